This is an optimization exercise on Yosys and OpenROAD, whose aim is small area, not a production implementation.
Where RTL was checked, it was by simulation tests only, not by an equivalence proof against the original.
Order is by start time. A run may have started before the one above it ended, and the first run may already hold edits.
The series may have gaps, and a smaller design here may also do less where the tests do not look.
For runs 3, 4, 7 and 8, only the layout was checked, not whether the RTL still works.
No activity file was given, so power comes from the tool's default toggle rates.

`flow/char_lib.hex`:
```
000000
000000
000000
000000
000000
000000
000400
000c00
007c00
07fc00
001c00
001c00
001c00
001c00
001c00
001c00
001c00
001c00
001c00
001c00
001c00
001c00
001c00
001c00
001c00
001c00
001c00
001c00
001c00
001c00
001c00
003c00
07ffe0
000000
000000
000000
000000
000000
000000
000000
000000
000000
000000
000000
000000
000000
000000
000000
000000
000000
000000
000000
000000
000000
000000
000000
000000
000000
000000
000000
000000
000000
000000
000000
000000
000000
000000
000000
000000
000000
000000
000000
000000
000000
000000
000000
000000
000000
000000
000000
000000
000000
000000
000000
000000
000000
000000
000000
000000
000000
000000
000000
000000
000000
000000
000000
000000
000000
000000
000000
000000
000000
000000
000000
000000
000000
000000
000000
000000
000000
000000
000000
000000
000000
000000
000000
000000
000000
000000
000000
000000
000000
000000
000000
000000
000000
000000
000000
000000
000000
000000
000000
000000
000000
000000
000000
000000
000000
000000
000000
000000
000000
000000
000000
000000
000000
000000
000000
000000
000000
000000
000000
000000
000000
000000
000000
000000
000000
000000
000000
000000
000000
000000
000000
000000
000000
000000
000000
000000
000000
000000
000000
000000
000000
000000
000000
000000
000000
000000
000000
000000
000000
000000
000000
000000
000000
000000
000000
000000
000000
000000
000000
000000
000000
000000
000000
000000
000000
000000
000000
000000
000000
000000
000000
000000
000000
000000
000000
000000
000000
000000
000000
000000
000000
000000
000000
000000
000000
000000
000000
000000
000000
000000
000000
000000
000000
000000
000000
000000
000000
000000
000000
000000
000000
000000
000000
000000
000000
000000
000000
000000
000000
000000
000000
000000
000000
000000
000000
000000
000000
000000
000000
000000
000000
000000
000000
000000
000000
000000
000000
000000
000000
000000
000000
000000
000000
000000
000000
000000
000000
000000
000000
000000
000000
000000
000000
000000
000000
000000
000000
000000
000000
000000
000000
000000
000000
000000
000000
000000
000000
000000
000000
000000
000000
000000
000000
000000
000000
000000
000000
000000
000000
000000
000000
000000
000000
000000
000000
000000
000000
000000
000000
000000
000000
000000
000000
000000
000000
000000
000000
000000
000000
000000
000000
000000
000000
000000
000000
000000
000000
000000
000000
000000
000000
000000
000000
000000
000000
000000
000000
000000
000000
000000
000000
000000
000000
000000
000000
000000
000000
000000
000000
000000
000000
000000
000000
000000
000000
000000
000000
000000
000000
000000
000000
000000
000000
000000
000000
000000
000000
000000
000000
000000
000000
000000
000000
000000
000000
000000
000000
000000
000000
000000
000000
000000
000000
000000
000000
000000
000000
000000
000000
000000
000000
000000
000000
000000
000000
000000
000000
000000
000000
000000
000000
000000
000000
000000
000000
000000
000000
000000
000000
000000
000000
000000
000000
000000
000000
000000
000000
000000
000000
000000
000000
000000
000000
000000
000000
000000
000000
000000
000000
000000
000000
000000
000000
000000
000000
000000
000000
000000
000000
000000
000000
000000
000000
000000
000000
000000
000000
000000
000000
000000
000000
000000
000000
000000
000000
000000
000000
000000
000000
000000
000000
000000
000000
000000
000000
000000
000000
000000
000000
000000
000000
000000
000000
000000
000000
000000
000000
000000
000000
000000
000000
000000
000000
000000
000000
000000
000000
000000
000000
000000
000000
000000
000000
000000
000000
000000
000000
000000
000000
000000
000000
000000
000000
000000
000000
000000
000000
000000
000000
000000
000000
000000
000000
000000
000000
000000
000000
000000
000000
000000
000000
000000
000000
000000
000000
000000
000000
000000
000000
000000
000000
000000
000000
000000
000000
000000
000000
000000
000000
000000
000000
000000
000000
000000
000000
000000
000000
000000
000000
000000
000000
000000
000000
000000
000000
000000
000000
000000
000000
000000
000000
000000
000000
000000
000000
000000
000000
000000
000000
000000
000000
000000
000000
000000
000000
000000
000000
000000
000000
000000
000000
000000
000000
000000
000000
000000
000000
000000
000000
000000
000000
000000
000000
000000
000000
000000
000000
000000
000000
000000
000000
000000
000000
000000
000000
000000
000000
000000
000000
000000
000000
000000
000000
000000
000000
000000
000000
000000
000000
000000
000000
000000
000000
000000
000000
000000
000000
000000
000000
000000
000000
000000
000000
000000
000000
000000
000000
000000
000000
000000
000000
000000
000000
000000
000000
000000
000000
000000
000000
000000
000000
000000
000000
000000
000000
000000
000000
000000
000000
000000
000000
000000
000000
000000
000000
000000
000000
000000
000000
000000
000000
000000
000000
000000
000000
000000
000000
000000
000000
000000
000000
000000
000000
000000
000000
000000
000000
000000
000000
000000
000000
000000
000000
000000
000000
000000
000000
000000
000000
000000
000000
000000
000000
000000
000000
000000
000000
000000
000000
000000
000000
000000
000000
000000
000000
000000
000000
000000
000000
000000
000000
000000
000000
000000
000000
000000
000000
000000
000000
000000
000000
000000
000000
000000
000000
000000
000000
000000
000000
000000
000000
000000
000000
000000
000000
000000
000000
000000
000000
000000
000000
000000
000000
000000
000000
000000
000000
000000
000000
000000
000000
000000
000000
000000
000000
000000
000000
000000
000000
000000
000000
000000
000000
000000
000000
000000
000000
000000
000000
000000
000000
000000
000000
000000
000000
000000
000000
000000
000000
000000
000000
000000
000000
000000
000000
000000
000000
000000
000000
000000
000000
000000
000000
000000
000000
000000
000000
000000
000000
000000
000000
000000
000000
000000
000000
000000
000000
000000
000000
000000
000000
000000
000000
000000
000000
000000
000000
000000
000000
000000
000000
000000
000000
000000
000000
000000
000000
000000
000000
000000
000000
000000
000000
000000
000000
000000
000000
000000
000000
000000
000000
000000
000000
000000
000000
000000
000000
000000
000000
000000
000000
000000
000000
000000
000000
000000
000000
000000
000000
000000
000000
000000
000000
000000
000000
000000
000000
000000
000000
000000
000000
000000
000000
000000
000000
000000
000000
000000
000000
000000
000000
000000
000000
000000
000000
000000
000000
000000
000000
000000
000000
000000
000000
000000
000000
000000
000000
000000
000000
000000
000000
000000
000000
000000
000000
000000
000000
000000
000000
000000
000000
000000
000000
000000
000000
000000
000000
000000
000000
000000
000000
000000
000000
000000
000000
000000
000000
000000
000000
000000
000000
000000
000000
000000
000000
000000
000000
000000
000000
000000
000000
000000
000000
000000
000000
000000
000000
000000
000000
000000
000000
000000
000000
000000
000000
000000
000000
000000
000000
000000
000000
000000
000000
000000
000000
000000
000000
000000
000000
000000
000000
000000
000000
000000
000000
000000
000000
000000
000000
000000
000000
000000
000000
000000
000000
000000
000000
000000
000000
000000
000000
000000
000000
000000
000000
000000
000000
000000
000000
000000
000000
000000
000000
000000
000000
000000
000000
000000
000000
000000
000000
```
`flow/refresh1.hex`:
```
3600
0000
2a00
0000
2a01
0000
2a02
0001
2a03
00df
2b00
0000
2b01
0000
2b02
0003
2b03
001f
2c00
ffff
0000
0000
0000
0000
0000
0000
0000
0000
0000
0000
0000
0000
```
`flow/run.sh`:
```
#!/bin/bash
# synth_recipe.tcl (not shown) runs the flow's synth.tcl, then flattens the netlist and writes it again
# the make line also repeats each setting of config.mk as NAME=value (left out here)
make -C /OpenROAD-flow-scripts/flow DESIGN_CONFIG=/design/flow/config.mk WORK_HOME=/design/flow/orfs CLKGATE_MAP_FILE= SYNTH_SCRIPT=/design/flow/synth_recipe.tcl finish
```
`flow/config.mk`:
```
export PLATFORM = sky130hd
export DESIGN_NAME = lcd_axi
export DESIGN_NICKNAME = lcd_axi
export VERILOG_FILES = /design/flow/design.v
export SDC_FILE = /design/flow/constraint.sdc
export NUM_CORES = 4
export LEC_CHECK = 0
export CAP_MARGIN = 20
export CORE_MARGIN = 2
export CORE_UTILIZATION = 40
export SLEW_MARGIN = 20
export SYNTH_MEMORY_MAX_BITS = 32768
```
`flow/constraint.sdc`:
```
create_clock -name core_clock -period 8.0 [get_ports {clk}]
set_input_delay 1.6000 -clock core_clock [delete_from_list [all_inputs] [get_ports {clk}]]
set_output_delay 1.6000 -clock core_clock [all_outputs]
set_load 0.01 [all_outputs]
```
`flow/design.v`:
```
module char_library (
        input  logic        clka,
        input  logic        ena,
        input  logic        wea,
        input  logic [9:0]  addra,
        input  logic [23:0] dina,
        output logic [23:0] douta
    );
    logic [23:0] rom [0:1023];
    initial $readmemh("char_lib.hex", rom);
    always_ff @(posedge clka) begin
        if (ena)
            douta <= rom[addra];
    end
endmodule
module refresh1_bram (
        input  logic        clka,
        input  logic        ena,
        input  logic        wea,
        input  logic [4:0]  addra,
        input  logic [15:0] dina,
        output logic [15:0] douta
    );
    logic [15:0] rom [0:31];
    initial $readmemh("refresh1.hex", rom);
    always_ff @(posedge clka) begin
        if (ena)
            douta <= rom[addra];
    end
endmodule
module char_lib (
        input      logic pclk,
        input      logic rst_n,
        input      logic [7:0]ascii_code,
        input      logic [7:0]chinese_code,
        input      logic is_en,
        input      logic char_req,
        output     logic data_ok,
        output     logic [23:0]douta,
        output     logic finish,
        output     logic [31:0]col
    );
    enum int{
             IDLE,
             BACK,
             ADDR,
             DATA
         } state;
    logic [31:0]count;
    logic flag;
    assign flag=(count==39)?1:0;
    always_ff @(posedge pclk) begin
        if(~rst_n)
            count<=0;
        else if(state==DATA)
            count<=count+1;
        else if(state==IDLE)
            count<=0;
    end
    logic start; 
    logic [9:0]addra;
    always_ff @(posedge pclk) begin
        if(~rst_n) begin
            addra<=0;
            data_ok<=0;
            state<=IDLE;
            start<=0;
            finish<=0;
            col<=0;
        end
        else begin
            case(state)
                IDLE: begin
                    if(char_req) begin
                        addra<=0;
                        state<=BACK;
                        start<=0;
                    end
                    finish<=0;
                    col<=0;
                end
                BACK: begin
                    state<=ADDR;
                    if(start) begin
                        addra<=addra+1;
                    end
                    else begin
                        addra<=addra;
                    end
                    start<=1;
                end
                ADDR: begin
                    state<=DATA;
                    data_ok<=1;
                    col<=count;
                    if(flag)
                        finish<=1;
                    else
                        finish<=0;
                end
                DATA: begin
                    data_ok<=0;
                    if(finish) begin
                        addra<=0;
                        state<=IDLE;
                        start<=0;
                        finish<=0;
                        col<=0;
                    end
                    else begin
                        state<=BACK;
                    end
                end
                default: begin
                    addra<=0;
                    data_ok<=0;
                    state<=IDLE;
                    start<=0;
                    finish<=0;
                    col<=0;
                end
            endcase
        end
    end
    char_library u_char_library (
                     .clka(pclk),     
                     .ena(1),       
                     .wea(0),       
                     .addra(addra),   
                     .dina(0),     
                     .douta(douta)   
                 );
endmodule  
module char_ctrl (
        input logic pclk,
        input logic rst_n,
        input logic [31:0]cpu_code,
        input logic char_work,
        input logic write_ok,
        output logic [15:0]data_o,
        output logic color_ok,
        output logic write_str_end,
        output logic [31:0]debug_col,
        output logic debug_char_req,
        output logic [23:0]debug_char_douta,
        output logic debug_char_data_ok,
        output logic debug_char_finish,
        output logic [5:0]debug_x,
        output logic [5:0]debug_y,
        output logic [31:0]debug_char_ctrl_state
    );
    logic [7:0]ascii_code;
    logic [7:0]chinese_code;
    logic is_en;
    logic char_req;
    logic data_ok;
    logic [23:0]douta;
    logic finish;
    logic [31:0]col;
    char_lib  u_char_lib(
                  .pclk(pclk),
                  .rst_n(rst_n),
                  .ascii_code(ascii_code),
                  .chinese_code(chinese_code),
                  .is_en(is_en),
                  .char_req(char_req),
                  .data_ok(data_ok),
                  .douta(douta),
                  .finish(finish),
                  .col(col)
              );
    logic [5:0]x;
    logic [5:0]y;
    enum int{
             SET_IDLE,
             SET_XY,
             SET_OK
         } xy_state;
    enum int{
             IDLE,
             GET_DATA,
             WRITE_COLOR
         } state;
    logic flag;
    logic str_end;
    logic start;
    always_ff @(posedge pclk) begin
        if(~rst_n) begin
            x<=0;
            y<=0;
            xy_state<=SET_IDLE;
            flag<=0;
            str_end<=0;
            start<=0;
        end
        else if(state==WRITE_COLOR) begin
            case(xy_state)
                SET_IDLE: begin
                    if(write_ok&&~start) begin
                        x<=0;
                        y<=0;
                        str_end<=0;
                        xy_state<=SET_XY;
                        flag<=1;
                        start<=1;
                    end
                    else if(write_ok&&start) begin
                        if(x<23) begin
                            x<=x+1;
                            flag<=1;
                        end
                        else if(y<39) begin
                            x<=0;
                            y<=y+1;
                            flag<=1;
                        end
                        else begin
                            x<=0;
                            y<=0;
                            str_end<=1;
                            flag<=0;
                        end
                        xy_state<=SET_XY;
                    end
                end
                SET_XY: begin
                    flag<=0;
                    xy_state<=SET_OK;
                end
                SET_OK: begin
                    flag<=0;
                    xy_state<=SET_IDLE;
                end
                default: begin
                    start<=0;
                    x<=0;
                    y<=0;
                    xy_state<=SET_IDLE;
                    flag<=0;
                    str_end<=0;
                end
            endcase
        end
        else begin
            x<=0;
            y<=0;
            xy_state<=SET_IDLE;
            flag<=0;
            str_end<=0;
            start<=0;
        end
    end
    logic [23:0]char_buffer[0:39];
    logic [31:0]cpu_code_buffer;
    always_ff @(posedge pclk) begin
        if(~rst_n) begin
            state<=IDLE;
            data_o<=0;
            color_ok<=0;
            cpu_code_buffer<=0;
            write_str_end<=0;
        end
        else begin
            case(state)
                IDLE: begin
                    if(char_work) begin
                        state<=GET_DATA;
                        cpu_code_buffer<=cpu_code;
                    end
                    write_str_end<=0;
                    data_o<=0;
                    color_ok<=0;
                end
                GET_DATA: begin
                    if(finish)
                        state<=WRITE_COLOR;
                end
                WRITE_COLOR: begin
                    if(~str_end) begin
                        if(flag) begin
                            color_ok<=1;
                            if(char_buffer[y][23-x])
                                data_o <= 16'h0000;     
                            else
                                data_o <= 16'hffff;     
                        end
                        else begin
                            color_ok<=0;
                        end
                    end
                    else begin
                        write_str_end<=1;
                        state<=IDLE;
                        data_o<=0;
                        color_ok<=0;
                        cpu_code_buffer<=0;
                    end
                end
                default: begin
                    write_str_end<=0;
                    state<=IDLE;
                    data_o<=0;
                    color_ok<=0;
                    cpu_code_buffer<=0;
                end
            endcase
        end
    end
    always_ff @(posedge pclk) begin
        if(~rst_n)  begin
            for(integer i=0;i<=39;i++) begin
                char_buffer[i]<=0;
            end
            ascii_code<=0;
            chinese_code<=0;
            is_en<=0;
            char_req<=0;
        end
        else if(char_work&&state==IDLE) begin
            ascii_code<=0;
            chinese_code<=0;
            is_en<=0;
            char_req<=1;
            for(integer i=0;i<=39;i++) begin
                char_buffer[i]<=0;
            end
        end
        else  if(state==GET_DATA) begin
            ascii_code<=0;
            chinese_code<=0;
            is_en<=0;
            char_req<=0;
            if(data_ok) begin
                char_buffer[col]<=douta;
            end
        end
    end
    assign debug_col=col;
    assign debug_char_req=char_req;
    assign debug_char_douta=douta;
    assign debug_char_data_ok=data_ok;
    assign debug_char_finish=finish;
    assign debug_x=x;
    assign debug_y=y;
    assign debug_char_ctrl_state=state;
endmodule
module lcd_refresh (
        input logic pclk,
        input logic rst_n,
        input logic enable,
        input logic [6:0]refresh_req, 
        output logic [15:0]refresh_data,
        output logic refresh_rs,
        output logic data_ok,
        output logic refresh_ok 
    );
    logic [31:0]addra;
    logic [15:0]info; 
    always_ff @(posedge pclk) begin
        if(~rst_n)
            info<=0;
        else if(addra==0)
            info<=refresh_data;
        else
            info<=info;
    end
    enum int{
             IDLE,
             ADDR,
             DATA
         } state;
    logic white; 
    logic start; 
    always_ff @(posedge pclk) begin
        if(~rst_n) begin
            addra<=0;
            data_ok<=0;
            refresh_ok<=0;
            state<=IDLE;
            refresh_rs<=0;
            white<=0;
            start<=0;
        end
        else begin
            case(state)
                IDLE: begin
                    refresh_rs<=0;
                    if(enable&&(addra==0)&&(~start)) begin
                        state<=ADDR;
                        start<=1;
                    end
                    else if(enable) begin
                        state<=ADDR;
                        addra<=addra+1;
                        start<=1;
                    end
                end
                ADDR: begin
                    state<=DATA;
                    data_ok<=1;
                    if(addra>=32'd19)
                        refresh_rs<=1;
                    else if(addra[0]==0)
                        refresh_rs<=0;
                    else if(addra[0]==1)
                        refresh_rs<=1;
                    if(addra==32'd384018&&((refresh_req==7'b000_00000)||refresh_req[0]))
                        refresh_ok<=1;
                    else
                        refresh_ok<=0;
                    if(addra>=32'd19&&((refresh_req==7'b000_00000)||refresh_req[0]))
                        white<=1;
                    else
                        white<=0;
                end
                DATA: begin
                    state<=IDLE;
                    data_ok<=0;
                    refresh_ok<=0;
                    if(refresh_ok) begin
                        addra<=0;
                        white<=0;
                        start<=0;
                    end
                    refresh_rs<=0;
                end
                default: begin
                    addra<=0;
                    data_ok<=0;
                    refresh_ok<=0;
                    state<=IDLE;
                    white<=0;
                    refresh_rs<=0;
                end
            endcase
        end
    end
    logic [15:0]data1_o;
    always_comb begin
        refresh_data=0;
        case(refresh_req)
            7'b000_0000,7'b000_0001:
                refresh_data=white?16'hffff:data1_o;
            default:
                refresh_data=0;
        endcase
    end
    refresh1_bram u_refresh1_bram (
                      .clka(pclk),     
                      .ena(1),       
                      .wea(0),       
                      .addra(addra[4:0]),   
                      .dina(0),     
                      .douta(data1_o)   
                  );
endmodule
module lcd_id (
        input logic pclk,
        input logic rst_n,
        input logic write_lcd_i,
        input logic [31:0] lcd_addr_i,
        input logic [31:0] lcd_data_i,
        input logic refresh_i,
        input logic refresh_rs_i,
        input logic [31:0] buffer_data_i,
        input logic [31:0] buffer_addr_i,
        input logic data_valid,
        input logic [31:0] graph_size_i,
        input logic char_color_i,
        input logic char_rs_i,
        output logic write_ok,
        output logic we,   
        output logic wr,   
        output logic lcd_rs,
        output logic [15:0] data_o,
        output logic id_fm,
        output logic read_color_o,
        input logic busy,
        input logic write_color_ok,
        input logic cpu_work,
        output [31:0]debug_current_state,
        output [31:0]debug_next_state
    );
    enum int {
             IDLE,
             READ_ID,
             SCAN_INST,
             SCAN_DATA,
             SC_INST1,     
             SC_DATA1,
             SC_INST2,     
             SC_DATA2,
             EC_INST1,
             EC_DATA1,
             EC_INST2,
             EC_DATA2,
             SP_INST1,
             SP_DATA1,
             SP_INST2,
             SP_DATA2,
             EP_INST1,
             EP_DATA1,
             EP_INST2,
             EP_DATA2,
             COLOR_INST,
             COLOR_DATA,
             READ_COLOR,
             REFRESH,
             CHAR
         }
         current_state, next_state;
    logic [31:0] graph_size;
    logic [31:0] lcd_data;
    logic [31:0] lcd_addr;
    logic write_lcd;
    logic delay;   
    logic refresh;
    logic refresh_rs;
    logic char_rs;
    logic char_color;
    always_ff @(posedge pclk) begin 
        if (~rst_n||~cpu_work)
            delay <= 0;
        else if (current_state != next_state)
            delay <= 1;
        else
            delay <= 0;
    end
    always_ff @(posedge pclk) begin
        if (~rst_n||~cpu_work) begin
            lcd_data   <= 0;
            lcd_addr   <= 0;
            graph_size <= 0;
            refresh_rs<=0;
            char_rs<=0;
        end
        else if (write_lcd_i) begin
            lcd_data   <= lcd_data_i;
            lcd_addr   <= lcd_addr_i;
            graph_size <= graph_size_i;
            refresh_rs<=refresh_rs_i;
            char_rs<=char_rs_i;
        end
        else begin
            lcd_data   <= lcd_data;
            lcd_addr   <= lcd_addr;
            graph_size <= graph_size;
            refresh_rs<=refresh_rs;
            char_rs<=char_rs;
        end
    end
    always_ff @(posedge pclk) begin
        if (~rst_n||~cpu_work) begin
            write_lcd <= 0;
            refresh<=0;
            char_color<=0;
        end
        else begin
            write_lcd <= write_lcd_i;
            refresh<=refresh_i;
            char_color<=char_color_i;
        end
    end
    logic [7:0] opcode;
    assign opcode = lcd_data[31:24];
    logic [7:0] op1;
    assign op1 = lcd_data[23:16];
    logic [15:0] data;
    assign data = lcd_data[15:0];
    logic [7:0] coordinate_h;
    assign coordinate_h = lcd_data[15:8];   
    logic [7:0] coordinate_l;
    assign coordinate_l = lcd_data[7:0];   
    logic [31:0] draw_counter;
    always_ff @(posedge pclk) begin
        if (~rst_n||~cpu_work)
            draw_counter <= 0;
        else if (next_state == IDLE)
            draw_counter <= 0;
        else if (next_state == COLOR_DATA && write_color_ok)
            draw_counter <= draw_counter + 1;
        else
            draw_counter <= draw_counter;
    end
    always_ff @(posedge pclk) begin
        if (~rst_n||~cpu_work)
            current_state <= IDLE;
        else
            current_state <= next_state;
    end
    always_comb begin
        case (current_state)
            IDLE: begin
                if (write_lcd&&(~refresh)&&(~char_color)) begin
                    case (opcode)
                        8'hDA, 8'hDB, 8'hDC:
                            next_state = READ_ID;
                        8'h36:
                            next_state = SCAN_INST;
                        8'h2A: begin
                            if (op1 == 8'h00)
                                next_state = SC_INST1;
                            else if (op1 == 8'h02)
                                next_state = EC_INST1;
                            else
                                next_state = IDLE;
                        end
                        8'h2B: begin
                            if (op1 == 8'h00)
                                next_state = SP_INST1;
                            else if (op1 == 8'h02)
                                next_state = EP_INST1;
                            else
                                next_state = IDLE;
                        end
                        8'h2C:
                            next_state = COLOR_INST;
                        8'h2E:
                            next_state = READ_COLOR;
                        default:
                            next_state = IDLE;
                    endcase
                end
                else if(write_lcd&&refresh) begin
                    next_state=REFRESH;
                end
                else if(write_lcd&&char_color)
                    next_state=CHAR;
                else
                    next_state = IDLE;
            end
            READ_ID: begin
                if (busy || delay)
                    next_state = READ_ID;
                else
                    next_state = IDLE;
            end
            SCAN_INST: begin
                if (busy || delay)
                    next_state = SCAN_INST;
                else
                    next_state = SCAN_DATA;
            end
            SCAN_DATA: begin
                if (busy || delay)
                    next_state = SCAN_DATA;
                else
                    next_state = IDLE;
            end
            SC_INST1: begin
                if (busy || delay)
                    next_state = SC_INST1;
                else
                    next_state = SC_DATA1;
            end
            SC_DATA1: begin
                if (busy || delay)
                    next_state = SC_DATA1;
                else
                    next_state = SC_INST2;
            end
            SC_INST2: begin
                if (busy || delay)
                    next_state = SC_INST2;
                else
                    next_state = SC_DATA2;
            end
            SC_DATA2: begin
                if (busy || delay)
                    next_state = SC_DATA2;
                else
                    next_state = IDLE;
            end
            EC_INST1: begin
                if (busy || delay)
                    next_state = EC_INST1;
                else
                    next_state = EC_DATA1;
            end
            EC_DATA1: begin
                if (busy || delay)
                    next_state = EC_DATA1;
                else
                    next_state = EC_INST2;
            end
            EC_INST2: begin
                if (busy || delay)
                    next_state = EC_INST2;
                else
                    next_state = EC_DATA2;
            end
            EC_DATA2: begin
                if (busy || delay)
                    next_state = EC_DATA2;
                else
                    next_state = IDLE;
            end
            SP_INST1: begin
                if (busy || delay)
                    next_state = SP_INST1;
                else
                    next_state = SP_DATA1;
            end
            SP_DATA1: begin
                if (busy || delay)
                    next_state = SP_DATA1;
                else
                    next_state = SP_INST2;
            end
            SP_INST2: begin
                if (busy || delay)
                    next_state = SP_INST2;
                else
                    next_state = SP_DATA2;
            end
            SP_DATA2: begin
                if (busy || delay)
                    next_state = SP_DATA2;
                else
                    next_state = IDLE;
            end
            EP_INST1: begin
                if (busy || delay)
                    next_state = EP_INST1;
                else
                    next_state = EP_DATA1;
            end
            EP_DATA1: begin
                if (busy || delay)
                    next_state = EP_DATA1;
                else
                    next_state = EP_INST2;
            end
            EP_INST2: begin
                if (busy || delay)
                    next_state = EP_INST2;
                else
                    next_state = EP_DATA2;
            end
            EP_DATA2: begin
                if (busy || delay)
                    next_state = EP_DATA2;
                else
                    next_state = IDLE;
            end
            COLOR_INST: begin
                if (busy || delay)
                    next_state = COLOR_INST;
                else
                    next_state = COLOR_DATA;
            end
            COLOR_DATA: begin
                if (busy || delay)
                    next_state = COLOR_DATA;
                else if (draw_counter < graph_size)
                    next_state = COLOR_DATA;
                else
                    next_state = IDLE;
            end
            READ_COLOR: begin
                if (busy || delay)
                    next_state = READ_COLOR;
                else
                    next_state = IDLE;
            end
            REFRESH: begin
                if (busy || delay)
                    next_state = REFRESH;
                else
                    next_state = IDLE;
            end
            CHAR: begin
                if (busy || delay)
                    next_state = CHAR;
                else
                    next_state = IDLE;
            end
            default: begin
                next_state = IDLE;
            end
        endcase
    end
    always_ff @(posedge pclk) begin
        if (~rst_n||~cpu_work) begin
            write_ok <= 1;
            we <= 0;
            wr <= 0;
            lcd_rs <= 0;
            data_o <= 0;
            id_fm <= 0;
            read_color_o <= 0;
        end
        else begin
            case (next_state)
                IDLE: begin
                    write_ok <= 1;
                    we <= 0;
                    wr <= 0;
                    lcd_rs <= 0;
                    data_o <= 0;
                    id_fm <= 0;
                    read_color_o <= 0;
                end
                READ_ID: begin
                    write_ok <= 0;
                    we <= 1;
                    wr <= 0;
                    lcd_rs <= 0;
                    data_o <= {opcode, {8{1'b0}}};
                    id_fm <= 0;
                    read_color_o <= 0;
                end
                SCAN_INST: begin
                    write_ok <= 0;
                    we <= 1;
                    wr <= 1;
                    lcd_rs <= 0;
                    data_o <= {opcode, {8{1'b0}}};
                end
                SCAN_DATA: begin
                    write_ok <= 0;
                    we <= 1;
                    wr <= 1;
                    lcd_rs <= 1;
                    data_o <= data;
                end
                SC_INST1: begin
                    write_ok <= 0;
                    we <= 1;
                    wr <= 1;
                    lcd_rs <= 0;
                    data_o <= {opcode, {8{1'b0}}};
                end
                SC_DATA1: begin
                    write_ok <= 0;
                    we <= 1;
                    wr <= 1;
                    lcd_rs <= 1;
                    data_o <= {{8{1'b0}}, coordinate_h};
                end
                SC_INST2: begin
                    write_ok <= 0;
                    we <= 1;
                    wr <= 1;
                    lcd_rs <= 0;
                    data_o <= {opcode, {8'h01}};
                end
                SC_DATA2: begin
                    write_ok <= 0;
                    we <= 1;
                    wr <= 1;
                    lcd_rs <= 1;
                    data_o <= {{8'h00}, coordinate_l};
                end
                EC_INST1: begin
                    write_ok <= 0;
                    we <= 1;
                    wr <= 1;
                    lcd_rs <= 0;
                    data_o <= {opcode, {8'h02}};
                end
                EC_DATA1: begin
                    write_ok <= 0;
                    we <= 1;
                    wr <= 1;
                    lcd_rs <= 1;
                    data_o <= {{8{1'b0}}, coordinate_h};
                end
                EC_INST2: begin
                    write_ok <= 0;
                    we <= 1;
                    wr <= 1;
                    lcd_rs <= 0;
                    data_o <= {opcode, {8'h03}};
                end
                EC_DATA2: begin
                    write_ok <= 0;
                    we <= 1;
                    wr <= 1;
                    lcd_rs <= 1;
                    data_o <= {{8'h00}, coordinate_l};
                end
                SP_INST1: begin
                    write_ok <= 0;
                    we <= 1;
                    wr <= 1;
                    lcd_rs <= 0;
                    data_o <= {opcode, {8{1'b0}}};
                end
                SP_DATA1: begin
                    write_ok <= 0;
                    we <= 1;
                    wr <= 1;
                    lcd_rs <= 1;
                    data_o <= {{8{1'b0}}, coordinate_h};
                end
                SP_INST2: begin
                    write_ok <= 0;
                    we <= 1;
                    wr <= 1;
                    lcd_rs <= 0;
                    data_o <= {opcode, {8'h01}};
                end
                SP_DATA2: begin
                    write_ok <= 0;
                    we <= 1;
                    wr <= 1;
                    lcd_rs <= 1;
                    data_o <= {{8'h00}, coordinate_l};
                end
                EP_INST1: begin
                    write_ok <= 0;
                    we <= 1;
                    wr <= 1;
                    lcd_rs <= 0;
                    data_o <= {opcode, {8'h02}};
                end
                EP_DATA1: begin
                    write_ok <= 0;
                    we <= 1;
                    wr <= 1;
                    lcd_rs <= 1;
                    data_o <= {{8{1'b0}}, coordinate_h};
                end
                EP_INST2: begin
                    write_ok <= 0;
                    we <= 1;
                    wr <= 1;
                    lcd_rs <= 0;
                    data_o <= {opcode, {8'h03}};
                end
                EP_DATA2: begin
                    write_ok <= 0;
                    we <= 1;
                    wr <= 1;
                    lcd_rs <= 1;
                    data_o <= {{8'h00}, coordinate_l};
                end
                COLOR_INST: begin
                    write_ok <= 0;
                    we <= 1;
                    wr <= 1;
                    lcd_rs <= 0;
                    data_o <= {opcode, {8'h00}};
                end
                COLOR_DATA: begin
                    write_ok <= 0;
                    we <= 1;
                    wr <= 1;
                    lcd_rs <= 1;
                    data_o <= data;
                end
                READ_COLOR: begin
                    write_ok <= 0;
                    we <= 1;
                    wr <= 0;
                    lcd_rs <= 0;
                    data_o <= {opcode, {8'h00}};
                    id_fm <= 1;
                    read_color_o <= 1;
                end
                REFRESH: begin
                    write_ok <= 0;
                    we <= 1;
                    wr <= 1;
                    lcd_rs <= refresh_rs;
                    data_o <= lcd_data[15:0];
                end
                CHAR: begin
                    write_ok <= 0;
                    we <= 1;
                    wr <= 1;
                    lcd_rs <= char_rs;
                    data_o <= lcd_data[15:0];
                end
                default: begin
                    write_ok <= 1;
                    we <= 0;
                    wr <= 0;
                    lcd_rs <= 0;
                    data_o <= 0;
                    id_fm <= 0;
                    read_color_o <= 0;
                end
            endcase
        end
    end
    assign debug_current_state=current_state;
    assign debug_next_state=next_state;
endmodule
module lcd_ctrl (
        input logic pclk,
        input logic rst_n,
        input logic [3:0] s_arid,   
        input logic [31:0] s_araddr,
        input logic [7:0] s_arlen,
        input logic [2:0] s_arsize,
        input logic [1:0] s_arburst,
        input logic [1:0] s_arlock,
        input logic [3:0] s_arcache,
        input logic [2:0] s_arprot,
        input logic s_arvalid,
        output logic s_arready,
        output logic [3:0] s_rid,
        output logic [31:0] s_rdata,
        output logic [1:0] s_rresp,
        output logic s_rlast,   
        output logic s_rvalid,
        input logic s_rready,
        input logic [3:0] s_awid,
        input logic [31:0] s_awaddr,
        input logic [7:0] s_awlen,
        input logic [2:0] s_awsize,
        input logic [1:0] s_awburst,
        input logic [1:0] s_awlock,
        input logic [3:0] s_awcache,
        input logic [2:0] s_awprot,
        input logic s_awvalid,
        output logic s_awready,
        input logic [3:0] s_wid,
        input logic [31:0] s_wdata,
        input logic [3:0] s_wstrb,   
        input logic s_wlast,
        input logic s_wvalid,
        output logic s_wready,
        output logic [3:0] s_bid,
        output logic [1:0] s_bresp,
        output logic s_bvalid,
        input logic s_bready,
        output logic [31:0]buffer_data, 
        output logic [31:0]buffer_addr, 
        output logic data_valid, 
        output logic [31:0]graph_size,
        output logic refresh,
        output logic refresh_rs_o,
        output logic char_color,
        output logic char_rs,
        input logic [31:0] lcd_input_data,   
        output logic enable,
        output logic [6:0]refresh_req, 
        input logic [15:0]refresh_data,
        input logic data_ok,
        input logic refresh_ok_i,
        input logic refresh_rs_i,
        input logic write_ok,   
        input logic [31:0]touch_reg,
        input logic cpu_work,
        output logic [31:0]cpu_code, 
        output logic char_work,
        output logic char_write_ok,
        input logic [15:0]char_data_i,
        input logic char_color_ok,
        input logic write_str_end,
        output logic [31:0]debug_buffer_state,
        output logic [31:0]debug_inst_num,
        output logic [31:0]debug_r_state,
        output logic [31:0]debug_w_state
    );
    enum logic [2:0] {
             R_ADDR = 3'b001,
             R_DATA = 3'b010
         } r_state;
    enum logic [2:0] {
             W_IDLE = 3'b011,
             W_ADDR = 3'b100,
             W_DATA = 3'b101,
             W_RESP = 3'b110
         } w_state;
    enum int{
             IDLE,
             GRAPH,
             CHAR,
             DISPATCH_GRAPH, 
             DISPATCH_CHAR, 
             DISPATCH_CHAR_COLOR, 
             WAITING,
             REFRESH
         } buffer_state;
    logic [31:0] addr_buffer;
    assign s_rresp = 0;
    always_ff @(posedge pclk) begin
        if (~rst_n) begin
            r_state <= R_ADDR;
            s_rid <= 0;
            addr_buffer <= 0;
            s_arready <= 1;
            s_rdata <= 0;
            s_rlast <= 0;
            s_rvalid <= 0;
        end
        else begin
            case (r_state)
                R_ADDR: begin
                    if (s_arvalid && s_arready) begin
                        r_state <= R_DATA;
                        s_rid <= s_arid;
                        addr_buffer <= s_araddr;
                        s_arready <= 0;
                        s_rdata <= 0;
                        s_rlast <= 0;
                        s_rvalid <= 0;
                    end
                    else begin
                        r_state <= R_ADDR;
                        s_rid <= 0;
                        addr_buffer <= 0;
                        s_arready <= 1;
                        s_rdata <= 0;
                        s_rlast <= 0;
                        s_rvalid <= 0;
                    end
                end
                R_DATA: begin
                    if (s_rvalid && s_rready) begin
                        r_state <= R_ADDR;
                        s_rid <= 0;
                        addr_buffer <= 0;
                        s_arready <= 1;
                        s_rdata <= 0;
                        s_rlast <= 0;
                        s_rvalid <= 0;
                    end
                    else begin
                        case (addr_buffer)
                            32'h1fd0c000:
                                s_rdata <= touch_reg;
                            32'h1fd0c004:
                                s_rdata <= 32'hffff_ffff;
                            default:
                                s_rdata <= 0;
                        endcase
                        r_state <= r_state;
                        s_rid <= s_rid;
                        addr_buffer <= addr_buffer;
                        s_arready <= 1;
                        s_rlast <= 1;
                        s_rvalid <= 1;
                    end
                end
                default: begin
                    r_state <= R_ADDR;
                    s_rid <= 0;
                    addr_buffer <= 0;
                    s_arready <= 1;
                    s_rdata <= 0;
                    s_rlast <= 0;
                    s_rvalid <= 0;
                end
            endcase
        end
    end
    assign s_bid   = 0;
    assign s_bresp = 0;
    logic buffer_ok; 
    logic [31:0] lcd_addr_buffer;  
    logic [31:0] lcd_data_buffer;  
    logic write_lcd;   
    always_ff @(posedge pclk) begin
        if (~rst_n) begin
            w_state <= W_IDLE;
            s_awready <= 0;
            s_wready <= 0;
            s_bvalid <= 0;
            lcd_addr_buffer <= 0;
            lcd_data_buffer <= 0;
            write_lcd <= 0;
        end
        else begin
            case (w_state)
                W_IDLE: begin    
                    if(!buffer_ok) 
                    begin
                        w_state <= W_ADDR;
                        s_awready <= 1;
                        s_wready <= 0;
                        s_bvalid <= 0;
                        lcd_addr_buffer <= 0;
                        lcd_data_buffer <= 0;
                        write_lcd <= 0;
                    end
                    else begin
                        w_state <= W_IDLE;
                        s_awready <= 0;
                        s_wready <= 0;
                        s_bvalid <= 0;
                        lcd_addr_buffer <= 0;
                        lcd_data_buffer <= 0;
                        write_lcd <= 0;
                    end
                end
                W_ADDR: begin
                    if (s_awvalid && s_awready) begin
                        w_state <= W_DATA;
                        s_awready <= 0;
                        s_wready <= 1;
                        s_bvalid <= 0;
                        lcd_addr_buffer <= s_awaddr;
                        lcd_data_buffer <= 0;
                        write_lcd <= 0;
                    end
                end
                W_DATA: begin
                    if (s_wvalid && s_wready&&s_wlast) begin
                        w_state <= W_RESP;
                        s_awready <= 0;
                        s_wready <= 0;
                        s_bvalid <= 0;
                        lcd_addr_buffer <= lcd_addr_buffer;
                        lcd_data_buffer <= s_wdata;
                        write_lcd <= 1&&(s_wstrb==4'b1111);
                    end
                end
                W_RESP: begin
                    if (s_bvalid && s_bready) begin
                        w_state <=  W_IDLE;
                        s_awready <= 0;
                        s_wready <= 0;
                        s_bvalid <= 0;
                        lcd_addr_buffer <= 0;
                        lcd_data_buffer <= 0;
                        write_lcd <= 0;
                    end
                    else begin
                        w_state <= W_RESP;
                        s_awready <= 0;
                        s_wready <= 0;
                        s_bvalid <= 1;
                        lcd_addr_buffer <= lcd_addr_buffer;
                        lcd_data_buffer <= lcd_data_buffer;
                        write_lcd <= write_lcd;
                    end
                end
                default: begin
                    w_state <= W_IDLE;
                    s_awready <= 0;
                    s_wready <= 0;
                    s_bvalid <= 0;
                    lcd_addr_buffer <= 0;
                    lcd_data_buffer <= 0;
                    write_lcd <= 0;
                end
            endcase
        end
    end
    logic dispatch_ok; 
    logic [3:0]delay_time; 
    assign dispatch_ok=(delay_time==2)?1:0;
    logic [31:0]inst_num;
    logic [31:0]count;
    logic [31:0]graph_buffer[0:6];
    logic [31:0]graph_addr[0:6];
    logic [31:0]char_buffer[0:6];
    logic [31:0]char_addr[0:6];
    logic refresh_ok;
    always_ff @( posedge pclk ) begin : lcd_buffer
        if(~rst_n||~cpu_work) begin
            for(integer i=0;i<7;i++) begin
                graph_buffer[i]<=32'b0;
                graph_addr[i]<=32'b0;
                char_addr[i]<=32'b0;
                char_buffer[i]<=32'b0;
            end
            buffer_state<=IDLE;
            buffer_ok<=1; 
            count<=0;
            buffer_data<=0;
            buffer_addr<=0;
            inst_num<=0;
            data_valid<=0;
            delay_time<=2;
            graph_size<=0;
            enable<=0;
            refresh_req<=0;
            refresh_ok<=0;
            refresh<=0;
            refresh_rs_o<=0;
            char_color<=0;
            cpu_code<=0;
            char_work<=0;
            char_write_ok<=0;
            char_rs<=0;
        end
        else begin
            case(buffer_state)
                IDLE: begin
                    count<=0;
                    buffer_addr<=0;
                    buffer_data<=0;
                    inst_num<=0;
                    data_valid<=0;
                    delay_time<=2;
                    graph_size<=0;
                    refresh_req<=0;
                    refresh_ok<=0;
                    refresh<=0;
                    refresh_rs_o<=0;
                    char_color<=0;
                    cpu_code<=0;
                    char_work<=0;
                    char_write_ok<=0;
                    char_rs<=0;
                    if(s_awvalid&&s_awready) begin
                        case(s_awaddr)
                            32'h1fd0c008: begin
                                buffer_state<=GRAPH;
                                enable<=0;
                                buffer_ok<=0;
                            end
                            32'h1fd0c00c: begin
                                buffer_state<=CHAR;
                                enable<=0;
                                buffer_ok<=0;
                            end
                            32'h1fd0c010: begin
                                buffer_state<=IDLE;
                                enable<=0;
                                buffer_ok<=0;
                            end
                            32'h1fd0c014:begin
                                buffer_state<=REFRESH;
                                enable<=1;
                                buffer_ok<=1;
                            end
                            default:begin
                                buffer_state<=IDLE;
                                enable<=0;
                                buffer_ok<=0;
                            end
                        endcase
                    end
                    else begin
                            buffer_ok<=0;
                            buffer_state<=IDLE;
                            enable<=0;
                    end
                end
                CHAR:begin  
                    if(s_wvalid&&s_wready&&w_state==W_DATA&&s_wstrb==4'b1111) begin
                        case(count)
                            0: begin
                                char_addr[0]<=lcd_addr_buffer;
                                char_buffer[0]<=s_wdata;
                            end
                            1: begin
                                char_addr[1]<=lcd_addr_buffer;
                                char_buffer[1]<=s_wdata;
                            end
                            2: begin
                                char_addr[2]<=lcd_addr_buffer;
                                char_buffer[2]<=s_wdata;
                            end
                            3: begin
                                char_addr[3]<=lcd_addr_buffer;
                                char_buffer[3]<=s_wdata;
                            end
                            4: begin
                                char_addr[4]<=lcd_addr_buffer;
                                char_buffer[4]<=s_wdata;
                            end
                            5:begin
                                char_addr[5]<=lcd_addr_buffer;
                                char_buffer[5]<=s_wdata;
                            end
                            default: begin
                            end
                        endcase
                        count<=count+1;
                        if(count==5)  begin
                            buffer_ok<=1; 
                            buffer_state<=DISPATCH_CHAR; 
                        end
                    end
                end
                GRAPH: begin
                    if(s_wvalid&&s_wready&&w_state==W_DATA&&s_wstrb==4'b1111) begin
                        case(count)
                            0: begin
                                graph_addr[0]<=lcd_addr_buffer;
                                graph_buffer[0]<=s_wdata;
                            end
                            1: begin
                                graph_addr[1]<=lcd_addr_buffer;
                                graph_buffer[1]<=s_wdata;
                            end
                            2: begin
                                graph_addr[2]<=lcd_addr_buffer;
                                graph_buffer[2]<=s_wdata;
                            end
                            3: begin
                                graph_addr[3]<=lcd_addr_buffer;
                                graph_buffer[3]<=s_wdata;
                            end
                            4: begin
                                graph_addr[4]<=lcd_addr_buffer;
                                graph_buffer[4]<=s_wdata;
                            end
                            5: begin
                                graph_addr[5]<=lcd_addr_buffer;
                                graph_buffer[5]<=s_wdata;
                            end
                            6: begin
                                graph_addr[6]<=lcd_addr_buffer;
                                graph_buffer[6]<=s_wdata;
                            end
                            default: begin
                            end
                        endcase
                        count<=count+1;
                        if(count==6)  begin
                            buffer_ok<=1; 
                            buffer_state<=DISPATCH_GRAPH; 
                        end
                    end
                end
                DISPATCH_CHAR: begin
                    refresh<=0;
                    if(write_ok&&dispatch_ok&&inst_num<=4) begin
                        inst_num<=inst_num+1;
                        buffer_addr<=char_addr[inst_num];
                        buffer_data<=char_buffer[inst_num];
                        data_valid<=1;
                        delay_time<=0;
                    end
                    else if(~dispatch_ok&&inst_num<=5) begin
                        delay_time<=delay_time+1;
                        data_valid<=0;
                    end
                    else if(write_ok&&inst_num==5) begin
                        for(integer i=0;i<7;i++) begin
                            char_buffer[i]<=32'b0;
                            char_addr[i]<=32'b0;
                        end
                        buffer_state<=DISPATCH_CHAR_COLOR;
                        buffer_ok<=1;
                        char_color<=1;
                        char_rs<=0;
                        buffer_data<={{16{1'b0}},16'h2c00};
                        buffer_addr<=0;
                        inst_num<=0;
                        data_valid<=1;
                        delay_time<=0;
                        char_work<=1;
                        cpu_code<=char_buffer[5];
                        char_write_ok<=0;
                    end
                end
                DISPATCH_CHAR_COLOR: begin
                    char_work<=0; 
                    refresh<=0;
                    if(char_color_ok) begin
                        char_write_ok<=0;
                        buffer_data<={{16{1'b0}},char_data_i};
                        buffer_addr<=0;
                        data_valid<=1;
                        delay_time<=0;
                        char_color<=1;
                        char_rs<=1;
                    end
                    else if(~dispatch_ok) begin 
                        delay_time<=delay_time+1;
                        data_valid<=0;
                        char_color<=0;
                    end
                    else if(write_str_end) begin
                        buffer_state<=IDLE;
                        buffer_ok<=0; 
                        buffer_data<=0;
                        buffer_addr<=0;
                        inst_num<=0;
                        data_valid<=0;
                        delay_time<=2;
                        char_color<=0;
                        char_rs<=0;
                        cpu_code<=0;
                        char_write_ok<=0;
                    end
                    else if(write_ok) begin
                        char_write_ok<=1;
                    end
                end
                DISPATCH_GRAPH: begin
                    if(write_ok&&dispatch_ok&&inst_num<=5) begin
                        inst_num<=inst_num+1;
                        buffer_addr<=graph_addr[inst_num];
                        buffer_data<=graph_buffer[inst_num];
                        graph_size<=graph_buffer[6];
                        data_valid<=1;
                        delay_time<=0;
                    end
                    else if(~dispatch_ok&&inst_num<=6) begin
                        delay_time<=delay_time+1;
                        data_valid<=0;
                    end
                    else if(write_ok&&inst_num==6) begin
                        for(integer i=0;i<7;i++) begin
                            graph_buffer[i]<=32'b0;
                            graph_addr[i]<=32'b0;
                        end
                        buffer_state<=IDLE;
                        buffer_ok<=0;
                        count<=0;
                        buffer_data<=0;
                        buffer_addr<=0;
                        inst_num<=0;
                        data_valid<=0;
                        delay_time<=2;
                        graph_size<=0;
                        enable<=0;
                        refresh_req<=0;
                        refresh_ok<=0;
                        refresh<=0;
                        refresh_rs_o<=0;
                    end
                end
                REFRESH: begin
                    char_color<=0;
                    if(data_ok) begin
                        enable<=0;
                        buffer_data<={{16{1'b0}},refresh_data};
                        buffer_addr<=0;
                        graph_size<=0;
                        data_valid<=1;
                        delay_time<=0;
                        refresh_ok<=refresh_ok_i;
                        refresh<=1;
                        refresh_rs_o<=refresh_rs_i;
                    end
                    else if(~dispatch_ok) begin 
                        delay_time<=delay_time+1;
                        data_valid<=0;
                        refresh<=0;
                        refresh_rs_o<=0;
                    end
                    else if(write_ok) begin
                        if(refresh_ok) begin
                            buffer_state<=IDLE;
                            buffer_ok<=0;
                            count<=0;
                            buffer_data<=0;
                            buffer_addr<=0;
                            inst_num<=0;
                            data_valid<=0;
                            delay_time<=2;
                            enable<=0;
                            refresh_req<=0;
                            refresh_ok<=0;
                            refresh<=0;
                            refresh_rs_o<=0;
                            cpu_code<=0;
                            char_work<=0;
                            char_write_ok<=0;
                            char_rs<=0;
                        end
                        else begin
                            enable<=1;
                        end
                    end
                end
                default: begin
                    for(integer i=0;i<7;i++) begin
                        graph_buffer[i]<=32'b0;
                        graph_addr[i]<=32'b0;
                        char_buffer[i]<=32'b0;
                        char_addr[i]<=32'b0;
                    end
                    buffer_state<=IDLE;
                    buffer_ok<=0;
                    count<=0;
                    buffer_data<=0;
                    buffer_addr<=0;
                    inst_num<=0;
                    data_valid<=0;
                    delay_time<=2;
                    graph_size<=0;
                    enable<=0;
                    refresh_req<=0;
                    refresh_ok<=0;
                    refresh<=0;
                    refresh_rs_o<=0;
                    char_color<=0;
                    cpu_code<=0;
                    char_work<=0;
                    char_write_ok<=0;
                    char_rs<=0;
                end
            endcase
        end
    end
    assign debug_buffer_state=buffer_state;
    assign debug_inst_num=inst_num;
    assign debug_w_state=w_state;
    assign debug_r_state=r_state;
endmodule
module lcd_interface #(
        parameter RD_ID_H = 5,
        parameter RD_ID_L = 3,
        parameter RD_FM_H = 13,
        parameter RD_FM_L = 8
    ) (
        input logic pclk,   
        input logic rst_n,  
        output logic lcd_rst,   
        output logic lcd_cs,
        output logic lcd_rs,   
        output logic lcd_wr,   
        output logic lcd_rd,   
        input logic [15:0] lcd_data_i,   
        output logic [15:0] lcd_data_o,   
        output logic lcd_bl_ctr,  
        output logic lcd_write_data_ctrl,   
        output logic [31:0] data_reg,
        input logic [15:0] data_i,
        input logic we,
        input logic wr,
        input logic lcd_rs_i,   
        input logic id_fm,   
        input logic read_color,   
        output logic busy,
        output logic write_color_ok,   
        output logic init_write_ok
    );
    always_ff @(posedge pclk) begin
        if (~rst_n)
            lcd_bl_ctr <= 0;
        else
            lcd_bl_ctr <= 1;
    end
    assign lcd_rst = rst_n;
    enum int {
             IDLE,
             SETUP_READ,
             READING,
             SETUP_WRITE,
             WRITING,
             WRITE_DELAY
         }
         current_state, next_state;
    logic [31:0] time_counter;   
    logic [31:0] delay_time;   
    logic [31:0] read_counter;   
    logic [31:0] read_number;   
    always_ff @(posedge pclk) begin
        if (~rst_n)
            delay_time <= 0;
        else begin
            case (next_state)
                IDLE, WRITE_DELAY,SETUP_WRITE, WRITING:
                    delay_time <= 0;
                SETUP_READ: begin
                    if (id_fm)
                        delay_time <= RD_FM_L;
                    else
                        delay_time <= RD_ID_L;
                end
                READING: begin
                    if (id_fm)
                        delay_time <= RD_FM_H;
                    else
                        delay_time <= RD_ID_H;
                end
                default:
                    delay_time <= 0;
            endcase
        end
    end
    always_ff @(posedge pclk) begin
        if (~rst_n)
            time_counter <= 0;
        else begin
            case (current_state)
                IDLE, WRITE_DELAY,SETUP_WRITE, WRITING:
                    time_counter <= 0;
                SETUP_READ, READING: begin
                    if (time_counter == delay_time)
                        time_counter <= 0;
                    else
                        time_counter <= time_counter + 1;
                end
                default:
                    time_counter <= 0;
            endcase
        end
    end
    always_ff @(posedge pclk) begin
        if (~rst_n)
            read_number <= 0;
        else begin
            case (next_state)
                IDLE, WRITE_DELAY,SETUP_WRITE, WRITING:
                    read_number <= 0;
                SETUP_READ: begin
                    if (read_color)
                        read_number <= 2;
                    else
                        read_number <= 1;
                end
                READING:
                    read_number <= read_number;
                default:
                    read_number <= 0;
            endcase
        end
    end
    always_ff @(posedge pclk) begin
        if (~rst_n)
            read_counter <= 0;
        else begin
            case (next_state)
                IDLE, WRITE_DELAY,SETUP_WRITE, WRITING:
                    read_counter <= 0;
                SETUP_READ:
                    read_counter <= read_counter;   
                READING: begin
                    if (current_state == SETUP_READ)
                        read_counter <= read_counter + 1;   
                    else
                        read_counter <= read_counter;
                end
            endcase
        end
    end
    always_ff @(posedge pclk) begin
        if (~rst_n)
            current_state <= IDLE;
        else
            current_state <= next_state;
    end
    always_comb begin
        case (current_state)
            IDLE: begin
                if (we) begin
                    next_state=WRITE_DELAY;
                end
                else begin
                    next_state = IDLE;
                end
            end
            WRITE_DELAY: begin
                next_state=SETUP_WRITE;
            end
            SETUP_WRITE: begin
                next_state = WRITING;
            end
            WRITING: begin
                if (wr) begin
                    next_state = IDLE;
                end
                else begin
                    next_state = SETUP_READ;
                end
            end
            SETUP_READ: begin
                if (time_counter == delay_time)
                    next_state = READING;
                else
                    next_state = SETUP_READ;
            end
            READING: begin
                if (time_counter == delay_time) begin
                    if (read_counter == read_number) begin
                        next_state = IDLE;
                    end
                    else begin
                        next_state = SETUP_READ;
                    end
                end
                else begin
                    next_state = READING;
                end
            end
            default: begin
                next_state = IDLE;
            end
        endcase
    end
    always_ff @(posedge pclk) begin
        if (~rst_n) begin
            lcd_cs <= 1;
            lcd_rs <= 0;
            lcd_wr <= 1;
            lcd_rd <= 1;
            lcd_data_o <= 16'h0000;
            lcd_write_data_ctrl <= 0;
            data_reg <= 32'b0;
            busy <= 0;
            write_color_ok <= 0;
            init_write_ok <= 0;
        end
        else begin
            case (next_state)
                IDLE: begin
                    lcd_cs <= 1;
                    lcd_rs <= 0;
                    lcd_wr <= 1;
                    lcd_rd <= 1;
                    lcd_data_o <= 16'h0000;
                    lcd_write_data_ctrl <= 0;
                    data_reg <= 0;
                    busy <= 0;
                    write_color_ok <= 0;
                    init_write_ok <= 0;
                end
                WRITE_DELAY: begin
                    lcd_cs <= 0;
                    lcd_rs <= lcd_rs_i;
                    lcd_wr <= 1;
                    lcd_rd <= 1;
                    lcd_data_o <= data_i;
                    lcd_write_data_ctrl <= 1;
                    busy <= 1;
                    write_color_ok <= 0;
                    init_write_ok <= 0;
                end
                SETUP_WRITE: begin
                    lcd_cs <= 0;
                    lcd_rs<=lcd_rs;
                    lcd_wr <= 0;
                    lcd_rd <= 1;
                    lcd_data_o<=lcd_data_o;
                    lcd_write_data_ctrl <= 1;
                    busy <= 1;
                    write_color_ok <= 1;
                    init_write_ok <= 0;
                end
                WRITING: begin
                    lcd_cs <= 0;
                    lcd_rs <= lcd_rs;
                    lcd_wr <= 1;
                    lcd_rd <= 1;
                    lcd_data_o <= lcd_data_o;
                    lcd_write_data_ctrl <= 1;
                    init_write_ok <= 1;
                    if (wr) begin
                        busy <= 0;
                    end
                    else begin
                        busy <= 1;
                    end
                    write_color_ok <= 0;
                end
                SETUP_READ: begin
                    lcd_cs <= 0;
                    lcd_rs <= 1;
                    lcd_wr <= 1;
                    lcd_rd <= 0;
                    lcd_data_o <= 16'h0000;
                    lcd_write_data_ctrl <= 0;
                    busy <= 1;
                    write_color_ok <= 0;
                    init_write_ok <= 0;
                end
                READING: begin
                    lcd_cs <= 0;
                    lcd_rs <= 1;
                    lcd_wr <= 1;
                    lcd_rd <= 1;
                    lcd_data_o <= 16'h0000;
                    lcd_write_data_ctrl <= 0;
                    data_reg <= {data_reg[15:0], lcd_data_i};
                    busy <= 1;
                    write_color_ok <= 0;
                    init_write_ok <= 0;
                end
                default: begin
                    lcd_cs <= 1;
                    lcd_rs <= 0;
                    lcd_wr <= 1;
                    lcd_rd <= 1;
                    lcd_data_o <= 16'h0000;
                    lcd_write_data_ctrl <= 0;
                    data_reg <= 32'b0;
                    busy <= 0;
                    write_color_ok <= 0;
                    init_write_ok <= 0;
                end
            endcase
        end
    end
endmodule
module lcd_mux (
        input  logic        pclk,
        input  logic        rst_n,
        input cpu_work,
        input logic cpu_draw,
        input  logic        id_we,              
        input  logic        id_wr,              
        input  logic        id_lcd_rs,
        input  logic [15:0] id_data_o,
        input  logic        id_fm_i,
        input  logic        id_read_color_o,
        input  logic [15:0] init_data,
        input  logic        init_we,
        input  logic        init_wr,
        input  logic        init_rs,
        input  logic        init_work,
        input  logic        init_finish,
        input  logic        init_write_ok_i,
        input  logic        busy_i,
        input  logic        write_color_ok_i,   
        output logic        busy_o,
        output logic        write_color_ok_o,   
        output logic init_write_ok_o,
        output logic [15:0] data_o,
        output logic we_o,
        output logic wr_o,
        output logic lcd_rs_o,   
        output logic id_fm_o,   
        output logic read_color_o   
    );
    assign data_o = (init_finish&&cpu_draw) ? id_data_o : init_data;
    assign we_o = (init_finish&&cpu_draw) ? id_we : init_we;
    assign wr_o = (init_finish&&cpu_draw) ? id_wr : init_wr;
    assign lcd_rs_o = (init_finish&&cpu_draw) ? id_lcd_rs : init_rs;
    assign id_fm_o = (init_finish&&cpu_draw) ? id_fm_i : 0;
    assign read_color_o = (init_finish&&cpu_draw) ? id_read_color_o : 0;
    assign init_write_ok_o = init_finish ? 0 : init_write_ok_i;
    logic delay;
    always_ff @(posedge pclk) begin
        if (~rst_n||~cpu_work)
            delay <= 1;
        else if (init_finish&&cpu_draw)
            delay <= 0;
        else
            delay <= delay;
    end
    assign busy_o = (init_finish&&cpu_draw) ? (delay ? 1 : busy_i) : 1; 
    assign write_color_ok_o = (init_finish&&cpu_draw) ? write_color_ok_i : 0;
endmodule
module lcd_axi (
        input  logic        clk,
        input  logic        rst_n,
        input  logic [3:0]   s_arid,
        input  logic [31:0] s_araddr,
        input  logic         s_arvalid,
        output logic         s_arready,
        output logic [3:0]   s_rid,
        output logic [31:0]  s_rdata,
        output logic [1:0] s_rresp,
        output logic         s_rlast,
        output logic         s_rvalid,
        input  logic         s_rready,
        input  logic [31:0] s_awaddr,
        input  logic         s_awvalid,
        output logic         s_awready,
        input  logic [31:0]  s_wdata,
        input  logic [3:0]   s_wstrb,
        input  logic         s_wlast,
        input  logic         s_wvalid,
        output logic         s_wready,
        output logic [3:0]   s_bid,
        output logic [1:0] s_bresp,
        output logic         s_bvalid,
        input  logic         s_bready,
        input  logic         cpu_work,
        input  logic         cpu_draw,
        input  logic [31:0]  touch_reg,
        output logic         lcd_rst,
        output logic         lcd_cs,
        output logic         lcd_rs,
        output logic         lcd_wr,
        output logic         lcd_rd,
        output logic [15:0]  lcd_data_o,
        output logic         lcd_data_oe,
        output logic         lcd_bl_ctr
    );
    logic pclk;
    assign pclk = clk;
    logic        id_we, id_wr, id_lcd_rs, id_fm, id_read_color, id_busy, id_write_color_ok;
    logic [15:0] id_data;
    logic        if_init_write_ok, if_busy, if_write_color_ok;
    logic [15:0] if_data;
    logic        if_we, if_wr, if_lcd_rs, if_id_fm, if_read_color;
    logic        init_write_ok_unused;
    logic [31:0] data_reg;
    lcd_mux u_lcd_mux (
                .pclk(pclk),
                .rst_n(rst_n),
                .cpu_draw(cpu_draw),
                .id_we(id_we),
                .id_wr(id_wr),
                .id_lcd_rs(id_lcd_rs),
                .id_data_o(id_data),
                .id_fm_i(id_fm),
                .id_read_color_o(id_read_color),
                .busy_o(id_busy),
                .write_color_ok_o(id_write_color_ok),
                .init_data(16'h0000),
                .init_we(1'b0),
                .init_wr(1'b0),
                .init_rs(1'b0),
                .init_work(1'b0),
                .init_finish(1'b1),
                .init_write_ok_o(init_write_ok_unused),
                .cpu_work(cpu_work),
                .init_write_ok_i(if_init_write_ok),
                .busy_i(if_busy),
                .write_color_ok_i(if_write_color_ok),
                .data_o(if_data),
                .we_o(if_we),
                .wr_o(if_wr),
                .lcd_rs_o(if_lcd_rs),
                .id_fm_o(if_id_fm),
                .read_color_o(if_read_color)
            );
    lcd_interface u_lcd_interface (
                      .pclk(pclk),
                      .rst_n(rst_n),
                      .lcd_rst(lcd_rst),
                      .lcd_cs(lcd_cs),
                      .lcd_rs(lcd_rs),
                      .lcd_wr(lcd_wr),
                      .lcd_rd(lcd_rd),
                      .lcd_data_i(16'h0000),
                      .lcd_data_o(lcd_data_o),
                      .lcd_bl_ctr(lcd_bl_ctr),
                      .lcd_write_data_ctrl(lcd_data_oe),
                      .data_reg(data_reg),
                      .data_i(if_data),
                      .we(if_we),
                      .wr(if_wr),
                      .lcd_rs_i(if_lcd_rs),
                      .id_fm(if_id_fm),
                      .read_color(if_read_color),
                      .busy(if_busy),
                      .write_color_ok(if_write_color_ok),
                      .init_write_ok(if_init_write_ok)
                  );
    logic        write_ok;
    logic [31:0] buffer_data, buffer_addr, graph_size;
    logic        data_valid, refresh, refresh_rs_o, char_color, char_rs;
    logic [31:0] debug_current_state, debug_next_state;
    lcd_id u_lcd_id (
               .pclk(pclk),
               .rst_n(rst_n),
               .write_lcd_i(data_valid),
               .lcd_addr_i(buffer_addr),
               .lcd_data_i(buffer_data),
               .refresh_i(refresh),
               .refresh_rs_i(refresh_rs_o),
               .buffer_addr_i(buffer_addr),
               .buffer_data_i(buffer_data),
               .data_valid(data_valid),
               .graph_size_i(graph_size),
               .char_color_i(char_color),
               .char_rs_i(char_rs),
               .cpu_work(cpu_work),
               .write_ok(write_ok),
               .we(id_we),
               .wr(id_wr),
               .lcd_rs(id_lcd_rs),
               .data_o(id_data),
               .id_fm(id_fm),
               .read_color_o(id_read_color),
               .busy(id_busy),
               .write_color_ok(id_write_color_ok),
               .debug_current_state(debug_current_state),
               .debug_next_state(debug_next_state)
           );
    logic        enable;
    logic [6:0]  refresh_req;
    logic [15:0] refresh_data;
    logic        data_ok, refresh_ok, refresh_rs;
    logic [31:0] cpu_code;
    logic        char_work, char_write_ok, char_color_ok, write_str_end;
    logic [15:0] char_data;
    logic [31:0] debug_buffer_state, debug_inst_num, debug_r_state, debug_w_state;
    lcd_ctrl u_lcd_ctrl (
                 .pclk(pclk),
                 .rst_n(rst_n),
                 .s_arid(s_arid),
                 .s_araddr(s_araddr),
                 .s_arlen(8'h00),
                 .s_arsize(3'b010),
                 .s_arburst(2'b01),
                 .s_arlock(2'b00),
                 .s_arcache(4'h0),
                 .s_arprot(3'b000),
                 .s_arvalid(s_arvalid),
                 .s_arready(s_arready),
                 .s_rid(s_rid),
                 .s_rdata(s_rdata),
                 .s_rresp(s_rresp),
                 .s_rlast(s_rlast),
                 .s_rvalid(s_rvalid),
                 .s_rready(s_rready),
                 .s_awid(4'h0),
                 .s_awaddr(s_awaddr),
                 .s_awlen(8'h00),
                 .s_awsize(3'b010),
                 .s_awburst(2'b01),
                 .s_awlock(2'b00),
                 .s_awcache(4'h0),
                 .s_awprot(3'b000),
                 .s_awvalid(s_awvalid),
                 .s_awready(s_awready),
                 .s_wid(4'h0),
                 .s_wdata(s_wdata),
                 .s_wstrb(s_wstrb),
                 .s_wlast(s_wlast),
                 .s_wvalid(s_wvalid),
                 .s_wready(s_wready),
                 .s_bid(s_bid),
                 .s_bresp(s_bresp),
                 .s_bvalid(s_bvalid),
                 .s_bready(s_bready),
                 .buffer_data(buffer_data),
                 .buffer_addr(buffer_addr),
                 .data_valid(data_valid),
                 .graph_size(graph_size),
                 .refresh(refresh),
                 .refresh_rs_o(refresh_rs_o),
                 .char_color(char_color),
                 .char_rs(char_rs),
                 .lcd_input_data(32'h0),
                 .enable(enable),
                 .refresh_req(refresh_req),
                 .refresh_data(refresh_data),
                 .data_ok(data_ok),
                 .refresh_ok_i(refresh_ok),
                 .refresh_rs_i(refresh_rs),
                 .touch_reg(touch_reg),
                 .cpu_work(cpu_work),
                 .write_ok(write_ok),
                 .debug_buffer_state(debug_buffer_state),
                 .debug_inst_num(debug_inst_num),
                 .debug_r_state(debug_r_state),
                 .debug_w_state(debug_w_state),
                 .cpu_code(cpu_code),
                 .char_work(char_work),
                 .char_write_ok(char_write_ok),
                 .char_data_i(char_data),
                 .char_color_ok(char_color_ok),
                 .write_str_end(write_str_end)
             );
    logic [31:0] debug_col, debug_char_ctrl_state;
    logic        debug_char_req, debug_char_data_ok, debug_char_finish;
    logic [23:0] debug_char_douta;
    logic [5:0]  debug_x, debug_y;
    char_ctrl u_char_ctrl (
                  .pclk(pclk),
                  .rst_n(rst_n),
                  .cpu_code(cpu_code),
                  .char_work(char_work),
                  .write_ok(char_write_ok),
                  .data_o(char_data),
                  .color_ok(char_color_ok),
                  .write_str_end(write_str_end),
                  .debug_col(debug_col),
                  .debug_char_req(debug_char_req),
                  .debug_char_douta(debug_char_douta),
                  .debug_char_data_ok(debug_char_data_ok),
                  .debug_char_finish(debug_char_finish),
                  .debug_x(debug_x),
                  .debug_y(debug_y),
                  .debug_char_ctrl_state(debug_char_ctrl_state)
              );
    lcd_refresh u_lcd_refresh (
                    .pclk(pclk),
                    .rst_n(rst_n),
                    .enable(enable),
                    .refresh_req(refresh_req),
                    .refresh_data(refresh_data),
                    .refresh_rs(refresh_rs),
                    .data_ok(data_ok),
                    .refresh_ok(refresh_ok)
                );
endmodule
```
==> impl_metrics.tcl, run 1 <==
set metrics [dict create \
    synth_enable_flop_cells 448 \
    route.final.wire_length_mm 178 \
    min_path_type "reg2reg" \
    power_density_nw_per_um2 211 \
    place_congestion 0.858 \
    post_synthesis_sequential_area_ratio_pct 52.8 \
    place.port_buffers 210 \
    final.setup.tns_ps 0 \
    totalPowerFinal_uw 15200 \
    worst_path_largest_cell_delay_ps 690 \
    peakVddDrop_uv 223 \
    grt_first_pass_wirelength_mm 272 \
    worstReg2RegStart "u_lcd_ctrl.inst_num[1]" \
    grt_use_total_pct 21.4 \
    share_of_synthesized_area_spent_on_multiplexers_pct 11.8 \
    whs_path_depth 1 \
    globalRouteMet1Util_pct 31.2 \
    tritoncts.num_buffers 156 \
    clkLatencyLatePin_ps 810 \
    synth-simple-area-share_pct 17.6 \
    sequential_cell_area_um2 33600 \
    grt_start_max_net_pins 186 \
    dr_total_vias 46400 \
    initialDrtViolationCount 4204 \
    max_freq_mhz 231 \
    cp_bufs_invs 1 \
    cts_root_buffer "clkbuf_16" \
    highest_utilization_routing_layer_at_the_global_route_stage "met2" \
    wire_per_inst_um 21.4 \
    synth.lib_cells_used.distinct 114 \
    startpoint_type_of_the_worst_setup_path "register" \
    synth_adder_area_share_pct 1.47 \
    met3_usage_pct 3.72 \
    biggestRegsByFlops "u_char_ctrl.char_buffer x448, u_lcd_ctrl.graph_buffer x224, u_lcd_ctrl.char_buffer x192" \
    drv_slew 0 \
    startpoint_of_the_worst_hold_path "u_lcd_id.data_o[3]" \
    drc_errors 0 \
    crit-reg2reg-capture "u_lcd_ctrl.char_buffer[5][6]" \
    num_io_pins 219 \
    layout_worst_path_cycle_share_pct 54.0 \
    overflow 0 \
    final_nets 6309 \
    synth_async_sr_flop_share_pct 0 \
    clock_sink_count 1452 \
    synth_xor_xnor_area_share_pct 2.25 \
    unrepaired_setup_endpoints_after_global_routing "false" \
    worst_hold_path.endpoint "u_lcd_interface.lcd_data_o[3]" \
    post-cts-setup-buffer-count 0 \
    post_synthesis_mean_instance_area_um2 10.4 \
    core_region_area_um2 158000 \
    rows 146 \
    htree_num_levels 4 \
    critical_path_peak_fanout 32 \
    vias_in_the_first_global_route 44200 \
    static-leakage-power_uw 0.0266 \
    initial_utilization_pct 40.2 \
    hold_viol_final 0 \
    endpoint_kind "register" \
    max-slew-margin-rel_pct 23.3 \
    crit_arrival_ps 4960 \
    first_pass_iters 8 \
    post_route_ant_nets 0 \
    timing.reg2reg.setup_slack_ps 3680 \
    synth-seq-cells 1452 \
    maxCapViolations 0 \
    multi_input_logic_area_um2 27800 \
    fin_worst_skew_ps 49.5 \
    timing_worst_slew_pin_value_ps 1140 \
    drive_above_1_share_pct 9.20 \
    route.detailed.vias_per_inst 5.59 \
    post_cts_hold_buffer_count 0 \
    n_fill_cell 14600 \
    worstSetupPathType "reg2reg" \
    largest_reg_flops 448 \
    cts.repair.resized 0 \
    syn-cell-area_um2 63500 \
    antenna_found_initial 4 \
    cp_slowest_cell "and2_1" \
    area_growth_pct 13.6 \
    finalCoreUtilization_pct 45.7 \
    synthCells 6099 \
    synth_top_family_by_area "simple AND/OR/NAND/NOR gates" \
    flip_flop_cell_with_the_highest_count_after_synthesis "dfxtp_1" \
    dp_hpwl_mm 114 \
    synthesis.yosys.warnings 19 \
    timing.critical_path.cells "inv_1 > ha_2 > and2_1 > o31ai_1 > nor2_1 > a31oi_1 > nor3_4 > nand2_2 > nand2_1 > a21oi_1" \
    floorplan.die.height_um 403 \
    cts_tree "done" \
    die_w_um 403 \
    floorplan.die_area_um2 162000 \
    post_synthesis_compound_gate_area_fraction_pct 10.3 \
    use_met2_pct 32.9 \
    cts.path.max_buffers 3 \
    cp.required_ps 8640 \
    ff2ff_path_depth 10 \
    path_clk_slew_ps 60 \
    cp_top_family "simple AND/OR/NAND/NOR gates" \
    setup_viol_count_final 0 \
    status "finished clean" \
    registers.top_by_ff_count "u_char_ctrl.char_buffer" \
    finalWorstPathRequiredPeriod_ps 4320 \
]
worst max path at each step:
stage | from | end | slack [ps] | cells after the start
after floorplan | cpu_draw | u_lcd_id.draw_counter[14] | 4360 | 10
after global placement | s_wstrb[2] | u_lcd_ctrl.count[16] | 3100 | 9
after detailed placement | rst_n | u_char_ctrl.char_buffer[14][14] | 3050 | 5
after CTS | rst_n | lcd_rst | 3740 | 2
after global routing | register | u_char_ctrl.data_o[14] | 3510 | 10
final | u_lcd_ctrl.inst_num[1] | u_lcd_ctrl.char_buffer[5][6] | 3680 | 10
synth_stat cells (11+ instances only):
library cell | n | area share, %
xnor2_1 | 84 | 1.2
buf_1 | 13 | 0.077
o211ai_1 | 28 | 0.33
nand2_1 | 441 | 2.6
o21ai_1 | 25 | 0.20
and4_1 | 21 | 0.29
and3_1 | 47 | 0.46
a22oi_1 | 59 | 0.70
a222oi_1 | 64 | 1.0
nor3_1 | 63 | 0.50
buf_4 | 30 | 0.35
a211oi_1 | 12 | 0.14
o21a_1 | 44 | 0.52
o22ai_1 | 16 | 0.16
inv_1 | 109 | 0.64
a22o_1 | 101 | 1.4
nor2b_1 | 32 | 0.32
a21oi_1 | 222 | 1.7
nor2_1 | 896 | 5.3
edfxtp_1 | 448 | 21
xor2_1 | 79 | 1.1
clkbuf_1 | 328 | 1.9
a31oi_1 | 58 | 0.57
dfxtp_1 | 1004 | 32
nand2b_1 | 19 | 0.19
o21ai_0 | 150 | 1.2
nor4_1 | 51 | 0.50
and2_1 | 389 | 3.8
nand4_1 | 66 | 0.65
mux4_2 | 94 | 3.3
nand3_1 | 111 | 0.87
mux2i_1 | 473 | 7.5
or4_1 | 12 | 0.14
a2111oi_0 | 11 | 0.15
mux2_2 | 60 | 1.1
ha_1 | 73 | 1.4
a221oi_1 | 19 | 0.26
nor4b_1 | 11 | 0.15
or3_1 | 49 | 0.48
buf_2 | 74 | 0.58
placed cells by master (no fill, tap or decap), types with 23 or more instances in the layout:
cell and n:
nand4_1 66, buf_4 65, nor2b_1 30, clkbuf_16 157, a22oi_1 59, a22o_1 101, nor3_1 63, clkdlybuf4s50_1 209
mux2i_1 473, and3_1 46, clkinv_2 26, o21a_1 44, edfxtp_1 448, nor2_1 891, a21oi_1 221, inv_1 108
mux2_2 60, ha_1 70, nor4_1 48, clkbuf_1 38, a31oi_1 57, dfxtp_1 992, or3_1 49, o21ai_1 23
and2_1 388, nand3_1 111, xor2_1 79, clkbuf_8 23, o211ai_1 28, a222oi_1 64, xnor2_1 84, o21ai_0 144
mux4_2 94, nand2_1 438
logic make-up after synthesis:
kind of cell             count (synthesis)
other                                    1
flip-flops                            1452
multiplexers                           627
XOR/XNOR                               163
buffers and inverters                  568
AO/OA/AOI/OAI                          928
AND/OR/NAND/NOR                       2285
adder cells (fa/ha/maj)                 75
through the flow:
stage / setup slack, ps / std cells / instance area (um2) / hold slack, ps
after floorplan: 4360 / 6106 / 63600 / 410
after global placement: 3100 / 8004 / 67100 / 426
after detailed placement: 3050 / 8004 / 67100 / 430
after CTS: 3740 / 8287 / 72200 / 433
after global routing: 3510 / 8287 / 72200 / 439
final: 3680 / 8289 / 72200 / 432
worst register-to-register path, stage by stage, from the launching register on:
cell	delay [ps]
dfxtp_1	400
inv_1	150
ha_2	660
and2_1	700
o31ai_1	180
nor2_1	130
a31oi_1	300
nor3_4	600
nand2_2	680
nand2_1	290
a21oi_1	90
routing by layer:
metal  vias to the layer above  wire, um  part of all wire (%)
met2                      1617     78000                    44
met3                       250     12600                   7.1
li1                      21700         -                     -
met1                     22800     83500                    47
met5                         -        17                0.0096
met4                         4      3600                   2.0
power breakdown:
group	total (uW)	internal (uW)	switching [uW]
logic	392	141	251
clock network	7170	4090	3080
registers	7670	7630	39.4
total	15200	11900	3370
layout make-up:
cell class / instances / area share, %
Tap cell: 2072 / 3.59
Sequential cell: 1452 / 46.5
Clock inverter: 64 / 0.986
Antenna cell: 2 / 0.00693
Multi-Input combinational cell: 4086 / 38.6
Inverter: 117 / 0.608
Clock buffer: 219 / 6.09
Timing Repair Buffer: 277 / 3.64
==> run 2: changes to the inputs <==
==> flow/design.v (replaced) <==
module lcd_axi (
        input  logic        clk,
        input  logic        rst_n,
        input  logic [3:0]   s_arid,
        input  logic [31:0] s_araddr,
        input  logic         s_arvalid,
        output logic         s_arready,
        output logic [3:0]   s_rid,
        output logic [31:0]  s_rdata,
        output logic [1:0] s_rresp,
        output logic         s_rlast,
        output logic         s_rvalid,
        input  logic         s_rready,
        input  logic [31:0] s_awaddr,
        input  logic         s_awvalid,
        output logic         s_awready,
        input  logic [31:0]  s_wdata,
        input  logic [3:0]   s_wstrb,
        input  logic         s_wlast,
        input  logic         s_wvalid,
        output logic         s_wready,
        output logic [3:0]   s_bid,
        output logic [1:0] s_bresp,
        output logic         s_bvalid,
        input  logic         s_bready,
        input  logic         cpu_work,
        input  logic         cpu_draw,
        input  logic [31:0]  touch_reg,
        output logic         lcd_rst,
        output logic         lcd_cs,
        output logic         lcd_rs,
        output logic         lcd_wr,
        output logic         lcd_rd,
        output logic [15:0]  lcd_data_o,
        output logic         lcd_data_oe,
        output logic         lcd_bl_ctr
    );
    logic srst;                  
    assign srst = ~rst_n | ~cpu_work;
    logic        r_data;         
    logic        rv;             
    logic [3:0]  rid_q;
    logic [31:0] rdata_q;
    logic        ra_lcd, ra_touch;
    always_ff @(posedge clk) begin
        if (~rst_n) begin
            r_data   <= 1'b0;
            rv       <= 1'b0;
            rid_q    <= 4'd0;
            rdata_q  <= 32'd0;
            ra_lcd   <= 1'b0;
            ra_touch <= 1'b0;
        end
        else if (~r_data) begin
            rdata_q <= 32'd0;
            rv      <= 1'b0;
            if (s_arvalid) begin
                r_data   <= 1'b1;
                rid_q    <= s_arid;
                ra_lcd   <= (s_araddr == 32'h1fd0c000);
                ra_touch <= (s_araddr == 32'h1fd0c004);
            end
        end
        else if (rv & s_rready) begin
            r_data   <= 1'b0;
            rv       <= 1'b0;
            rid_q    <= 4'd0;
            rdata_q  <= 32'd0;
            ra_lcd   <= 1'b0;
            ra_touch <= 1'b0;
        end
        else begin
            rv      <= 1'b1;
            rdata_q <= ({32{ra_lcd}} & touch_reg) | {32{ra_touch}};
        end
    end
    assign s_arready = ~(r_data & ~rv);
    assign s_rid     = rid_q;
    assign s_rdata   = rdata_q;
    assign s_rresp   = 2'b00;
    assign s_rlast   = rv;
    assign s_rvalid  = rv;
    localparam logic [1:0] W_IDLE = 2'd0, W_ADDR = 2'd1, W_DATA = 2'd2, W_RESP = 2'd3;
    logic [1:0] ws;
    logic       bv;
    logic       buffer_ok;
    always_ff @(posedge clk) begin
        if (~rst_n) begin
            ws <= W_IDLE;
            bv <= 1'b0;
        end
        else begin
            case (ws)
                W_IDLE: if (~buffer_ok) ws <= W_ADDR;
                W_ADDR: if (s_awvalid) ws <= W_DATA;
                W_DATA: if (s_wvalid & s_wlast) ws <= W_RESP;
                default: begin
                    if (bv & s_bready) begin
                        ws <= W_IDLE;
                        bv <= 1'b0;
                    end
                    else
                        bv <= 1'b1;
                end
            endcase
        end
    end
    assign s_awready = (ws == W_ADDR);
    assign s_wready  = (ws == W_DATA);
    assign s_bvalid  = bv;
    assign s_bid     = 4'd0;
    assign s_bresp   = 2'b00;
    localparam logic [2:0] B_IDLE0 = 3'd0,   
                           B_IDLE  = 3'd1,
                           B_GRAPH = 3'd2,
                           B_CHAR  = 3'd3,
                           B_DG    = 3'd4,   
                           B_DC    = 3'd5,   
                           B_DCC   = 3'd6,   
                           B_REF   = 3'd7;   
    logic [2:0] bst;
    logic [2:0] cnt;             
    logic [1:0] dt;              
    logic       enable;
    logic       refresh_ok;
    logic       char_write_ok;
    logic       char_rs;
    logic [31:0] gsize;          
    localparam logic [3:0] C_NONE = 4'd0, C_ID1 = 4'd1, C_ID2 = 4'd2, C_ID3 = 4'd3,
                           C_SCAN = 4'd4, C_WCOL = 4'd5, C_RCOL = 4'd6,
                           C_SC = 4'd8, C_EC = 4'd10, C_SP = 4'd12, C_EP = 4'd14;
    logic [19:0] fifo [0:5];     
    logic [3:0]  h_cls;
    logic [15:0] h_dat;
    assign h_cls = fifo[0][19:16];
    assign h_dat = fifo[0][15:0];
    localparam logic [4:0] S_IDLE   = 5'b00000,
                           S_RID1   = 5'b00001,
                           S_RID2   = 5'b00010,
                           S_RID3   = 5'b00011,
                           S_SCAN_I = 5'b00100,
                           S_COL_I  = 5'b00101,
                           S_RCOL   = 5'b00110,
                           S_SCAN_D = 5'b01100,
                           S_COL_D  = 5'b01101,
                           S_REFR   = 5'b01001,
                           S_CHAR   = 5'b01010;
    logic [4:0] st, nst;
    logic       id_delay;
    logic       gs_sel;
    logic [31:0] draw_counter;
    logic       write_ok;
    assign write_ok = (st == S_IDLE);
    logic       if_busy;
    logic       if_wco;
    logic       mux_delay;
    localparam logic [1:0] X_IDLE = 2'd0, X_XY = 2'd1, X_OK = 2'd2;
    localparam logic [1:0] CS_IDLE = 2'd0, CS_GET = 2'd1, CS_WC = 2'd2;
    logic [1:0] cst;
    logic [1:0] xy;
    logic [4:0] cx;
    logic [5:0] cy;
    logic       str_end, cstart;
    logic       color_ok, write_str_end, char_work;
    localparam logic [1:0] R_IDLE = 2'd0, R_ADDR = 2'd1, R_DATA = 2'd2;
    logic [1:0]  rst_q;
    logic        rstart;
    logic [18:0] addra;
    logic        data_ok;
    assign data_ok = (rst_q == R_DATA);
    logic dispatch_ok;
    assign dispatch_ok = (dt == 2'd2);
    logic wr_acc;
    assign wr_acc = s_wvalid & (ws == W_DATA) & (s_wstrb == 4'hf);
    assign buffer_ok = (bst == B_IDLE0) | bst[2];
    logic [3:0] w_cls;
    always_comb begin
        case (s_wdata[31:24])
            8'hDA: w_cls = C_ID1;
            8'hDB: w_cls = C_ID2;
            8'hDC: w_cls = C_ID3;
            8'h36: w_cls = C_SCAN;
            8'h2A: w_cls = (s_wdata[23:16] == 8'h00) ? C_SC :
                           (s_wdata[23:16] == 8'h02) ? C_EC : C_NONE;
            8'h2B: w_cls = (s_wdata[23:16] == 8'h00) ? C_SP :
                           (s_wdata[23:16] == 8'h02) ? C_EP : C_NONE;
            8'h2C: w_cls = C_WCOL;
            8'h2E: w_cls = C_RCOL;
            default: w_cls = C_NONE;
        endcase
    end
    logic fifo_shift;
    always_comb begin
        fifo_shift = 1'b0;
        case (bst)
            B_GRAPH: fifo_shift = wr_acc & (cnt != 3'd6);
            B_CHAR:  fifo_shift = wr_acc;
            B_DG:    fifo_shift = write_ok & dispatch_ok & (cnt <= 3'd5) & (cnt != 3'd0);
            B_DC:    fifo_shift = write_ok & dispatch_ok & (cnt <= 3'd4) & (cnt != 3'd0);
            default: fifo_shift = 1'b0;
        endcase
    end
    always_ff @(posedge clk) begin
        if (fifo_shift) begin
            for (integer i = 0; i < 5; i++)
                fifo[i] <= fifo[i+1];
            fifo[5] <= {w_cls, s_wdata[15:0]};
        end
    end
    always_ff @(posedge clk) begin
        if ((bst == B_GRAPH) & wr_acc & (cnt == 3'd6))
            gsize <= s_wdata;
    end
    always_ff @(posedge clk) begin
        if (srst) begin
            bst           <= B_IDLE0;
            cnt           <= 3'd0;
            dt            <= 2'd2;
            enable        <= 1'b0;
            refresh_ok    <= 1'b0;
            char_write_ok <= 1'b0;
            char_rs       <= 1'b0;
        end
        else begin
            case (bst)
                B_IDLE0, B_IDLE: begin
                    cnt           <= 3'd0;
                    dt            <= 2'd2;
                    refresh_ok    <= 1'b0;
                    char_write_ok <= 1'b0;
                    char_rs       <= 1'b0;
                    enable        <= 1'b0;
                    bst           <= B_IDLE;
                    if (s_awvalid & (ws == W_ADDR)) begin
                        case (s_awaddr)
                            32'h1fd0c008: bst <= B_GRAPH;
                            32'h1fd0c00c: bst <= B_CHAR;
                            32'h1fd0c014: begin
                                bst    <= B_REF;
                                enable <= 1'b1;
                            end
                            default: bst <= B_IDLE;
                        endcase
                    end
                end
                B_GRAPH: begin
                    if (wr_acc) begin
                        cnt <= cnt + 3'd1;
                        if (cnt == 3'd6) begin
                            bst <= B_DG;
                            cnt <= 3'd0;
                        end
                    end
                end
                B_CHAR: begin
                    if (wr_acc) begin
                        cnt <= cnt + 3'd1;
                        if (cnt == 3'd5) begin
                            bst <= B_DC;
                            cnt <= 3'd0;
                        end
                    end
                end
                B_DC: begin
                    if (write_ok & dispatch_ok & (cnt <= 3'd4)) begin
                        cnt <= cnt + 3'd1;
                        dt  <= 2'd0;
                    end
                    else if (~dispatch_ok)
                        dt <= dt + 2'd1;
                    else if (write_ok & (cnt == 3'd5)) begin
                        bst           <= B_DCC;
                        char_rs       <= 1'b0;
                        cnt           <= 3'd0;
                        dt            <= 2'd0;
                        char_write_ok <= 1'b0;
                    end
                end
                B_DCC: begin
                    if (color_ok) begin
                        char_write_ok <= 1'b0;
                        dt            <= 2'd0;
                        char_rs       <= 1'b1;
                    end
                    else if (~dispatch_ok)
                        dt <= dt + 2'd1;
                    else if (write_str_end) begin
                        bst           <= B_IDLE;
                        cnt           <= 3'd0;
                        dt            <= 2'd2;
                        char_rs       <= 1'b0;
                        char_write_ok <= 1'b0;
                    end
                    else if (write_ok)
                        char_write_ok <= 1'b1;
                end
                B_DG: begin
                    if (write_ok & dispatch_ok & (cnt <= 3'd5)) begin
                        cnt <= cnt + 3'd1;
                        dt  <= 2'd0;
                    end
                    else if (~dispatch_ok)
                        dt <= dt + 2'd1;
                    else if (write_ok & (cnt == 3'd6)) begin
                        bst        <= B_IDLE;
                        cnt        <= 3'd0;
                        dt         <= 2'd2;
                        enable     <= 1'b0;
                        refresh_ok <= 1'b0;
                    end
                end
                default: begin  
                    if (data_ok) begin
                        enable     <= 1'b0;
                        dt         <= 2'd0;
                        refresh_ok <= (addra == 19'd384018);
                    end
                    else if (~dispatch_ok)
                        dt <= dt + 2'd1;
                    else if (write_ok) begin
                        if (refresh_ok) begin
                            bst           <= B_IDLE;
                            cnt           <= 3'd0;
                            dt            <= 2'd2;
                            enable        <= 1'b0;
                            refresh_ok    <= 1'b0;
                            char_write_ok <= 1'b0;
                            char_rs       <= 1'b0;
                        end
                        else
                            enable <= 1'b1;
                    end
                end
            endcase
        end
    end
    logic write_lcd, wl_refresh, wl_char;
    assign write_lcd  = (dt == 2'd1);
    assign wl_refresh = write_lcd & (bst == B_REF);
    assign wl_char    = write_lcd & (bst == B_DCC);
    assign char_work  = (bst == B_DCC) & (dt == 2'd0) & ~char_rs;
    logic busy_o;
    assign busy_o = cpu_draw ? (mux_delay | if_busy) : 1'b1;
    logic hold;
    assign hold = busy_o | id_delay;
    always_comb begin
        nst = S_IDLE;
        if (st[4]) begin
            if (hold)
                nst = st;
            else if (st[1:0] == 2'b11)
                nst = S_IDLE;
            else
                nst = {st[4:2], st[1:0] + 2'b01};
        end
        else begin
            case (st)
                S_IDLE: begin
                    if (write_lcd) begin
                        if (wl_refresh)
                            nst = S_REFR;
                        else if (wl_char)
                            nst = S_CHAR;
                        else if (h_cls[3])
                            nst = {1'b1, h_cls[2:1], 2'b00};
                        else
                            nst = {2'b00, h_cls[2:0]};
                    end
                end
                S_SCAN_I: nst = hold ? S_SCAN_I : S_SCAN_D;
                S_COL_I:  nst = hold ? S_COL_I : S_COL_D;
                S_COL_D:  nst = (hold | (gs_sel & (draw_counter < gsize))) ? S_COL_D : S_IDLE;
                default:  nst = hold ? st : S_IDLE;
            endcase
        end
    end
    always_ff @(posedge clk) begin
        if (srst) begin
            st           <= S_IDLE;
            id_delay     <= 1'b0;
            gs_sel       <= 1'b0;
            draw_counter <= 32'd0;
        end
        else begin
            st       <= nst;
            id_delay <= (st != nst);
            if (dt == 2'd0)
                gs_sel <= (bst == B_DG);
            if (nst == S_IDLE)
                draw_counter <= 32'd0;
            else if ((nst == S_COL_D) & if_wco & cpu_draw)
                draw_counter <= draw_counter + 32'd1;
        end
    end
    logic pix;
    always_comb begin
        case (cy)
            6'd6:  pix = (cx == 5'd13);
            6'd7:  pix = (cx == 5'd12) | (cx == 5'd13);
            6'd8:  pix = (cx >= 5'd9) & (cx <= 5'd13);
            6'd9:  pix = (cx >= 5'd5) & (cx <= 5'd13);
            6'd31: pix = (cx >= 5'd10) & (cx <= 5'd13);
            6'd32: pix = (cx >= 5'd5) & (cx <= 5'd18);
            default: pix = (cy >= 6'd10) & (cy <= 6'd30) & (cx >= 5'd11) & (cx <= 5'd13);
        endcase
    end
    logic        r_white;
    logic [15:0] r_rom;
    logic [15:0] rpix;
    logic        rrs;
    assign r_white = ~rstart | (addra >= 19'd19);
    always_comb begin
        case (addra[4:0])
            5'd0:  r_rom = 16'h3600;
            5'd2:  r_rom = 16'h2a00;
            5'd4:  r_rom = 16'h2a01;
            5'd6:  r_rom = 16'h2a02;
            5'd7:  r_rom = 16'h0001;
            5'd8:  r_rom = 16'h2a03;
            5'd9:  r_rom = 16'h00df;
            5'd10: r_rom = 16'h2b00;
            5'd12: r_rom = 16'h2b01;
            5'd14: r_rom = 16'h2b02;
            5'd15: r_rom = 16'h0003;
            5'd16: r_rom = 16'h2b03;
            5'd17: r_rom = 16'h001f;
            5'd18: r_rom = 16'h2c00;
            default: r_rom = 16'h0000;
        endcase
    end
    assign rpix = r_white ? 16'hffff : r_rom;
    assign rrs  = r_white | addra[0];
    logic        id_we, id_wr, id_rs, id_fm;
    logic [15:0] id_data;
    always_comb begin
        id_we   = (st != S_IDLE);
        id_wr   = 1'b1;
        id_rs   = 1'b0;
        id_fm   = 1'b0;
        id_data = 16'h0000;
        if (st[4]) begin
            id_rs = st[0];
            if (~st[0])
                id_data = {7'b0010101, st[3], 6'b000000, st[2], st[1]};
            else if (st[1])
                id_data = {8'h00, h_dat[7:0]};
            else
                id_data = {8'h00, h_dat[15:8]};
        end
        else begin
            case (st)
                S_IDLE: begin
                    id_wr = 1'b0;
                end
                S_RID1: begin
                    id_wr = 1'b0;
                    id_data = 16'hda00;
                end
                S_RID2: begin
                    id_wr = 1'b0;
                    id_data = 16'hdb00;
                end
                S_RID3: begin
                    id_wr = 1'b0;
                    id_data = 16'hdc00;
                end
                S_SCAN_I: id_data = 16'h3600;
                S_COL_I:  id_data = 16'h2c00;
                S_SCAN_D, S_COL_D: begin
                    id_rs   = 1'b1;
                    id_data = h_dat;
                end
                S_RCOL: begin
                    id_wr   = 1'b0;
                    id_fm   = 1'b1;
                    id_data = 16'h2e00;
                end
                S_REFR: begin
                    id_rs   = rrs;
                    id_data = rpix;
                end
                default: begin  
                    id_rs   = char_rs;
                    id_data = char_rs ? {16{~pix}} : 16'h2c00;
                end
            endcase
        end
    end
    always_ff @(posedge clk) begin
        if (srst)
            mux_delay <= 1'b1;
        else if (cpu_draw)
            mux_delay <= 1'b0;
    end
    logic        m_we, m_wr, m_rs, m_fm;
    logic [15:0] m_data;
    assign m_we   = cpu_draw & id_we;
    assign m_wr   = cpu_draw & id_wr;
    assign m_rs   = cpu_draw & id_rs;
    assign m_fm   = cpu_draw & id_fm;
    assign m_data = cpu_draw ? id_data : 16'h0000;
    localparam logic [2:0] I_IDLE = 3'd0, I_WD = 3'd1, I_SW = 3'd2, I_WR = 3'd3,
                           I_SR = 3'd4, I_RD = 3'd5;
    logic [2:0] ist, inst_n;
    logic       fm_q;
    logic [3:0] tc;
    logic       rnum2;
    logic [1:0] rc;
    logic       irs;
    logic [15:0] idata;
    logic [3:0] if_dt;
    logic       tc_hit;
    always_ff @(posedge clk) begin
        if (~rst_n)
            lcd_bl_ctr <= 1'b0;
        else
            lcd_bl_ctr <= 1'b1;
    end
    assign lcd_rst = rst_n;
    always_comb begin
        case (ist)
            I_SR:    if_dt = fm_q ? 4'd8 : 4'd3;
            I_RD:    if_dt = fm_q ? 4'd13 : 4'd5;
            default: if_dt = 4'd0;
        endcase
    end
    assign tc_hit = (tc == if_dt);
    always_comb begin
        case (ist)
            I_IDLE:  inst_n = m_we ? I_WD : I_IDLE;
            I_WD:    inst_n = I_SW;
            I_SW:    inst_n = I_WR;
            I_WR:    inst_n = m_wr ? I_IDLE : I_SR;
            I_SR:    inst_n = tc_hit ? I_RD : I_SR;
            I_RD:    inst_n = tc_hit ? ((rc == {rnum2, ~rnum2}) ? I_IDLE : I_SR) : I_RD;
            default: inst_n = I_IDLE;
        endcase
    end
    always_ff @(posedge clk) begin
        if (~rst_n) begin
            ist     <= I_IDLE;
            fm_q    <= 1'b0;
            tc      <= 4'd0;
            rnum2   <= 1'b0;
            rc      <= 2'd0;
            irs     <= 1'b0;
            idata   <= 16'h0000;
            if_busy <= 1'b0;
        end
        else begin
            ist  <= inst_n;
            fm_q <= m_fm;
            if ((ist == I_SR) | (ist == I_RD))
                tc <= tc_hit ? 4'd0 : (tc == 4'd15) ? tc : tc + 4'd1;
            else
                tc <= 4'd0;
            if (inst_n == I_SR)
                rnum2 <= cpu_draw & id_fm;
            case (inst_n)
                I_SR: ;
                I_RD: if ((ist == I_SR) & (rc != 2'd3)) rc <= rc + 2'd1;
                default: rc <= 2'd0;
            endcase
            case (inst_n)
                I_IDLE: begin
                    irs     <= 1'b0;
                    idata   <= 16'h0000;
                    if_busy <= 1'b0;
                end
                I_WD: begin
                    irs     <= m_rs;
                    idata   <= m_data;
                    if_busy <= 1'b1;
                end
                I_SW: begin
                    if_busy <= 1'b1;
                end
                I_WR: begin
                    if_busy <= ~m_wr;
                end
                default: begin  
                    irs     <= 1'b1;
                    idata   <= 16'h0000;
                    if_busy <= 1'b1;
                end
            endcase
        end
    end
    assign if_wco      = (ist == I_SW);
    assign lcd_cs      = (ist == I_IDLE);
    assign lcd_rs      = irs;
    assign lcd_wr      = (ist != I_SW);
    assign lcd_rd      = (ist != I_SR);
    assign lcd_data_o  = idata;
    assign lcd_data_oe = (ist == I_WD) | (ist == I_SW) | (ist == I_WR);
    logic       get_done;
    assign get_done = (cy == 6'd5) & (cx == 5'd0);
    assign color_ok      = (xy == X_OK) & (cst == CS_WC);
    assign write_str_end = (xy == X_OK) & (cst == CS_IDLE);
    always_ff @(posedge clk) begin
        if (~rst_n) begin
            cst     <= CS_IDLE;
            xy      <= X_IDLE;
            cx      <= 5'd0;
            cy      <= 6'd0;
            str_end <= 1'b0;
            cstart  <= 1'b0;
        end
        else begin
            case (cst)
                CS_IDLE: if (char_work) cst <= CS_GET;
                CS_GET:  if (get_done) cst <= CS_WC;
                CS_WC:   if (str_end) cst <= CS_IDLE;
                default: cst <= CS_IDLE;
            endcase
            if (cst == CS_WC) begin
                case (xy)
                    X_IDLE: begin
                        if (char_write_ok & ~cstart) begin
                            cx      <= 5'd0;
                            cy      <= 6'd0;
                            str_end <= 1'b0;
                            xy      <= X_XY;
                            cstart  <= 1'b1;
                        end
                        else if (char_write_ok) begin
                            if (cx != 5'd23)
                                cx <= cx + 5'd1;
                            else if (cy != 6'd39) begin
                                cx <= 5'd0;
                                cy <= cy + 6'd1;
                            end
                            else begin
                                cx      <= 5'd0;
                                cy      <= 6'd0;
                                str_end <= 1'b1;
                            end
                            xy <= X_XY;
                        end
                    end
                    X_XY: xy <= X_OK;
                    X_OK: xy <= X_IDLE;
                    default: begin
                        cstart  <= 1'b0;
                        cx      <= 5'd0;
                        cy      <= 6'd0;
                        xy      <= X_IDLE;
                        str_end <= 1'b0;
                    end
                endcase
            end
            else begin
                xy      <= X_IDLE;
                str_end <= 1'b0;
                cstart  <= 1'b0;
                if ((cst == CS_GET) & ~get_done) begin
                    if (cx != 5'd23)
                        cx <= cx + 5'd1;
                    else begin
                        cx <= 5'd0;
                        cy <= cy + 6'd1;
                    end
                end
                else begin
                    cx <= 5'd0;
                    cy <= 6'd0;
                end
            end
        end
    end
    always_ff @(posedge clk) begin
        if (~rst_n) begin
            rst_q  <= R_IDLE;
            rstart <= 1'b0;
            addra  <= 19'd0;
        end
        else begin
            case (rst_q)
                R_IDLE: begin
                    if (enable) begin
                        rst_q  <= R_ADDR;
                        rstart <= 1'b1;
                        if (rstart)
                            addra <= addra + 19'd1;
                    end
                end
                R_ADDR: rst_q <= R_DATA;
                default: begin
                    rst_q <= R_IDLE;
                    if (addra == 19'd384018) begin
                        addra  <= 19'd0;
                        rstart <= 1'b0;
                    end
                end
            endcase
        end
    end
endmodule
removed: flow/char_lib.hex
removed: flow/refresh1.hex
==> run 2 against run 1 <==
Non-clock buffer count shrank 53. Critical path type is now in2out. Clock power shrank 76%. Synthesized area shrank 75%. Count of clock-buffer cells in the layout shrank 170. Sequential cell count shrank 1126. Hold slack lost 20 ps. Register-to-register slack gained 190 ps.
==> impl_metrics.tcl, run 2 <==
set metrics [dict create \
    clkPwrFrac_pct 47.0 \
    htree_num_levels 2 \
    cts_tree "done" \
    top_metal_used "met4" \
    core_region_area_um2 39500 \
    place.port_buffers 210 \
    routed-wl-met2_mm 19.3 \
    post_synthesis_mean_instance_area_um2 10.2 \
    worst_path_largest_cell_delay_ps 610 \
    maxCapViolations 0 \
    timing.reg2reg.setup_slack_ps 3870 \
    synth-seq-cells 326 \
    min_path_type "reg2reg" \
    static-leakage-power_uw 0.00699 \
    cp_slowest_cell "clkdlybuf4s50_1" \
    post-synth-top-area-cell "edfxtp_1" \
    ys_top_cells_by_count "dfxtp_1 (174), nor2_1 (167), edfxtp_1 (152)" \
    rows 73 \
    floorplan.die.height_um 204 \
    clkLatencyLatePin_ps 560 \
    peakVddDrop_uv 129 \
    cts.repair.resized 0 \
    met3_length_mm 2.05 \
    cp.required_ps 6400 \
    num_io_pins 219 \
    cts.path.max_buffers 3 \
    p_switching_uw 759 \
    synth_enable_flop_cells 152 \
    clock_sink_count 326 \
    place_congestion 0.852 \
    antenna_found_initial 0 \
    vias_in_the_first_global_route 12000 \
    setup_viol_count_final 0 \
    synth_async_sr_flop_share_pct 0 \
    area_growth_pct 23.0 \
    hold_viol_final 0 \
    synthCells 1559 \
    cp_top_family "buffers and inverters" \
    critical_path_peak_fanout 28 \
    yosysTopAreaCellShare_pct 28.6 \
    timing_worst_slew_pin_value_ps 986 \
    registers.top_by_ff_count "fifo" \
    initial_utilization_pct 40.3 \
    power_report.internal_total_uw 2850 \
    final_nets 1946 \
    overflow 0 \
    die_w_um 204 \
    final_common_cell "clkdlybuf4s50_1" \
    power_density_nw_per_um2 184 \
    fin_worst_skew_ps 21.3 \
    timing.critical_path.cells "clkdlybuf4s50_1 > buf_4 > clkdlybuf4s50_1" \
    post_cts_hold_buffer_count 0 \
    flip_flop_cell_with_the_highest_count_after_synthesis "dfxtp_1" \
    worstSetupPathType "in2out" \
    final.setup.tns_ps 0 \
    floorplan.die_area_um2 41500 \
    max-slew-margin-rel_pct 34.1 \
    first_pass_iters 5 \
    grt_start_max_net_pins 66 \
    grt_use_total_pct 18.6 \
    initialDrtViolationCount 884 \
    cp_bufs_invs 3 \
    startpoint_type_of_the_worst_setup_path "input port" \
    dr_total_vias 12400 \
    syn-cell-area_um2 15900 \
    grt_first_pass_wirelength_mm 62.9 \
    post_synth_main_area_contributors "edfxtp_1 (29%), dfxtp_1 (22%), ha_1 (5.3%)" \
    cts_root_buffer "clkbuf_16" \
    synth.lib_cells_used.distinct 94 \
    dp_hpwl_mm 27.3 \
    max_freq_mhz 217 \
    pwr-share-seq_pct 48.4 \
    comb_power_share_pct 4.6 \
    endpoint_kind "output pin" \
    largest_reg_flops 120 \
    drt-met1-wl_mm 16.9 \
    post_route_ant_nets 0 \
    switching_share_pct 21.0 \
    drv_slew 0 \
    post-cts-setup-buffer-count 0 \
    status "finished clean" \
    n_fill_cell 3636 \
    synth.most_common_cell "dfxtp_1" \
    synthesis.yosys.warnings 2 \
    drc_errors 0 \
    antenna-diode-count 0 \
    crit_arrival_ps 3010 \
    layout.cells.most_common_list "clkdlybuf4s50_1 (210), dfxtp_1 (172), nor2_1 (166), edfxtp_1 (152), a21oi_1 (114)" \
    layout_worst_path_cycle_share_pct 57.7 \
    path_clk_slew_ps 60 \
    route.final.wire_length_mm 39.2 \
    route.detailed.vias_per_inst 5.42 \
    critPathMostFrequentCell "clkdlybuf4s50_1" \
    drive_above_1_share_pct 8.29 \
    post_synthesis_sequential_area_ratio_pct 50.5 \
    tritoncts.num_buffers 38 \
    wire_per_inst_um 17.2 \
    timing.hold.ws_ps 412 \
    finalWorstPathRequiredPeriod_ps 4610 \
    unrepaired_setup_endpoints_after_global_routing "false" \
]
## run 2: cell types whose count changed in the layout (fill, tap and decap cells not counted), moves of 94 or more
cell,delta
clkbuf_16,-119
edfxtp_1,-296
dfxtp_1,-820
nand2_1,-349
and2_1,-374
mux4_2,-94
a21oi_1,-107
nor2_1,-725
mux2i_1,-424
## run 2: cells by family (layout without fill, tap and decap cells)
logic type | count (synthesis) | count (layout) | share of synthesized area (%)
mux | 52 | 52 | 3.29
compound gates | 383 | 383 | 17.0
xor+xnor | 28 | 28 | 1.54
fa+ha+maj | 67 | 67 | 5.26
other cells | 1 | 8 | 0.0235
buf+inv | 178 | 373 | 5.01
flops | 326 | 326 | 50.5
simple gates | 524 | 524 | 17.4
## run 2: power by group through the flow
stage	clock [uW]	sequential (uW)	combinational [uW]
2_1_floorplan	0	1780	64.4
3_3_place_gp	0	1780	165
3_5_place_dp	0	1780	166
4_1_cts	1740	1750	167
5_1_grt	1810	1750	179
6_report	1700	1750	165
## run 2: per-layer routing
| layer | track usage (%) | vias to the layer above |
|---|---|---|
| met3 | 3.82 | 65 |
| met2 | 31.9 | 281 |
| met1 | 23.8 | 5953 |
| li1 | - | 6080 |
| met4 | 5.37 | 0 |
| met5 | 0 | - |
## run 2: layout make-up
class | instances | area (um2) | area share [%]
clock buffer | 49 | 1030 | 5.26
clock inverter | 19 | 189 | 0.963
sequential | 326 | 8050 | 41.0
tap | 525 | 657 | 3.35
inverter | 81 | 304 | 1.55
multi-input combinational | 1062 | 7160 | 36.5
timing repair buffer | 224 | 2220 | 11.3
## run 2: final timing paths
kind / start / to / cells after the start
setup reg to reg: st[1] / fifo[3][11] / 9
setup / recovery: rst_n / lcd_rst / 3
hold / removal: fifo[1][6] / fifo[0][6] / 0
hold reg to reg: fifo[1][6] / fifo[0][6] / 0
## run 2: per-stage QoR
stage | util, % | power [uW] | instances | cell area (um2) | setup slack (ps)
2_1_floorplan | - | 1850 | 1566 | 16000 | 173
3_3_place_gp | 46.4 | 1950 | 2217 | 18400 | 2750
3_5_place_dp | 46.4 | 1950 | 2217 | 18400 | 2680
4_1_cts | 49.5 | 3660 | 2285 | 19600 | 3230
5_1_grt | 49.6 | 3740 | 2286 | 19600 | 3330
6_report | 49.6 | 3610 | 2286 | 19600 | 3390
==> run 3: changes to the inputs <==
--- a/flow/design.v
+++ b/flow/design.v
@@ -35,6 +35,29 @@
         output logic         lcd_data_oe,
         output logic         lcd_bl_ctr
     );
+    function automatic logic [31:0] inc32(input logic [31:0] a, input logic cin);
+        logic c;
+        c = cin;
+        for (integer i = 0; i < 32; i++) begin
+            inc32[i] = a[i] ^ c;
+            c = c & a[i];
+        end
+    endfunction
+    function automatic logic [18:0] inc19(input logic [18:0] a, input logic cin);
+        logic c;
+        c = cin;
+        for (integer i = 0; i < 19; i++) begin
+            inc19[i] = a[i] ^ c;
+            c = c & a[i];
+        end
+    endfunction
+    function automatic logic lt32(input logic [31:0] a, input logic [31:0] b);
+        logic l;
+        l = 1'b0;
+        for (integer i = 0; i < 32; i++)
+            l = (~a[i] & b[i]) | (~a[i] & l) | (b[i] & l);
+        lt32 = l;
+    endfunction
     logic srst;                  
     assign srst = ~rst_n | ~cpu_work;
     logic        r_data;         
@@ -369,7 +392,7 @@
                 end
                 S_SCAN_I: nst = hold ? S_SCAN_I : S_SCAN_D;
                 S_COL_I:  nst = hold ? S_COL_I : S_COL_D;
-                S_COL_D:  nst = (hold | (gs_sel & (draw_counter < gsize))) ? S_COL_D : S_IDLE;
+                S_COL_D:  nst = (hold | (gs_sel & lt32(draw_counter, gsize))) ? S_COL_D : S_IDLE;
                 default:  nst = hold ? st : S_IDLE;
             endcase
         end
@@ -386,10 +409,8 @@
             id_delay <= (st != nst);
             if (dt == 2'd0)
                 gs_sel <= (bst == B_DG);
-            if (nst == S_IDLE)
-                draw_counter <= 32'd0;
-            else if ((nst == S_COL_D) & if_wco & cpu_draw)
-                draw_counter <= draw_counter + 32'd1;
+            draw_counter <= {32{nst != S_IDLE}} &
+                            inc32(draw_counter, (nst == S_COL_D) & if_wco & cpu_draw);
         end
     end
     logic pix;
@@ -409,25 +430,14 @@
     logic [15:0] rpix;
     logic        rrs;
     assign r_white = ~rstart | (addra >= 19'd19);
-    always_comb begin
-        case (addra[4:0])
-            5'd0:  r_rom = 16'h3600;
-            5'd2:  r_rom = 16'h2a00;
-            5'd4:  r_rom = 16'h2a01;
-            5'd6:  r_rom = 16'h2a02;
-            5'd7:  r_rom = 16'h0001;
-            5'd8:  r_rom = 16'h2a03;
-            5'd9:  r_rom = 16'h00df;
-            5'd10: r_rom = 16'h2b00;
-            5'd12: r_rom = 16'h2b01;
-            5'd14: r_rom = 16'h2b02;
-            5'd15: r_rom = 16'h0003;
-            5'd16: r_rom = 16'h2b03;
-            5'd17: r_rom = 16'h001f;
-            5'd18: r_rom = 16'h2c00;
-            default: r_rom = 16'h0000;
-        endcase
-    end
+    logic [4:0] ra;
+    logic [7:0] r_hi, r_lo_e, r_lo_o;
+    assign ra = addra[4:0];
+    assign r_hi   = (ra == 5'd0) ? 8'h36 : (ra <= 5'd8) ? 8'h2a : (ra <= 5'd16) ? 8'h2b : 8'h2c;
+    assign r_lo_e = (ra == 5'd0) ? 8'h00 : {6'd0, ra[2:1] - 2'd1};
+    assign r_lo_o = (ra == 5'd7) ? 8'h01 : (ra == 5'd9) ? 8'hdf : (ra == 5'd15) ? 8'h03 :
+                    (ra == 5'd17) ? 8'h1f : 8'h00;
+    assign r_rom  = ra[0] ? {8'h00, r_lo_o} : {r_hi, r_lo_e};
     assign rpix = r_white ? 16'hffff : r_rom;
     assign rrs  = r_white | addra[0];
     logic        id_we, id_wr, id_rs, id_fm;
@@ -498,10 +508,9 @@
     assign m_wr   = cpu_draw & id_wr;
     assign m_rs   = cpu_draw & id_rs;
     assign m_fm   = cpu_draw & id_fm;
-    assign m_data = cpu_draw ? id_data : 16'h0000;
-    localparam logic [2:0] I_IDLE = 3'd0, I_WD = 3'd1, I_SW = 3'd2, I_WR = 3'd3,
-                           I_SR = 3'd4, I_RD = 3'd5;
-    logic [2:0] ist, inst_n;
+    assign m_data = id_data;     
+    logic       i_wd, i_sw, i_wr, i_sr, i_rd, i_idle;
+    logic       n_wd, n_sw, n_wr, n_sr, n_rd, n_idle;
     logic       fm_q;
     logic [3:0] tc;
     logic       rnum2;
@@ -509,7 +518,7 @@
     logic       irs;
     logic [15:0] idata;
     logic [3:0] if_dt;
-    logic       tc_hit;
+    logic       tc_hit, rc_eq;
     always_ff @(posedge clk) begin
         if (~rst_n)
             lcd_bl_ctr <= 1'b0;
@@ -517,28 +526,23 @@
             lcd_bl_ctr <= 1'b1;
     end
     assign lcd_rst = rst_n;
-    always_comb begin
-        case (ist)
-            I_SR:    if_dt = fm_q ? 4'd8 : 4'd3;
-            I_RD:    if_dt = fm_q ? 4'd13 : 4'd5;
-            default: if_dt = 4'd0;
-        endcase
-    end
+    assign i_idle = ~(i_wd | i_sw | i_wr | i_sr | i_rd);
+    assign if_dt  = i_sr ? (fm_q ? 4'd8 : 4'd3) : (fm_q ? 4'd13 : 4'd5);
     assign tc_hit = (tc == if_dt);
-    always_comb begin
-        case (ist)
-            I_IDLE:  inst_n = m_we ? I_WD : I_IDLE;
-            I_WD:    inst_n = I_SW;
-            I_SW:    inst_n = I_WR;
-            I_WR:    inst_n = m_wr ? I_IDLE : I_SR;
-            I_SR:    inst_n = tc_hit ? I_RD : I_SR;
-            I_RD:    inst_n = tc_hit ? ((rc == {rnum2, ~rnum2}) ? I_IDLE : I_SR) : I_RD;
-            default: inst_n = I_IDLE;
-        endcase
-    end
+    assign rc_eq  = (rc == {rnum2, ~rnum2});
+    assign n_wd   = i_idle & m_we;
+    assign n_sw   = i_wd;
+    assign n_wr   = i_sw;
+    assign n_sr   = (i_wr & ~m_wr) | (i_sr & ~tc_hit) | (i_rd & tc_hit & ~rc_eq);
+    assign n_rd   = (i_sr & tc_hit) | (i_rd & ~tc_hit);
+    assign n_idle = (i_idle & ~m_we) | (i_wr & m_wr) | (i_rd & tc_hit & rc_eq);
     always_ff @(posedge clk) begin
         if (~rst_n) begin
-            ist     <= I_IDLE;
+            i_wd    <= 1'b0;
+            i_sw    <= 1'b0;
+            i_wr    <= 1'b0;
+            i_sr    <= 1'b0;
+            i_rd    <= 1'b0;
             fm_q    <= 1'b0;
             tc      <= 4'd0;
             rnum2   <= 1'b0;
@@ -548,51 +552,46 @@
             if_busy <= 1'b0;
         end
         else begin
-            ist  <= inst_n;
+            i_wd <= n_wd;
+            i_sw <= n_sw;
+            i_wr <= n_wr;
+            i_sr <= n_sr;
+            i_rd <= n_rd;
             fm_q <= m_fm;
-            if ((ist == I_SR) | (ist == I_RD))
+            if (i_sr | i_rd)
                 tc <= tc_hit ? 4'd0 : (tc == 4'd15) ? tc : tc + 4'd1;
             else
                 tc <= 4'd0;
-            if (inst_n == I_SR)
+            if (n_sr)
                 rnum2 <= cpu_draw & id_fm;
-            case (inst_n)
-                I_SR: ;
-                I_RD: if ((ist == I_SR) & (rc != 2'd3)) rc <= rc + 2'd1;
-                default: rc <= 2'd0;
-            endcase
-            case (inst_n)
-                I_IDLE: begin
-                    irs     <= 1'b0;
-                    idata   <= 16'h0000;
-                    if_busy <= 1'b0;
-                end
-                I_WD: begin
-                    irs     <= m_rs;
-                    idata   <= m_data;
-                    if_busy <= 1'b1;
-                end
-                I_SW: begin
-                    if_busy <= 1'b1;
-                end
-                I_WR: begin
-                    if_busy <= ~m_wr;
-                end
-                default: begin  
-                    irs     <= 1'b1;
-                    idata   <= 16'h0000;
-                    if_busy <= 1'b1;
-                end
-            endcase
+            if (n_rd) begin
+                if (i_sr & (rc != 2'd3))
+                    rc <= rc + 2'd1;
+            end
+            else if (~n_sr)
+                rc <= 2'd0;
+            if (n_wd) begin
+                irs   <= m_rs;
+                idata <= m_data;
+            end
+            else if (n_sr | n_rd) begin
+                irs   <= 1'b1;
+                idata <= 16'h0000;
+            end
+            else if (n_idle) begin
+                irs   <= 1'b0;
+                idata <= 16'h0000;
+            end
+            if_busy <= ~n_idle & ~(i_sw & m_wr);
         end
     end
-    assign if_wco      = (ist == I_SW);
-    assign lcd_cs      = (ist == I_IDLE);
+    assign if_wco      = i_sw;
+    assign lcd_cs      = i_idle;
     assign lcd_rs      = irs;
-    assign lcd_wr      = (ist != I_SW);
-    assign lcd_rd      = (ist != I_SR);
+    assign lcd_wr      = ~i_sw;
+    assign lcd_rd      = ~i_sr;
     assign lcd_data_o  = idata;
-    assign lcd_data_oe = (ist == I_WD) | (ist == I_SW) | (ist == I_WR);
+    assign lcd_data_oe = i_wd | i_sw | i_wr;
     logic       get_done;
     assign get_done = (cy == 6'd5) & (cx == 5'd0);
     assign color_ok      = (xy == X_OK) & (cst == CS_WC);
@@ -680,9 +679,8 @@
                     if (enable) begin
                         rst_q  <= R_ADDR;
                         rstart <= 1'b1;
-                        if (rstart)
-                            addra <= addra + 19'd1;
                     end
+                    addra <= inc19(addra, enable & rstart);
                 end
                 R_ADDR: rst_q <= R_DATA;
                 default: begin
--- a/flow/config.mk
+++ b/flow/config.mk
@@ -7,6 +7,6 @@
 export LEC_CHECK = 0
 export CAP_MARGIN = 20
 export CORE_MARGIN = 2
-export CORE_UTILIZATION = 40
+export CORE_UTILIZATION = 60
 export SLEW_MARGIN = 20
 export SYNTH_MEMORY_MAX_BITS = 32768
==> run 3 against run 2 <==
Still clean. Hold slack improved by 3.7 ps. Clock power down 15%. Die area fell by 40%. Setup slack worse by 3300 ps. Maximum frequency shrank 42%. Wire length is 18% lower. Sequential cell count down 8. Register-to-register slack worse by 3400 ps. Critical path depth grew 38. Critical path type is now in2reg. Largest cell class unchanged. Highest routed layer unchanged.
==> impl_metrics.tcl, run 3 <==
set metrics [dict create \
    synth_async_sr_flop_share_pct 0 \
    cts.path.max_buffers 3 \
    startpoint_type_of_the_worst_setup_path "input port" \
    post_synthesis_sequential_area_ratio_pct 55.6 \
    first_pass_iters 5 \
    finalCoreUtilization_pct 77.2 \
    fin_worst_skew_ps 10.7 \
    use_met2_pct 44.2 \
    drv_slew 0 \
    route.detailed.vias_per_inst 5.67 \
    overflow 0 \
    p_switching_uw 685 \
    grt_use_total_pct 25.1 \
    synth.most_common_cell "dfxtp_1" \
    synthesis.yosys.warnings 2 \
    post_route_ant_nets 0 \
    crit_arrival_ps 8400 \
    met3_usage_pct 3.42 \
    max_freq_mhz 126 \
    status "finished clean" \
    layout.cells.most_common_list "clkdlybuf4s50_1 (209), dfxtp_1 (164), nor2_1 (155), edfxtp_1 (152), nand2_1 (113)" \
    dr_total_vias 10800 \
    switching_share_pct 20.6 \
    path_clk_slew_ps 60 \
    vias_in_the_first_global_route 10400 \
    die_w_um 158 \
    num_io_pins 219 \
    clock_sink_count 318 \
    power_density_nw_per_um2 185 \
    tritoncts.num_buffers 31 \
    comb_power_share_pct 4.9 \
    antenna_found_initial 0 \
    ys_top_cells_by_count "dfxtp_1 (166), nor2_1 (156), edfxtp_1 (152)" \
    pwr-share-seq_pct 51.4 \
    place_congestion 0.899 \
    post-synth-top-area-cell "edfxtp_1" \
    clkPwrFrac_pct 43.7 \
    place_worst_setup_slack_ps -1040 \
    antenna-diode-count 0 \
    timing_worst_slew_pin_value_ps 819 \
    core_region_area_um2 23300 \
    max-slew-margin-rel_pct 44.7 \
    grt_first_pass_wirelength_mm 50.6 \
    endpoint_kind "register" \
    yosysTopAreaCellShare_pct 32.2 \
    floorplan.die.height_um 158 \
    drive_above_1_share_pct 9.36 \
    rows 56 \
    highest_utilization_routing_layer_at_the_global_route_stage "met2" \
    worst_path_largest_cell_delay_ps 300 \
    htree_num_levels 1 \
    cp_slowest_cell "a211oi_2" \
    globalRouteMet1Util_pct 32.5 \
    place.port_buffers 210 \
    cts_tree "done" \
    post_cts_hold_buffer_count 0 \
    largest_reg_flops 120 \
    hold_viol_final 0 \
    initialDrtViolationCount 814 \
    cp.required_ps 8490 \
    synth-seq-cells 318 \
    syn-cell-area_um2 14200 \
    critical_path_peak_fanout 5 \
    cts_root_buffer "clkbuf_16" \
    post_synth_main_area_contributors "edfxtp_1 (32%), dfxtp_1 (23%), ha_1 (7.0%)" \
    setup_viol_count_final 0 \
    area_growth_pct 27.0 \
    dpl_cell_area_um2 16700 \
    static-leakage-power_uw 0.00643 \
    route.final.wire_length_mm 32.1 \
    critPathMostFrequentCell "ha_4" \
    synth_enable_flop_cells 152 \
    worstSetupPathType "in2reg" \
    wire_per_inst_um 16.9 \
    min_path_type "reg2reg" \
    dp_hpwl_mm 22.6 \
    dpl.cell_count 1839 \
    post-route-worst-setup-slack_ps 85.6 \
    drc_errors 0 \
    layout_worst_path_cycle_share_pct 98.9 \
    grt_start_max_net_pins 97 \
    maxCapViolations 0 \
    synthCells 1347 \
    clkLatencyLatePin_ps 570 \
    synth.lib_cells_used.distinct 83 \
    final_nets 1782 \
    finalWorstPathRequiredPeriod_ps 7910 \
    post_synthesis_mean_instance_area_um2 10.5 \
    final_design_area_no_fill_um2 18000 \
    timing.hold.ws_ps 416 \
    floorplan.die_area_um2 24900 \
    initial_utilization_pct 60.8 \
    number_of_standard_cells_in_the_layout_taps_in_and_fillers_out 1901 \
    power_report.internal_total_uw 2640 \
    flip_flop_cell_with_the_highest_count_after_synthesis "dfxtp_1" \
    registers.top_by_ff_count "fifo" \
    final_common_cell "clkdlybuf4s50_1" \
    peakVddDrop_uv 211 \
]
## run 3: layout make-up
class | count | area (um2)
Tap cell | 319 | 399
Clock inverter | 20 | 199
Multi-Input combinational cell | 902 | 6110
Sequential cell | 318 | 7890
Fill cell | 1524 | 5310
Inverter | 63 | 236
Timing Repair Buffer | 241 | 2350
Clock buffer | 38 | 832
## run 3: cells by family (layout without fill, tap and decap cells)
group	after synthesis	count (layout)	synth area share [%]
XOR/XNOR	17	17	1.05
buffers and inverters	134	362	3.90
AND/OR/NAND/NOR	465	465	16.1
adder cells (fa/ha/maj)	84	84	7.32
flip-flops	318	318	55.6
other	1	8	0.0264
multiplexers	16	16	1.18
AO/OA/AOI/OAI	312	312	14.8
## run 3: power groups by stage
stage | Sequential (uW) | Combinational, uW | Clock, uW
2_1_floorplan | 1740 | 61.0 | 0
3_3_place_gp | 1740 | 161 | 0
3_5_place_dp | 1740 | 164 | 0
4_1_cts | 1710 | 165 | 1480
5_1_grt | 1710 | 179 | 1550
6_report | 1710 | 164 | 1450
## run 3: routing by layer
layer / wire, um / vias up
li1: - / 5318
met4: 858 / 0
met1: 13400 / 5075
met5: 0 / -
met2: 16100 / 310
met3: 1800 / 79
## run 3: repair_timing
action	in CTS	in global routing
endpoints found under the setup margin	4	4
pin swaps	4	5
setup buffers	3	1
resized for setup	9	31
## run 3: worst paths after layout
kind,start,to,slack (ps),depth (start not counted)
worst max register to register,st[0],draw_counter[31],490,43
worst min-delay path,fifo[2][18],fifo[1][18],420,0
worst max-delay path,cpu_draw,draw_counter[31],90,41
worst min register to register,fifo[2][18],fifo[1][18],420,0
## run 3: metrics by stage
step	setup TNS, ps	power [uW]
floorplan	0	1800
global placement	-3420	1900
detailed placement	-4570	1910
CTS	0	3360
global route	-58.6	3430
finish	0	3330
## run 3: critical path, delay by kind of cell
family	cells	cell delay [ps]
AOI/OAI and AO/OA	4	820
xor gates and xnor gates	1	130
adders and majority gates	31	5030
buffers and inverters	2	380
and+or+nand+nor	3	420
==> run 4: changes to the inputs <==
--- a/flow/config.mk
+++ b/flow/config.mk
@@ -8,5 +8,7 @@
 export CAP_MARGIN = 20
 export CORE_MARGIN = 2
 export CORE_UTILIZATION = 60
+export CTS_BUF_LIST = sky130_fd_sc_hd__clkbuf_4
+export CTS_CLUSTER_SIZE = 30
 export SLEW_MARGIN = 20
 export SYNTH_MEMORY_MAX_BITS = 32768
==> run 4 against run 3 <==
Clock skew increased by 34 ps. Final area decreased by 0.59%. Synthesized cell count unchanged. Clock power about the same. Via count up 3.1%. Hold slack worse by 9.1 ps. Combinational power about the same. Critical endpoint unchanged. Still clean.
==> impl_metrics.tcl, run 4 <==
set metrics [dict create \
    cts_tree "done" \
    post_synthesis_sequential_area_ratio_pct 55.6 \
    peakVddDrop_uv 177 \
    place_worst_setup_slack_ps -1040 \
    area_growth_pct 26.3 \
    syn-cell-area_um2 14200 \
    rows 56 \
    critPathMostFrequentCell "ha_2" \
    cp_bufs_invs 2 \
    synth_xor_xnor_area_share_pct 1.05 \
    critical_path_peak_fanout 4 \
    grt_first_pass_wirelength_mm 51.0 \
    startpoint_type_of_the_worst_setup_path "input port" \
    route.detailed.vias_per_inst 5.58 \
    synthesis.yosys.warnings 2 \
    layout.cells.most_common_list "clkdlybuf4s50_1 (209), dfxtp_1 (163), nor2_1 (155), edfxtp_1 (152), clkbuf_4 (116)" \
    core_region_area_um2 23300 \
    wire_per_inst_um 16.1 \
    finalWorstPathRequiredPeriod_ps 7830 \
    drc_errors 0 \
    die_w_um 158 \
    n_fill_cell 1604 \
    crit_arrival_ps 8450 \
    htree_num_levels 3 \
    critPathLaunch "cpu_draw" \
    route.final.wire_length_mm 32.1 \
    flip_flop_cell_with_the_highest_count_after_synthesis "dfxtp_1" \
    finalCoreUtilization_pct 76.8 \
    worstSetupPathType "in2reg" \
    post_synthesis_compound_gate_area_fraction_pct 14.8 \
    ys_top_cells_by_count "dfxtp_1 (166), nor2_1 (156), edfxtp_1 (152)" \
    cts_root_buffer "clkbuf_4" \
    registers.top_by_ff_count "fifo" \
    synth_top_family_by_area "simple AND/OR/NAND/NOR gates" \
    place.port_buffers 210 \
    clkLatencyLatePin_ps 730 \
    cts.path.max_buffers 3 \
    timing.reg2reg.setup_slack_ps 410 \
    floorplan.die.height_um 158 \
    timing_worst_slew_pin_value_ps 838 \
    final_nets 1835 \
    antenna_found_initial 1 \
    final_common_cell "clkdlybuf4s50_1" \
    overflow 0 \
    dr_total_vias 11100 \
    initialDrtViolationCount 691 \
    hold_viol_final 0 \
    cp_slowest_cell "a32o_2" \
    floorplan.die_area_um2 24900 \
    num_io_pins 219 \
    synthCells 1347 \
    drive_above_1_share_pct 13.6 \
    grt_start_max_net_pins 97 \
    place_congestion 0.899 \
    endpoint_kind "register" \
    synth_enable_flop_cells 152 \
    post_synth_main_area_contributors "edfxtp_1 (32%), dfxtp_1 (23%), ha_1 (7.0%)" \
    post_route_ant_nets 0 \
    post_synthesis_mean_instance_area_um2 10.5 \
    max_freq_mhz 128 \
    totalPowerFinal_uw 3290 \
    synth-seq-cells 318 \
    post-route-worst-setup-slack_ps 171 \
    max-slew-margin-rel_pct 43.3 \
    largest_reg_flops 120 \
    static-leakage-power_uw 0.00661 \
    worst_path_largest_cell_delay_ps 260 \
    dp_hpwl_mm 22.6 \
    layout_worst_path_cycle_share_pct 97.9 \
    setup_viol_count_final 0 \
    first_pass_iters 5 \
    synth_adder_area_share_pct 7.32 \
    vias_in_the_first_global_route 10600 \
    clock_sink_count 318 \
    synth.most_common_cell "dfxtp_1" \
    post-synth-top-area-cell "edfxtp_1" \
    status "finished clean" \
    initial_utilization_pct 60.8 \
    synth-simple-area-share_pct 16.1 \
    synth_async_sr_flop_share_pct 0 \
    grt_use_total_pct 25.5 \
    tritoncts.num_buffers 82 \
    fin_worst_skew_ps 44.5 \
    synth.lib_cells_used.distinct 83 \
    share_of_synthesized_area_spent_on_multiplexers_pct 1.18 \
    worstReg2RegStart "gsize[27]" \
    yosysTopAreaCellShare_pct 32.2 \
    cp_top_family "adder cells" \
    cp.required_ps 8620 \
    startpoint_of_the_worst_hold_path "fifo[5][0]" \
    drv_slew 0 \
    maxCapViolations 0 \
    min_path_type "reg2reg" \
    path_clk_slew_ps 70 \
    power_density_nw_per_um2 184 \
]
[run 4: worst paths after layout]
path                 endpoint  cells past startpoint
max          draw_counter[31]                     41
min                fifo[4][0]                      0
max reg2reg  draw_counter[31]                     41
min reg2reg        fifo[4][0]                      0
[run 4: stage by stage]
step	std cells	setup TNS (ps)	hold WS, ps	instance area (um2)
floorplan	1354	0	400	14300
global placement	1839	-3420	400	16700
detailed placement	1839	-4570	405	16700
CTS	1987	0	405	17800
global route	1992	-99.1	393	17900
finish	1992	0	406	17900
[run 4: timing repair]
item                       CTS  global route
pin swaps                    2             7
gates resized for setup      3            17
setup buffers                2             4
setup endpoints to repair    3             3
hold buffers                 0             0
[run 4: where the power goes]
part	leakage [uW]	switching, uW	internal, uW
Combinational	0.00326	64.8	99.9
Clock	0.000642	668	749
Sequential	0.00270	7.81	1700
Total	0.00661	741	2550
[run 4: worst reg2reg max path, delay by kind of cell, from the launching register on]
family | cells | cell delay, ps
adders and majority gates | 31 | 5220
AOI/OAI and AO/OA | 4 | 1070
and+or+nand+nor | 4 | 460
DFF | 1 | 400
buffers and inverters | 1 | 190
xor gates and xnor gates | 1 | 140
[run 4: logic make-up (layout without fill, tap and decap cells)]
logic type	after synthesis	in the layout
compound gates	312	312
buf+inv	134	452
fa+ha+maj	84	84
simple gates	465	465
mux	16	16
xor+xnor	17	17
flops	318	318
other cells	1	9
[run 4: final cells by class]
type	instances	area (um2)	area share [%]
Inverter	63	236	1.32
Clock inverter	30	224	1.25
Clock buffer	116	871	4.86
Multi-Input combinational cell	902	5930	33.1
Tap cell	319	399	2.23
Timing Repair Buffer	243	2360	13.2
Antenna cell	1	2.50	0.0140
Sequential cell	318	7890	44.1
[run 4: routing by layer]
| metal | vias to the layer above | GRT usage (%) | wire (um) |
|---|---|---|---|
| met5 | - | 0 | 0 |
| met4 | 0 | 10.3 | 811 |
| met3 | 74 | 5.12 | 1710 |
| met2 | 329 | 44.2 | 16000 |
| met1 | 5231 | 31.3 | 13600 |
| li1 | 5481 | - | - |
==> run 5: changes to the inputs <==
--- a/flow/design.v
+++ b/flow/design.v
@@ -410,7 +410,7 @@
             if (dt == 2'd0)
                 gs_sel <= (bst == B_DG);
             draw_counter <= {32{nst != S_IDLE}} &
-                            inc32(draw_counter, (nst == S_COL_D) & if_wco & cpu_draw);
+                            inc32(draw_counter, (st == S_COL_D) & if_wco & cpu_draw);
         end
     end
     logic pix;
==> flow/flow/run.sh (new file) <==
#!/bin/bash
# The standard layout (standard.sh, unchanged synthesis and steps), with
# one change: the port buffers that global placement inserts on every input
# and output are made from the smallest buffer cell (buf_1) instead of the
# cell buffer_ports picks by default.
export BUFFER_PORTS_ARGS="-buffer_cell sky130_fd_sc_hd__buf_1"
bash standard.sh > standard_flow.log 2>&1
status=$?
# keep each tool's full output next to the flow log
cp -r orfs/logs ./tool_logs 2>/dev/null
exit $status
==> flow/standard.sh (new file) <==
#!/bin/bash
# synth_recipe.tcl (not shown) runs the flow's synth.tcl, then flattens the netlist and writes it again
# the make line also repeats each setting of config.mk as NAME=value (left out here)
make -C /OpenROAD-flow-scripts/flow DESIGN_CONFIG=/design/flow/config.mk WORK_HOME=/design/flow/orfs CLKGATE_MAP_FILE= SYNTH_SCRIPT=/design/flow/synth_recipe.tcl "${@:-finish}"
--- a/flow/config.mk
+++ b/flow/config.mk
@@ -8,7 +8,5 @@
 export CAP_MARGIN = 20
 export CORE_MARGIN = 2
 export CORE_UTILIZATION = 60
-export CTS_BUF_LIST = sky130_fd_sc_hd__clkbuf_4
-export CTS_CLUSTER_SIZE = 30
 export SLEW_MARGIN = 20
 export SYNTH_MEMORY_MAX_BITS = 32768
removed: flow/run.sh
==> run 5 against run 4 <==
Count of clock-buffer cells in the layout is 74 lower. Sequential power hardly changed. Hold slack better by 7.2 ps. Highest routed layer unchanged. Die area is 1.3% higher. Combinational power is 32% lower. Cell count is 6.9% lower. Sequential share of layout area is 3.9 points higher. Critical path type unchanged. Critical path depth is 5 lower. Largest power group unchanged. Still clean.
==> impl_metrics.tcl, run 5 <==
set metrics [dict create \
    synth_enable_flop_cells 152 \
    unrepaired_setup_endpoints_after_global_routing "false" \
    htree_num_levels 1 \
    layout_worst_path_cycle_share_pct 93.7 \
    cp_top_family "adder cells" \
    maxCapViolations 0 \
    floorplan.die.height_um 159 \
    hold_viol_final 0 \
    synthesis.yosys.warnings 2 \
    n_fill_cell 1824 \
    sequential_cell_area_um2 7890 \
    finalCoreUtilization_pct 70.0 \
    synth.most_common_cell "dfxtp_1" \
    overflow 0 \
    post-cts-setup-buffer-count 0 \
    route.detailed.vias_per_inst 5.71 \
    core_region_area_um2 23500 \
    post_synthesis_sequential_area_ratio_pct 54.9 \
    comb_power_share_pct 3.4 \
    peakVddDrop_uv 216 \
    cts_root_buffer "clkbuf_16" \
    crit_arrival_ps 7960 \
    post-synth-top-area-cell "edfxtp_1" \
    route.final.wire_length_mm 30.4 \
    cts_tree "done" \
    place_congestion 0.943 \
    worstSetupPathType "in2reg" \
    number_of_standard_cells_in_the_layout_taps_in_and_fillers_out 1855 \
    vias_in_the_first_global_route 10000 \
    finalWorstPathRequiredPeriod_ps 7490 \
    grt_first_pass_wirelength_mm 49.7 \
    registers.top_by_ff_count "fifo" \
    pwr-share-seq_pct 51.2 \
    area_growth_pct 14.3 \
    clkLatencyLatePin_ps 570 \
    critical_path_peak_fanout 5 \
    worst_path_largest_cell_delay_ps 200 \
    cts.path.max_buffers 3 \
    synth_async_sr_flop_share_pct 0 \
    clock_sink_count 318 \
    multi_input_logic_area_um2 5940 \
    initialDrtViolationCount 763 \
    flip_flop_cell_with_the_highest_count_after_synthesis "dfxtp_1" \
    syn-cell-area_um2 14400 \
    startpoint_type_of_the_worst_setup_path "input port" \
    synth.lib_cells_used.distinct 92 \
    dr_total_vias 10600 \
    cp.required_ps 8470 \
    place.port_buffers 210 \
    cts.repair.resized 0 \
    initial_utilization_pct 61.2 \
    power_report.internal_total_uw 2660 \
    yosysTopAreaCellShare_pct 31.8 \
    layout.cells.most_common_list "buf_1 (210), dfxtp_1 (166), edfxtp_1 (152), nor2_1 (112), a21oi_1 (108)" \
    largest_reg_flops 120 \
    synthCells 1324 \
    post_synthesis_mean_instance_area_um2 10.9 \
    status "finished clean" \
    wire_per_inst_um 16.4 \
    static-leakage-power_uw 0.00600 \
    cp.depth 36 \
    dpl.cell_count 1796 \
    max-slew-margin-rel_pct 25.4 \
    p_switching_uw 677 \
    min_path_type "reg2reg" \
    final_nets 1736 \
    antenna_found_initial 0 \
    drive_above_1_share_pct 6.12 \
    synth-seq-cells 318 \
    grt_use_total_pct 23.6 \
    tritoncts.num_buffers 31 \
    floorplan.die_area_um2 25200 \
    grt_start_max_net_pins 87 \
    drc_errors 0 \
    dp_hpwl_mm 21.6 \
    power_density_nw_per_um2 203 \
    path_clk_slew_ps 60 \
    post_synth_main_area_contributors "edfxtp_1 (32%), dfxtp_1 (23%), ha_1 (6.9%)" \
    drv_slew 0 \
    first_pass_iters 5 \
    antenna-diode-count 0 \
    cp_bufs_invs 2 \
    cp_slowest_cell "ha_1" \
    whs_path_depth 0 \
    final_common_cell "buf_1" \
    ff2ff_path_depth 38 \
    rows 56 \
    switching_share_pct 20.3 \
    num_io_pins 219 \
    max_freq_mhz 133 \
    fin_worst_skew_ps 8.31 \
    setup_viol_count_final 0 \
    die_w_um 159 \
    critPathMostFrequentCell "ha_1" \
    clkPwrFrac_pct 45.4 \
    timing_worst_slew_pin_value_ps 1120 \
    post_cts_hold_buffer_count 0 \
    post_route_ant_nets 0 \
    ys_top_cells_by_count "dfxtp_1 (166), edfxtp_1 (152), nor2_1 (112)" \
    endpoint_kind "register" \
]
==> run 5: per-stage QoR <==
| stage | area, um2 | TNS (ps) | setup slack [ps] | hold WS (ps) | power, uW |
|---|---|---|---|---|---|
| final | 16400 | 0 | 507 | 414 | 3340 |
| after detailed placement | 15300 | -61.8 | -61.8 | 405 | 1850 |
| after CTS | 16400 | 0 | 505 | 415 | 3360 |
| after floorplan | 14400 | 0 | 621 | 400 | 1800 |
| after global placement | 15300 | 0 | 149 | 400 | 1850 |
| after global routing | 16400 | 0 | 223 | 423 | 3440 |
==> run 5: final cells by class <==
| cell class | count | share of cell area [%] |
|---|---|---|
| clock buffers | 42 | 5.22 |
| multi-input cells | 878 | 36.2 |
| well taps | 319 | 2.43 |
| inverters | 59 | 1.35 |
| clock inverters | 16 | 1.34 |
| repair buffers | 223 | 5.48 |
| flip-flops and latches | 318 | 48.0 |
==> run 5: worst paths after layout <==
path	from	to	slack, ps
min	fifo[4][13]	fifo[3][13]	410
max reg2reg	st[1]	draw_counter[31]	520
max	cpu_draw	draw_counter[31]	510
min reg2reg	fifo[4][13]	fifo[3][13]	410
==> run 5: cells by family after synthesis <==
| logic type | count (synthesis) | synth area share (%) |
|---|---|---|
| AO/OA/AOI/OAI | 336 | 16.2 |
| buffers and inverters | 135 | 4.13 |
| flip-flops | 318 | 54.9 |
| XOR/XNOR | 15 | 0.914 |
| AND/OR/NAND/NOR | 415 | 15.2 |
| adder cells (fa/ha/maj) | 86 | 7.36 |
| other | 1 | 0.0261 |
| multiplexers | 18 | 1.27 |
==> run 5: layer usage <==
| layer | vias to the layer above | GRT usage (%) | share of wire (%) | routed length [um] |
|---|---|---|---|---|
| met1 | 4982 | 33.1 | 47 | 14200 |
| met4 | 0 | 6.01 | 2.2 | 680 |
| met5 | - | 0 | 0 | 0 |
| li1 | 5263 | - | - | - |
| met3 | 59 | 3.32 | 4.6 | 1400 |
| met2 | 286 | 38.7 | 46 | 14100 |
==> run 5: power groups by stage <==
stage	registers, uW	logic, uW	clock network, uW
2_1_floorplan	1740	61.7	0
4_1_cts	1710	111	1550
3_5_place_dp	1740	110	0
6_report	1710	112	1520
5_1_grt	1710	124	1610
3_3_place_gp	1740	108	0
==> run 6: changes to the inputs <==
--- a/flow/config.mk
+++ b/flow/config.mk
@@ -8,5 +8,8 @@
 export CAP_MARGIN = 20
 export CORE_MARGIN = 2
 export CORE_UTILIZATION = 60
+export CTS_BUF_LIST = sky130_fd_sc_hd__clkbuf_8
+export CTS_CLUSTER_DIAMETER = 60
+export CTS_CLUSTER_SIZE = 20
 export SLEW_MARGIN = 20
 export SYNTH_MEMORY_MAX_BITS = 32768
==> run 6 against run 5 <==
Synthesized area did not move. Wire length is 2.0% lower. Die area did not move. Final area down 3.2%. Power is 17% lower. Hold slack got worse by 5.0 ps. Via count is 1.1% lower. Critical path depth grew 2. Clock skew increased by 23 ps. First-iteration DRC count shrank 1.8%. Synthesized cell count unchanged. Combinational power hardly changed. Critical endpoint unchanged. Largest power group unchanged.
==> impl_metrics.tcl, run 6 <==
set metrics [dict create \
    status "finished clean" \
    crit_arrival_ps 7930 \
    synth.most_common_cell "dfxtp_1" \
    maxCapViolations 0 \
    num_io_pins 219 \
    synth-seq-cells 318 \
    grt_start_max_net_pins 87 \
    rows 56 \
    static-leakage-power_uw 0.00576 \
    final_common_cell "buf_1" \
    overflow 0 \
    first_pass_iters 5 \
    worst_path_largest_cell_delay_ps 340 \
    drc_errors 0 \
    ff2ff_path_depth 38 \
    synthCells 1324 \
    post_synthesis_mean_instance_area_um2 10.9 \
    yosysTopAreaCellShare_pct 31.8 \
    wire_per_inst_um 16.2 \
    core_region_area_um2 23500 \
    timing.hold.ws_ps 409 \
    grt_use_total_pct 23.0 \
    startpoint_type_of_the_worst_setup_path "register" \
    critPathMostFrequentCell "ha_1" \
    peakVddDrop_uv 197 \
    whs_path_depth 0 \
    layout.cells.most_common_list "buf_1 (210), dfxtp_1 (166), edfxtp_1 (152), nor2_1 (112), a21oi_1 (108)" \
    endpoint_kind "register" \
    timing.reg2reg.setup_slack_ps 550 \
    cts_root_buffer "clkbuf_8" \
    post_synth_main_area_contributors "edfxtp_1 (32%), dfxtp_1 (23%), ha_1 (6.9%)" \
    drv_slew 0 \
    max_freq_mhz 134 \
    power_density_nw_per_um2 174 \
    clkLatencyLatePin_ps 600 \
    cts_tree "done" \
    registers.top_by_ff_count "fifo" \
    fin_worst_skew_ps 31.2 \
    cts.repair.resized 0 \
    unrepaired_setup_endpoints_after_global_routing "false" \
    path_clk_slew_ps 110 \
    synth_async_sr_flop_share_pct 0 \
    floorplan.die.height_um 159 \
    place.port_buffers 210 \
    min_path_type "reg2reg" \
    setup_viol_count_final 0 \
    ys_top_cells_by_count "dfxtp_1 (166), edfxtp_1 (152), nor2_1 (112)" \
    tritoncts.num_buffers 25 \
    dp_hpwl_mm 21.6 \
    clock_sink_count 318 \
    antenna-diode-count 0 \
    area_growth_pct 10.7 \
    final.setup.tns_ps 0 \
    die_w_um 159 \
    synth.lib_cells_used.distinct 92 \
    post_route_ant_nets 0 \
    dr_total_vias 10500 \
    syn-cell-area_um2 14400 \
    hold_viol_final 0 \
    post-cts-setup-buffer-count 0 \
    grt_first_pass_wirelength_mm 48.6 \
    post_cts_hold_buffer_count 0 \
    timing_worst_slew_pin_value_ps 1130 \
    post-route-worst-setup-slack_ps 549 \
    htree_num_levels 1 \
    cp.required_ps 8480 \
    initialDrtViolationCount 749 \
    cp_slowest_cell "ha_1" \
    post-synth-top-area-cell "edfxtp_1" \
    drive_above_1_share_pct 5.78 \
    place_congestion 0.943 \
    cts.path.max_buffers 3 \
    largest_reg_flops 120 \
    route.detailed.vias_per_inst 5.69 \
    final_nets 1729 \
    initial_utilization_pct 61.2 \
    post_synthesis_sequential_area_ratio_pct 54.9 \
    layout_worst_path_cycle_share_pct 93.1 \
    critical_path_peak_fanout 13 \
    floorplan.die_area_um2 25200 \
    synthesis.yosys.warnings 2 \
    worstSetupPathType "reg2reg" \
    antenna_found_initial 0 \
    finalWorstPathRequiredPeriod_ps 7450 \
    max-slew-margin-rel_pct 24.5 \
    route.final.wire_length_mm 29.8 \
    flip_flop_cell_with_the_highest_count_after_synthesis "dfxtp_1" \
    synth_enable_flop_cells 152 \
    place_worst_setup_slack_ps -61.8 \
    vias_in_the_first_global_route 9844 \
]
## run 6: cell counts after synthesis
No cell type changed its count.
## run 6: cell type report
| type | count | area [um2] |
|---|---|---|
| clock buffer | 27 | 372 |
| clock inverter | 19 | 196 |
| fill | 1895 | 7570 |
| inverter | 59 | 221 |
| multi-input combinational | 878 | 5940 |
| sequential | 318 | 7890 |
| tap | 319 | 399 |
| timing repair buffer | 222 | 886 |
## run 6: per-stage QoR
stage | cells | utilization, % | instance area [um2] | total power (uW)
final | 1842 | 67.8 | 15900 | 2770
after global routing | 1842 | 67.8 | 15900 | 2870
after CTS | 1842 | 67.8 | 15900 | 2800
after floorplan | 1331 | - | 14400 | 1800
after detailed placement | 1796 | 65.3 | 15300 | 1850
after global placement | 1794 | 65.3 | 15300 | 1850
## run 6: cells by family (layout without fill, tap and decap cells)
kind of cell | count (synthesis) | after routing | share of synthesized area (%)
flops | 318 | 318 | 54.9
mux | 18 | 18 | 1.27
other cells | 1 | 8 | 0.0261
fa+ha+maj | 86 | 86 | 7.36
xor+xnor | 15 | 15 | 0.914
simple gates | 415 | 415 | 15.2
buf+inv | 135 | 327 | 4.13
compound gates | 336 | 336 | 16.2
## run 6: where the power goes
part / total [uW] / internal, uW / switching, uW / leakage, uW
clock network: 952 / 381 / 571 / 0.000295
logic: 112 / 45.1 / 66.8 / 0.00277
registers: 1710 / 1700 / 7.83 / 0.00270
total: 2770 / 2120 / 645 / 0.00576
## run 6: worst max-delay path, delay by kind of cell (launching register included)
family / cells / cell delay (ps)
buffers and inverters: 2 / 340
flip-flops: 1 / 320
XOR/XNOR: 1 / 120
adder cells (fa/ha/maj): 32 / 6030
AND/OR/NAND/NOR: 2 / 370
AO/OA/AOI/OAI: 1 / 180
## run 6: metal layers
layer | share of wire (%) | GRT usage [%] | vias up
li1 | - | - | 5232
met1 | 47 | 32.4 | 4949
met2 | 47 | 38.0 | 246
met3 | 4.4 | 3.27 | 45
met4 | 2.0 | 5.25 | 0
met5 | 0 | 0 | -
## run 6: final timing paths
check	to	startpoint
hold / removal	fifo[1][5]	fifo[2][5]
hold reg to reg	fifo[1][5]	fifo[2][5]
setup / recovery	draw_counter[31]	st[1]
setup reg to reg	draw_counter[31]	st[1]
==> run 7: changes to the inputs <==
--- a/flow/design.v
+++ b/flow/design.v
@@ -152,10 +152,10 @@
     localparam logic [3:0] C_NONE = 4'd0, C_ID1 = 4'd1, C_ID2 = 4'd2, C_ID3 = 4'd3,
                            C_SCAN = 4'd4, C_WCOL = 4'd5, C_RCOL = 4'd6,
                            C_SC = 4'd8, C_EC = 4'd10, C_SP = 4'd12, C_EP = 4'd14;
-    logic [19:0] fifo [0:5];     
-    logic [3:0]  h_cls;
+    logic [18:0] fifo [0:5];
+    logic [2:0]  h_cls;
     logic [15:0] h_dat;
-    assign h_cls = fifo[0][19:16];
+    assign h_cls = fifo[0][18:16];
     assign h_dat = fifo[0][15:0];
     localparam logic [4:0] S_IDLE   = 5'b00000,
                            S_RID1   = 5'b00001,
@@ -212,6 +212,17 @@
             default: w_cls = C_NONE;
         endcase
     end
+    logic [18:0] w_ent;
+    always_comb begin
+        if (w_cls[3])
+            w_ent = {1'b1, w_cls[2:1], s_wdata[15:0]};
+        else if (w_cls == C_SCAN)
+            w_ent = {3'b001, s_wdata[15:0]};
+        else if (w_cls == C_WCOL)
+            w_ent = {3'b010, s_wdata[15:0]};
+        else
+            w_ent = {3'b000, s_wdata[15:3], w_cls[2:0]};
+    end
     logic fifo_shift;
     always_comb begin
         fifo_shift = 1'b0;
@@ -227,7 +238,7 @@
         if (fifo_shift) begin
             for (integer i = 0; i < 5; i++)
                 fifo[i] <= fifo[i+1];
-            fifo[5] <= {w_cls, s_wdata[15:0]};
+            fifo[5] <= w_ent;
         end
     end
     always_ff @(posedge clk) begin
@@ -384,10 +395,14 @@
                             nst = S_REFR;
                         else if (wl_char)
                             nst = S_CHAR;
-                        else if (h_cls[3])
-                            nst = {1'b1, h_cls[2:1], 2'b00};
+                        else if (h_cls[2])
+                            nst = {1'b1, h_cls[1:0], 2'b00};
+                        else if (h_cls[0])
+                            nst = S_SCAN_I;
+                        else if (h_cls[1])
+                            nst = S_COL_I;
                         else
-                            nst = {2'b00, h_cls[2:0]};
+                            nst = {2'b00, h_dat[2:0]};
                     end
                 end
                 S_SCAN_I: nst = hold ? S_SCAN_I : S_SCAN_D;
--- a/flow/config.mk
+++ b/flow/config.mk
@@ -8,8 +8,8 @@
 export CAP_MARGIN = 20
 export CORE_MARGIN = 2
 export CORE_UTILIZATION = 60
-export CTS_BUF_LIST = sky130_fd_sc_hd__clkbuf_8
-export CTS_CLUSTER_DIAMETER = 60
-export CTS_CLUSTER_SIZE = 20
+export CTS_BUF_LIST = sky130_fd_sc_hd__clkbuf_16
+export CTS_CLUSTER_DIAMETER = 80
+export CTS_CLUSTER_SIZE = 30
 export SLEW_MARGIN = 20
 export SYNTH_MEMORY_MAX_BITS = 32768
==> run 7 against run 6 <==
Combinational power hardly changed. Die area is 0.84% lower. Synthesized area is 0.86% lower. Wire length is 2.3% higher. Global-route usage is 0.52 points higher. Hold slack better by 4.1 ps. Count of clock-buffer cells in the layout is 10 lower.
==> impl_metrics.tcl, run 7 <==
set metrics [dict create \
    first_pass_iters 5 \
    num_io_pins 219 \
    startpoint_type_of_the_worst_setup_path "input port" \
    largest_reg_flops 114 \
    layout_worst_path_cycle_share_pct 94.3 \
    timing_worst_slew_pin_value_ps 972 \
    synth.lib_cells_used.distinct 91 \
    worstReg2RegStart "st[0]" \
    grt_start_max_net_pins 82 \
    synthesis.yosys.warnings 2 \
    worst_path_largest_cell_delay_ps 220 \
    comb_power_share_pct 4.1 \
    cts_tree "done" \
    power_density_nw_per_um2 175 \
    worstSetupPathType "in2reg" \
    post-cts-setup-buffer-count 0 \
    flip_flop_cell_with_the_highest_count_after_synthesis "dfxtp_1" \
    htree_num_levels 1 \
    area_growth_pct 10.8 \
    clock_sink_count 312 \
    cts.repair.resized 0 \
    post_synthesis_mean_instance_area_um2 10.6 \
    ys_top_cells_by_count "dfxtp_1 (166), edfxtp_1 (146), nor2_1 (129)" \
    cp_slowest_cell "ha_1" \
    crit_arrival_ps 7960 \
    synth_enable_flop_cells 146 \
    critPathMostFrequentCell "ha_1" \
    floorplan.die.height_um 158 \
    clkPwrFrac_pct 35.4 \
    post-synth-top-area-cell "edfxtp_1" \
    grt_first_pass_wirelength_mm 47.5 \
    post_route_ant_nets 0 \
    post_synthesis_sequential_area_ratio_pct 54.1 \
    cts.path.max_buffers 3 \
    syn-cell-area_um2 14300 \
    final_common_cell "buf_1" \
    maxCapViolations 0 \
    initial_utilization_pct 60.9 \
    timing.reg2reg.setup_slack_ps 720 \
    wire_per_inst_um 16.5 \
    route.detailed.vias_per_inst 5.75 \
    static-leakage-power_uw 0.00587 \
    dr_total_vias 10600 \
    pwr-share-seq_pct 60.6 \
    max_freq_mhz 133 \
    synth-seq-cells 312 \
    startpoint_of_the_worst_hold_path "fifo[3][14]" \
    max-slew-margin-rel_pct 35.2 \
    cts_root_buffer "clkbuf_16" \
    final.setup.tns_ps 0 \
    overflow 0 \
    synth_async_sr_flop_share_pct 0 \
    antenna-diode-count 0 \
    setup_viol_count_final 0 \
    route.final.wire_length_mm 30.5 \
    critical_path_peak_fanout 2 \
    synthCells 1339 \
    n_fill_cell 1909 \
    synth.most_common_cell "dfxtp_1" \
    drc_errors 0 \
    vias_in_the_first_global_route 9548 \
    clkLatencyLatePin_ps 510 \
    status "finished clean" \
    grt_use_total_pct 23.5 \
    post_cts_hold_buffer_count 0 \
    die_w_um 158 \
    peakVddDrop_uv 223 \
    rows 56 \
    layout.cells.most_common_list "buf_1 (210), dfxtp_1 (164), edfxtp_1 (146), nor2_1 (128), a21oi_1 (89)" \
    registers.top_by_ff_count "fifo" \
    switching_share_pct 21.9 \
    post_synth_main_area_contributors "edfxtp_1 (31%), dfxtp_1 (23%), ha_1 (7.2%)" \
    antenna_found_initial 0 \
    unrepaired_setup_endpoints_after_global_routing "false" \
    min_path_type "reg2reg" \
    p_switching_uw 604 \
    hold_viol_final 0 \
    drive_above_1_share_pct 4.99 \
    tritoncts.num_buffers 16 \
    core_region_area_um2 23400 \
    fin_worst_skew_ps 21.0 \
    finalCoreUtilization_pct 67.5 \
    drv_slew 0 \
    power_report.internal_total_uw 2160 \
    final_nets 1742 \
    critPathLaunch "cpu_draw" \
    endpoint_kind "register" \
    place.port_buffers 210 \
    place_congestion 0.892 \
    dp_hpwl_mm 22.4 \
    cp.required_ps 8420 \
    initialDrtViolationCount 872 \
    yosysTopAreaCellShare_pct 30.8 \
    finalWorstPathRequiredPeriod_ps 7540 \
    path_clk_slew_ps 110 \
    floorplan.die_area_um2 25000 \
]
==> run 7: final timing paths <==
kind	end	cells after the start
max	draw_counter[31]	36
min	fifo[2][14]	0
max reg2reg	draw_counter[31]	36
min reg2reg	fifo[2][14]	0
==> run 7: power groups by stage <==
| stage | registers, uW | logic [uW] | clock network, uW |
|---|---|---|---|
| 3_5_place_dp | 1710 | 111 | 0 |
| 6_report | 1670 | 112 | 976 |
| 3_3_place_gp | 1710 | 110 | 0 |
| 2_1_floorplan | 1710 | 62.4 | 0 |
| 4_1_cts | 1670 | 112 | 1000 |
| 5_1_grt | 1670 | 126 | 1060 |
==> run 7: metal layers <==
layer	part of all wire, %	track usage (%)	vias up	wire length [um]
li1	-	-	5245	-
met1	47	34.5	5019	14200
met2	47	37.8	285	14200
met3	4.9	2.63	42	1510
met4	1.7	5.41	0	511
met5	0	0	-	0
==> run 7: layout make-up <==
class / count / area, um2 / share of cell area, %
clock buffers: 17 / 425 / 2.69
repair buffers: 223 / 886 / 5.61
clock inverters: 11 / 126 / 0.800
well taps: 319 / 399 / 2.53
multi-input cells: 886 / 5960 / 37.8
flip-flops and latches: 312 / 7710 / 48.8
inverters: 75 / 282 / 1.78
==> run 7: kinds of logic (layout without fill, tap and decap cells) <==
logic type | after synthesis | after routing | share of synthesized area, %
AO/OA/AOI/OAI | 312 | 312 | 14.7
XOR/XNOR | 14 | 14 | 0.860
adder cells (fa/ha/maj) | 90 | 90 | 7.76
buffers and inverters | 148 | 326 | 4.44
flip-flops | 312 | 312 | 54.1
multiplexers | 18 | 18 | 1.27
other | 1 | 8 | 0.0263
AND/OR/NAND/NOR | 444 | 444 | 16.8
==> run 7: worst max-delay path: cells and delay by family <==
| family | cells | cell delay, ps |
|---|---|---|
| adder cells (fa/ha/maj) | 31 | 5750 |
| AND/OR/NAND/NOR | 3 | 370 |
| XOR/XNOR | 1 | 130 |
| buffers and inverters | 1 | 80 |
==> run 7: through the flow <==
| step | hold slack, ps | power (uW) | instance area, um2 | worst slack (ps) | instances |
|---|---|---|---|---|---|
| finish | 413 | 2760 | 15800 | 459 | 1843 |
| global route | 417 | 2850 | 15800 | 185 | 1843 |
| CTS | 412 | 2790 | 15800 | 470 | 1843 |
| detailed placement | 405 | 1820 | 15200 | -40.6 | 1815 |
| global placement | 400 | 1820 | 15200 | 115 | 1815 |
| floorplan | 400 | 1770 | 14300 | 613 | 1346 |
==> run 8: changes to the inputs <==
--- a/flow/config.mk
+++ b/flow/config.mk
@@ -7,7 +7,7 @@
 export LEC_CHECK = 0
 export CAP_MARGIN = 20
 export CORE_MARGIN = 2
-export CORE_UTILIZATION = 60
+export CORE_UTILIZATION = 70
 export CTS_BUF_LIST = sky130_fd_sc_hd__clkbuf_16
 export CTS_CLUSTER_DIAMETER = 80
 export CTS_CLUSTER_SIZE = 30
==> run 8 against run 7 <==
Clock skew up 8.2 ps. Cell count fell by 2.8%. Sequential cell count stayed put. Non-clock buffer count fell by 2.
==> impl_metrics.tcl, run 8 <==
set metrics [dict create \
    route.final.wire_length_mm 31.1 \
    overflow 0 \
    fin_worst_skew_ps 29.2 \
    drive_above_1_share_pct 4.86 \
    post-cts-setup-buffer-count 0 \
    ys_top_cells_by_count "dfxtp_1 (166), edfxtp_1 (146), nor2_1 (129)" \
    area_growth_pct 10.2 \
    unrepaired_setup_endpoints_after_global_routing "false" \
    grt_start_max_net_pins 80 \
    cp.required_ps 8400 \
    whs_path_depth 0 \
    synth_enable_flop_cells 146 \
    min_path_type "reg2reg" \
    status "finished clean" \
    multi_input_logic_area_um2 5960 \
    clkLatencyLatePin_ps 520 \
    vias_in_the_first_global_route 10200 \
    initialDrtViolationCount 1084 \
    post_cts_hold_buffer_count 0 \
    layout_worst_path_cycle_share_pct 94.8 \
    critPathMostFrequentCell "ha_1" \
    synthCells 1339 \
    wire_per_inst_um 17.4 \
    setup_viol_count_final 0 \
    post_route_ant_nets 0 \
    max_freq_mhz 132 \
    drc_errors 0 \
    initial_utilization_pct 70.9 \
    registers.top_by_ff_count "fifo" \
    yosysTopAreaCellShare_pct 30.8 \
    comb_power_share_pct 4.1 \
    worst_path_largest_cell_delay_ps 210 \
    post-synth-top-area-cell "edfxtp_1" \
    synthesis.yosys.warnings 2 \
    post_synth_main_area_contributors "edfxtp_1 (31%), dfxtp_1 (23%), ha_1 (7.2%)" \
    antenna_found_initial 0 \
    place_congestion 0.930 \
    layout.cells.most_common_list "buf_1 (210), dfxtp_1 (164), edfxtp_1 (146), nor2_1 (128), a21oi_1 (89)" \
    synth.most_common_cell "dfxtp_1" \
    synth.lib_cells_used.distinct 91 \
    grt_first_pass_wirelength_mm 50.0 \
    floorplan.die_area_um2 21500 \
    flip_flop_cell_with_the_highest_count_after_synthesis "dfxtp_1" \
    htree_num_levels 1 \
    sequential_cell_area_um2 7710 \
    timing.hold.ws_ps 413 \
    switching_share_pct 22.3 \
    grt_use_total_pct 27.9 \
    crit_arrival_ps 7990 \
    drv_slew 0 \
    route.detailed.vias_per_inst 6.06 \
    largest_reg_flops 114 \
    peakVddDrop_uv 224 \
    floorplan.die.height_um 147 \
    tritoncts.num_buffers 16 \
    num_io_pins 219 \
    syn-cell-area_um2 14300 \
    synth_async_sr_flop_share_pct 0 \
    path_clk_slew_ps 100 \
    post_synthesis_mean_instance_area_um2 10.6 \
    p_switching_uw 610 \
    cp_slowest_cell "ha_1" \
    power_density_nw_per_um2 174 \
    clkPwrFrac_pct 34.8 \
    startpoint_type_of_the_worst_setup_path "input port" \
    final_nets 1740 \
    post_synthesis_sequential_area_ratio_pct 54.1 \
    endpoint_kind "register" \
    ff2ff_path_depth 36 \
    place.port_buffers 210 \
    critical_path_peak_fanout 2 \
    first_pass_iters 5 \
    static-leakage-power_uw 0.00587 \
    n_fill_cell 1322 \
    cts_tree "done" \
    rows 52 \
    maxCapViolations 0 \
    hold_viol_final 0 \
    max-slew-margin-rel_pct 38.2 \
    worstSetupPathType "in2reg" \
    power_report.internal_total_uw 2130 \
    core_region_area_um2 20100 \
    clock_sink_count 312 \
    cts.repair.resized 0 \
    antenna-diode-count 0 \
    final_common_cell "buf_1" \
    timing_worst_slew_pin_value_ps 927 \
    pwr-share-seq_pct 61.1 \
    dr_total_vias 10900 \
    final.setup.tns_ps 0 \
    dp_hpwl_mm 22.3 \
    die_w_um 147 \
    finalWorstPathRequiredPeriod_ps 7580 \
    cts_root_buffer "clkbuf_16" \
    synth-seq-cells 312 \
    cts.path.max_buffers 3 \
]
run 8: cells by family after synthesis:
kind of cell,Yosys count,synth area share [%]
other,1,0.0263
buffers and inverters,148,4.44
AOI/OAI and AO/OA,312,14.7
and+or+nand+nor,444,16.8
DFF,312,54.1
adders and majority gates,90,7.76
xor gates and xnor gates,14,0.860
muxes,18,1.27
run 8: worst max-delay path: cells and delay by family:
family / cells / cell delay, ps
simple gates: 3 / 360
fa+ha+maj: 31 / 5810
buf+inv: 1 / 80
xor+xnor: 1 / 140
run 8: path summary, 6_finish.rpt:
kind	startpoint	to	slack (ps)
worst max-delay path	cpu_draw	draw_counter[31]	420
worst min-delay path	fifo[5][13]	fifo[4][13]	410
worst min register to register	fifo[5][13]	fifo[4][13]	410
worst max register to register	st[0]	draw_counter[31]	630
run 8: routing by layer:
layer / vias to the layer above / track usage [%] / share of wire (%)
met5: - / 0 / 0
met4: 0 / 5.05 / 1.5
met3: 48 / 3.59 / 5.8
met2: 391 / 47.1 / 48
met1: 5172 / 39.6 / 44
li1: 5242 / - / -
run 8: power by group through the flow:
| stage | registers [uW] | logic [uW] | clock network, uW |
|---|---|---|---|
| after global placement | 1710 | 106 | 0 |
| after global routing | 1670 | 123 | 1020 |
| final | 1670 | 112 | 954 |
| after floorplan | 1710 | 62.4 | 0 |
| after CTS | 1670 | 110 | 972 |
| after detailed placement | 1710 | 110 | 0 |
run 8: stage by stage:
| stage | cell area, um2 | power, uW | utilization [%] | setup WS [ps] | std cells |
|---|---|---|---|---|---|
| 3_3_place_gp | 15200 | 1810 | 75.4 | 146 | 1764 |
| 6_report | 15700 | 2740 | 78.1 | 417 | 1792 |
| 2_1_floorplan | 14300 | 1770 | - | 613 | 1346 |
| 3_5_place_dp | 15200 | 1820 | 75.4 | -53.0 | 1764 |
| 4_1_cts | 15700 | 2750 | 78.1 | 441 | 1792 |
| 5_1_grt | 15700 | 2820 | 78.1 | 164 | 1792 |
run 8: final cells by class:
class | count | share of cell area [%]
sequential | 312 | 49.1
tap | 270 | 2.15
inverter | 75 | 1.79
multi-input combinational | 886 | 38.0
clock buffer | 17 | 2.71
timing repair buffer | 221 | 5.54
clock inverter | 11 | 0.765
==> run 9: changes to the inputs <==
--- a/flow/design.v
+++ b/flow/design.v
@@ -457,60 +457,44 @@
     assign rrs  = r_white | addra[0];
     logic        id_we, id_wr, id_rs, id_fm;
     logic [15:0] id_data;
+    logic s_full, s_d1, s_d2, s_ref, s_chr, s_pix;
+    logic [7:0] c_hi, c_lo;
+    assign s_full = (st[4:1] == 4'b0110);             
+    assign s_d1   = st[4] & st[0] & ~st[1];           
+    assign s_d2   = st[4] & st[0] & st[1];            
+    assign s_ref  = (st == S_REFR);
+    assign s_chr  = (st == S_CHAR);
+    assign s_pix  = s_chr & char_rs;
     always_comb begin
-        id_we   = (st != S_IDLE);
-        id_wr   = 1'b1;
-        id_rs   = 1'b0;
-        id_fm   = 1'b0;
-        id_data = 16'h0000;
+        c_hi = 8'h00;
+        c_lo = 8'h00;
         if (st[4]) begin
-            id_rs = st[0];
-            if (~st[0])
-                id_data = {7'b0010101, st[3], 6'b000000, st[2], st[1]};
-            else if (st[1])
-                id_data = {8'h00, h_dat[7:0]};
-            else
-                id_data = {8'h00, h_dat[15:8]};
+            if (~st[0]) begin
+                c_hi = {7'b0010101, st[3]};
+                c_lo = {6'b000000, st[2], st[1]};
+            end
         end
         else begin
             case (st)
-                S_IDLE: begin
-                    id_wr = 1'b0;
-                end
-                S_RID1: begin
-                    id_wr = 1'b0;
-                    id_data = 16'hda00;
-                end
-                S_RID2: begin
-                    id_wr = 1'b0;
-                    id_data = 16'hdb00;
-                end
-                S_RID3: begin
-                    id_wr = 1'b0;
-                    id_data = 16'hdc00;
-                end
-                S_SCAN_I: id_data = 16'h3600;
-                S_COL_I:  id_data = 16'h2c00;
-                S_SCAN_D, S_COL_D: begin
-                    id_rs   = 1'b1;
-                    id_data = h_dat;
-                end
-                S_RCOL: begin
-                    id_wr   = 1'b0;
-                    id_fm   = 1'b1;
-                    id_data = 16'h2e00;
-                end
-                S_REFR: begin
-                    id_rs   = rrs;
-                    id_data = rpix;
-                end
-                default: begin  
-                    id_rs   = char_rs;
-                    id_data = char_rs ? {16{~pix}} : 16'h2c00;
-                end
+                S_RID1:   c_hi = 8'hda;
+                S_RID2:   c_hi = 8'hdb;
+                S_RID3:   c_hi = 8'hdc;
+                S_SCAN_I: c_hi = 8'h36;
+                S_COL_I:  c_hi = 8'h2c;
+                S_RCOL:   c_hi = 8'h2e;
+                S_CHAR:   c_hi = char_rs ? 8'h00 : 8'h2c;
+                default:  c_hi = 8'h00;
             endcase
         end
     end
+    assign id_data[15:8] = ({8{s_full}} & h_dat[15:8]) | ({8{s_ref}} & rpix[15:8]) |
+                           ({8{s_pix}} & {8{~pix}}) | c_hi;
+    assign id_data[7:0]  = ({8{s_full | s_d2}} & h_dat[7:0]) | ({8{s_d1}} & h_dat[15:8]) |
+                           ({8{s_ref}} & rpix[7:0]) | ({8{s_pix}} & {8{~pix}}) | c_lo;
+    assign id_we = (st != S_IDLE);
+    assign id_wr = ~((st[4:2] == 3'b000) | (st == S_RCOL));
+    assign id_fm = (st == S_RCOL);
+    assign id_rs = (st[4] & st[0]) | s_full | (s_ref & rrs) | s_pix;
     always_ff @(posedge clk) begin
         if (srst)
             mux_delay <= 1'b1;
--- a/flow/config.mk
+++ b/flow/config.mk
@@ -7,7 +7,7 @@
 export LEC_CHECK = 0
 export CAP_MARGIN = 20
 export CORE_MARGIN = 2
-export CORE_UTILIZATION = 70
+export CORE_UTILIZATION = 60
 export CTS_BUF_LIST = sky130_fd_sc_hd__clkbuf_16
 export CTS_CLUSTER_DIAMETER = 80
 export CTS_CLUSTER_SIZE = 30
==> run 9 against run 8 <==
Still clean on timing, DRC and antenna. Wire length down 3.6%. First-iteration DRC count down 30%. Clock skew down 4.3 ps. Setup slack better by 180 ps. Register-to-register slack worse by 20 ps. Core utilization down 11 points. Hold slack better by 8.2 ps. Die area up 16%. Synthesized cell count up 0.97%. Combinational power up 17%. Critical path depth down 1. Power up 0.91%. Critical path type unchanged.
==> impl_metrics.tcl, run 9 <==
set metrics [dict create \
    setup_viol_count_final 0 \
    startpoint_of_the_worst_hold_path "fifo[4][1]" \
    drc_errors 0 \
    initialDrtViolationCount 762 \
    worst_path_largest_cell_delay_ps 200 \
    hold_viol_final 0 \
    crit-reg2reg-capture "draw_counter[31]" \
    post_route_ant_nets 0 \
    startpoint_type_of_the_worst_setup_path "input port" \
    cts.repair.resized 0 \
    rows 56 \
    switching_share_pct 22.8 \
    flip_flop_cell_with_the_highest_count_after_synthesis "dfxtp_1" \
    ys_top_cells_by_count "dfxtp_1 (166), edfxtp_1 (146), nand2_1 (122)" \
    status "finished clean" \
    place_congestion 0.907 \
    layout_worst_path_cycle_share_pct 92.5 \
    synth-seq-cells 312 \
    post_cts_hold_buffer_count 0 \
    power_report.internal_total_uw 2140 \
    final_nets 1752 \
    grt_first_pass_wirelength_mm 47.7 \
    drv_slew 0 \
    synth.lib_cells_used.distinct 88 \
    synth_enable_flop_cells 146 \
    antenna-diode-count 0 \
    critPathLaunch "cpu_draw" \
    timing.reg2reg.setup_slack_ps 610 \
    pwr-share-seq_pct 60.6 \
    post_synth_main_area_contributors "edfxtp_1 (31%), dfxtp_1 (23%), ha_1 (7.2%)" \
    tritoncts.num_buffers 16 \
    number_of_standard_cells_in_the_layout_taps_in_and_fillers_out 1853 \
    worstSetupPathType "in2reg" \
    yosysTopAreaCellShare_pct 30.8 \
    cts_tree "done" \
    worstReg2RegStart "st[1]" \
    dpl.cell_count 1825 \
    post-cts-setup-buffer-count 0 \
    synthCells 1352 \
    max_freq_mhz 135 \
    grt_start_max_net_pins 87 \
    timing_worst_slew_pin_value_ps 1030 \
    num_io_pins 219 \
    peakVddDrop_uv 181 \
    synth_async_sr_flop_share_pct 0 \
    clkLatencyLatePin_ps 530 \
    fin_worst_skew_ps 24.9 \
    dr_total_vias 10400 \
    p_switching_uw 630 \
    whs_path_depth 0 \
    route.final.wire_length_mm 30.0 \
    min_path_type "reg2reg" \
    finalWorstPathRequiredPeriod_ps 7400 \
    overflow 0 \
    drive_above_1_share_pct 5.67 \
    dp_hpwl_mm 21.9 \
    cp.required_ps 8440 \
    die_w_um 158 \
    synth.most_common_cell "dfxtp_1" \
    post-synth-top-area-cell "edfxtp_1" \
    synthesis.yosys.warnings 2 \
    unrepaired_setup_endpoints_after_global_routing "false" \
    critPathMostFrequentCell "ha_1" \
    path_clk_slew_ps 120 \
    htree_num_levels 1 \
    floorplan.die.height_um 158 \
    floorplan.die_area_um2 24900 \
    largest_reg_flops 114 \
    registers.top_by_ff_count "fifo" \
    antenna_found_initial 0 \
    comb_power_share_pct 4.7 \
    vias_in_the_first_global_route 9447 \
    initial_utilization_pct 60.8 \
    grt_use_total_pct 23.6 \
    core_region_area_um2 23400 \
    cp_slowest_cell "and3_1" \
    area_growth_pct 10.4 \
    syn-cell-area_um2 14200 \
    max-slew-margin-rel_pct 30.6 \
    maxCapViolations 0 \
    layout.cells.most_common_list "buf_1 (210), dfxtp_1 (164), edfxtp_1 (146), nand2_1 (122), nor2_1 (117)" \
    clkPwrFrac_pct 34.6 \
    power_density_nw_per_um2 176 \
    finalCoreUtilization_pct 67.1 \
    place.port_buffers 210 \
    final_common_cell "buf_1" \
    post_synthesis_mean_instance_area_um2 10.5 \
    worst_hold_path.endpoint "fifo[3][1]" \
    wire_per_inst_um 16.2 \
    critical_path_peak_fanout 2 \
    first_pass_iters 5 \
    cts.path.max_buffers 3 \
    post_synthesis_sequential_area_ratio_pct 54.2 \
    ff2ff_path_depth 38 \
    final.setup.tns_ps 0 \
    endpoint_kind "register" \
    crit_arrival_ps 7840 \
    route.detailed.vias_per_inst 5.64 \
    clock_sink_count 312 \
    static-leakage-power_uw 0.00564 \
    cts_root_buffer "clkbuf_16" \
]
==> run 9: worst max path at each step <==
stage | end | slack [ps] | cells past startpoint
floorplan | draw_counter[31] | 620 | 34
global placement | draw_counter[31] | 80 | 35
detailed placement | draw_counter[31] | 20 | 35
CTS | draw_counter[31] | 550 | 38
global route | draw_counter[31] | 10 | 38
finish | draw_counter[31] | 600 | 35
==> run 9: area by class of cell <==
cell class	count	area, um2
Tap cell	319	399
Clock buffer	17	425
Clock inverter	11	108
Multi-Input combinational cell	911	5960
Inverter	64	240
Fill cell	1879	7700
Timing Repair Buffer	219	860
Sequential cell	312	7710
==> run 9: kinds of logic after synthesis <==
kind of cell,synth area share (%)
muxes,0.713
xor gates and xnor gates,0.801
AOI/OAI and AO/OA,14.9
DFF,54.2
adders and majority gates,7.50
buffers and inverters,4.14
and+or+nand+nor,17.7
other,0.0264
==> run 9: critical path: cells and delay by family <==
kind          cells  cell delay, ps
simple gates      2             340
fa+ha+maj        31            5650
xor+xnor          1             120
buf+inv           1             120
==> run 9: metal layers <==
metal  vias to the layer above  track usage (%)  share of wire, %
li1                       5231                -                 -
met1                      4926             34.1                47
met2                       241             38.1                47
met3                        45             3.01               4.3
met4                         0             5.49               2.1
met5                         -                0                 0
==> run 9: per-stage QoR <==
stage	area (um2)	total power [uW]	hold slack [ps]	worst slack (ps)
after floorplan	14200	1790	400	623
after detailed placement	15200	1840	405	24.2
final	15700	2760	421	597
after global placement	15200	1840	401	77.1
after CTS	15700	2790	421	550
after global routing	15700	2860	425	14.4
==> run 9: power by group through the flow <==
stage	logic (uW)	registers [uW]	clock network [uW]
final	131	1680	958
after global routing	149	1680	1030
after CTS	131	1680	982
after detailed placement	130	1710	0
after global placement	126	1710	0
after floorplan	81.3	1710	0
==> run 10: changes to the inputs <==
--- a/flow/design.v
+++ b/flow/design.v
@@ -71,8 +71,6 @@
             rv       <= 1'b0;
             rid_q    <= 4'd0;
             rdata_q  <= 32'd0;
-            ra_lcd   <= 1'b0;
-            ra_touch <= 1'b0;
         end
         else if (~r_data) begin
             rdata_q <= 32'd0;
@@ -80,8 +78,6 @@
             if (s_arvalid) begin
                 r_data   <= 1'b1;
                 rid_q    <= s_arid;
-                ra_lcd   <= (s_araddr == 32'h1fd0c000);
-                ra_touch <= (s_araddr == 32'h1fd0c004);
             end
         end
         else if (rv & s_rready) begin
@@ -89,14 +85,18 @@
             rv       <= 1'b0;
             rid_q    <= 4'd0;
             rdata_q  <= 32'd0;
-            ra_lcd   <= 1'b0;
-            ra_touch <= 1'b0;
         end
         else begin
             rv      <= 1'b1;
             rdata_q <= ({32{ra_lcd}} & touch_reg) | {32{ra_touch}};
         end
     end
+    always_ff @(posedge clk) begin
+        if (~r_data) begin
+            ra_lcd   <= (s_araddr == 32'h1fd0c000);
+            ra_touch <= (s_araddr == 32'h1fd0c004);
+        end
+    end
     assign s_arready = ~(r_data & ~rv);
     assign s_rid     = rid_q;
     assign s_rdata   = rdata_q;
@@ -229,8 +229,8 @@
         case (bst)
             B_GRAPH: fifo_shift = wr_acc & (cnt != 3'd6);
             B_CHAR:  fifo_shift = wr_acc;
-            B_DG:    fifo_shift = write_ok & dispatch_ok & (cnt <= 3'd5) & (cnt != 3'd0);
-            B_DC:    fifo_shift = write_ok & dispatch_ok & (cnt <= 3'd4) & (cnt != 3'd0);
+            B_DG:    fifo_shift = write_ok & dispatch_ok & ~(cnt[2] & cnt[1]) & (cnt != 3'd0);
+            B_DC:    fifo_shift = write_ok & dispatch_ok & (~cnt[2] | (cnt[1:0] == 2'b00)) & (cnt != 3'd0);
             default: fifo_shift = 1'b0;
         endcase
     end
@@ -296,7 +296,7 @@
                     end
                 end
                 B_DC: begin
-                    if (write_ok & dispatch_ok & (cnt <= 3'd4)) begin
+                    if (write_ok & dispatch_ok & (~cnt[2] | (cnt[1:0] == 2'b00))) begin
                         cnt <= cnt + 3'd1;
                         dt  <= 2'd0;
                     end
@@ -329,7 +329,7 @@
                         char_write_ok <= 1'b1;
                 end
                 B_DG: begin
-                    if (write_ok & dispatch_ok & (cnt <= 3'd5)) begin
+                    if (write_ok & dispatch_ok & ~(cnt[2] & cnt[1])) begin
                         cnt <= cnt + 3'd1;
                         dt  <= 2'd0;
                     end
@@ -413,43 +413,52 @@
         end
     end
     always_ff @(posedge clk) begin
-        if (srst) begin
-            st           <= S_IDLE;
-            id_delay     <= 1'b0;
-            gs_sel       <= 1'b0;
-            draw_counter <= 32'd0;
-        end
-        else begin
-            st       <= nst;
+        if (srst)
+            st <= S_IDLE;
+        else
+            st <= nst;
+    end
+    always_ff @(posedge clk) begin
+        begin
             id_delay <= (st != nst);
             if (dt == 2'd0)
                 gs_sel <= (bst == B_DG);
-            draw_counter <= {32{nst != S_IDLE}} &
-                            inc32(draw_counter, (st == S_COL_D) & if_wco & cpu_draw);
+            draw_counter <= {32{st == S_COL_D}} &
+                            inc32(draw_counter, if_wco & cpu_draw);
         end
     end
     logic pix;
+    logic x13, x12_13, x11_13, x10_13, x9_13, x5_13, x5_18, y10_30;
     always_comb begin
-        case (cy)
-            6'd6:  pix = (cx == 5'd13);
-            6'd7:  pix = (cx == 5'd12) | (cx == 5'd13);
-            6'd8:  pix = (cx >= 5'd9) & (cx <= 5'd13);
-            6'd9:  pix = (cx >= 5'd5) & (cx <= 5'd13);
-            6'd31: pix = (cx >= 5'd10) & (cx <= 5'd13);
-            6'd32: pix = (cx >= 5'd5) & (cx <= 5'd18);
-            default: pix = (cy >= 6'd10) & (cy <= 6'd30) & (cx >= 5'd11) & (cx <= 5'd13);
-        endcase
+        x13    = (cx == 5'd13);
+        x12_13 = x13 | (cx == 5'd12);
+        x11_13 = x12_13 | (cx == 5'd11);
+        x10_13 = x11_13 | (cx == 5'd10);
+        x9_13  = x10_13 | (cx == 5'd9);
+        x5_13  = x9_13 | (cx == 5'd5) | (cx == 5'd6) | (cx == 5'd7) | (cx == 5'd8);
+        x5_18  = x5_13 | (cx == 5'd14) | (cx == 5'd15) | (cx == 5'd16) | (cx == 5'd17) |
+                 (cx == 5'd18);
+        y10_30 = 1'b0;
+        for (integer k = 10; k <= 30; k++)
+            y10_30 = y10_30 | (cy == k[5:0]);
+        pix = ((cy == 6'd6) & x13) | ((cy == 6'd7) & x12_13) | ((cy == 6'd8) & x9_13) |
+              ((cy == 6'd9) & x5_13) | (y10_30 & x11_13) | ((cy == 6'd31) & x10_13) |
+              ((cy == 6'd32) & x5_18);
     end
     logic        r_white;
     logic [15:0] r_rom;
     logic [15:0] rpix;
     logic        rrs;
-    assign r_white = ~rstart | (addra >= 19'd19);
+    assign r_white = ~rstart | (|addra[18:5]) | (addra[4] & (addra[3] | addra[2] | (addra[1] & addra[0])));
     logic [4:0] ra;
     logic [7:0] r_hi, r_lo_e, r_lo_o;
     assign ra = addra[4:0];
-    assign r_hi   = (ra == 5'd0) ? 8'h36 : (ra <= 5'd8) ? 8'h2a : (ra <= 5'd16) ? 8'h2b : 8'h2c;
-    assign r_lo_e = (ra == 5'd0) ? 8'h00 : {6'd0, ra[2:1] - 2'd1};
+    logic [3:0] rh;
+    assign rh     = ra[4:1];
+    assign r_hi   = (rh == 4'd0) ? 8'h36 :
+                    ((rh == 4'd1) | (rh == 4'd2) | (rh == 4'd3) | (rh == 4'd4)) ? 8'h2a :
+                    (rh == 4'd9) ? 8'h2c : 8'h2b;
+    assign r_lo_e = ((rh == 4'd0) | (rh == 4'd9)) ? 8'h00 : {6'd0, ~(rh[1] ^ rh[0]), ~rh[0]};
     assign r_lo_o = (ra == 5'd7) ? 8'h01 : (ra == 5'd9) ? 8'hdf : (ra == 5'd15) ? 8'h03 :
                     (ra == 5'd17) ? 8'h1f : 8'h00;
     assign r_rom  = ra[0] ? {8'h00, r_lo_o} : {r_hi, r_lo_e};
@@ -542,10 +551,6 @@
             i_wr    <= 1'b0;
             i_sr    <= 1'b0;
             i_rd    <= 1'b0;
-            fm_q    <= 1'b0;
-            tc      <= 4'd0;
-            rnum2   <= 1'b0;
-            rc      <= 2'd0;
             irs     <= 1'b0;
             idata   <= 16'h0000;
             if_busy <= 1'b0;
@@ -556,19 +561,6 @@
             i_wr <= n_wr;
             i_sr <= n_sr;
             i_rd <= n_rd;
-            fm_q <= m_fm;
-            if (i_sr | i_rd)
-                tc <= tc_hit ? 4'd0 : (tc == 4'd15) ? tc : tc + 4'd1;
-            else
-                tc <= 4'd0;
-            if (n_sr)
-                rnum2 <= cpu_draw & id_fm;
-            if (n_rd) begin
-                if (i_sr & (rc != 2'd3))
-                    rc <= rc + 2'd1;
-            end
-            else if (~n_sr)
-                rc <= 2'd0;
             if (n_wd) begin
                 irs   <= m_rs;
                 idata <= m_data;
@@ -584,6 +576,21 @@
             if_busy <= ~n_idle & ~(i_sw & m_wr);
         end
     end
+    always_ff @(posedge clk) begin
+        fm_q <= m_fm;
+        if (i_sr | i_rd)
+            tc <= tc_hit ? 4'd0 : (tc == 4'd15) ? tc : tc + 4'd1;
+        else
+            tc <= 4'd0;
+        if (n_sr)
+            rnum2 <= cpu_draw & id_fm;
+        if (n_rd) begin
+            if (i_sr & (rc != 2'd3))
+                rc <= rc + 2'd1;
+        end
+        else if (~n_sr)
+            rc <= 2'd0;
+    end
     assign if_wco      = i_sw;
     assign lcd_cs      = i_idle;
     assign lcd_rs      = irs;
@@ -596,14 +603,8 @@
     assign color_ok      = (xy == X_OK) & (cst == CS_WC);
     assign write_str_end = (xy == X_OK) & (cst == CS_IDLE);
     always_ff @(posedge clk) begin
-        if (~rst_n) begin
-            cst     <= CS_IDLE;
-            xy      <= X_IDLE;
-            cx      <= 5'd0;
-            cy      <= 6'd0;
-            str_end <= 1'b0;
-            cstart  <= 1'b0;
-        end
+        if (~rst_n)
+            cst <= CS_IDLE;
         else begin
             case (cst)
                 CS_IDLE: if (char_work) cst <= CS_GET;
@@ -611,6 +612,10 @@
                 CS_WC:   if (str_end) cst <= CS_IDLE;
                 default: cst <= CS_IDLE;
             endcase
+        end
+    end
+    always_ff @(posedge clk) begin
+        begin
             if (cst == CS_WC) begin
                 case (xy)
                     X_IDLE: begin
==> run 10 against run 9 <==
Sequential power about the same. Via count decreased by 6.9%. Critical path type unchanged. Setup slack better by 98 ps. Critical endpoint is now draw_counter[30]. Critical path depth did not move. Largest cell class unchanged. Power fell by 0.11%. First-iteration DRC count rose by 1.6%. Highest routed layer unchanged. Synthesized cell count down 9.5%.
==> impl_metrics.tcl, run 10 <==
set metrics [dict create \
    cts.repair.resized 0 \
    post_synthesis_mean_instance_area_um2 11.2 \
    fin_worst_skew_ps 19.2 \
    critPathMostFrequentCell "ha_1" \
    post_synth_main_area_contributors "edfxtp_1 (36%), dfxtp_1 (22%), ha_1 (7.6%)" \
    clkPwrFrac_pct 34.2 \
    die_w_um 155 \
    power_density_nw_per_um2 181 \
    switching_share_pct 22.3 \
    cp.depth 35 \
    critical_path_peak_fanout 5 \
    syn-cell-area_um2 13700 \
    n_fill_cell 1786 \
    wire_per_inst_um 16.6 \
    grt_use_total_pct 22.8 \
    largest_reg_flops 114 \
    cp_top_family "adder cells" \
    dp_hpwl_mm 20.5 \
    registers.top_by_ff_count "fifo" \
    final.setup.tns_ps 0 \
    antenna-diode-count 0 \
    initial_utilization_pct 60.8 \
    post-cts-setup-buffer-count 0 \
    dr_total_vias 9723 \
    comb_power_share_pct 4.2 \
    initialDrtViolationCount 774 \
    area_growth_pct 11.1 \
    pwr-share-seq_pct 61.6 \
    overflow 0 \
    cp_bufs_invs 2 \
    max-slew-margin-rel_pct 30.0 \
    first_pass_iters 5 \
    status "finished clean" \
    cts.path.max_buffers 3 \
    timing.hold.ws_ps 425 \
    cts_root_buffer "clkbuf_16" \
    place.port_buffers 210 \
    finalCoreUtilization_pct 67.6 \
    unrepaired_setup_endpoints_after_global_routing "false" \
    worst_path_largest_cell_delay_ps 270 \
    synth.lib_cells_used.distinct 84 \
    crit_arrival_ps 7710 \
    p_switching_uw 615 \
    totalPowerFinal_uw 2760 \
    post_route_ant_nets 0 \
    yosysTopAreaCellShare_pct 35.6 \
    cp.required_ps 8410 \
    tritoncts.num_buffers 16 \
    post_cts_hold_buffer_count 0 \
    startpoint_type_of_the_worst_setup_path "input port" \
    finalWorstPathRequiredPeriod_ps 7300 \
    vias_in_the_first_global_route 9051 \
    flip_flop_cell_with_the_highest_count_after_synthesis "edfxtp_1" \
    ff2ff_path_depth 34 \
    synth.most_common_cell "edfxtp_1" \
    post-synth-top-area-cell "edfxtp_1" \
    rows 55 \
    synth_enable_flop_cells 163 \
    cts_tree "done" \
    final_nets 1640 \
    clkLatencyLatePin_ps 500 \
    cp_slowest_cell "ha_1" \
    antenna_found_initial 0 \
    floorplan.die.height_um 155 \
    drv_slew 0 \
    post_synthesis_sequential_area_ratio_pct 57.4 \
    hold_viol_final 0 \
    clock_sink_count 312 \
    synthCells 1224 \
    power_report.internal_total_uw 2150 \
    path_clk_slew_ps 110 \
    synth_async_sr_flop_share_pct 0 \
    maxCapViolations 0 \
    synth-seq-cells 312 \
    core_region_area_um2 22600 \
    place_congestion 0.942 \
    peakVddDrop_uv 185 \
    final_common_cell "buf_1" \
    drc_errors 0 \
    layout.cells.most_common_list "buf_1 (210), edfxtp_1 (163), dfxtp_1 (149), nor2_1 (121), ha_1 (83)" \
    static-leakage-power_uw 0.00568 \
    setup_viol_count_final 0 \
    endpoint_kind "register" \
    layout_worst_path_cycle_share_pct 91.3 \
    grt_first_pass_wirelength_mm 45.0 \
    htree_num_levels 1 \
    ys_top_cells_by_count "edfxtp_1 (163), dfxtp_1 (149), nor2_1 (122)" \
    floorplan.die_area_um2 24100 \
    min_path_type "reg2reg" \
    whs_path_depth 0 \
    route.final.wire_length_mm 28.2 \
    max_freq_mhz 137 \
    grt_start_max_net_pins 91 \
    timing_worst_slew_pin_value_ps 1050 \
    synthesis.yosys.warnings 2 \
    worstSetupPathType "in2reg" \
    num_io_pins 219 \
    route.detailed.vias_per_inst 5.70 \
    drive_above_1_share_pct 4.15 \
]
## run 10: cell count changes after synthesis, sizes merged, moves of 8 or more
| cell | change |
|---|---|
| nor3b | -9 |
| o21ai | -24 |
| and2 | +30 |
| o2bb2ai | +9 |
| nor2 | -25 |
| dfxtp | -17 |
| a221o | -8 |
| nor3 | -10 |
| clkbuf | -13 |
| edfxtp | +17 |
| nand2 | -52 |
## run 10: power groups by stage
stage          logic [uW]  registers (uW)  clock network (uW)
3_5_place_dp          115            1740                   0
5_1_grt               131            1700                1020
4_1_cts               116            1700                 966
2_1_floorplan        70.0            1730                   0
3_3_place_gp          113            1740                   0
6_report              116            1700                 945
## run 10: final timing paths
kind | from | slack, ps | to
max reg2reg | i_sw | 1640 | draw_counter[30]
max | cpu_draw | 700 | draw_counter[30]
min reg2reg | fifo[2][2] | 420 | fifo[1][2]
min | fifo[2][2] | 420 | fifo[1][2]
## run 10: worst register-to-register path, delay by kind of cell (launching register included)
| family | cells | cell delay, ps |
|---|---|---|
| DFF | 1 | 340 |
| buffers and inverters | 1 | 70 |
| adders and majority gates | 31 | 5690 |
| and+or+nand+nor | 2 | 190 |
## run 10: metrics by stage
step | setup WS [ps] | std cells | area (um2)
floorplan | 626 | 1231 | 13800
global placement | 205 | 1677 | 14700
detailed placement | 124 | 1677 | 14700
CTS | 633 | 1705 | 15200
global route | 368 | 1706 | 15300
finish | 696 | 1706 | 15300
## run 10: metal layers
layer | track usage, % | vias to the layer above | wire, um | part of all wire (%)
met3 | 2.65 | 32 | 1200 | 4.3
met4 | 4.33 | 0 | 418 | 1.5
met5 | 0 | - | 0 | 0
met2 | 39.3 | 258 | 13900 | 49
met1 | 31.7 | 4612 | 12700 | 45
li1 | - | 4821 | - | -
## run 10: kinds of logic after synthesis
kind of cell | Yosys count | share of synthesized area, %
compound gates | 268 | 13.4
xor+xnor | 15 | 0.957
fa+ha+maj | 92 | 8.22
buf+inv | 121 | 3.71
flops | 312 | 57.4
mux | 7 | 0.519
other cells | 1 | 0.0273
simple gates | 408 | 15.7
## run 10: layout make-up
class / instances / area [um2] / area share (%)
multi-input combinational: 798 / 5390 / 35.3
timing repair buffer: 215 / 846 / 5.54
inverter: 68 / 255 / 1.67
sequential: 312 / 7880 / 51.6
clock inverter: 11 / 109 / 0.714
tap: 285 / 357 / 2.34
clock buffer: 17 / 425 / 2.79
==> run 11: changes to the inputs <==
--- a/flow/design.v
+++ b/flow/design.v
@@ -69,7 +69,6 @@
         if (~rst_n) begin
             r_data   <= 1'b0;
             rv       <= 1'b0;
-            rid_q    <= 4'd0;
             rdata_q  <= 32'd0;
         end
         else if (~r_data) begin
@@ -77,13 +76,11 @@
             rv      <= 1'b0;
             if (s_arvalid) begin
                 r_data   <= 1'b1;
-                rid_q    <= s_arid;
             end
         end
         else if (rv & s_rready) begin
             r_data   <= 1'b0;
             rv       <= 1'b0;
-            rid_q    <= 4'd0;
             rdata_q  <= 32'd0;
         end
         else begin
@@ -95,10 +92,11 @@
         if (~r_data) begin
             ra_lcd   <= (s_araddr == 32'h1fd0c000);
             ra_touch <= (s_araddr == 32'h1fd0c004);
+            rid_q    <= s_arid;
         end
     end
     assign s_arready = ~(r_data & ~rv);
-    assign s_rid     = rid_q;
+    assign s_rid     = rid_q & {4{r_data}};
     assign s_rdata   = rdata_q;
     assign s_rresp   = 2'b00;
     assign s_rlast   = rv;
--- a/flow/config.mk
+++ b/flow/config.mk
@@ -9,7 +9,7 @@
 export CORE_MARGIN = 2
 export CORE_UTILIZATION = 60
 export CTS_BUF_LIST = sky130_fd_sc_hd__clkbuf_16
-export CTS_CLUSTER_DIAMETER = 80
-export CTS_CLUSTER_SIZE = 30
+export CTS_CLUSTER_DIAMETER = 70
+export CTS_CLUSTER_SIZE = 24
 export SLEW_MARGIN = 20
 export SYNTH_MEMORY_MAX_BITS = 32768
==> run 11 against run 10 <==
Largest cell class unchanged. First-iteration DRC count shrank 15%. Largest power group unchanged. Still clean. Clock power is 2% higher. Global-route usage down 0.54 points.
==> impl_metrics.tcl, run 11 <==
set metrics [dict create \
    final_nets 1661 \
    use_met2_pct 36.6 \
    route.final.wire_length_mm 27.1 \
    power_density_nw_per_um2 183 \
    post-synth-top-area-cell "edfxtp_1" \
    clkLatencyLatePin_ps 510 \
    min_path_type "reg2reg" \
    wire_per_inst_um 15.7 \
    cts_tree "done" \
    final.setup.tns_ps 0 \
    globalRouteMet1Util_pct 30.9 \
    status "finished clean" \
    timing_worst_slew_pin_value_ps 1050 \
    critPathMostFrequentCell "ha_1" \
    post_synthesis_compound_gate_area_fraction_pct 13.3 \
    n_fill_cell 1742 \
    static-leakage-power_uw 0.00567 \
    htree_num_levels 1 \
    cp.required_ps 8410 \
    sequential_cell_area_um2 7920 \
    multi_input_logic_area_um2 5350 \
    route.detailed.vias_per_inst 5.57 \
    vias_in_the_first_global_route 9002 \
    synth.most_common_cell "edfxtp_1" \
    drc_errors 0 \
    highest_utilization_routing_layer_at_the_global_route_stage "met2" \
    tritoncts.num_buffers 18 \
    max_freq_mhz 136 \
    cp_top_family "adder cells" \
    synth.lib_cells_used.distinct 79 \
    antenna-diode-count 0 \
    cp_bufs_invs 2 \
    fin_worst_skew_ps 15.1 \
    finalCoreUtilization_pct 68.0 \
    floorplan.die.height_um 155 \
    place_congestion 0.916 \
    finalWorstPathRequiredPeriod_ps 7370 \
    crit_arrival_ps 7790 \
    flip_flop_cell_with_the_highest_count_after_synthesis "edfxtp_1" \
    place.port_buffers 210 \
    rows 55 \
    worstSetupPathType "in2reg" \
    startpoint_type_of_the_worst_setup_path "input port" \
    dp_hpwl_mm 19.8 \
    cp_slowest_cell "ha_1" \
    layout_worst_path_cycle_share_pct 92.2 \
    overflow 0 \
    post_route_ant_nets 0 \
    num_io_pins 219 \
    drv_slew 0 \
    maxCapViolations 0 \
    setup_viol_count_final 0 \
    synth_adder_area_share_pct 8.09 \
    cts_root_buffer "clkbuf_16" \
    hold_viol_final 0 \
    ys_top_cells_by_count "edfxtp_1 (167), dfxtp_1 (145), nor2_1 (124)" \
    synth-simple-area-share_pct 16.0 \
    synthesis.yosys.warnings 2 \
    antenna_found_initial 0 \
    post_synthesis_mean_instance_area_um2 11.1 \
    peakVddDrop_uv 215 \
    die_w_um 155 \
    synth_enable_flop_cells 167 \
    cts.path.max_buffers 3 \
    post_synthesis_sequential_area_ratio_pct 57.8 \
    dr_total_vias 9629 \
    worst_path_largest_cell_delay_ps 270 \
    met3_usage_pct 3.51 \
    path_clk_slew_ps 90 \
    endpoint_kind "register" \
    grt_start_max_net_pins 82 \
    final_common_cell "buf_1" \
    first_pass_iters 7 \
    floorplan.die_area_um2 24100 \
    grt_first_pass_wirelength_mm 44.0 \
    post_cts_hold_buffer_count 0 \
    grt_use_total_pct 22.3 \
    synth_xor_xnor_area_share_pct 0.831 \
    drive_above_1_share_pct 3.60 \
    synth-seq-cells 312 \
    largest_reg_flops 114 \
    clock_sink_count 312 \
    post_synth_main_area_contributors "edfxtp_1 (37%), dfxtp_1 (21%), ha_1 (7.6%)" \
    cts.repair.resized 0 \
    share_of_synthesized_area_spent_on_multiplexers_pct 0.383 \
    max-slew-margin-rel_pct 29.5 \
    area_growth_pct 11.6 \
    initialDrtViolationCount 656 \
    synth_async_sr_flop_share_pct 0 \
    synthCells 1234 \
    post-cts-setup-buffer-count 0 \
    registers.top_by_ff_count "fifo" \
    synth_top_family_by_area "simple AND/OR/NAND/NOR gates" \
    core_region_area_um2 22500 \
    layout.cells.most_common_list "buf_1 (210), edfxtp_1 (167), dfxtp_1 (145), nor2_1 (123), a21oi_1 (86)" \
    yosysTopAreaCellShare_pct 36.6 \
    syn-cell-area_um2 13700 \
    unrepaired_setup_endpoints_after_global_routing "false" \
    initial_utilization_pct 60.9 \
    critical_path_peak_fanout 5 \
]
run 11: logic make-up (layout without fill, tap and decap cells):
kind of cell	Yosys count	count (layout)
xor+xnor	13	13
mux	5	5
other cells	1	8
flops	312	312
buf+inv	117	320
fa+ha+maj	90	90
compound gates	272	272
simple gates	424	424
run 11: final cells by class:
| class | instances | share of cell area, % |
|---|---|---|
| tap | 285 | 2.33 |
| timing repair buffer | 216 | 5.45 |
| sequential | 312 | 51.8 |
| clock inverter | 13 | 0.605 |
| clock buffer | 19 | 3.11 |
| multi-input combinational | 812 | 35.0 |
| inverter | 72 | 1.77 |
run 11: worst paths after layout:
kind                                          to  startpoint  slack, ps  cells past startpoint
worst min register to register        fifo[3][8]  fifo[4][8]        420                      0
worst max register to register  draw_counter[30]        i_sw       1560                     34
worst min-delay path                  fifo[3][8]  fifo[4][8]        420                      0
worst max-delay path            draw_counter[30]    cpu_draw        630                     35
run 11: report_power, final:
part,leakage (uW),internal (uW),switching [uW]
registers,0.00272,1690,18.7
clock network,0.000297,448,516
logic,0.00266,52.2,69.6
total,0.00567,2190,604
run 11: routing by layer:
layer / up-vias / wire length, um / share of wire [%]
li1: 4871 / - / -
met4: 0 / 793 / 2.9
met2: 218 / 12900 / 48
met1: 4487 / 12100 / 45
met3: 53 / 1270 / 4.7
met5: - / 0 / 0
run 11: metrics by stage:
stage	hold slack (ps)	worst slack, ps	instance area [um2]	instances	total power (uW)
6_report	419	626	15300	1729	2790
2_1_floorplan	400	442	13700	1241	1810
3_5_place_dp	405	88.0	14700	1697	1860
5_1_grt	424	300	15300	1729	2900
4_1_cts	419	601	15300	1729	2820
3_3_place_gp	400	205	14700	1697	1860

==> re-timing with driven ports <==
The results above use ideal ports. As a check the final layouts listed here were re-extracted and re-timed, cells and wires unchanged. Step 1 (the two cells are an assumption about what drives the block):
set clk [get_ports {clk}]
set_driving_cell -lib_cell sky130_fd_sc_hd__clkbuf_16 $clk
set_driving_cell -lib_cell sky130_fd_sc_hd__buf_2 [delete_from_list [all_inputs] $clk]
Step 2 also shifts input and output timing later by t, the mid clock arrival at the registers, as if the neighbouring blocks saw the same clock. Slacks: ideal / step 1 / step 2; pairs: ideal / step 1.
run	t, ns	setup slack, ns	worst register clock-pin slew, ns	worst slew at a driven data input, ns	pins driven straight from the clock port
run 1	0.867	3.678 / 3.678 / 3.068	0.07 / 0.07	0.13	1
run 2	0.599	3.387 / 3.346 / 2.881	0.06 / 0.06	0.10	1
run 3	0.610	0.086 / 0.102 / -0.508	0.06 / 0.06	0.06	1
run 4	0.746	0.171 / 0.185 / -0.561	0.07 / 0.07	0.07	1
run 5	0.611	0.507 / 0.523 / -0.088	0.06 / 0.06	0.07	1
run 6	0.627	0.549 / 0.549 / -0.048	0.12 / 0.12	0.07	1
run 7	0.550	0.459 / 0.486 / -0.064	0.11 / 0.11	0.07	1
run 8	0.536	0.417 / 0.418 / -0.119	0.11 / 0.11	0.09	1
run 9	0.560	0.597 / 0.614 / 0.059	0.12 / 0.12	0.05	1
run 10	0.532	0.696 / 0.690 / 0.158	0.11 / 0.11	0.06	1
run 11	0.552	0.626 / 0.629 / 0.076	0.09 / 0.09	0.06	1
With both steps, setup timing fails in 6 of these runs, where it was met with ideal ports. The setup slack of run 4, which loses most, moves by +0.014 ns with the drivers and by -0.732 ns with both steps.
